Context: an optimization exercise on an open-source flow, tuned for small area. The choices shown serve that exercise and are no tape-out recipe.
Where RTL was checked, it was by simulation tests only, not by an equivalence proof against the original.
The runs stand in the order in which they began. Some may have run side by side, so a run need not build on the results above it, and the first need not be the original design.
The series may have gaps, and a smaller design here may also do less where the tests do not look.
The RTL of runs 3 to 9 was laid out without a check of its function.
Power is estimated from default activity; no workload was simulated.

<file path="design.v">
module Systolic_array (
    input clk, reset,
    input [7:0] in_a, in_b,
    output reg [7:0] out_a, out_b,
    output reg [16:0] out_c
);
    always @(posedge clk or posedge reset) 
		begin
			if (reset) begin
				out_a <= 8'b0;
				out_b <= 8'b0;
				out_c <= 17'b0;
        end
			else 
				begin
					out_c <= out_c + (in_a * in_b);
					out_a <= in_a;
					out_b <= in_b;
				end
			end
endmodule
module Matrix_Multiplication (
  input clk, reset,
  input [7:0] a1, a2, a3, a4, b1, b2, b3, b4,
  output [16:0] c1, c2, c3, c4, c5, c6, c7, c8, c9, c10, c11, c12, c13, c14, c15, c16
);
  wire [7:0] 
  p12, p15, p23, p26, 
  p34, p37, p48, p56, 
  p59, p610, p67, p78, 
  p711, p812, p913, p910, 
  p1014, p1011, p1115, p1112, 
  p1216, p1314, p1415, p1516;
  Systolic_array B1(
    .clk(clk),
    .reset(reset),
    .in_a(a1),
    .in_b(b1),
    .out_a(p15),
    .out_b(p12),
    .out_c(c1)
  );
  Systolic_array B2(
    .clk(clk),
    .reset(reset),
    .in_a(a2),
    .in_b(p12),
    .out_a(p26),
    .out_b(p23),
    .out_c(c2)
  );
  Systolic_array B3(
    .clk(clk),
    .reset(reset),
    .in_a(a3),
    .in_b(p23),
    .out_a(p37),
    .out_b(p34),
    .out_c(c3)
  );
  Systolic_array B4(
    .clk(clk),
    .reset(reset),
    .in_a(a4),
    .in_b(p34),
    .out_a(p48),
    .out_b(),
    .out_c(c4)
  );
  Systolic_array B5(
    .clk(clk),
    .reset(reset),
    .in_a(p15),
    .in_b(b2),
    .out_a(p59),
    .out_b(p56),
    .out_c(c5)
  );
  Systolic_array B6(
    .clk(clk),
    .reset(reset),
    .in_a(p26),
    .in_b(p56),
    .out_a(p610),
    .out_b(p67),
    .out_c(c6)
  );
  Systolic_array B7(
    .clk(clk),
    .reset(reset),
    .in_a(p37),
    .in_b(p67),
    .out_a(p711),
    .out_b(p78),
    .out_c(c7)
  );
  Systolic_array B8(
    .clk(clk),
    .reset(reset),
    .in_a(p48),
    .in_b(p78),
    .out_a(p812),
    .out_b(),
    .out_c(c8)
  );
  Systolic_array B9(
    .clk(clk),
    .reset(reset),
    .in_a(p59),
    .in_b(b3),
    .out_a(p913),
    .out_b(p910),
    .out_c(c9)
  );
  Systolic_array B10(
    .clk(clk),
    .reset(reset),
    .in_a(p610),
    .in_b(p910),
    .out_a(p1014),
    .out_b(p1011),
    .out_c(c10)
  );
  Systolic_array B11(
    .clk(clk),
    .reset(reset),
    .in_a(p711),
    .in_b(p1011),
    .out_a(p1115),
    .out_b(p1112),
    .out_c(c11)
  );
  Systolic_array B12(
    .clk(clk),
    .reset(reset),
    .in_a(p812),
    .in_b(p1112),
    .out_a(p1216),
    .out_b(),
    .out_c(c12)
  );
  Systolic_array B13(
    .clk(clk),
    .reset(reset),
    .in_a(p913),
    .in_b(b4),
    .out_a(),
    .out_b(p1314),
    .out_c(c13)
  );
  Systolic_array B14(
    .clk(clk),
    .reset(reset),
    .in_a(p1014),
    .in_b(p1314),
    .out_a(),
    .out_b(p1415),
    .out_c(c14)
  );
  Systolic_array B15(
    .clk(clk),
    .reset(reset),
    .in_a(p1115),
    .in_b(p1415),
    .out_a(),
    .out_b(p1516),
    .out_c(c15)
  );
  Systolic_array B16(
    .clk(clk),
    .reset(reset),
    .in_a(p1216),
    .in_b(p1516),
    .out_a(),
    .out_b(),
    .out_c(c16)
  );
endmodule
</file>
<file path="run.sh">
#!/bin/bash
# synth_recipe.tcl (not shown) runs the flow's synth.tcl, then flattens the netlist and writes it again
# the make line also repeats each setting of config.mk as NAME=value (left out here)
make -C /OpenROAD-flow-scripts/flow DESIGN_CONFIG=/design/flow/config.mk WORK_HOME=/design/flow/orfs CLKGATE_MAP_FILE= SYNTH_SCRIPT=/design/flow/synth_recipe.tcl finish
</file>
<file path="config.mk">
export PLATFORM = sky130hd
export DESIGN_NAME = Matrix_Multiplication
export DESIGN_NICKNAME = Matrix_Multiplication
export VERILOG_FILES = /design/flow/design.v
export SDC_FILE = /design/flow/constraint.sdc
export NUM_CORES = 4
export LEC_CHECK = 0
export CAP_MARGIN = 20
export CORE_MARGIN = 2
export CORE_UTILIZATION = 40
export SLEW_MARGIN = 20
</file>
<file path="constraint.sdc">
create_clock -name core_clock -period 8.0 [get_ports {clk}]
set_input_delay 1.6000 -clock core_clock [delete_from_list [all_inputs] [get_ports {clk}]]
set_output_delay 1.6000 -clock core_clock [all_outputs]
set_load 0.01 [all_outputs]
</file>
==> results of run 1 <==
-- where the power goes --
group / leakage [uW] / internal [uW] / switching [uW]
Combinational: 0.0255 / 10200 / 11500
Sequential: 0.00540 / 3480 / 739
Clock: 0.00118 / 2060 / 1300
Total: 0.0321 / 15700 / 13600
-- cells in the mapped netlist, types with 16 or more instances --
cell type  count
or2_2         18
nor2b_1       25
and2_1       869
xnor2_1      291
o21bai_1      86
nand2_1      274
fa_1         592
a21oi_1      309
dfrtp_1      464
a211oi_1      18
and3_1        19
a31oi_1       32
o21ai_0      117
o21a_1        47
nand2b_1      27
nor3_1        51
xor2_1       104
nand3_1       35
o31ai_1       24
inv_1        949
clkbuf_1      19
ha_1         848
nand4_1       35
a21oi_2       18
or3_1         19
nor4_1        16
a21o_1       149
nor2_1       154
-- stage by stage --
step                      hold slack (ps)  cells  worst slack, ps
after floorplan                       432   5788              119
after global placement                459   7989              625
after detailed placement              461   7989              596
after CTS                             473   8115             1310
after global routing                  488   8115              931
final                                 468   8116             1150
-- cell type report --
| cell class | count | area (sq um) | share of cell area |
|---|---|---|---|
| multi-input cells | 4352 | 40900 | 0.635 |
| clock buffers | 88 | 1950 | 0.0303 |
| well taps | 1876 | 2350 | 0.0365 |
| clock inverters | 38 | 513 | 0.00797 |
| repair buffers | 348 | 3490 | 0.0543 |
| flip-flops and latches | 464 | 11600 | 0.180 |
| inverters | 949 | 3570 | 0.0554 |
| diodes | 1 | 2.50 | 0.0000389 |
-- worst min path at each step --
stage                  start       endpoint  slack [ps]  depth (start not counted)
2_1_floorplan   B13.out_b[0]   B14.out_b[0]         430                          0
6_report       B12.out_c[16]  B12.out_c[16]         470                          1
3_5_place_dp   B13.out_c[16]  B13.out_c[16]         460                          1
3_3_place_gp   B14.out_c[16]  B14.out_c[16]         460                          1
5_1_grt        B10.out_c[16]  B10.out_c[16]         490                          1
4_1_cts        B11.out_c[16]  B11.out_c[16]         470                          1
-- flip-flops by register name, summed over array words and instances (netlist names), 17 cells and up --
name       flops
B1.out_c      17
B10.out_c     17
B11.out_c     17
B12.out_c     17
B13.out_c     17
B14.out_c     17
B15.out_c     17
B16.out_c     17
B2.out_c      17
B3.out_c      17
B4.out_c      17
B5.out_c      17
B6.out_c      17
B7.out_c      17
B8.out_c      17
B9.out_c      17
-- kinds of logic (layout without fill, tap and decap cells) --
group	Yosys count	in the layout	synth area share
compound gates	928	928	0.109
xor+xnor	395	395	0.0616
fa+ha+maj	1440	1440	0.400
buf+inv	972	1423	0.0650
flops	464	464	0.207
mux	6	6	0.00107
other cells	0	1	0
simple gates	1583	1583	0.157
-- metal layers --
| metal | GRT usage | vias to the layer above |
|---|---|---|
| li1 | - | 19767 |
| met1 | 0.246 | 20173 |
| met2 | 0.334 | 685 |
| met3 | 0.0411 | 183 |
| met4 | 0.0549 | 14 |
| met5 | 0 | - |
==> qor.yml, run 1 <==
power:
  peakVddDrop_uv: 444
  p_per_area_nw_per_um2: 455
  leakagePower_uw: 0.0321
  power_uw: 29300
final_layout:
  fillers: 13209
  drive_gt1_frac: 0.0303
  final_cell_mix: "inv_1, and2_1, ha_1"
  area_growth_pct: 14.6
  finish.utilization: 0.462
  final_common_cell: "inv_1"
  nets: 7691
  stdcell_area_sq_um: 64400
cts:
  ctsHoldBuffers: 0
  cts_resized: 0
  root_buffer: "clkbuf_16"
  clock_latency_ps: 670
  cts_setup_buffers: 0
  clk_path_buf_depth: 3
  h-tree-depth: 3
  clk_pin_slew_ps: 50
  cts_tree: "done"
  cts.sinks: 464
  cts_buffers: 70
synth:
  yosysSeqAreaShare: 0.207
  synth_edf_count: 0
  synth_top_area_frac: 0.211
  syn_area_sq_um: 56100
  synthFlopType: "dfrtp_1"
  yosys-top-cells-area: "fa_1, dfrtp_1, ha_1"
  ys_types: 75
  yosys_warnings: 1
  synth-seq-cells: 464
  netlist_instances: 5788
  async_reset_ff_frac: 1.00
  yosys.area.top_type: "fa_1"
  synth_area_per_cell_sq_um: 9.70
setup_path:
  cp.depth: 20
  path_buf_inv: 4
  cp_cell_sequence: "clkdlybuf4s50_1 > nand2_1 > fa_1 > fa_1 > inv_1 > fa_1 > inv_1 > fa_1 > inv_1 > ha_1 > or3_1 > o22ai_1 > o21ba_2 > xnor2_1 > ha_1 > nand4_1 > or3_1 > a31oi_2 > nor4_1 > a311o_1"
  timing.rr.end: "B16.out_c[16]"
  critical-path-top-delay-family: "adder cells"
  worst_ep_arrival_time_ps: 7380
  cp_common_cell: "fa_1"
  reg2regPathDepth: 22
  crit_start: "a1[4]"
  worst_setup_path_start_kind: "primary input"
  rrSetupSlack_ps: 2170
  cp-end-kind: "flip-flop"
  crit_type: "primary input to flip-flop"
  crit_end: "B1.out_c[14]"
  cp.required_ps: 8530
  cp_max_fo: 11
  rr_startpoint: "B15.out_b[2]"
  cp_slowest_cell: "clkdlybuf4s50_1"
  cpPeakStageDelay_ps: 780
grt:
  grt_overflow: 0
  grt_pass1_wl_um: 225000
  track_usage: 0.195
  grt_max_degree: 127
  grt_antenna_before_repair: 11
  grt_pass1_vias: 43252
sta:
  maxSlewViolCount: 0
  setup_viol: 0
  min_period_ps: 6850
  hold_viol_final: 0
  rsz0062_at_grt: "false"
  clock_skew_ps: 35.8
  clock.fmax_mhz: 146
  tns_ps: 0
  finalCritPeriodShare: 0.856
  maxSlewHeadroom: 0.426
  worst_pin_slew_ps: 861
routing:
  met3WireLength_um: 7170
  initialDrtViolationCount: 1602
  final_antenna_net_count: 0
  viasPerCell: 5.03
  wl_um: 136000
  wl_met1_um: 58500
  drc: 0
  wl_per_cell_um: 16.7
  drt-pass1-iter-count: 5
  dr_wl_met2_um: 66100
  vias: 40822
  highest_layer: "met5"
worst_hold_path:
  worstHoldPathType: "flip-flop to flip-flop"
die:
  core-area_sq_um: 139000
  rows: 137
  die_h_um: 379
  die_x_um: 379
  die-area_sq_um: 143000
  start_util: 0.403
  pin_count: 338
run_status:
  outcome: "timing/DRC/antenna clean"
job:
  drv_cap: 0
placed_design:
  port_buffers: 337
  hpwl_um: 110000
  place_area_sq_um: 61900
  gp_congestion: 0.880
==> run 2, diff against run 1 <==
--- a/design.v
+++ b/design.v
@@ -6,16 +6,191 @@
 );
-    always @(posedge clk or posedge reset) 
-		begin
-			if (reset) begin
-				out_a <= 8'b0;
-				out_b <= 8'b0;
-				out_c <= 17'b0;
-        end
-			else 
-				begin
-					out_c <= out_c + (in_a * in_b);
-					out_a <= in_a;
-					out_b <= in_b;
-				end
-			end
+  wire [16:0] nxt;
+  wire [63:0] pp;
+  Systolic_pp P (.a(in_a), .b(in_b), .p(pp));
+  wire hs1 = pp[0] ^ out_c[0];
+  wire hc2 = (~pp[0]) & (out_c[0]);
+  wire s3, c4;
+  assign {c4, s3} = {1'b0, ~out_c[1]} + {1'b0, pp[1]} + {1'b0, pp[8]};
+  wire hs5 = hc2 ^ s3;
+  wire hc6 = (hc2) & (~s3);
+  wire s7, c8;
+  assign {c8, s7} = {1'b0, ~out_c[2]} + {1'b0, pp[2]} + {1'b0, pp[9]};
+  wire s9, c10;
+  assign {c10, s9} = {1'b0, pp[16]} + {1'b0, c4} + {1'b0, s7};
+  wire hs11 = hc6 ^ s9;
+  wire hc12 = (hc6) & (~s9);
+  wire s13, c14;
+  assign {c14, s13} = {1'b0, ~out_c[3]} + {1'b0, pp[3]} + {1'b0, pp[10]};
+  wire s15, c16;
+  assign {c16, s15} = {1'b0, pp[17]} + {1'b0, pp[24]} + {1'b0, c8};
+  wire s17, c18;
+  assign {c18, s17} = {1'b0, s13} + {1'b0, c10} + {1'b0, s15};
+  wire hs19 = hc12 ^ s17;
+  wire hc20 = (hc12) & (~s17);
+  wire s21, c22;
+  assign {c22, s21} = {1'b0, ~out_c[4]} + {1'b0, pp[4]} + {1'b0, pp[11]};
+  wire s23, c24;
+  assign {c24, s23} = {1'b0, pp[18]} + {1'b0, pp[25]} + {1'b0, pp[32]};
+  wire s25, c26;
+  assign {c26, s25} = {1'b0, c14} + {1'b0, s21} + {1'b0, s23};
+  wire s27, c28;
+  assign {c28, s27} = {1'b0, c16} + {1'b0, s25} + {1'b0, c18};
+  wire hs29 = hc20 ^ s27;
+  wire hc30 = (hc20) & (~s27);
+  wire s31, c32;
+  assign {c32, s31} = {1'b0, ~out_c[5]} + {1'b0, pp[5]} + {1'b0, pp[12]};
+  wire s33, c34;
+  assign {c34, s33} = {1'b0, pp[19]} + {1'b0, pp[26]} + {1'b0, pp[33]};
+  wire s35, c36;
+  assign {c36, s35} = {1'b0, pp[40]} + {1'b0, c22} + {1'b0, c24};
+  wire s37, c38;
+  assign {c38, s37} = {1'b0, s31} + {1'b0, s33} + {1'b0, c26};
+  wire s39, c40;
+  assign {c40, s39} = {1'b0, s35} + {1'b0, s37} + {1'b0, c28};
+  wire hs41 = hc30 ^ s39;
+  wire hc42 = (hc30) & (~s39);
+  wire s43, c44;
+  assign {c44, s43} = {1'b0, ~out_c[6]} + {1'b0, pp[6]} + {1'b0, pp[13]};
+  wire s45, c46;
+  assign {c46, s45} = {1'b0, pp[20]} + {1'b0, pp[27]} + {1'b0, pp[34]};
+  wire s47, c48;
+  assign {c48, s47} = {1'b0, pp[41]} + {1'b0, pp[48]} + {1'b0, c32};
+  wire s49, c50;
+  assign {c50, s49} = {1'b0, c34} + {1'b0, s43} + {1'b0, s45};
+  wire s51, c52;
+  assign {c52, s51} = {1'b0, c36} + {1'b0, s47} + {1'b0, s49};
+  wire s53, c54;
+  assign {c54, s53} = {1'b0, c38} + {1'b0, s51} + {1'b0, c40};
+  wire hs55 = hc42 ^ s53;
+  wire hc56 = (hc42) & (~s53);
+  wire s57, c58;
+  assign {c58, s57} = {1'b0, ~out_c[7]} + {1'b0, pp[7]} + {1'b0, pp[14]};
+  wire s59, c60;
+  assign {c60, s59} = {1'b0, pp[21]} + {1'b0, pp[28]} + {1'b0, pp[35]};
+  wire s61, c62;
+  assign {c62, s61} = {1'b0, pp[42]} + {1'b0, pp[49]} + {1'b0, pp[56]};
+  wire s63, c64;
+  assign {c64, s63} = {1'b0, c44} + {1'b0, c46} + {1'b0, s57};
+  wire s65, c66;
+  assign {c66, s65} = {1'b0, s59} + {1'b0, s61} + {1'b0, c48};
+  wire s67, c68;
+  assign {c68, s67} = {1'b0, c50} + {1'b0, s63} + {1'b0, s65};
+  wire s69, c70;
+  assign {c70, s69} = {1'b0, c52} + {1'b0, s67} + {1'b0, c54};
+  wire hs71 = hc56 ^ s69;
+  wire hc72 = (hc56) & (~s69);
+  wire s73, c74;
+  assign {c74, s73} = {1'b0, ~out_c[8]} + {1'b0, pp[15]} + {1'b0, pp[22]};
+  wire s75, c76;
+  assign {c76, s75} = {1'b0, pp[29]} + {1'b0, pp[36]} + {1'b0, pp[43]};
+  wire s77, c78;
+  assign {c78, s77} = {1'b0, pp[50]} + {1'b0, pp[57]} + {1'b0, c58};
+  wire s79, c80;
+  assign {c80, s79} = {1'b0, c60} + {1'b0, c62} + {1'b0, s73};
+  wire s81, c82;
+  assign {c82, s81} = {1'b0, s75} + {1'b0, c64} + {1'b0, s77};
+  wire s83, c84;
+  assign {c84, s83} = {1'b0, s79} + {1'b0, c66} + {1'b0, s81};
+  wire s85, c86;
+  assign {c86, s85} = {1'b0, c68} + {1'b0, s83} + {1'b0, c70};
+  wire hs87 = hc72 ^ s85;
+  wire hc88 = (hc72) & (~s85);
+  wire s89, c90;
+  assign {c90, s89} = {1'b0, ~out_c[9]} + {1'b0, pp[23]} + {1'b0, pp[30]};
+  wire s91, c92;
+  assign {c92, s91} = {1'b0, pp[37]} + {1'b0, pp[44]} + {1'b0, pp[51]};
+  wire s93, c94;
+  assign {c94, s93} = {1'b0, pp[58]} + {1'b0, c74} + {1'b0, c76};
+  wire s95, c96;
+  assign {c96, s95} = {1'b0, s89} + {1'b0, s91} + {1'b0, c78};
+  wire s97, c98;
+  assign {c98, s97} = {1'b0, c80} + {1'b0, s93} + {1'b0, c82};
+  wire s99, c100;
+  assign {c100, s99} = {1'b0, s95} + {1'b0, c84} + {1'b0, s97};
+  wire s101, c102;
+  assign {c102, s101} = {1'b0, s99} + {1'b0, c86} + {1'b0, ~hc88};
+  wire s103, c104;
+  assign {c104, s103} = {1'b0, ~out_c[10]} + {1'b0, pp[31]} + {1'b0, pp[38]};
+  wire s105, c106;
+  assign {c106, s105} = {1'b0, pp[45]} + {1'b0, pp[52]} + {1'b0, pp[59]};
+  wire s107, c108;
+  assign {c108, s107} = {1'b0, c90} + {1'b0, c92} + {1'b0, s103};
+  wire s109, c110;
+  assign {c110, s109} = {1'b0, s105} + {1'b0, c94} + {1'b0, s107};
+  wire s111, c112;
+  assign {c112, s111} = {1'b0, c96} + {1'b0, s109} + {1'b0, c98};
+  wire s113, c114;
+  assign {c114, s113} = {1'b0, c100} + {1'b0, s111} + {1'b0, c102};
+  wire s115, c116;
+  assign {c116, s115} = {1'b0, ~out_c[11]} + {1'b0, pp[39]} + {1'b0, pp[46]};
+  wire s117, c118;
+  assign {c118, s117} = {1'b0, pp[53]} + {1'b0, pp[60]} + {1'b0, c104};
+  wire s119, c120;
+  assign {c120, s119} = {1'b0, c106} + {1'b0, s115} + {1'b0, c108};
+  wire s121, c122;
+  assign {c122, s121} = {1'b0, s117} + {1'b0, c110} + {1'b0, s119};
+  wire s123, c124;
+  assign {c124, s123} = {1'b0, s121} + {1'b0, c112} + {1'b0, c114};
+  wire s125, c126;
+  assign {c126, s125} = {1'b0, ~out_c[12]} + {1'b0, pp[47]} + {1'b0, pp[54]};
+  wire s127, c128;
+  assign {c128, s127} = {1'b0, pp[61]} + {1'b0, c116} + {1'b0, s125};
+  wire s129, c130;
+  assign {c130, s129} = {1'b0, c118} + {1'b0, s127} + {1'b0, c120};
+  wire s131, c132;
+  assign {c132, s131} = {1'b0, c122} + {1'b0, s129} + {1'b0, c124};
+  wire s133, c134;
+  assign {c134, s133} = {1'b0, ~out_c[13]} + {1'b0, pp[55]} + {1'b0, pp[62]};
+  wire s135, c136;
+  assign {c136, s135} = {1'b0, c126} + {1'b0, s133} + {1'b0, c128};
+  wire s137, c138;
+  assign {c138, s137} = {1'b0, s135} + {1'b0, c130} + {1'b0, c132};
+  wire s139, c140;
+  assign {c140, s139} = {1'b0, ~out_c[14]} + {1'b0, pp[63]} + {1'b0, c134};
+  wire s141, c142;
+  assign {c142, s141} = {1'b0, s139} + {1'b0, c136} + {1'b0, c138};
+  wire s143, c144;
+  assign {c144, s143} = {1'b0, ~out_c[15]} + {1'b0, c140} + {1'b0, c142};
+  wire x145 = out_c[16] ^ c144;
+  assign nxt[0] = ~hs1;
+  assign nxt[1] = ~hs5;
+  assign nxt[2] = ~hs11;
+  assign nxt[3] = ~hs19;
+  assign nxt[4] = ~hs29;
+  assign nxt[5] = ~hs41;
+  assign nxt[6] = ~hs55;
+  assign nxt[7] = ~hs71;
+  assign nxt[8] = ~hs87;
+  assign nxt[9] = ~s101;
+  assign nxt[10] = ~s113;
+  assign nxt[11] = ~s123;
+  assign nxt[12] = ~s131;
+  assign nxt[13] = ~s137;
+  assign nxt[14] = ~s141;
+  assign nxt[15] = ~s143;
+  assign nxt[16] = ~x145;
+  always @(posedge clk or posedge reset) begin
+    if (reset) begin
+      out_a <= 8'b0;
+      out_b <= 8'b0;
+      out_c <= 17'b0;
+    end else begin
+      out_c <= nxt;
+      out_a <= in_a;
+      out_b <= in_b;
+    end
+  end
+endmodule
+module Systolic_pp (
+    input [7:0] a, b,
+    output [63:0] p
+);
+  genvar i, j;
+  generate
+    for (i = 0; i < 8; i = i + 1) begin : g_i
+      for (j = 0; j < 8; j = j + 1) begin : g_j
+        assign p[8*i+j] = ~(a[i] & b[j]);
+      end
+    end
+  endgenerate
 endmodule
==> qor.yml, run 2 <==
synth:
  yosysMostFrequentCell: "and2_1"  # was inv_1
  yosys.area.top_type: "fa_1"  # unchanged
  synth-seq-cells: 464  # unchanged
  netlist_instances: 2833  # was 5,788
  synthFlopType: "dfrtp_1"  # unchanged
  synth_area_per_cell_sq_um: 14.4  # was 9.70 sq um
  yosys_warnings: 1  # unchanged
  ys_types: 6  # was 75
  synth_top_area_frac: 0.495  # was 0.211
  synth.top_cells.by_count: "and2_1, fa_1, dfrtp_1"  # was inv_1, and2_1, ha_1
  synth_edf_count: 0  # unchanged
  yosys-top-cells-area: "fa_1, dfrtp_1, and2_1"  # was fa_1, dfrtp_1, ha_1
  yosysSeqAreaShare: 0.285  # was 0.207
  syn_area_sq_um: 40800  # was 56,100 sq um
  async_reset_ff_frac: 1.00  # unchanged
routing:
  wl_per_cell_um: 20.2  # was 16.7 um
  wl_um: 96400  # was 136,000 um
  drc: 0  # unchanged
  initialDrtViolationCount: 977  # was 1,602
  vias: 22665  # was 40,822
  drt-pass1-iter-count: 4  # was 5
  viasPerCell: 4.74  # was 5.03
  final_antenna_net_count: 0  # unchanged
sta:
  rsz0062_at_grt: "false"  # unchanged
  maxSlewViolCount: 0  # unchanged
  hold_viol_final: 0  # unchanged
  fin_hold_ws_ps: 464  # was 468 ps
  finalCritPeriodShare: 0.978  # was 0.856
  clock.fmax_mhz: 128  # was 146 MHz
  maxSlewHeadroom: 0.363  # was 0.426
  min_period_ps: 7820  # was 6850 ps
  worst_pin_slew_ps: 955  # was 861 ps
  setup_viol: 0  # unchanged
  clock_skew_ps: 16.3  # was 35.8 ps
grt:
  grt_pass1_vias: 27909  # was 43,252
  grt_pass1_wl_um: 160000  # was 225,000 um
  grt_antenna_before_repair: 5  # was 11
  track_usage: 0.200  # was 0.195
  grt_overflow: 0  # unchanged
  grt_max_degree: 157  # was 127
setup_path:
  rr_startpoint: "B11.out_b[2]"  # was B15.out_b[2]
  cp_max_fo: 5  # was 11
  crit_type: "primary input to flip-flop"  # unchanged
  crit_start: "b1[3]"  # was a1[4]
  reg2regPathDepth: 19  # was 22
  cp-end-kind: "flip-flop"  # unchanged
  worst_setup_path_start_kind: "primary input"  # unchanged
  cp.required_ps: 8530  # about the same
  worst_ep_arrival_time_ps: 8350  # was 7380 ps
run_status:
  outcome: "timing/DRC/antenna clean"  # unchanged
cts:
  cts_setup_buffers: 0  # unchanged
  cts_tree: "done"  # unchanged
  root_buffer: "clkbuf_16"  # unchanged
  h-tree-depth: 2  # was 3
  clk_path_buf_depth: 3  # unchanged
  clock_latency_ps: 650  # was 670 ps
  ctsHoldBuffers: 0  # unchanged
  cts.sinks: 464  # unchanged
  clk_pin_slew_ps: 60  # was 50 ps
  cts_buffers: 60  # was 70
die:
  die_x_um: 323  # was 379 um
  core-area_sq_um: 101000  # was 139,000 sq um
  die_h_um: 323  # was 379 um
  die-area_sq_um: 105000  # was 143,000 sq um
  rows: 117  # was 137
  pin_count: 338  # unchanged
  start_util: 0.402  # was 0.403
final_layout:
  area_growth_pct: 20.8  # was 14.6%
  drive_gt1_frac: 0.0868  # was 0.0303
  multi_input_comb_area_sq_um: 28700  # was 40,900 sq um
  final_cell_mix: "and2_1, fa_1, dfrtp_1"  # was inv_1, and2_1, ha_1
  seq_area_sq_um: 11600  # unchanged
  nets: 4579  # was 7,691
  final_common_cell: "and2_1"  # was inv_1
  fillers: 8895  # was 13,209
  finish.utilization: 0.486  # was 0.462
power:
  power_uw: 21000  # was 29,300 uW
  leakagePower_uw: 0.0222  # was 0.0321 uW
  peakVddDrop_uv: 253  # was 444 uV
  p_per_area_nw_per_um2: 425  # was 455 nW/um^2
placed_design:
  port_buffers: 337  # unchanged
  hpwl_um: 76700  # was 110,000 um
  gp_congestion: 0.844  # was 0.880
job:
  drv_cap: 0  # unchanged
worst_hold_path:
  worstHoldPathType: "flip-flop to flip-flop"  # unchanged
  hp-start: "B16.out_c[16]"  # was B12.out_c[16]
  min_path_cells: 1  # unchanged
-- run 2: cells by family after synthesis --
group | synth area share
simple gates | 0.157
fa+ha+maj | 0.539
buf+inv | 0.0163
flops | 0.285
xor+xnor | 0.00343
-- run 2: metal layers --
layer	vias to the layer above	share of wire	track usage
met5	-	0.00057	0
met4	8	0.025	0.0547
met3	145	0.053	0.0424
met2	391	0.50	0.328
met1	12479	0.43	0.271
li1	9642	-	-
-- run 2: critical path: stages --
cell	delay, ps
clkdlybuf4s50_1	540
and2_1	170
fa_1	440
fa_2	360
fa_1	520
fa_1	170
inv_1	60
fa_2	400
fa_2	410
fa_1	530
inv_1	40
ha_1	210
fa_2	410
fa_2	400
fa_2	380
fa_2	400
fa_2	370
fa_2	370
fa_1	400
xor2_1	170
-- run 2: what timing repair did --
| item | in CTS | in global routing |
|---|---|---|
| pin swaps | 0 | 6 |
| gates resized for setup | 7 | 37 |
| endpoints found under the setup margin | 4 | 14 |
-- run 2: layout make-up --
cell class / count / share of cell area
diodes: 1 / 0.0000508
clock buffers: 81 / 0.0343
repair buffers: 466 / 0.0896
inverters: 177 / 0.0136
clock inverters: 31 / 0.0102
flip-flops and latches: 464 / 0.236
well taps: 1368 / 0.0347
multi-input cells: 2192 / 0.582
-- run 2: path summary, 6_finish.rpt --
check	slack, ps	endpoint
setup / recovery	180	B1.out_c[16]
min in group asynchronous	1450	B3.out_c[4]
max in group asynchronous	5050	B5.out_c[9]
hold reg to reg	460	B16.out_c[16]
setup reg to reg	370	B12.out_c[16]
hold / removal	460	B16.out_c[16]
-- run 2: report_power, final --
group	internal [uW]	total [uW]	switching, uW
clock	1890	3040	1150
combinational	6740	13500	6740
sequential	3520	4450	928
-- run 2: metrics by stage --
step                instance area (sq um)  cells  setup slack [ps]  TNS [ps]
finish                              49300   4780               175         0
detailed placement                  47000   4667              -840    -11500
floorplan                           40900   2833              29.6         0
global placement                    47000   4667              -711     -9940
CTS                                 49200   4779              1.30         0
global route                        49300   4779              11.8         0
==> run 3, diff against run 2 <==
==> design.v (replaced) <==
module Systolic_array (
    input clk, reset,
    input [7:0] in_a, in_b,
    output reg [7:0] out_a, out_b,
    output reg [16:0] out_c
);
  wire [16:0] nxt;
  wire w1;
  Systolic_and2 u2 (.a(in_a[0]), .b(in_b[0]), .y(w1));
  wire w3;
  Systolic_nand2 u4 (.a(in_a[0]), .b(in_b[1]), .y(w3));
  wire w5;
  Systolic_nand2 u6 (.a(in_a[0]), .b(in_b[2]), .y(w5));
  wire w7;
  Systolic_nand2 u8 (.a(in_a[0]), .b(in_b[3]), .y(w7));
  wire w9;
  Systolic_nand2 u10 (.a(in_a[0]), .b(in_b[4]), .y(w9));
  wire w11;
  Systolic_nand2 u12 (.a(in_a[0]), .b(in_b[5]), .y(w11));
  wire w13;
  Systolic_nand2 u14 (.a(in_a[0]), .b(in_b[6]), .y(w13));
  wire w15;
  Systolic_nand2 u16 (.a(in_a[0]), .b(in_b[7]), .y(w15));
  wire w17;
  Systolic_nand2 u18 (.a(in_a[1]), .b(in_b[0]), .y(w17));
  wire w19;
  Systolic_nand2 u20 (.a(in_a[1]), .b(in_b[1]), .y(w19));
  wire w21;
  Systolic_nand2 u22 (.a(in_a[1]), .b(in_b[2]), .y(w21));
  wire w23;
  Systolic_nand2 u24 (.a(in_a[1]), .b(in_b[3]), .y(w23));
  wire w25;
  Systolic_nand2 u26 (.a(in_a[1]), .b(in_b[4]), .y(w25));
  wire w27;
  Systolic_nand2 u28 (.a(in_a[1]), .b(in_b[5]), .y(w27));
  wire w29;
  Systolic_nand2 u30 (.a(in_a[1]), .b(in_b[6]), .y(w29));
  wire w31;
  Systolic_nand2 u32 (.a(in_a[1]), .b(in_b[7]), .y(w31));
  wire w33;
  Systolic_nand2 u34 (.a(in_a[2]), .b(in_b[0]), .y(w33));
  wire w35;
  Systolic_nand2 u36 (.a(in_a[2]), .b(in_b[1]), .y(w35));
  wire w37;
  Systolic_nand2 u38 (.a(in_a[2]), .b(in_b[2]), .y(w37));
  wire w39;
  Systolic_nand2 u40 (.a(in_a[2]), .b(in_b[3]), .y(w39));
  wire w41;
  Systolic_nand2 u42 (.a(in_a[2]), .b(in_b[4]), .y(w41));
  wire w43;
  Systolic_nand2 u44 (.a(in_a[2]), .b(in_b[5]), .y(w43));
  wire w45;
  Systolic_nand2 u46 (.a(in_a[2]), .b(in_b[6]), .y(w45));
  wire w47;
  Systolic_nand2 u48 (.a(in_a[2]), .b(in_b[7]), .y(w47));
  wire w49;
  Systolic_nand2 u50 (.a(in_a[3]), .b(in_b[0]), .y(w49));
  wire w51;
  Systolic_nand2 u52 (.a(in_a[3]), .b(in_b[1]), .y(w51));
  wire w53;
  Systolic_nand2 u54 (.a(in_a[3]), .b(in_b[2]), .y(w53));
  wire w55;
  Systolic_nand2 u56 (.a(in_a[3]), .b(in_b[3]), .y(w55));
  wire w57;
  Systolic_nand2 u58 (.a(in_a[3]), .b(in_b[4]), .y(w57));
  wire w59;
  Systolic_nand2 u60 (.a(in_a[3]), .b(in_b[5]), .y(w59));
  wire w61;
  Systolic_nand2 u62 (.a(in_a[3]), .b(in_b[6]), .y(w61));
  wire w63;
  Systolic_nand2 u64 (.a(in_a[3]), .b(in_b[7]), .y(w63));
  wire w65;
  Systolic_nand2 u66 (.a(in_a[4]), .b(in_b[0]), .y(w65));
  wire w67;
  Systolic_nand2 u68 (.a(in_a[4]), .b(in_b[1]), .y(w67));
  wire w69;
  Systolic_nand2 u70 (.a(in_a[4]), .b(in_b[2]), .y(w69));
  wire w71;
  Systolic_nand2 u72 (.a(in_a[4]), .b(in_b[3]), .y(w71));
  wire w73;
  Systolic_nand2 u74 (.a(in_a[4]), .b(in_b[4]), .y(w73));
  wire w75;
  Systolic_nand2 u76 (.a(in_a[4]), .b(in_b[5]), .y(w75));
  wire w77;
  Systolic_nand2 u78 (.a(in_a[4]), .b(in_b[6]), .y(w77));
  wire w79;
  Systolic_nand2 u80 (.a(in_a[4]), .b(in_b[7]), .y(w79));
  wire w81;
  Systolic_nand2 u82 (.a(in_a[5]), .b(in_b[0]), .y(w81));
  wire w83;
  Systolic_nand2 u84 (.a(in_a[5]), .b(in_b[1]), .y(w83));
  wire w85;
  Systolic_nand2 u86 (.a(in_a[5]), .b(in_b[2]), .y(w85));
  wire w87;
  Systolic_nand2 u88 (.a(in_a[5]), .b(in_b[3]), .y(w87));
  wire w89;
  Systolic_nand2 u90 (.a(in_a[5]), .b(in_b[4]), .y(w89));
  wire w91;
  Systolic_nand2 u92 (.a(in_a[5]), .b(in_b[5]), .y(w91));
  wire w93;
  Systolic_nand2 u94 (.a(in_a[5]), .b(in_b[6]), .y(w93));
  wire w95;
  Systolic_nand2 u96 (.a(in_a[5]), .b(in_b[7]), .y(w95));
  wire w97;
  Systolic_nand2 u98 (.a(in_a[6]), .b(in_b[0]), .y(w97));
  wire w99;
  Systolic_nand2 u100 (.a(in_a[6]), .b(in_b[1]), .y(w99));
  wire w101;
  Systolic_nand2 u102 (.a(in_a[6]), .b(in_b[2]), .y(w101));
  wire w103;
  Systolic_nand2 u104 (.a(in_a[6]), .b(in_b[3]), .y(w103));
  wire w105;
  Systolic_nand2 u106 (.a(in_a[6]), .b(in_b[4]), .y(w105));
  wire w107;
  Systolic_nand2 u108 (.a(in_a[6]), .b(in_b[5]), .y(w107));
  wire w109;
  Systolic_nand2 u110 (.a(in_a[6]), .b(in_b[6]), .y(w109));
  wire w111;
  Systolic_nand2 u112 (.a(in_a[6]), .b(in_b[7]), .y(w111));
  wire w113;
  Systolic_nand2 u114 (.a(in_a[7]), .b(in_b[0]), .y(w113));
  wire w115;
  Systolic_nand2 u116 (.a(in_a[7]), .b(in_b[1]), .y(w115));
  wire w117;
  Systolic_nand2 u118 (.a(in_a[7]), .b(in_b[2]), .y(w117));
  wire w119;
  Systolic_nand2 u120 (.a(in_a[7]), .b(in_b[3]), .y(w119));
  wire w121;
  Systolic_nand2 u122 (.a(in_a[7]), .b(in_b[4]), .y(w121));
  wire w123;
  Systolic_nand2 u124 (.a(in_a[7]), .b(in_b[5]), .y(w123));
  wire w125;
  Systolic_nand2 u126 (.a(in_a[7]), .b(in_b[6]), .y(w125));
  wire w127;
  Systolic_nand2 u128 (.a(in_a[7]), .b(in_b[7]), .y(w127));
  wire w129;
  wire w130;
  Systolic_xor2 u131 (.a(w1), .b(out_c[0]), .y(w129));
  Systolic_nand2 u132 (.a(w1), .b(out_c[0]), .y(w130));
  wire w133;
  Systolic_inv u134 (.a(out_c[1]), .y(w133));
  wire w135;
  wire w136;
  Systolic_fa u137 (.a(w3), .b(w17), .ci(w133), .s(w135), .co(w136));
  wire w138;
  wire w139;
  Systolic_xor2 u140 (.a(w130), .b(w135), .y(w138));
  Systolic_nor2 u141 (.a(w130), .b(w135), .y(w139));
  wire w142;
  wire w143;
  Systolic_fa u144 (.a(w5), .b(w19), .ci(w33), .s(w142), .co(w143));
  wire w145;
  Systolic_inv u146 (.a(out_c[2]), .y(w145));
  wire w147;
  wire w148;
  Systolic_fa u149 (.a(w145), .b(w142), .ci(w136), .s(w147), .co(w148));
  wire w150;
  Systolic_inv u151 (.a(w147), .y(w150));
  wire w152;
  wire w153;
  Systolic_xor2 u154 (.a(w139), .b(w150), .y(w152));
  Systolic_nand2 u155 (.a(w139), .b(w150), .y(w153));
  wire w156;
  wire w157;
  Systolic_fa u158 (.a(w7), .b(w21), .ci(w35), .s(w156), .co(w157));
  wire w159;
  Systolic_inv u160 (.a(out_c[3]), .y(w159));
  wire w161;
  wire w162;
  Systolic_fa u163 (.a(w49), .b(w159), .ci(w143), .s(w161), .co(w162));
  wire w164;
  wire w165;
  Systolic_fa u166 (.a(w156), .b(w161), .ci(w148), .s(w164), .co(w165));
  wire w167;
  wire w168;
  Systolic_xor2 u169 (.a(w153), .b(w164), .y(w167));
  Systolic_nor2 u170 (.a(w153), .b(w164), .y(w168));
  wire w171;
  wire w172;
  Systolic_fa u173 (.a(w9), .b(w23), .ci(w37), .s(w171), .co(w172));
  wire w174;
  Systolic_inv u175 (.a(out_c[4]), .y(w174));
  wire w176;
  wire w177;
  Systolic_fa u178 (.a(w51), .b(w65), .ci(w174), .s(w176), .co(w177));
  wire w179;
  wire w180;
  Systolic_fa u181 (.a(w157), .b(w171), .ci(w176), .s(w179), .co(w180));
  wire w182;
  wire w183;
  Systolic_fa u184 (.a(w162), .b(w179), .ci(w165), .s(w182), .co(w183));
  wire w185;
  Systolic_inv u186 (.a(w182), .y(w185));
  wire w187;
  wire w188;
  Systolic_xor2 u189 (.a(w168), .b(w185), .y(w187));
  Systolic_nand2 u190 (.a(w168), .b(w185), .y(w188));
  wire w191;
  wire w192;
  Systolic_fa u193 (.a(w11), .b(w25), .ci(w39), .s(w191), .co(w192));
  wire w194;
  wire w195;
  Systolic_fa u196 (.a(w53), .b(w67), .ci(w81), .s(w194), .co(w195));
  wire w197;
  Systolic_inv u198 (.a(out_c[5]), .y(w197));
  wire w199;
  wire w200;
  Systolic_fa u201 (.a(w197), .b(w172), .ci(w191), .s(w199), .co(w200));
  wire w202;
  wire w203;
  Systolic_fa u204 (.a(w194), .b(w177), .ci(w199), .s(w202), .co(w203));
  wire w205;
  wire w206;
  Systolic_fa u207 (.a(w180), .b(w202), .ci(w183), .s(w205), .co(w206));
  wire w208;
  wire w209;
  Systolic_xor2 u210 (.a(w188), .b(w205), .y(w208));
  Systolic_nor2 u211 (.a(w188), .b(w205), .y(w209));
  wire w212;
  wire w213;
  Systolic_fa u214 (.a(w13), .b(w27), .ci(w41), .s(w212), .co(w213));
  wire w215;
  wire w216;
  Systolic_fa u217 (.a(w55), .b(w69), .ci(w83), .s(w215), .co(w216));
  wire w218;
  Systolic_inv u219 (.a(out_c[6]), .y(w218));
  wire w220;
  wire w221;
  Systolic_fa u222 (.a(w97), .b(w218), .ci(w192), .s(w220), .co(w221));
  wire w223;
  wire w224;
  Systolic_fa u225 (.a(w195), .b(w212), .ci(w215), .s(w223), .co(w224));
  wire w226;
  wire w227;
  Systolic_fa u228 (.a(w220), .b(w200), .ci(w223), .s(w226), .co(w227));
  wire w229;
  wire w230;
  Systolic_fa u231 (.a(w203), .b(w226), .ci(w206), .s(w229), .co(w230));
  wire w232;
  Systolic_inv u233 (.a(w229), .y(w232));
  wire w234;
  wire w235;
  Systolic_xor2 u236 (.a(w209), .b(w232), .y(w234));
  Systolic_nand2 u237 (.a(w209), .b(w232), .y(w235));
  wire w238;
  wire w239;
  Systolic_fa u240 (.a(w15), .b(w29), .ci(w43), .s(w238), .co(w239));
  wire w241;
  wire w242;
  Systolic_fa u243 (.a(w57), .b(w71), .ci(w85), .s(w241), .co(w242));
  wire w244;
  Systolic_inv u245 (.a(out_c[7]), .y(w244));
  wire w246;
  wire w247;
  Systolic_fa u248 (.a(w99), .b(w113), .ci(w244), .s(w246), .co(w247));
  wire w249;
  wire w250;
  Systolic_fa u251 (.a(w213), .b(w216), .ci(w238), .s(w249), .co(w250));
  wire w252;
  wire w253;
  Systolic_fa u254 (.a(w241), .b(w246), .ci(w221), .s(w252), .co(w253));
  wire w255;
  wire w256;
  Systolic_fa u257 (.a(w249), .b(w224), .ci(w252), .s(w255), .co(w256));
  wire w258;
  wire w259;
  Systolic_fa u260 (.a(w227), .b(w255), .ci(w230), .s(w258), .co(w259));
  wire w261;
  wire w262;
  Systolic_xor2 u263 (.a(w235), .b(w258), .y(w261));
  Systolic_nor2 u264 (.a(w235), .b(w258), .y(w262));
  wire w265;
  wire w266;
  Systolic_fa u267 (.a(w31), .b(w45), .ci(w59), .s(w265), .co(w266));
  wire w268;
  wire w269;
  Systolic_fa u270 (.a(w73), .b(w87), .ci(w101), .s(w268), .co(w269));
  wire w271;
  Systolic_inv u272 (.a(out_c[8]), .y(w271));
  wire w273;
  wire w274;
  Systolic_fa u275 (.a(w115), .b(w271), .ci(w239), .s(w273), .co(w274));
  wire w276;
  wire w277;
  Systolic_fa u278 (.a(w242), .b(w265), .ci(w268), .s(w276), .co(w277));
  wire w279;
  wire w280;
  Systolic_fa u281 (.a(w247), .b(w273), .ci(w250), .s(w279), .co(w280));
  wire w282;
  wire w283;
  Systolic_fa u284 (.a(w276), .b(w253), .ci(w279), .s(w282), .co(w283));
  wire w285;
  wire w286;
  Systolic_fa u287 (.a(w256), .b(w282), .ci(w259), .s(w285), .co(w286));
  wire w288;
  Systolic_inv u289 (.a(w285), .y(w288));
  wire w290;
  wire w291;
  Systolic_xor2 u292 (.a(w262), .b(w288), .y(w290));
  Systolic_nand2 u293 (.a(w262), .b(w288), .y(w291));
  wire w294;
  wire w295;
  Systolic_fa u296 (.a(w47), .b(w61), .ci(w75), .s(w294), .co(w295));
  wire w297;
  wire w298;
  Systolic_fa u299 (.a(w89), .b(w103), .ci(w117), .s(w297), .co(w298));
  wire w300;
  Systolic_inv u301 (.a(out_c[9]), .y(w300));
  wire w302;
  wire w303;
  Systolic_fa u304 (.a(w300), .b(w266), .ci(w269), .s(w302), .co(w303));
  wire w305;
  wire w306;
  Systolic_fa u307 (.a(w294), .b(w297), .ci(w274), .s(w305), .co(w306));
  wire w308;
  wire w309;
  Systolic_fa u310 (.a(w302), .b(w277), .ci(w305), .s(w308), .co(w309));
  wire w311;
  wire w312;
  Systolic_fa u313 (.a(w280), .b(w308), .ci(w283), .s(w311), .co(w312));
  wire w314;
  wire w315;
  Systolic_fa u316 (.a(w311), .b(w286), .ci(w291), .s(w314), .co(w315));
  wire w317;
  wire w318;
  Systolic_fa u319 (.a(w63), .b(w77), .ci(w91), .s(w317), .co(w318));
  wire w320;
  Systolic_inv u321 (.a(out_c[10]), .y(w320));
  wire w322;
  wire w323;
  Systolic_fa u324 (.a(w105), .b(w119), .ci(w320), .s(w322), .co(w323));
  wire w325;
  wire w326;
  Systolic_fa u327 (.a(w295), .b(w298), .ci(w317), .s(w325), .co(w326));
  wire w328;
  wire w329;
  Systolic_fa u330 (.a(w322), .b(w303), .ci(w325), .s(w328), .co(w329));
  wire w331;
  wire w332;
  Systolic_fa u333 (.a(w306), .b(w328), .ci(w309), .s(w331), .co(w332));
  wire w334;
  wire w335;
  Systolic_fa u336 (.a(w331), .b(w312), .ci(w315), .s(w334), .co(w335));
  wire w337;
  wire w338;
  Systolic_fa u339 (.a(w79), .b(w93), .ci(w107), .s(w337), .co(w338));
  wire w340;
  Systolic_inv u341 (.a(out_c[11]), .y(w340));
  wire w342;
  wire w343;
  Systolic_fa u344 (.a(w121), .b(w340), .ci(w318), .s(w342), .co(w343));
  wire w345;
  wire w346;
  Systolic_fa u347 (.a(w337), .b(w323), .ci(w342), .s(w345), .co(w346));
  wire w348;
  wire w349;
  Systolic_fa u350 (.a(w326), .b(w345), .ci(w329), .s(w348), .co(w349));
  wire w351;
  wire w352;
  Systolic_fa u353 (.a(w348), .b(w332), .ci(w335), .s(w351), .co(w352));
  wire w354;
  wire w355;
  Systolic_fa u356 (.a(w95), .b(w109), .ci(w123), .s(w354), .co(w355));
  wire w357;
  Systolic_inv u358 (.a(out_c[12]), .y(w357));
  wire w359;
  wire w360;
  Systolic_fa u361 (.a(w357), .b(w338), .ci(w354), .s(w359), .co(w360));
  wire w362;
  wire w363;
  Systolic_fa u364 (.a(w343), .b(w359), .ci(w346), .s(w362), .co(w363));
  wire w365;
  wire w366;
  Systolic_fa u367 (.a(w362), .b(w349), .ci(w352), .s(w365), .co(w366));
  wire w368;
  Systolic_inv u369 (.a(out_c[13]), .y(w368));
  wire w370;
  wire w371;
  Systolic_fa u372 (.a(w111), .b(w125), .ci(w368), .s(w370), .co(w371));
  wire w373;
  wire w374;
  Systolic_fa u375 (.a(w355), .b(w370), .ci(w360), .s(w373), .co(w374));
  wire w376;
  wire w377;
  Systolic_fa u378 (.a(w373), .b(w363), .ci(w366), .s(w376), .co(w377));
  wire w379;
  Systolic_inv u380 (.a(out_c[14]), .y(w379));
  wire w381;
  wire w382;
  Systolic_fa u383 (.a(w127), .b(w379), .ci(w371), .s(w381), .co(w382));
  wire w384;
  wire w385;
  Systolic_fa u386 (.a(w381), .b(w374), .ci(w377), .s(w384), .co(w385));
  wire w387;
  Systolic_inv u388 (.a(out_c[15]), .y(w387));
  wire w389;
  wire w390;
  Systolic_fa u391 (.a(w387), .b(w382), .ci(w385), .s(w389), .co(w390));
  wire w392;
  Systolic_xnor2 u393 (.a(out_c[16]), .b(w390), .y(w392));
  assign nxt[0] = w129;
  assign nxt[1] = w138;
  assign nxt[2] = w152;
  assign nxt[3] = w167;
  assign nxt[4] = w187;
  assign nxt[5] = w208;
  assign nxt[6] = w234;
  assign nxt[7] = w261;
  assign nxt[8] = w290;
  wire w394;
  Systolic_inv u395 (.a(w314), .y(w394));
  assign nxt[9] = w394;
  wire w396;
  Systolic_inv u397 (.a(w334), .y(w396));
  assign nxt[10] = w396;
  wire w398;
  Systolic_inv u399 (.a(w351), .y(w398));
  assign nxt[11] = w398;
  wire w400;
  Systolic_inv u401 (.a(w365), .y(w400));
  assign nxt[12] = w400;
  wire w402;
  Systolic_inv u403 (.a(w376), .y(w402));
  assign nxt[13] = w402;
  wire w404;
  Systolic_inv u405 (.a(w384), .y(w404));
  assign nxt[14] = w404;
  wire w406;
  Systolic_inv u407 (.a(w389), .y(w406));
  assign nxt[15] = w406;
  assign nxt[16] = w392;
  always @(posedge clk or posedge reset) begin
    if (reset) begin
      out_a <= 8'b0;
      out_b <= 8'b0;
      out_c <= 17'b0;
    end else begin
      out_c <= nxt;
      out_a <= in_a;
      out_b <= in_b;
    end
  end
endmodule
module Systolic_and2 (input a, b, output y);
  assign y = a & b;
endmodule
module Systolic_fa (input a, b, ci, output s, co);
  assign s = a ^ b ^ ci;
  assign co = (a & b) | (a & ci) | (b & ci);
endmodule
module Systolic_ha (input a, b, output s, co);
  assign s = a ^ b;
  assign co = a & b;
endmodule
module Systolic_inv (input a, output y);
  assign y = ~a;
endmodule
module Systolic_nand2 (input a, b, output y);
  assign y = ~(a & b);
endmodule
module Systolic_nor2 (input a, b, output y);
  assign y = ~(a | b);
endmodule
module Systolic_or2 (input a, b, output y);
  assign y = a | b;
endmodule
module Systolic_xnor2 (input a, b, output y);
  assign y = ~(a ^ b);
endmodule
module Systolic_xor2 (input a, b, output y);
  assign y = a ^ b;
endmodule
module Matrix_Multiplication (
  input clk, reset,
  input [7:0] a1, a2, a3, a4, b1, b2, b3, b4,
  output [16:0] c1, c2, c3, c4, c5, c6, c7, c8, c9, c10, c11, c12, c13, c14, c15, c16
);
  wire [7:0] 
  p12, p15, p23, p26, 
  p34, p37, p48, p56, 
  p59, p610, p67, p78, 
  p711, p812, p913, p910, 
  p1014, p1011, p1115, p1112, 
  p1216, p1314, p1415, p1516;
  Systolic_array B1(
    .clk(clk),
    .reset(reset),
    .in_a(a1),
    .in_b(b1),
    .out_a(p15),
    .out_b(p12),
    .out_c(c1)
  );
  Systolic_array B2(
    .clk(clk),
    .reset(reset),
    .in_a(a2),
    .in_b(p12),
    .out_a(p26),
    .out_b(p23),
    .out_c(c2)
  );
  Systolic_array B3(
    .clk(clk),
    .reset(reset),
    .in_a(a3),
    .in_b(p23),
    .out_a(p37),
    .out_b(p34),
    .out_c(c3)
  );
  Systolic_array B4(
    .clk(clk),
    .reset(reset),
    .in_a(a4),
    .in_b(p34),
    .out_a(p48),
    .out_b(),
    .out_c(c4)
  );
  Systolic_array B5(
    .clk(clk),
    .reset(reset),
    .in_a(p15),
    .in_b(b2),
    .out_a(p59),
    .out_b(p56),
    .out_c(c5)
  );
  Systolic_array B6(
    .clk(clk),
    .reset(reset),
    .in_a(p26),
    .in_b(p56),
    .out_a(p610),
    .out_b(p67),
    .out_c(c6)
  );
  Systolic_array B7(
    .clk(clk),
    .reset(reset),
    .in_a(p37),
    .in_b(p67),
    .out_a(p711),
    .out_b(p78),
    .out_c(c7)
  );
  Systolic_array B8(
    .clk(clk),
    .reset(reset),
    .in_a(p48),
    .in_b(p78),
    .out_a(p812),
    .out_b(),
    .out_c(c8)
  );
  Systolic_array B9(
    .clk(clk),
    .reset(reset),
    .in_a(p59),
    .in_b(b3),
    .out_a(p913),
    .out_b(p910),
    .out_c(c9)
  );
  Systolic_array B10(
    .clk(clk),
    .reset(reset),
    .in_a(p610),
    .in_b(p910),
    .out_a(p1014),
    .out_b(p1011),
    .out_c(c10)
  );
  Systolic_array B11(
    .clk(clk),
    .reset(reset),
    .in_a(p711),
    .in_b(p1011),
    .out_a(p1115),
    .out_b(p1112),
    .out_c(c11)
  );
  Systolic_array B12(
    .clk(clk),
    .reset(reset),
    .in_a(p812),
    .in_b(p1112),
    .out_a(p1216),
    .out_b(),
    .out_c(c12)
  );
  Systolic_array B13(
    .clk(clk),
    .reset(reset),
    .in_a(p913),
    .in_b(b4),
    .out_a(),
    .out_b(p1314),
    .out_c(c13)
  );
  Systolic_array B14(
    .clk(clk),
    .reset(reset),
    .in_a(p1014),
    .in_b(p1314),
    .out_a(),
    .out_b(p1415),
    .out_c(c14)
  );
  Systolic_array B15(
    .clk(clk),
    .reset(reset),
    .in_a(p1115),
    .in_b(p1415),
    .out_a(),
    .out_b(p1516),
    .out_c(c15)
  );
  Systolic_array B16(
    .clk(clk),
    .reset(reset),
    .in_a(p1216),
    .in_b(p1516),
    .out_a(),
    .out_b(),
    .out_c(c16)
  );
endmodule
==> flow/run.sh (new file) <==
#!/bin/bash
# Own flow: the standard layout, with the PE's leaf modules mapped one-to-one
# onto standard cells before synthesis, buf_1 port buffers and synthesis
# buffers removed at floorplan.  Each tool's output goes to a log in this folder.
set -euo pipefail
python3 flow/map.py design.v > design_mapped.v 2> map.log
EXTRA=()
[[ -f flow/cts_args ]] && EXTRA+=("CTS_ARGS=$(cat flow/cts_args)")
bash standard.sh VERILOG_FILES=$PWD/design_mapped.v \
  "BUFFER_PORTS_ARGS=-buffer_cell sky130_fd_sc_hd__buf_1" \
  REMOVE_ABC_BUFFERS=1 "${EXTRA[@]}" \
  finish > standard.log 2>&1
==> flow/map.py (new file) <==
#!/usr/bin/env python3
"""Map the leaf modules of the PE netlist (Systolic_fa, Systolic_nand2, ...)
one-to-one onto sky130hd cells.  Reads design.v, writes the mapped design to
stdout.  Each leaf module keeps its name and ports; only its body becomes a
single standard-cell instance with the same function."""
import re, sys

CELLS = {
    'fa':    ("input a, b, ci, output s, co", "sky130_fd_sc_hd__fa_1 c (.A(a), .B(b), .CIN(ci), .SUM(s), .COUT(co));"),
    'ha':    ("input a, b, output s, co", "sky130_fd_sc_hd__ha_1 c (.A(a), .B(b), .SUM(s), .COUT(co));"),
    'nand2': ("input a, b, output y", "sky130_fd_sc_hd__nand2_1 c (.A(a), .B(b), .Y(y));"),
    'and2':  ("input a, b, output y", "sky130_fd_sc_hd__and2_1 c (.A(a), .B(b), .X(y));"),
    'nor2':  ("input a, b, output y", "sky130_fd_sc_hd__nor2_1 c (.A(a), .B(b), .Y(y));"),
    'or2':   ("input a, b, output y", "sky130_fd_sc_hd__or2_1 c (.A(a), .B(b), .X(y));"),
    'xor2':  ("input a, b, output y", "sky130_fd_sc_hd__xor2_1 c (.A(a), .B(b), .X(y));"),
    'xnor2': ("input a, b, output y", "sky130_fd_sc_hd__xnor2_1 c (.A(a), .B(b), .Y(y));"),
    'inv':   ("input a, output y", "sky130_fd_sc_hd__inv_1 c (.A(a), .Y(y));"),
}

src = open(sys.argv[1]).read()
n = 0
for m, (ports, body) in CELLS.items():
    pat = re.compile(r'\bmodule\s+Systolic_' + m + r'\b.*?\bendmodule\b', re.S)
    src, k = pat.subn(f"module Systolic_{m} ({ports});\n  {body}\nendmodule", src)
    n += k
sys.stdout.write(src)
print(f"map.py: mapped {n} leaf modules", file=sys.stderr)
==> standard.sh (new file) <==
#!/bin/bash
# synth_recipe.tcl (not shown) runs the flow's synth.tcl, then flattens the netlist and writes it again
# the make line also repeats each setting of config.mk as NAME=value (left out here)
make -C /OpenROAD-flow-scripts/flow DESIGN_CONFIG=/design/flow/config.mk WORK_HOME=/design/flow/orfs CLKGATE_MAP_FILE= SYNTH_SCRIPT=/design/flow/synth_recipe.tcl "${@:-finish}"
removed: run.sh
==> qor.yml, run 3 <==
final_layout:
  drive_gt1_frac: 0.0637  # was 0.0868
  finish.utilization: 0.444  # was 0.486
  final_common_cell: "nand2_1"  # was and2_1
  fillers: 9642  # was 8,895
  diodes: 0  # was 1
  final_cell_mix: "nand2_1, fa_1, dfrtp_1"  # was and2_1, fa_1, dfrtp_1
  area_growth_pct: 9.86  # was 20.8%
  nets: 4825  # was 4,579
  stdcell_area_sq_um: 45300  # was 49,300 sq um
synth:
  synth_compound_area_frac: 0  # unchanged
  yosysMostFrequentCell: "nand2_1"  # was and2_1
  synth-seq-cells: 464  # unchanged
  synth_top_family_by_area: "adder cells"  # unchanged
  synth.top_cells.by_count: "nand2_1, fa_1, dfrtp_1"  # was and2_1, fa_1, dfrtp_1
  synth_mux_area_frac: 0  # unchanged
  synth_area_per_cell_sq_um: 11.8  # was 14.4 sq um
  ys_types: 9  # was 6
  netlist_instances: 3489  # was 2,833
  synth_xor_area_frac: 0.0340  # was 0.00343
  yosys.area_share.simple: 0.107  # was 0.157
  synth_adder_area_share: 0.490  # was 0.539
  yosysSeqAreaShare: 0.282  # was 0.285
  synth_top_area_frac: 0.490  # was 0.495
  yosys.area.top_type: "fa_1"  # unchanged
  synth_edf_count: 0  # unchanged
  yosys-top-cells-area: "fa_1, dfrtp_1, nand2_1"  # was fa_1, dfrtp_1, and2_1
  yosys_warnings: 1  # unchanged
  synthFlopType: "dfrtp_1"  # unchanged
  syn_area_sq_um: 41200  # was 40,800 sq um
  async_reset_ff_frac: 1.00  # unchanged
setup_path:
  worst_ep_arrival_time_ps: 8300  # was 8350 ps
  cp_max_fo: 4  # was 5
  crit_start: "a1[1]"  # was b1[3]
  worst_setup_path_start_kind: "primary input"  # unchanged
  crit_type: "primary input to flip-flop"  # unchanged
  cp-end-kind: "flip-flop"  # unchanged
  rr_startpoint: "B1.out_a[0]"  # was B11.out_b[2]
  cp.required_ps: 8550  # was 8530 ps
routing:
  initialDrtViolationCount: 1274  # was 977
  drc: 0  # unchanged
  vias: 24534  # was 22,665
  viasPerCell: 4.75  # was 4.74
  drt-pass1-iter-count: 7  # was 4
  final_antenna_net_count: 0  # unchanged
  wl_per_cell_um: 19.2  # was 20.2 um
  wl_um: 99100  # was 96,400 um
sta:
  fin_hold_ws_ps: 467  # was 464 ps
  worst_slack_ps: 248  # was 175 ps
  worst_pin_slew_ps: 850  # was 955 ps
  min_period_ps: 7750  # was 7820 ps
  hold_viol_final: 0  # unchanged
  finalCritPeriodShare: 0.969  # was 0.978
  clock_skew_ps: 26.4  # was 16.3 ps
  clock.fmax_mhz: 129  # was 128 MHz
  maxSlewHeadroom: 0.434  # was 0.363
  maxSlewViolCount: 0  # unchanged
  tns_ps: 0  # unchanged
  rsz0062_at_grt: "false"  # unchanged
  setup_viol: 0  # unchanged
die:
  start_util: 0.404  # was 0.402
  die-area_sq_um: 106000  # was 105,000 sq um
  pin_count: 338  # unchanged
  rows: 117  # unchanged
  die_x_um: 325  # was 323 um
  die_h_um: 325  # was 323 um
  core-area_sq_um: 102000  # was 101,000 sq um
placed_design:
  hpwl_um: 82400  # was 76,700 um
  gp_congestion: 0.881  # was 0.844
  port_buffers: 337  # unchanged
  place_ws_ps: -635  # was -840 ps
  place_area_sq_um: 43300  # was 47,000 sq um
grt:
  grt_max_degree: 105  # was 157
  grt_pass1_vias: 28472  # was 27,909
  grt_overflow: 0  # unchanged
  grt_antenna_before_repair: 7  # was 5
  grt_pass1_wl_um: 163000  # was 160,000 um
  track_usage: 0.200  # about the same
power:
  peakVddDrop_uv: 287  # was 253 uV
  p_per_area_nw_per_um2: 448  # was 425 nW/um^2
  leakagePower_uw: 0.0186  # was 0.0222 uW
cts:
  h-tree-depth: 2  # unchanged
  cts_setup_buffers: 0  # unchanged
  clk_path_buf_depth: 3  # unchanged
  cts_tree: "done"  # unchanged
  ctsHoldBuffers: 0  # unchanged
  clk_pin_slew_ps: 60  # about the same
  clock_latency_ps: 660  # was 650 ps
  cts.sinks: 464  # unchanged
  cts_buffers: 58  # was 60
  root_buffer: "clkbuf_16"  # unchanged
run_status:
  outcome: "timing/DRC/antenna clean"  # unchanged
worst_hold_path:
  worstHoldPathType: "flip-flop to flip-flop"  # unchanged
  hp-start: "B4.out_c[16]"  # was B16.out_c[16]
job:
  drv_cap: 0  # unchanged
[run 3: cell count changes in the layout (fill, tap and decap cells not counted), sizes merged, moves of 16 or more]
cell / delta
and2: -1008
clkdlybuf4s50: -304
nand2: +1088
inv: +243
buf: +342
xnor2: +16
nor2: +64
dlymetal6s2s: -26
ha: -144
xor2: +128
[run 3: path summary, 6_finish.rpt]
kind / to / slack [ps] / cells past startpoint
max: B1.out_c[15] / 250 / 21
min: B4.out_c[16] / 470 / 1
max reg2reg: B5.out_c[15] / 670 / 19
min reg2reg: B4.out_c[16] / 470 / 1
max in group asynchronous: B13.out_c[13] / 5630 / 3
min in group asynchronous: B15.out_c[8] / 1030 / 2
[run 3: layout make-up]
type                            instances  area [sq um]  area share
Clock buffer                           78          1650      0.0364
Tap cell                             1368          1710      0.0378
Multi-Input combinational cell       2336         26000       0.574
Clock inverter                         28           375     0.00829
Inverter                              417          1570      0.0347
Sequential cell                       464         11600       0.256
Timing Repair Buffer                  474          2360      0.0521
[run 3: logic make-up after synthesis]
kind of cell / count (synthesis)
simple gates: 1168
fa+ha+maj: 1008
buf+inv: 689
flops: 464
xor+xnor: 160
[run 3: where the power goes]
part	switching, uW	leakage [uW]	internal (uW)
combinational	7350	0.0122	6000
sequential	630	0.00541	3490
clock	1120	0.000988	1700
[run 3: worst max-delay path, cell delays in order]
cell and delay [ps]:
buf_1 150, buf_4 160, nand2_1 70, fa_1 410, fa_1 400, fa_1 410, fa_1 410, fa_1 430
fa_1 410, fa_1 410, fa_1 430, inv_1 80, nand2_1 60, fa_1 400, fa_1 390, fa_1 390
fa_1 380, fa_1 400, fa_1 390, fa_1 490, inv_1 40
[run 3: what timing repair did]
action,in CTS,in global routing
resized for setup,0,6
endpoints found under the hold margin,0,0
setup endpoints to repair,0,5
[run 3: metrics by stage]
step	power [uW]	instances
after CTS	20800	5165
final	20300	5165
after global routing	23000	5165
after detailed placement	17800	5059
after floorplan	13900	3217
after global placement	17400	5059
[run 3: routing by layer]
metal / global-route usage / part of all wire / wire, um
met1: 0.264 / 0.40 / 39900
met2: 0.327 / 0.49 / 48500
met3: 0.0516 / 0.079 / 7780
met4: 0.0563 / 0.028 / 2790
met5: 0 / 0.00076 / 75
==> run 4, diff against run 3 <==
==> flow/cts_args (new file) <==
-sink_clustering_enable -repair_clock_nets -dont_use_dummy_load -buf_list sky130_fd_sc_hd__clkbuf_4
==> qor.yml, run 4 <==
grt:
  grt_overflow: 0  # unchanged
  grt_max_degree: 105  # unchanged
  grt_pass1_vias: 28919  # was 28,472
  track_usage: 0.202  # was 0.200
  grt_pass1_wl_um: 163000  # about the same
  grt_antenna_before_repair: 8  # was 7
die:
  die_h_um: 325  # unchanged
  pin_count: 338  # unchanged
  core-area_sq_um: 102000  # unchanged
  die-area_sq_um: 106000  # unchanged
  die_x_um: 325  # unchanged
  start_util: 0.404  # unchanged
  rows: 117  # unchanged
synth:
  yosysSeqAreaShare: 0.282  # unchanged
  synth_edf_count: 0  # unchanged
  async_reset_ff_frac: 1.00  # unchanged
  synth_top_area_frac: 0.490  # unchanged
  yosys-top-cells-area: "fa_1, dfrtp_1, nand2_1"  # unchanged
  synth-seq-cells: 464  # unchanged
  ys_types: 9  # unchanged
  yosysMostFrequentCell: "nand2_1"  # unchanged
  syn_area_sq_um: 41200  # unchanged
  synthFlopType: "dfrtp_1"  # unchanged
  synth.top_cells.by_count: "nand2_1, fa_1, dfrtp_1"  # unchanged
  yosys.area.top_type: "fa_1"  # unchanged
  netlist_instances: 3489  # unchanged
  yosys_warnings: 1  # unchanged
  synth_area_per_cell_sq_um: 11.8  # unchanged
setup_path:
  worst_ep_arrival_time_ps: 8480  # was 8300 ps
  cp_max_fo: 6  # was 4
  crit_type: "primary input to flip-flop"  # unchanged
  cp-end-kind: "flip-flop"  # unchanged
  rrSetupSlack_ps: 650  # was 670 ps
  cp.required_ps: 8950  # was 8550 ps
  worst_setup_path_start_kind: "primary input"  # unchanged
cts:
  cts_tree: "done"  # unchanged
  clock_latency_ps: 1050  # was 660 ps
  root_buffer: "clkbuf_4"  # was clkbuf_16
  clk_path_buf_depth: 3  # unchanged
  cts_setup_buffers: 0  # unchanged
  h-tree-depth: 4  # was 2
  cts_resized: 0  # unchanged
  clk_pin_slew_ps: 60  # about the same
  ctsHoldBuffers: 0  # unchanged
  cts.sinks: 464  # unchanged
  cts_buffers: 144  # was 58
sta:
  rsz0062_at_grt: "false"  # unchanged
  setup_viol: 0  # unchanged
  finalCritPeriodShare: 0.942  # was 0.969
  fin_hold_ws_ps: 464  # was 467 ps
  clock_skew_ps: 126  # was 26.4 ps
  worst_pin_slew_ps: 835  # was 850 ps
  maxSlewHeadroom: 0.443  # was 0.434
  clock.fmax_mhz: 133  # was 129 MHz
  hold_viol_final: 0  # unchanged
  tns_ps: 0  # unchanged
  maxSlewViolCount: 0  # unchanged
  min_period_ps: 7530  # was 7750 ps
power:
  clockPowerShare: 0.093  # was 0.139
  pwr-share-comb: 0.693  # was 0.658
  leakagePower_uw: 0.0182  # was 0.0186 uW
  power_switching_uw: 8950  # was 9100 uW
  p_per_area_nw_per_um2: 434  # was 448 nW/um^2
  p_int_uw: 10300  # was 11,200 uW
  seq_power_share: 0.214  # was 0.203
  netSwitchingFraction: 0.465  # was 0.449
  peakVddDrop_uv: 255  # was 287 uV
final_layout:
  area_growth_pct: 7.57  # was 9.86%
  fillers: 9797  # was 9,642
  nets: 4911  # was 4,825
  final_cell_mix: "nand2_1, fa_1, dfrtp_1"  # unchanged
  instances_no_fill: 5205  # was 5,165
  drive_gt1_frac: 0.0735  # was 0.0637
  final_common_cell: "nand2_1"  # unchanged
placed_design:
  hpwl_um: 82400  # unchanged
  gp_congestion: 0.881  # unchanged
  port_buffers: 337  # unchanged
  dp.cells: 5059  # unchanged
routing:
  wl_um: 99400  # was 99,100 um
  drc: 0  # unchanged
  final_antenna_net_count: 0  # unchanged
  vias: 24745  # was 24,534
  initialDrtViolationCount: 1253  # was 1,274
  wl_per_cell_um: 19.1  # was 19.2 um
  viasPerCell: 4.75  # about the same
  drt-pass1-iter-count: 6  # was 7
job:
  drv_cap: 0  # unchanged
worst_hold_path:
  worstHoldPathType: "flip-flop to flip-flop"  # unchanged
run_status:
  outcome: "timing/DRC/antenna clean"  # unchanged
[run 4: cell counts after synthesis]
No cell type changed its count.
[run 4: per-layer routing]
metal | vias to the layer above | GRT usage | part of all wire
li1 | 10578 | - | -
met1 | 13247 | 0.260 | 0.40
met2 | 732 | 0.325 | 0.48
met3 | 176 | 0.0631 | 0.081
met4 | 12 | 0.0658 | 0.030
met5 | - | 0 | 0.00074
[run 4: worst paths after layout]
kind                               startpoint             to  depth (start not counted)
max in group asynchronous               reset   B5.out_c[12]                          3
worst min-delay path            B10.out_c[16]  B10.out_c[16]                          1
worst max register to register    B1.out_a[0]   B5.out_c[16]                         19
min in group asynchronous               reset   B15.out_c[3]                          2
worst min register to register  B10.out_c[16]  B10.out_c[16]                          1
worst max-delay path                    a2[1]   B2.out_c[15]                         20
[run 4: through the flow]
| step | worst slack [ps] | cell area (sq um) | power [uW] | utilization |
|---|---|---|---|---|
| 2_1_floorplan | -6540 | 39200 | 13900 | - |
| 3_3_place_gp | -451 | 43300 | 17400 | 0.424 |
| 3_5_place_dp | -635 | 43300 | 17800 | 0.424 |
| 4_1_cts | 590 | 44300 | 19800 | 0.435 |
| 5_1_grt | 319 | 44300 | 22000 | 0.435 |
| 6_report | 467 | 44300 | 19200 | 0.435 |
[run 4: cell type report]
class / instances / area, sq um / share of cell area
multi-input combinational: 2336 / 26000 / 0.586
antenna: 2 / 5.00 / 0.000113
inverter: 417 / 1570 / 0.0355
sequential: 464 / 11600 / 0.262
clock buffer: 144 / 1080 / 0.0244
timing repair buffer: 474 / 2360 / 0.0531
tap: 1368 / 1710 / 0.0386
[run 4: cells by family after synthesis]
family / Yosys count / synth area share
xor+xnor: 160 / 0.0340
buf+inv: 689 / 0.0875
flops: 464 / 0.282
fa+ha+maj: 1008 / 0.490
simple gates: 1168 / 0.107
[run 4: power by group through the flow]
stage          combinational (uW)  sequential, uW  clock, uW
2_1_floorplan                9560            4320          0
3_3_place_gp                13300            4130          0
3_5_place_dp                13700            4150          0
4_1_cts                     13800            4130       1900
5_1_grt                     15800            4230       2010
6_report                    13300            4120       1800
[run 4: critical path, stage by stage]
cell and delay [ps]:
buf_1 270, nand2_1 130, fa_1 430, fa_1 480
fa_1 420, fa_1 390, fa_1 390, fa_1 380
fa_1 390, fa_1 440, inv_1 80, nand2_1 80
fa_1 410, fa_1 440, fa_1 410, fa_1 390
fa_1 400, fa_1 400, fa_1 500, inv_1 40
==> run 5, diff against run 4 <==
==> flow/run.sh (replaced) <==
#!/bin/bash
# Own flow: the standard layout, with the PE's leaf modules mapped one-to-one
# onto standard cells before synthesis (flow/map.py), buf_1 port buffers,
# synthesis buffers removed at floorplan, and the extra ORFS settings listed
# one per line in flow/make_args.  Each tool's output goes to a log here.
set -euo pipefail
python3 flow/map.py design.v > design_mapped.v 2> map.log
EXTRA=()
if [[ -f flow/make_args ]]; then
  while IFS= read -r line; do
    [[ -n "$line" && "$line" != \#* ]] && EXTRA+=("$line")
  done < flow/make_args
fi
bash standard.sh VERILOG_FILES=$PWD/design_mapped.v \
  "BUFFER_PORTS_ARGS=-buffer_cell sky130_fd_sc_hd__buf_1" \
  REMOVE_ABC_BUFFERS=1 "${EXTRA[@]}" \
  finish > standard.log 2>&1
==> flow/make_args (new file) <==
CTS_ARGS=-sink_clustering_enable -repair_clock_nets -dont_use_dummy_load -buf_list sky130_fd_sc_hd__clkbuf_4
--- a/config.mk
+++ b/config.mk
@@ -9,3 +9,3 @@
 export CORE_MARGIN = 2
-export CORE_UTILIZATION = 40
+export CORE_UTILIZATION = 65
 export SLEW_MARGIN = 20
removed: flow/cts_args
==> qor.yml, run 5 <==
routing:
  drt-pass1-iter-count: 5  # was 6
  wl_per_cell_um: 19.7  # was 19.1 um
  initialDrtViolationCount: 1347  # was 1,253
  wl_um: 91600  # was 99,400 um
  final_antenna_net_count: 0  # unchanged
  drc: 0  # unchanged
  viasPerCell: 5.34  # was 4.75
  vias: 24818  # was 24,745
cts:
  ctsHoldBuffers: 0  # unchanged
  root_buffer: "clkbuf_4"  # unchanged
  clk_path_buf_depth: 3  # unchanged
  clock_latency_ps: 990  # was 1050 ps
  cts_resized: 0  # unchanged
  cts_setup_buffers: 0  # unchanged
  cts.sinks: 464  # unchanged
  clk_pin_slew_ps: 60  # about the same
  cts_buffers: 135  # was 144
  cts_tree: "done"  # unchanged
  h-tree-depth: 4  # unchanged
setup_path:
  cp_cell_sequence: "buf_1 > nand2_1 > fa_1 > fa_1 > fa_1 > fa_1 > fa_1 > fa_1 > fa_1 > fa_1 > inv_1 > nand2_1 > fa_1 > fa_1 > fa_1 > fa_1 > fa_1 > fa_1 > fa_1 > inv_1"  # unchanged
  critical-path-top-delay-family: "adder cells"  # unchanged
  worst_setup_path_start_kind: "primary input"  # unchanged
  cp_slowest_cell: "fa_1"  # unchanged
  cp_max_fo: 2  # was 6
  crit_type: "primary input to flip-flop"  # unchanged
  reg2regPathDepth: 19  # unchanged
  timing.rr.end: "B6.out_c[16]"  # was B5.out_c[16]
  rrSetupSlack_ps: 550  # was 650 ps
  cp.required_ps: 8790  # was 8950 ps
  path_buf_inv: 3  # unchanged
  worst_ep_arrival_time_ps: 8350  # was 8480 ps
  cpPeakStageDelay_ps: 500  # about the same
  cp-end-kind: "flip-flop"  # unchanged
  rr_startpoint: "B2.out_a[0]"  # was B1.out_a[0]
  cp_common_cell: "fa_1"  # unchanged
final_layout:
  finish.utilization: 0.690  # was 0.435
  final_cell_mix: "nand2_1, fa_1, dfrtp_1"  # unchanged
  area_growth_pct: 5.18  # was 7.57%
  fillers: 4752  # was 9,797
  final_common_cell: "nand2_1"  # unchanged
  drive_gt1_frac: 0.0643  # was 0.0735
  nets: 4873  # was 4,911
  stdcell_area_sq_um: 43400  # was 44,300 sq um
placed_design:
  gp_congestion: 0.923  # was 0.881
  port_buffers: 337  # unchanged
  place_area_sq_um: 42300  # was 43,300 sq um
  place_ws_ps: -512  # was -635 ps
  hpwl_um: 74800  # was 82,400 um
grt:
  grt_pass1_wl_um: 156000  # was 163,000 um
  gr-usage-met2: 0.515  # was 0.325
  track_usage: 0.310  # was 0.202
  gr-usage-met3: 0.0742  # was 0.0631
  use_met1: 0.401  # was 0.260
  grt_antenna_before_repair: 4  # was 8
  grt_overflow: 0  # unchanged
  grt_pass1_vias: 29886  # was 28,919
  grt-busiest-layer: "met2"  # unchanged
  grt_max_degree: 168  # was 105
die:
  rows: 92  # was 117
  start_util: 0.656  # was 0.404
  pin_count: 338  # unchanged
  die-area_sq_um: 65500  # was 106,000 sq um
  core-area_sq_um: 62900  # was 102,000 sq um
  die_h_um: 256  # was 325 um
  die_x_um: 256  # was 325 um
sta:
  finalCritPeriodShare: 0.945  # was 0.942
  maxSlewHeadroom: 0.369  # was 0.443
  min_period_ps: 7560  # was 7530 ps
  maxSlewViolCount: 0  # unchanged
  setup_viol: 0  # unchanged
  worst_pin_slew_ps: 946  # was 835 ps
  clock.fmax_mhz: 132  # was 133 MHz
  clock_skew_ps: 90.9  # was 126 ps
  worst_slack_ps: 437  # was 467 ps
  rsz0062_at_grt: "false"  # unchanged
  hold_viol_final: 0  # unchanged
power:
  netSwitchingFraction: 0.465  # about the same
  pwr-share-comb: 0.693  # about the same
  power_switching_uw: 8900  # was 8950 uW
  p_per_area_nw_per_um2: 442  # was 434 nW/um^2
  seq_power_share: 0.218  # was 0.214
  power_uw: 19100  # was 19,200 uW
  leakagePower_uw: 0.0180  # was 0.0182 uW
  clockPowerShare: 0.089  # was 0.093
  p_int_uw: 10200  # was 10,300 uW
  peakVddDrop_uv: 435  # was 255 uV
synth:
  synth_xor_area_frac: 0.0340  # unchanged
  synth_mux_area_frac: 0  # unchanged
  synth_top_family_by_area: "adder cells"  # unchanged
  synth_top_area_frac: 0.490  # unchanged
  synthFlopType: "dfrtp_1"  # unchanged
  synth_compound_area_frac: 0  # unchanged
  synth_area_per_cell_sq_um: 11.8  # unchanged
  async_reset_ff_frac: 1.00  # unchanged
  yosys.area.top_type: "fa_1"  # unchanged
  synth_adder_area_share: 0.490  # unchanged
  yosysMostFrequentCell: "nand2_1"  # unchanged
  synth.top_cells.by_count: "nand2_1, fa_1, dfrtp_1"  # unchanged
  netlist_instances: 3489  # unchanged
  synth_edf_count: 0  # unchanged
  yosys_warnings: 1  # unchanged
  yosys-top-cells-area: "fa_1, dfrtp_1, nand2_1"  # unchanged
  ys_types: 9  # unchanged
  yosys.area_share.simple: 0.107  # unchanged
  synth-seq-cells: 464  # unchanged
  yosysSeqAreaShare: 0.282  # unchanged
  syn_area_sq_um: 41200  # unchanged
worst_hold_path:
  hp-start: "B1.out_c[16]"  # was B10.out_c[16]
  min_to: "B1.out_c[16]"  # was B10.out_c[16]
  min_path_cells: 1  # unchanged
  worstHoldPathType: "flip-flop to flip-flop"  # unchanged
job:
  drv_cap: 0  # unchanged
run_status:
  outcome: "timing/DRC/antenna clean"  # unchanged
## run 5: cell counts after synthesis
No cell type changed its count.
## run 5: cells by family after synthesis
family	count (synthesis)
simple gates	1168
fa+ha+maj	1008
xor+xnor	160
flops	464
buf+inv	689
## run 5: area by class of cell
class	instances	area, sq um	area share
tap	846	1060	0.0244
antenna	4	10.0	0.000231
clock buffer	135	1010	0.0234
inverter	417	1570	0.0363
sequential	464	11600	0.268
timing repair buffer	445	2090	0.0482
multi-input combinational	2336	26000	0.600
## run 5: worst max-delay path by stage
stage,startpoint,endpoint,cells after the start
floorplan,reset,B1.out_a[0],1
global placement,b2[2],B5.out_c[15],20
detailed placement,b2[2],B5.out_c[15],20
CTS,b2[2],B5.out_c[15],20
global route,b2[2],B5.out_c[16],20
finish,b2[2],B5.out_c[15],20
## run 5: power by group through the flow
stage	logic (uW)	clock network, uW	registers [uW]
after CTS	13600	1780	4180
after global placement	13000	0	4190
after global routing	15700	1880	4270
final	13300	1700	4180
after floorplan	9560	0	4320
after detailed placement	13500	0	4200
## run 5: through the flow
step	instances	setup TNS [ps]	hold WS [ps]
2_1_floorplan	3217	-3034070	479
3_3_place_gp	4508	-4430	460
3_5_place_dp	4508	-5740	462
4_1_cts	4643	0	472
5_1_grt	4646	0	490
6_report	4647	0	469
## run 5: layer usage
metal,part of all wire,vias to the layer above
met2,0.52,902
met3,0.075,211
met4,0.037,0
li1,-,10483
met1,0.37,13222
met5,0,-
==> run 6, diff against run 5 <==
==> flow/make_args (replaced) <==
CTS_ARGS=-sink_clustering_enable -repair_clock_nets -dont_use_dummy_load -buf_list sky130_fd_sc_hd__clkbuf_8 -sink_clustering_size 20 -sink_clustering_max_diameter 60
--- a/config.mk
+++ b/config.mk
@@ -10,2 +10,3 @@
 export CORE_UTILIZATION = 65
+export GPL_TIMING_DRIVEN = 0
 export SLEW_MARGIN = 20
==> qor.yml, run 6 <==
run_status:
  outcome: "timing/DRC/antenna clean"  # unchanged
synth:
  synthFlopType: "dfrtp_1"  # unchanged
  yosysSeqAreaShare: 0.282  # unchanged
  synth_area_per_cell_sq_um: 11.8  # unchanged
  synth-seq-cells: 464  # unchanged
  async_reset_ff_frac: 1.00  # unchanged
  ys_types: 9  # unchanged
  yosys-top-cells-area: "fa_1, dfrtp_1, nand2_1"  # unchanged
  yosys.area.top_type: "fa_1"  # unchanged
  synth.top_cells.by_count: "nand2_1, fa_1, dfrtp_1"  # unchanged
  yosysMostFrequentCell: "nand2_1"  # unchanged
  synth_top_area_frac: 0.490  # unchanged
  syn_area_sq_um: 41200  # unchanged
  synth_edf_count: 0  # unchanged
  yosys_warnings: 1  # unchanged
  netlist_instances: 3489  # unchanged
setup_path:
  worst_setup_path_start_kind: "primary input"  # unchanged
  critical-path-top-delay-family: "adder cells"  # unchanged
  cp_slowest_cell: "fa_1"  # unchanged
  rr_startpoint: "B5.out_b[2]"  # was B2.out_a[0]
  cp-end-kind: "flip-flop"  # unchanged
  cp_max_fo: 9  # was 2
  path_buf_inv: 2  # was 3
  cpPeakStageDelay_ps: 590  # was 500 ps
  timing.rr.end: "B6.out_c[15]"  # was B6.out_c[16]
  cp_common_cell: "fa_1"  # unchanged
  cp_cell_sequence: "buf_1 > nand2_1 > fa_1 > fa_1 > fa_1 > fa_1 > fa_1 > fa_1 > fa_1 > inv_1 > nand2_1 > fa_1 > fa_1 > fa_1 > fa_1 > fa_1 > fa_1 > fa_1 > xnor2_1"  # was buf_1 > nand2_1 > fa_1 > fa_1 > fa_1 > fa_1 > fa_1 > fa_1 > fa_1 > fa_1 > inv_1 > nand2_1 > fa_1 > fa_1 > fa_1 > fa_1 > fa_1 > fa_1 > fa_1 > inv_1
  worst_ep_arrival_time_ps: 8350  # about the same
  cp.required_ps: 8540  # was 8790 ps
  crit_type: "primary input to flip-flop"  # unchanged
  rrSetupSlack_ps: 550  # about the same
  reg2regPathDepth: 19  # unchanged
die:
  pin_count: 338  # unchanged
  die_h_um: 256  # unchanged
  die_x_um: 256  # unchanged
  core-area_sq_um: 62900  # unchanged
  rows: 92  # unchanged
  start_util: 0.656  # unchanged
  die-area_sq_um: 65500  # unchanged
power:
  netSwitchingFraction: 0.471  # was 0.465
  peakVddDrop_uv: 330  # was 435 uV
  leakagePower_uw: 0.0174  # was 0.0180 uW
  seq_power_share: 0.226  # was 0.218
  power_switching_uw: 8610  # was 8900 uW
  p_int_uw: 9660  # was 10,200 uW
  power_uw: 18300  # was 19,100 uW
  p_per_area_nw_per_um2: 431  # was 442 nW/um^2
  pwr-share-comb: 0.701  # was 0.693
  clockPowerShare: 0.073  # was 0.089
worst_hold_path:
  min_to: "B12.out_c[16]"  # was B1.out_c[16]
  hp-start: "B12.out_c[16]"  # was B1.out_c[16]
  min_path_cells: 1  # unchanged
  worstHoldPathType: "flip-flop to flip-flop"  # unchanged
cts:
  clock_latency_ps: 690  # was 990 ps
  cts_setup_buffers: 0  # unchanged
  cts_tree: "done"  # unchanged
  cts_buffers: 47  # was 135
  clk_path_buf_depth: 3  # unchanged
  clk_pin_slew_ps: 80  # was 60 ps
  h-tree-depth: 2  # was 4
  cts.sinks: 464  # unchanged
  root_buffer: "clkbuf_8"  # was clkbuf_4
final_layout:
  fillers: 4883  # was 4,752
  area_growth_pct: 2.72  # was 5.18%
  nets: 4681  # was 4,873
  multi_input_comb_area_sq_um: 26000  # about the same
  seq_area_sq_um: 11600  # unchanged
  finish.utilization: 0.674  # was 0.690
  final_common_cell: "nand2_1"  # unchanged
  drive_gt1_frac: 0.0227  # was 0.0643
  final_cell_mix: "nand2_1, fa_1, dfrtp_1"  # unchanged
  stdcell_area_sq_um: 42300  # was 43,400 sq um
sta:
  min_period_ps: 7810  # was 7560 ps
  tns_ps: 0  # unchanged
  maxSlewHeadroom: 0.530  # was 0.369
  worst_pin_slew_ps: 705  # was 946 ps
  finalCritPeriodShare: 0.976  # was 0.945
  rsz0062_at_grt: "false"  # unchanged
  setup_viol: 0  # unchanged
  maxSlewViolCount: 0  # unchanged
  clock.fmax_mhz: 128  # was 132 MHz
  worst_slack_ps: 195  # was 437 ps
  hold_viol_final: 0  # unchanged
  clock_skew_ps: 72.2  # was 90.9 ps
routing:
  drt-pass1-iter-count: 6  # was 5
  vias: 23941  # was 24,818
  final_antenna_net_count: 0  # unchanged
  drc: 0  # unchanged
  wl_um: 86400  # was 91,600 um
  viasPerCell: 5.38  # was 5.34
  wl_per_cell_um: 19.4  # was 19.7 um
  initialDrtViolationCount: 1451  # was 1,347
grt:
  track_usage: 0.290  # was 0.310
  grt_pass1_wl_um: 148000  # was 156,000 um
  grt_antenna_before_repair: 4  # unchanged
  grt_max_degree: 104  # was 168
  grt_overflow: 0  # unchanged
  grt_pass1_vias: 28456  # was 29,886
placed_design:
  port_buffers: 337  # unchanged
  place_ws_ps: -798  # was -512 ps
  gp_congestion: 0.881  # was 0.923
  place_area_sq_um: 41600  # was 42,300 sq um
  hpwl_um: 70600  # was 74,800 um
job:
  drv_cap: 0  # unchanged
[run 6: metrics by stage]
step	hold slack, ps	cells
2_1_floorplan	479	3217
3_3_place_gp	458	4400
3_5_place_dp	460	4404
4_1_cts	476	4451
5_1_grt	502	4453
6_report	475	4454
[run 6: logic make-up (layout without fill, tap and decap cells)]
family / Yosys count / count (layout) / share of synthesized area
xor gates and xnor gates: 160 / 160 / 0.0340
and+or+nand+nor: 1168 / 1168 / 0.107
adders and majority gates: 1008 / 1008 / 0.490
DFF: 464 / 464 / 0.282
other: 0 / 3 / 0
buffers and inverters: 689 / 805 / 0.0875
[run 6: worst max-delay path by stage]
stage          cells past startpoint  start  slack, ps             to
2_1_floorplan                      1  reset      -6540    B1.out_a[0]
3_3_place_gp                       2  reset     -11270   B13.out_c[8]
3_5_place_dp                      20  b2[2]       -800   B5.out_c[16]
4_1_cts                           20  a2[0]          4   B2.out_c[16]
5_1_grt                           20  b4[0]          5  B13.out_c[16]
6_report                          19  b2[4]        190   B5.out_c[16]
[run 6: layout make-up]
| type | count | share of cell area |
|---|---|---|
| sequential | 464 | 0.274 |
| antenna | 3 | 0.000177 |
| multi-input combinational | 2336 | 0.614 |
| inverter | 417 | 0.0371 |
| timing repair buffer | 341 | 0.0338 |
| tap | 846 | 0.0250 |
| clock buffer | 47 | 0.0153 |
[run 6: power by group through the flow]
stage | Combinational [uW] | Sequential, uW | Clock (uW)
finish | 12800 | 4120 | 1330
global route | 15200 | 4230 | 1490
CTS | 13200 | 4130 | 1390
detailed placement | 13000 | 4160 | 0
global placement | 12600 | 4150 | 0
floorplan | 9560 | 4320 | 0
[run 6: what timing repair did]
item | in CTS | in global routing
gates resized for setup | 6 | 40
endpoints found under the setup margin | 5 | 14
pin swaps | 0 | 2
hold buffers | 0 | 0
[run 6: layer usage]
layer | track usage | part of all wire | up-vias
met4 | 0.109 | 0.041 | 0
met3 | 0.0547 | 0.067 | 194
met1 | 0.383 | 0.38 | 12900
met2 | 0.487 | 0.51 | 786
li1 | - | - | 10061
met5 | 0 | 0 | -
==> run 7, diff against run 6 <==
==> flow/make_args (replaced) <==
CTS_ARGS=-sink_clustering_enable -repair_clock_nets -dont_use_dummy_load -buf_list sky130_fd_sc_hd__clkbuf_4
==> qor.yml, run 7 <==
cts:
  ctsHoldBuffers: 0  # unchanged
  h-tree-depth: 4  # was 2
  clk_pin_slew_ps: 50  # was 80 ps
  cts.sinks: 464  # unchanged
  root_buffer: "clkbuf_4"  # was clkbuf_8
  cts_tree: "done"  # unchanged
  clk_path_buf_depth: 3  # unchanged
  cts_buffers: 135  # was 47
  cts_setup_buffers: 0  # unchanged
  clock_latency_ps: 990  # was 690 ps
placed_design:
  port_buffers: 337  # unchanged
  gp_congestion: 0.881  # unchanged
  dp.cells: 4404  # unchanged
  hpwl_um: 70600  # unchanged
synth:
  ys_types: 9  # unchanged
  yosysMostFrequentCell: "nand2_1"  # unchanged
  yosys-top-cells-area: "fa_1, dfrtp_1, nand2_1"  # unchanged
  synth_top_area_frac: 0.490  # unchanged
  synth-seq-cells: 464  # unchanged
  synth_area_per_cell_sq_um: 11.8  # unchanged
  yosys_warnings: 1  # unchanged
  syn_area_sq_um: 41200  # unchanged
  synthFlopType: "dfrtp_1"  # unchanged
  synth.top_cells.by_count: "nand2_1, fa_1, dfrtp_1"  # unchanged
  async_reset_ff_frac: 1.00  # unchanged
  yosysSeqAreaShare: 0.282  # unchanged
  synth_edf_count: 0  # unchanged
  yosys.area.top_type: "fa_1"  # unchanged
  netlist_instances: 3489  # unchanged
setup_path:
  cp_common_cell: "fa_1"  # unchanged
  cp_max_fo: 9  # unchanged
  crit_type: "primary input to flip-flop"  # unchanged
  cp.required_ps: 8830  # was 8540 ps
  cp_cell_sequence: "buf_1 > nand2_1 > fa_1 > fa_1 > fa_1 > fa_1 > fa_1 > fa_1 > fa_1 > fa_1 > inv_1 > nand2_1 > fa_1 > fa_1 > fa_1 > fa_1 > fa_1 > fa_1 > fa_1 > inv_1"  # was buf_1 > nand2_1 > fa_1 > fa_1 > fa_1 > fa_1 > fa_1 > fa_1 > fa_1 > inv_1 > nand2_1 > fa_1 > fa_1 > fa_1 > fa_1 > fa_1 > fa_1 > fa_1 > xnor2_1
  cp_slowest_cell: "fa_1"  # unchanged
  critical-path-top-delay-family: "adder cells"  # unchanged
  cpPeakStageDelay_ps: 530  # was 590 ps
  path_buf_inv: 3  # was 2
  cp-end-kind: "flip-flop"  # unchanged
  rrSetupSlack_ps: 600  # was 550 ps
  worst_setup_path_start_kind: "primary input"  # unchanged
  worst_ep_arrival_time_ps: 8580  # was 8350 ps
final_layout:
  final_cell_mix: "nand2_1, fa_1, dfrtp_1"  # unchanged
  final_common_cell: "nand2_1"  # unchanged
  finish.utilization: 0.679  # was 0.674
  instances_no_fill: 4549  # was 4,454
  nets: 4769  # was 4,681
  area_growth_pct: 3.51  # was 2.72%
  drive_gt1_frac: 0.0395  # was 0.0227
run_status:
  outcome: "timing/DRC/antenna clean"  # unchanged
routing:
  dr_wl_met2_um: 44500  # was 44,100 um
  highest_layer: "met4"  # unchanged
  drt-pass1-iter-count: 5  # was 6
  drc: 0  # unchanged
  wl_per_cell_um: 19.3  # was 19.4 um
  wl_um: 87600  # was 86,400 um
  viasPerCell: 5.39  # was 5.38
  vias: 24509  # was 23,941
  final_antenna_net_count: 0  # unchanged
  met3WireLength_um: 5950  # was 5750 um
  initialDrtViolationCount: 1359  # was 1,451
  wl_met1_um: 33200  # was 33,000 um
sta:
  finalCritPeriodShare: 0.969  # was 0.976
  fin_hold_ws_ps: 467  # was 475 ps
  maxSlewViolCount: 0  # unchanged
  clock.fmax_mhz: 129  # was 128 MHz
  hold_viol_final: 0  # unchanged
  worst_pin_slew_ps: 704  # was 705 ps
  clock_skew_ps: 83.8  # was 72.2 ps
  min_period_ps: 7750  # was 7810 ps
  rsz0062_at_grt: "false"  # unchanged
  maxSlewHeadroom: 0.531  # was 0.530
  setup_viol: 0  # unchanged
die:
  core-area_sq_um: 62900  # unchanged
  die_h_um: 256  # unchanged
  rows: 92  # unchanged
  die-area_sq_um: 65500  # unchanged
  start_util: 0.656  # unchanged
  die_x_um: 256  # unchanged
  pin_count: 338  # unchanged
grt:
  track_usage: 0.296  # was 0.290
  grt_pass1_wl_um: 150000  # was 148,000 um
  grt_pass1_vias: 29206  # was 28,456
  grt_antenna_before_repair: 5  # was 4
  grt_max_degree: 104  # unchanged
  grt_overflow: 0  # unchanged
power:
  p_per_area_nw_per_um2: 437  # was 431 nW/um^2
  power_uw: 18600  # was 18,300 uW
  peakVddDrop_uv: 331  # was 330 uV
  leakagePower_uw: 0.0176  # was 0.0174 uW
job:
  drv_cap: 0  # unchanged
worst_hold_path:
  worstHoldPathType: "flip-flop to flip-flop"  # unchanged
## run 7: cell types whose count changed in the layout (fill, tap and decap cells not counted), sizes merged
cell,change
diode,+7
clkbuf,+70
buf,+18
## run 7: metrics by stage
stage	TNS, ps	cell area [sq um]	setup slack [ps]
finish	0	42700	247
global route	0	42700	59.7
CTS	0	42600	260
detailed placement	-12220	41600	-798
global placement	-5200810	41500	-11270
floorplan	-3034070	39200	-6540
## run 7: logic make-up (layout without fill, tap and decap cells)
kind of cell,after synthesis,after routing,share of synthesized area
and+or+nand+nor,1168,1168,0.107
other,0,10,0
adders and majority gates,1008,1008,0.490
DFF,464,464,0.282
buffers and inverters,689,893,0.0875
xor gates and xnor gates,160,160,0.0340
## run 7: worst paths after layout
check | start | to | cells after the start
min in group asynchronous | reset | B8.out_c[15] | 2
setup reg to reg | B5.out_b[2] | B6.out_c[15] | 19
setup / recovery | b1[1] | B1.out_c[15] | 20
hold / removal | B10.out_c[16] | B10.out_c[16] | 1
hold reg to reg | B10.out_c[16] | B10.out_c[16] | 1
max in group asynchronous | reset | B5.out_c[16] | 5
## run 7: timing repair
action                                  in CTS  in global routing
resized for setup                            0                  6
endpoints found under the setup margin       0                  5
endpoints found under the hold margin        0                  0
## run 7: final cells by class
cell class	instances	area (sq um)
sequential	464	11600
fill	4874	20200
antenna	10	25.0
tap	846	1060
multi-input combinational	2336	26000
inverter	417	1570
timing repair buffer	341	1380
clock buffer	135	1010
## run 7: report_power, final
part           switching, uW  internal, uW
registers                643          3490
logic                   7160          5660
clock network            936           763
## run 7: layer usage
metal,vias to the layer above,GRT usage
met4,0,0.136
met3,233,0.0658
met1,13090,0.382
met5,-,0
li1,10277,-
met2,909,0.487
==> run 8, diff against run 7 <==
==> design.v (replaced) <==
module Systolic_array (
    input clk, reset,
    input [7:0] in_a, in_b,
    output reg [7:0] out_a, out_b,
    output reg [16:0] out_c
);
  wire [16:0] nxt;
  wire w1;
  Systolic_and2 u2 (.a(in_a[0]), .b(in_b[0]), .y(w1));
  wire w3;
  Systolic_and2 u4 (.a(in_a[0]), .b(in_b[1]), .y(w3));
  wire w5;
  Systolic_nand2 u6 (.a(in_a[0]), .b(in_b[2]), .y(w5));
  wire w7;
  Systolic_nand2 u8 (.a(in_a[0]), .b(in_b[3]), .y(w7));
  wire w9;
  Systolic_nand2 u10 (.a(in_a[0]), .b(in_b[4]), .y(w9));
  wire w11;
  Systolic_nand2 u12 (.a(in_a[0]), .b(in_b[5]), .y(w11));
  wire w13;
  Systolic_nand2 u14 (.a(in_a[0]), .b(in_b[6]), .y(w13));
  wire w15;
  Systolic_nand2 u16 (.a(in_a[0]), .b(in_b[7]), .y(w15));
  wire w17;
  Systolic_and2 u18 (.a(in_a[1]), .b(in_b[0]), .y(w17));
  wire w19;
  Systolic_nand2 u20 (.a(in_a[1]), .b(in_b[1]), .y(w19));
  wire w21;
  Systolic_nand2 u22 (.a(in_a[1]), .b(in_b[2]), .y(w21));
  wire w23;
  Systolic_nand2 u24 (.a(in_a[1]), .b(in_b[3]), .y(w23));
  wire w25;
  Systolic_nand2 u26 (.a(in_a[1]), .b(in_b[4]), .y(w25));
  wire w27;
  Systolic_nand2 u28 (.a(in_a[1]), .b(in_b[5]), .y(w27));
  wire w29;
  Systolic_nand2 u30 (.a(in_a[1]), .b(in_b[6]), .y(w29));
  wire w31;
  Systolic_nand2 u32 (.a(in_a[1]), .b(in_b[7]), .y(w31));
  wire w33;
  Systolic_nand2 u34 (.a(in_a[2]), .b(in_b[0]), .y(w33));
  wire w35;
  Systolic_nand2 u36 (.a(in_a[2]), .b(in_b[1]), .y(w35));
  wire w37;
  Systolic_nand2 u38 (.a(in_a[2]), .b(in_b[2]), .y(w37));
  wire w39;
  Systolic_nand2 u40 (.a(in_a[2]), .b(in_b[3]), .y(w39));
  wire w41;
  Systolic_nand2 u42 (.a(in_a[2]), .b(in_b[4]), .y(w41));
  wire w43;
  Systolic_nand2 u44 (.a(in_a[2]), .b(in_b[5]), .y(w43));
  wire w45;
  Systolic_nand2 u46 (.a(in_a[2]), .b(in_b[6]), .y(w45));
  wire w47;
  Systolic_nand2 u48 (.a(in_a[2]), .b(in_b[7]), .y(w47));
  wire w49;
  Systolic_nand2 u50 (.a(in_a[3]), .b(in_b[0]), .y(w49));
  wire w51;
  Systolic_nand2 u52 (.a(in_a[3]), .b(in_b[1]), .y(w51));
  wire w53;
  Systolic_nand2 u54 (.a(in_a[3]), .b(in_b[2]), .y(w53));
  wire w55;
  Systolic_nand2 u56 (.a(in_a[3]), .b(in_b[3]), .y(w55));
  wire w57;
  Systolic_nand2 u58 (.a(in_a[3]), .b(in_b[4]), .y(w57));
  wire w59;
  Systolic_nand2 u60 (.a(in_a[3]), .b(in_b[5]), .y(w59));
  wire w61;
  Systolic_nand2 u62 (.a(in_a[3]), .b(in_b[6]), .y(w61));
  wire w63;
  Systolic_nand2 u64 (.a(in_a[3]), .b(in_b[7]), .y(w63));
  wire w65;
  Systolic_nand2 u66 (.a(in_a[4]), .b(in_b[0]), .y(w65));
  wire w67;
  Systolic_nand2 u68 (.a(in_a[4]), .b(in_b[1]), .y(w67));
  wire w69;
  Systolic_nand2 u70 (.a(in_a[4]), .b(in_b[2]), .y(w69));
  wire w71;
  Systolic_nand2 u72 (.a(in_a[4]), .b(in_b[3]), .y(w71));
  wire w73;
  Systolic_nand2 u74 (.a(in_a[4]), .b(in_b[4]), .y(w73));
  wire w75;
  Systolic_nand2 u76 (.a(in_a[4]), .b(in_b[5]), .y(w75));
  wire w77;
  Systolic_nand2 u78 (.a(in_a[4]), .b(in_b[6]), .y(w77));
  wire w79;
  Systolic_nand2 u80 (.a(in_a[4]), .b(in_b[7]), .y(w79));
  wire w81;
  Systolic_nand2 u82 (.a(in_a[5]), .b(in_b[0]), .y(w81));
  wire w83;
  Systolic_nand2 u84 (.a(in_a[5]), .b(in_b[1]), .y(w83));
  wire w85;
  Systolic_nand2 u86 (.a(in_a[5]), .b(in_b[2]), .y(w85));
  wire w87;
  Systolic_nand2 u88 (.a(in_a[5]), .b(in_b[3]), .y(w87));
  wire w89;
  Systolic_nand2 u90 (.a(in_a[5]), .b(in_b[4]), .y(w89));
  wire w91;
  Systolic_nand2 u92 (.a(in_a[5]), .b(in_b[5]), .y(w91));
  wire w93;
  Systolic_nand2 u94 (.a(in_a[5]), .b(in_b[6]), .y(w93));
  wire w95;
  Systolic_nand2 u96 (.a(in_a[5]), .b(in_b[7]), .y(w95));
  wire w97;
  Systolic_nand2 u98 (.a(in_a[6]), .b(in_b[0]), .y(w97));
  wire w99;
  Systolic_nand2 u100 (.a(in_a[6]), .b(in_b[1]), .y(w99));
  wire w101;
  Systolic_nand2 u102 (.a(in_a[6]), .b(in_b[2]), .y(w101));
  wire w103;
  Systolic_nand2 u104 (.a(in_a[6]), .b(in_b[3]), .y(w103));
  wire w105;
  Systolic_nand2 u106 (.a(in_a[6]), .b(in_b[4]), .y(w105));
  wire w107;
  Systolic_nand2 u108 (.a(in_a[6]), .b(in_b[5]), .y(w107));
  wire w109;
  Systolic_nand2 u110 (.a(in_a[6]), .b(in_b[6]), .y(w109));
  wire w111;
  Systolic_nand2 u112 (.a(in_a[6]), .b(in_b[7]), .y(w111));
  wire w113;
  Systolic_nand2 u114 (.a(in_a[7]), .b(in_b[0]), .y(w113));
  wire w115;
  Systolic_nand2 u116 (.a(in_a[7]), .b(in_b[1]), .y(w115));
  wire w117;
  Systolic_nand2 u118 (.a(in_a[7]), .b(in_b[2]), .y(w117));
  wire w119;
  Systolic_nand2 u120 (.a(in_a[7]), .b(in_b[3]), .y(w119));
  wire w121;
  Systolic_nand2 u122 (.a(in_a[7]), .b(in_b[4]), .y(w121));
  wire w123;
  Systolic_nand2 u124 (.a(in_a[7]), .b(in_b[5]), .y(w123));
  wire w125;
  Systolic_nand2 u126 (.a(in_a[7]), .b(in_b[6]), .y(w125));
  wire w127;
  Systolic_nand2 u128 (.a(in_a[7]), .b(in_b[7]), .y(w127));
  wire w129;
  wire w130;
  Systolic_ha u131 (.a(w1), .b(out_c[0]), .s(w129), .co(w130));
  wire w132;
  wire w133;
  Systolic_fa u134 (.a(out_c[1]), .b(w17), .ci(w3), .s(w132), .co(w133));
  wire w135;
  wire w136;
  Systolic_ha u137 (.a(w132), .b(w130), .s(w135), .co(w136));
  wire w138;
  wire w139;
  Systolic_fa u140 (.a(w5), .b(w19), .ci(w33), .s(w138), .co(w139));
  wire w141;
  Systolic_inv u142 (.a(w138), .y(w141));
  wire w143;
  wire w144;
  Systolic_fa u145 (.a(out_c[2]), .b(w133), .ci(w141), .s(w143), .co(w144));
  wire w146;
  wire w147;
  Systolic_ha u148 (.a(w143), .b(w136), .s(w146), .co(w147));
  wire w149;
  wire w150;
  Systolic_fa u151 (.a(w49), .b(w35), .ci(w7), .s(w149), .co(w150));
  wire w152;
  wire w153;
  Systolic_fa u154 (.a(w21), .b(w139), .ci(w149), .s(w152), .co(w153));
  wire w155;
  Systolic_inv u156 (.a(w152), .y(w155));
  wire w157;
  wire w158;
  Systolic_fa u159 (.a(out_c[3]), .b(w144), .ci(w155), .s(w157), .co(w158));
  wire w160;
  wire w161;
  Systolic_ha u162 (.a(w157), .b(w147), .s(w160), .co(w161));
  wire w163;
  wire w164;
  Systolic_fa u165 (.a(w51), .b(w23), .ci(w65), .s(w163), .co(w164));
  wire w166;
  wire w167;
  Systolic_fa u168 (.a(w9), .b(w37), .ci(w150), .s(w166), .co(w167));
  wire w169;
  wire w170;
  Systolic_fa u171 (.a(w163), .b(w166), .ci(w153), .s(w169), .co(w170));
  wire w172;
  Systolic_inv u173 (.a(w169), .y(w172));
  wire w174;
  wire w175;
  Systolic_fa u176 (.a(out_c[4]), .b(w158), .ci(w172), .s(w174), .co(w175));
  wire w177;
  wire w178;
  Systolic_ha u179 (.a(w174), .b(w161), .s(w177), .co(w178));
  wire w180;
  wire w181;
  Systolic_fa u182 (.a(w39), .b(w81), .ci(w67), .s(w180), .co(w181));
  wire w183;
  wire w184;
  Systolic_fa u185 (.a(w53), .b(w25), .ci(w11), .s(w183), .co(w184));
  wire w186;
  wire w187;
  Systolic_fa u188 (.a(w164), .b(w180), .ci(w183), .s(w186), .co(w187));
  wire w189;
  wire w190;
  Systolic_fa u191 (.a(w167), .b(w186), .ci(w170), .s(w189), .co(w190));
  wire w192;
  Systolic_inv u193 (.a(w189), .y(w192));
  wire w194;
  wire w195;
  Systolic_fa u196 (.a(out_c[5]), .b(w192), .ci(w175), .s(w194), .co(w195));
  wire w197;
  wire w198;
  Systolic_ha u199 (.a(w194), .b(w178), .s(w197), .co(w198));
  wire w200;
  wire w201;
  Systolic_fa u202 (.a(w41), .b(w69), .ci(w27), .s(w200), .co(w201));
  wire w203;
  wire w204;
  Systolic_fa u205 (.a(w55), .b(w97), .ci(w83), .s(w203), .co(w204));
  wire w206;
  wire w207;
  Systolic_fa u208 (.a(w13), .b(w184), .ci(w200), .s(w206), .co(w207));
  wire w209;
  wire w210;
  Systolic_fa u211 (.a(w181), .b(w203), .ci(w187), .s(w209), .co(w210));
  wire w212;
  wire w213;
  Systolic_fa u214 (.a(w206), .b(w209), .ci(w190), .s(w212), .co(w213));
  wire w215;
  Systolic_inv u216 (.a(w212), .y(w215));
  wire w217;
  wire w218;
  Systolic_fa u219 (.a(out_c[6]), .b(w215), .ci(w195), .s(w217), .co(w218));
  wire w220;
  wire w221;
  Systolic_ha u222 (.a(w217), .b(w198), .s(w220), .co(w221));
  wire w223;
  wire w224;
  Systolic_fa u225 (.a(w71), .b(w29), .ci(w15), .s(w223), .co(w224));
  wire w226;
  wire w227;
  Systolic_fa u228 (.a(w57), .b(w113), .ci(w99), .s(w226), .co(w227));
  wire w229;
  wire w230;
  Systolic_fa u231 (.a(w85), .b(w43), .ci(w201), .s(w229), .co(w230));
  wire w232;
  wire w233;
  Systolic_fa u234 (.a(w204), .b(w226), .ci(w223), .s(w232), .co(w233));
  wire w235;
  wire w236;
  Systolic_fa u237 (.a(w229), .b(w207), .ci(w232), .s(w235), .co(w236));
  wire w238;
  wire w239;
  Systolic_fa u240 (.a(w210), .b(w235), .ci(w213), .s(w238), .co(w239));
  wire w241;
  Systolic_inv u242 (.a(w238), .y(w241));
  wire w243;
  wire w244;
  Systolic_fa u245 (.a(out_c[7]), .b(w241), .ci(w218), .s(w243), .co(w244));
  wire w246;
  wire w247;
  Systolic_ha u248 (.a(w243), .b(w221), .s(w246), .co(w247));
  wire w249;
  wire w250;
  Systolic_fa u251 (.a(w73), .b(w31), .ci(w87), .s(w249), .co(w250));
  wire w252;
  wire w253;
  Systolic_fa u254 (.a(w101), .b(w59), .ci(w45), .s(w252), .co(w253));
  wire w255;
  wire w256;
  Systolic_fa u257 (.a(w115), .b(w227), .ci(w252), .s(w255), .co(w256));
  wire w258;
  wire w259;
  Systolic_fa u260 (.a(w224), .b(w249), .ci(w233), .s(w258), .co(w259));
  wire w261;
  wire w262;
  Systolic_fa u263 (.a(w230), .b(w255), .ci(w258), .s(w261), .co(w262));
  wire w264;
  wire w265;
  Systolic_fa u266 (.a(w236), .b(w261), .ci(w239), .s(w264), .co(w265));
  wire w267;
  Systolic_inv u268 (.a(w264), .y(w267));
  wire w269;
  wire w270;
  Systolic_fa u271 (.a(out_c[8]), .b(w267), .ci(w244), .s(w269), .co(w270));
  wire w272;
  wire w273;
  Systolic_ha u274 (.a(w269), .b(w247), .s(w272), .co(w273));
  wire w275;
  wire w276;
  Systolic_fa u277 (.a(w89), .b(w61), .ci(w117), .s(w275), .co(w276));
  wire w278;
  wire w279;
  Systolic_fa u280 (.a(w75), .b(w103), .ci(w47), .s(w278), .co(w279));
  wire w281;
  wire w282;
  Systolic_fa u283 (.a(w253), .b(w278), .ci(w275), .s(w281), .co(w282));
  wire w284;
  wire w285;
  Systolic_fa u286 (.a(w250), .b(w256), .ci(w281), .s(w284), .co(w285));
  wire w287;
  wire w288;
  Systolic_fa u289 (.a(w259), .b(w284), .ci(w262), .s(w287), .co(w288));
  wire w290;
  Systolic_inv u291 (.a(w270), .y(w290));
  wire w292;
  wire w293;
  Systolic_fa u294 (.a(w287), .b(w265), .ci(w290), .s(w292), .co(w293));
  wire w295;
  Systolic_inv u296 (.a(w292), .y(w295));
  wire w297;
  wire w298;
  Systolic_fa u299 (.a(out_c[9]), .b(w273), .ci(w295), .s(w297), .co(w298));
  wire w300;
  wire w301;
  Systolic_fa u302 (.a(w77), .b(w105), .ci(w119), .s(w300), .co(w301));
  wire w303;
  wire w304;
  Systolic_fa u305 (.a(w63), .b(w91), .ci(w300), .s(w303), .co(w304));
  wire w306;
  wire w307;
  Systolic_fa u308 (.a(w279), .b(w276), .ci(w282), .s(w306), .co(w307));
  wire w309;
  wire w310;
  Systolic_fa u311 (.a(w303), .b(w285), .ci(w306), .s(w309), .co(w310));
  wire w312;
  wire w313;
  Systolic_fa u314 (.a(w309), .b(w288), .ci(w293), .s(w312), .co(w313));
  wire w315;
  Systolic_inv u316 (.a(w312), .y(w315));
  wire w317;
  wire w318;
  Systolic_fa u319 (.a(out_c[10]), .b(w315), .ci(w298), .s(w317), .co(w318));
  wire w320;
  wire w321;
  Systolic_fa u322 (.a(w121), .b(w93), .ci(w107), .s(w320), .co(w321));
  wire w323;
  wire w324;
  Systolic_fa u325 (.a(w79), .b(w301), .ci(w320), .s(w323), .co(w324));
  wire w326;
  wire w327;
  Systolic_fa u328 (.a(w304), .b(w323), .ci(w307), .s(w326), .co(w327));
  wire w329;
  wire w330;
  Systolic_fa u331 (.a(w326), .b(w310), .ci(w313), .s(w329), .co(w330));
  wire w332;
  Systolic_inv u333 (.a(w329), .y(w332));
  wire w334;
  wire w335;
  Systolic_fa u336 (.a(out_c[11]), .b(w332), .ci(w318), .s(w334), .co(w335));
  wire w337;
  wire w338;
  Systolic_fa u339 (.a(w123), .b(w95), .ci(w109), .s(w337), .co(w338));
  wire w340;
  wire w341;
  Systolic_fa u342 (.a(w321), .b(w337), .ci(w324), .s(w340), .co(w341));
  wire w343;
  wire w344;
  Systolic_fa u345 (.a(w340), .b(w327), .ci(w330), .s(w343), .co(w344));
  wire w346;
  Systolic_inv u347 (.a(w343), .y(w346));
  wire w348;
  wire w349;
  Systolic_fa u350 (.a(out_c[12]), .b(w346), .ci(w335), .s(w348), .co(w349));
  wire w351;
  wire w352;
  Systolic_fa u353 (.a(w125), .b(w111), .ci(w338), .s(w351), .co(w352));
  wire w354;
  wire w355;
  Systolic_fa u356 (.a(w351), .b(w341), .ci(w344), .s(w354), .co(w355));
  wire w357;
  Systolic_inv u358 (.a(w354), .y(w357));
  wire w359;
  wire w360;
  Systolic_fa u361 (.a(out_c[13]), .b(w357), .ci(w349), .s(w359), .co(w360));
  wire w362;
  wire w363;
  Systolic_fa u364 (.a(w127), .b(w352), .ci(w355), .s(w362), .co(w363));
  wire w365;
  Systolic_inv u366 (.a(w362), .y(w365));
  wire w367;
  wire w368;
  Systolic_fa u369 (.a(out_c[14]), .b(w365), .ci(w360), .s(w367), .co(w368));
  wire w370;
  Systolic_inv u371 (.a(w363), .y(w370));
  wire w372;
  wire w373;
  Systolic_fa u374 (.a(out_c[15]), .b(w370), .ci(w368), .s(w372), .co(w373));
  wire w375;
  Systolic_xor2 u376 (.a(out_c[16]), .b(w373), .y(w375));
  assign nxt[0] = w129;
  assign nxt[1] = w135;
  assign nxt[2] = w146;
  assign nxt[3] = w160;
  assign nxt[4] = w177;
  assign nxt[5] = w197;
  assign nxt[6] = w220;
  assign nxt[7] = w246;
  assign nxt[8] = w272;
  assign nxt[9] = w297;
  assign nxt[10] = w317;
  assign nxt[11] = w334;
  assign nxt[12] = w348;
  assign nxt[13] = w359;
  assign nxt[14] = w367;
  assign nxt[15] = w372;
  assign nxt[16] = w375;
  always @(posedge clk or posedge reset) begin
    if (reset) begin
      out_a <= 8'b0;
      out_b <= 8'b0;
      out_c <= 17'b0;
    end else begin
      out_c <= nxt;
      out_a <= in_a;
      out_b <= in_b;
    end
  end
endmodule
module Systolic_array_in (
    input clk, reset,
    input [7:0] in_a, in_b,
    output reg [7:0] out_a, out_b,
    output reg [16:0] out_c
);
  wire [16:0] nxt;
  wire w1;
  Systolic_and2 u2 (.a(in_a[0]), .b(in_b[0]), .y(w1));
  wire w3;
  Systolic_and2 u4 (.a(in_a[0]), .b(in_b[1]), .y(w3));
  wire w5;
  Systolic_nand2 u6 (.a(in_a[0]), .b(in_b[2]), .y(w5));
  wire w7;
  Systolic_nand2 u8 (.a(in_a[0]), .b(in_b[3]), .y(w7));
  wire w9;
  Systolic_nand2 u10 (.a(in_a[0]), .b(in_b[4]), .y(w9));
  wire w11;
  Systolic_nand2 u12 (.a(in_a[0]), .b(in_b[5]), .y(w11));
  wire w13;
  Systolic_nand2 u14 (.a(in_a[0]), .b(in_b[6]), .y(w13));
  wire w15;
  Systolic_nand2 u16 (.a(in_a[0]), .b(in_b[7]), .y(w15));
  wire w17;
  Systolic_and2 u18 (.a(in_a[1]), .b(in_b[0]), .y(w17));
  wire w19;
  Systolic_nand2 u20 (.a(in_a[1]), .b(in_b[1]), .y(w19));
  wire w21;
  Systolic_nand2 u22 (.a(in_a[1]), .b(in_b[2]), .y(w21));
  wire w23;
  Systolic_nand2 u24 (.a(in_a[1]), .b(in_b[3]), .y(w23));
  wire w25;
  Systolic_nand2 u26 (.a(in_a[1]), .b(in_b[4]), .y(w25));
  wire w27;
  Systolic_nand2 u28 (.a(in_a[1]), .b(in_b[5]), .y(w27));
  wire w29;
  Systolic_nand2 u30 (.a(in_a[1]), .b(in_b[6]), .y(w29));
  wire w31;
  Systolic_nand2 u32 (.a(in_a[1]), .b(in_b[7]), .y(w31));
  wire w33;
  Systolic_nand2 u34 (.a(in_a[2]), .b(in_b[0]), .y(w33));
  wire w35;
  Systolic_nand2 u36 (.a(in_a[2]), .b(in_b[1]), .y(w35));
  wire w37;
  Systolic_nand2 u38 (.a(in_a[2]), .b(in_b[2]), .y(w37));
  wire w39;
  Systolic_nand2 u40 (.a(in_a[2]), .b(in_b[3]), .y(w39));
  wire w41;
  Systolic_nand2 u42 (.a(in_a[2]), .b(in_b[4]), .y(w41));
  wire w43;
  Systolic_nand2 u44 (.a(in_a[2]), .b(in_b[5]), .y(w43));
  wire w45;
  Systolic_nand2 u46 (.a(in_a[2]), .b(in_b[6]), .y(w45));
  wire w47;
  Systolic_nand2 u48 (.a(in_a[2]), .b(in_b[7]), .y(w47));
  wire w49;
  Systolic_nand2 u50 (.a(in_a[3]), .b(in_b[0]), .y(w49));
  wire w51;
  Systolic_nand2 u52 (.a(in_a[3]), .b(in_b[1]), .y(w51));
  wire w53;
  Systolic_nand2 u54 (.a(in_a[3]), .b(in_b[2]), .y(w53));
  wire w55;
  Systolic_nand2 u56 (.a(in_a[3]), .b(in_b[3]), .y(w55));
  wire w57;
  Systolic_nand2 u58 (.a(in_a[3]), .b(in_b[4]), .y(w57));
  wire w59;
  Systolic_nand2 u60 (.a(in_a[3]), .b(in_b[5]), .y(w59));
  wire w61;
  Systolic_nand2 u62 (.a(in_a[3]), .b(in_b[6]), .y(w61));
  wire w63;
  Systolic_nand2 u64 (.a(in_a[3]), .b(in_b[7]), .y(w63));
  wire w65;
  Systolic_nand2 u66 (.a(in_a[4]), .b(in_b[0]), .y(w65));
  wire w67;
  Systolic_nand2 u68 (.a(in_a[4]), .b(in_b[1]), .y(w67));
  wire w69;
  Systolic_nand2 u70 (.a(in_a[4]), .b(in_b[2]), .y(w69));
  wire w71;
  Systolic_nand2 u72 (.a(in_a[4]), .b(in_b[3]), .y(w71));
  wire w73;
  Systolic_nand2 u74 (.a(in_a[4]), .b(in_b[4]), .y(w73));
  wire w75;
  Systolic_nand2 u76 (.a(in_a[4]), .b(in_b[5]), .y(w75));
  wire w77;
  Systolic_nand2 u78 (.a(in_a[4]), .b(in_b[6]), .y(w77));
  wire w79;
  Systolic_nand2 u80 (.a(in_a[4]), .b(in_b[7]), .y(w79));
  wire w81;
  Systolic_nand2 u82 (.a(in_a[5]), .b(in_b[0]), .y(w81));
  wire w83;
  Systolic_nand2 u84 (.a(in_a[5]), .b(in_b[1]), .y(w83));
  wire w85;
  Systolic_nand2 u86 (.a(in_a[5]), .b(in_b[2]), .y(w85));
  wire w87;
  Systolic_nand2 u88 (.a(in_a[5]), .b(in_b[3]), .y(w87));
  wire w89;
  Systolic_nand2 u90 (.a(in_a[5]), .b(in_b[4]), .y(w89));
  wire w91;
  Systolic_nand2 u92 (.a(in_a[5]), .b(in_b[5]), .y(w91));
  wire w93;
  Systolic_nand2 u94 (.a(in_a[5]), .b(in_b[6]), .y(w93));
  wire w95;
  Systolic_nand2 u96 (.a(in_a[5]), .b(in_b[7]), .y(w95));
  wire w97;
  Systolic_nand2 u98 (.a(in_a[6]), .b(in_b[0]), .y(w97));
  wire w99;
  Systolic_nand2 u100 (.a(in_a[6]), .b(in_b[1]), .y(w99));
  wire w101;
  Systolic_nand2 u102 (.a(in_a[6]), .b(in_b[2]), .y(w101));
  wire w103;
  Systolic_nand2 u104 (.a(in_a[6]), .b(in_b[3]), .y(w103));
  wire w105;
  Systolic_nand2 u106 (.a(in_a[6]), .b(in_b[4]), .y(w105));
  wire w107;
  Systolic_nand2 u108 (.a(in_a[6]), .b(in_b[5]), .y(w107));
  wire w109;
  Systolic_nand2 u110 (.a(in_a[6]), .b(in_b[6]), .y(w109));
  wire w111;
  Systolic_nand2 u112 (.a(in_a[6]), .b(in_b[7]), .y(w111));
  wire w113;
  Systolic_nand2 u114 (.a(in_a[7]), .b(in_b[0]), .y(w113));
  wire w115;
  Systolic_nand2 u116 (.a(in_a[7]), .b(in_b[1]), .y(w115));
  wire w117;
  Systolic_nand2 u118 (.a(in_a[7]), .b(in_b[2]), .y(w117));
  wire w119;
  Systolic_nand2 u120 (.a(in_a[7]), .b(in_b[3]), .y(w119));
  wire w121;
  Systolic_nand2 u122 (.a(in_a[7]), .b(in_b[4]), .y(w121));
  wire w123;
  Systolic_nand2 u124 (.a(in_a[7]), .b(in_b[5]), .y(w123));
  wire w125;
  Systolic_nand2 u126 (.a(in_a[7]), .b(in_b[6]), .y(w125));
  wire w127;
  Systolic_nand2 u128 (.a(in_a[7]), .b(in_b[7]), .y(w127));
  wire w129;
  wire w130;
  Systolic_ha u131 (.a(w1), .b(out_c[0]), .s(w129), .co(w130));
  wire w132;
  wire w133;
  Systolic_fa u134 (.a(out_c[1]), .b(w3), .ci(w17), .s(w132), .co(w133));
  wire w135;
  wire w136;
  Systolic_ha u137 (.a(w132), .b(w130), .s(w135), .co(w136));
  wire w138;
  wire w139;
  Systolic_fa u140 (.a(w33), .b(w19), .ci(w5), .s(w138), .co(w139));
  wire w141;
  Systolic_inv u142 (.a(w138), .y(w141));
  wire w143;
  wire w144;
  Systolic_fa u145 (.a(out_c[2]), .b(w133), .ci(w141), .s(w143), .co(w144));
  wire w146;
  wire w147;
  Systolic_ha u148 (.a(w143), .b(w136), .s(w146), .co(w147));
  wire w149;
  wire w150;
  Systolic_fa u151 (.a(w21), .b(w49), .ci(w35), .s(w149), .co(w150));
  wire w152;
  wire w153;
  Systolic_fa u154 (.a(w7), .b(w139), .ci(w149), .s(w152), .co(w153));
  wire w155;
  Systolic_inv u156 (.a(w152), .y(w155));
  wire w157;
  wire w158;
  Systolic_fa u159 (.a(out_c[3]), .b(w144), .ci(w155), .s(w157), .co(w158));
  wire w160;
  wire w161;
  Systolic_ha u162 (.a(w157), .b(w147), .s(w160), .co(w161));
  wire w163;
  wire w164;
  Systolic_fa u165 (.a(w37), .b(w9), .ci(w23), .s(w163), .co(w164));
  wire w166;
  wire w167;
  Systolic_fa u168 (.a(w51), .b(w65), .ci(w150), .s(w166), .co(w167));
  wire w169;
  wire w170;
  Systolic_fa u171 (.a(w163), .b(w166), .ci(w153), .s(w169), .co(w170));
  wire w172;
  Systolic_inv u173 (.a(w169), .y(w172));
  wire w174;
  wire w175;
  Systolic_fa u176 (.a(out_c[4]), .b(w158), .ci(w172), .s(w174), .co(w175));
  wire w177;
  wire w178;
  Systolic_ha u179 (.a(w174), .b(w161), .s(w177), .co(w178));
  wire w180;
  wire w181;
  Systolic_fa u182 (.a(w53), .b(w25), .ci(w39), .s(w180), .co(w181));
  wire w183;
  wire w184;
  Systolic_fa u185 (.a(w67), .b(w81), .ci(w11), .s(w183), .co(w184));
  wire w186;
  wire w187;
  Systolic_fa u188 (.a(w164), .b(w183), .ci(w180), .s(w186), .co(w187));
  wire w189;
  wire w190;
  Systolic_fa u191 (.a(w167), .b(w186), .ci(w170), .s(w189), .co(w190));
  wire w192;
  Systolic_inv u193 (.a(w189), .y(w192));
  wire w194;
  wire w195;
  Systolic_fa u196 (.a(out_c[5]), .b(w192), .ci(w175), .s(w194), .co(w195));
  wire w197;
  wire w198;
  Systolic_ha u199 (.a(w194), .b(w178), .s(w197), .co(w198));
  wire w200;
  wire w201;
  Systolic_fa u202 (.a(w13), .b(w41), .ci(w55), .s(w200), .co(w201));
  wire w203;
  wire w204;
  Systolic_fa u205 (.a(w27), .b(w83), .ci(w97), .s(w203), .co(w204));
  wire w206;
  wire w207;
  Systolic_fa u208 (.a(w69), .b(w184), .ci(w200), .s(w206), .co(w207));
  wire w209;
  wire w210;
  Systolic_fa u211 (.a(w181), .b(w203), .ci(w206), .s(w209), .co(w210));
  wire w212;
  wire w213;
  Systolic_fa u214 (.a(w187), .b(w209), .ci(w190), .s(w212), .co(w213));
  wire w215;
  Systolic_inv u216 (.a(w212), .y(w215));
  wire w217;
  wire w218;
  Systolic_fa u219 (.a(out_c[6]), .b(w215), .ci(w195), .s(w217), .co(w218));
  wire w220;
  wire w221;
  Systolic_ha u222 (.a(w217), .b(w198), .s(w220), .co(w221));
  wire w223;
  wire w224;
  Systolic_fa u225 (.a(w113), .b(w71), .ci(w57), .s(w223), .co(w224));
  wire w226;
  wire w227;
  Systolic_fa u228 (.a(w85), .b(w29), .ci(w43), .s(w226), .co(w227));
  wire w229;
  wire w230;
  Systolic_fa u231 (.a(w99), .b(w15), .ci(w204), .s(w229), .co(w230));
  wire w232;
  wire w233;
  Systolic_fa u234 (.a(w201), .b(w226), .ci(w223), .s(w232), .co(w233));
  wire w235;
  wire w236;
  Systolic_fa u237 (.a(w229), .b(w207), .ci(w232), .s(w235), .co(w236));
  wire w238;
  wire w239;
  Systolic_fa u240 (.a(w210), .b(w235), .ci(w213), .s(w238), .co(w239));
  wire w241;
  Systolic_inv u242 (.a(w238), .y(w241));
  wire w243;
  wire w244;
  Systolic_fa u245 (.a(out_c[7]), .b(w241), .ci(w218), .s(w243), .co(w244));
  wire w246;
  wire w247;
  Systolic_ha u248 (.a(w243), .b(w221), .s(w246), .co(w247));
  wire w249;
  wire w250;
  Systolic_fa u251 (.a(w87), .b(w31), .ci(w73), .s(w249), .co(w250));
  wire w252;
  wire w253;
  Systolic_fa u254 (.a(w115), .b(w59), .ci(w101), .s(w252), .co(w253));
  wire w255;
  wire w256;
  Systolic_fa u257 (.a(w45), .b(w227), .ci(w224), .s(w255), .co(w256));
  wire w258;
  wire w259;
  Systolic_fa u260 (.a(w249), .b(w252), .ci(w230), .s(w258), .co(w259));
  wire w261;
  wire w262;
  Systolic_fa u263 (.a(w255), .b(w233), .ci(w258), .s(w261), .co(w262));
  wire w264;
  wire w265;
  Systolic_fa u266 (.a(w236), .b(w261), .ci(w239), .s(w264), .co(w265));
  wire w267;
  Systolic_inv u268 (.a(w264), .y(w267));
  wire w269;
  wire w270;
  Systolic_fa u271 (.a(out_c[8]), .b(w267), .ci(w244), .s(w269), .co(w270));
  wire w272;
  wire w273;
  Systolic_ha u274 (.a(w269), .b(w247), .s(w272), .co(w273));
  wire w275;
  wire w276;
  Systolic_fa u277 (.a(w75), .b(w103), .ci(w117), .s(w275), .co(w276));
  wire w278;
  wire w279;
  Systolic_fa u280 (.a(w89), .b(w61), .ci(w47), .s(w278), .co(w279));
  wire w281;
  wire w282;
  Systolic_fa u283 (.a(w250), .b(w253), .ci(w275), .s(w281), .co(w282));
  wire w284;
  wire w285;
  Systolic_fa u286 (.a(w278), .b(w256), .ci(w281), .s(w284), .co(w285));
  wire w287;
  wire w288;
  Systolic_fa u289 (.a(w259), .b(w284), .ci(w262), .s(w287), .co(w288));
  wire w290;
  Systolic_inv u291 (.a(w270), .y(w290));
  wire w292;
  wire w293;
  Systolic_fa u294 (.a(w287), .b(w265), .ci(w290), .s(w292), .co(w293));
  wire w295;
  Systolic_inv u296 (.a(w292), .y(w295));
  wire w297;
  wire w298;
  Systolic_fa u299 (.a(out_c[9]), .b(w273), .ci(w295), .s(w297), .co(w298));
  wire w300;
  wire w301;
  Systolic_fa u302 (.a(w63), .b(w91), .ci(w77), .s(w300), .co(w301));
  wire w303;
  wire w304;
  Systolic_fa u305 (.a(w119), .b(w105), .ci(w276), .s(w303), .co(w304));
  wire w306;
  wire w307;
  Systolic_fa u308 (.a(w279), .b(w300), .ci(w282), .s(w306), .co(w307));
  wire w309;
  wire w310;
  Systolic_fa u311 (.a(w303), .b(w306), .ci(w285), .s(w309), .co(w310));
  wire w312;
  wire w313;
  Systolic_fa u314 (.a(w309), .b(w288), .ci(w293), .s(w312), .co(w313));
  wire w315;
  Systolic_inv u316 (.a(w312), .y(w315));
  wire w317;
  wire w318;
  Systolic_fa u319 (.a(out_c[10]), .b(w315), .ci(w298), .s(w317), .co(w318));
  wire w320;
  wire w321;
  Systolic_fa u322 (.a(w79), .b(w121), .ci(w107), .s(w320), .co(w321));
  wire w323;
  wire w324;
  Systolic_fa u325 (.a(w93), .b(w301), .ci(w320), .s(w323), .co(w324));
  wire w326;
  wire w327;
  Systolic_fa u328 (.a(w304), .b(w323), .ci(w307), .s(w326), .co(w327));
  wire w329;
  wire w330;
  Systolic_fa u331 (.a(w326), .b(w310), .ci(w313), .s(w329), .co(w330));
  wire w332;
  Systolic_inv u333 (.a(w329), .y(w332));
  wire w334;
  wire w335;
  Systolic_fa u336 (.a(out_c[11]), .b(w332), .ci(w318), .s(w334), .co(w335));
  wire w337;
  wire w338;
  Systolic_fa u339 (.a(w123), .b(w109), .ci(w95), .s(w337), .co(w338));
  wire w340;
  wire w341;
  Systolic_fa u342 (.a(w321), .b(w337), .ci(w324), .s(w340), .co(w341));
  wire w343;
  wire w344;
  Systolic_fa u345 (.a(w340), .b(w327), .ci(w330), .s(w343), .co(w344));
  wire w346;
  Systolic_inv u347 (.a(w343), .y(w346));
  wire w348;
  wire w349;
  Systolic_fa u350 (.a(out_c[12]), .b(w346), .ci(w335), .s(w348), .co(w349));
  wire w351;
  wire w352;
  Systolic_fa u353 (.a(w125), .b(w111), .ci(w338), .s(w351), .co(w352));
  wire w354;
  wire w355;
  Systolic_fa u356 (.a(w351), .b(w341), .ci(w344), .s(w354), .co(w355));
  wire w357;
  Systolic_inv u358 (.a(w354), .y(w357));
  wire w359;
  wire w360;
  Systolic_fa u361 (.a(out_c[13]), .b(w357), .ci(w349), .s(w359), .co(w360));
  wire w362;
  wire w363;
  Systolic_fa u364 (.a(w127), .b(w352), .ci(w355), .s(w362), .co(w363));
  wire w365;
  Systolic_inv u366 (.a(w362), .y(w365));
  wire w367;
  wire w368;
  Systolic_fa u369 (.a(out_c[14]), .b(w365), .ci(w360), .s(w367), .co(w368));
  wire w370;
  Systolic_inv u371 (.a(w363), .y(w370));
  wire w372;
  wire w373;
  Systolic_fa u374 (.a(out_c[15]), .b(w370), .ci(w368), .s(w372), .co(w373));
  wire w375;
  Systolic_xor2 u376 (.a(out_c[16]), .b(w373), .y(w375));
  assign nxt[0] = w129;
  assign nxt[1] = w135;
  assign nxt[2] = w146;
  assign nxt[3] = w160;
  assign nxt[4] = w177;
  assign nxt[5] = w197;
  assign nxt[6] = w220;
  assign nxt[7] = w246;
  assign nxt[8] = w272;
  assign nxt[9] = w297;
  assign nxt[10] = w317;
  assign nxt[11] = w334;
  assign nxt[12] = w348;
  assign nxt[13] = w359;
  assign nxt[14] = w367;
  assign nxt[15] = w372;
  assign nxt[16] = w375;
  always @(posedge clk or posedge reset) begin
    if (reset) begin
      out_a <= 8'b0;
      out_b <= 8'b0;
      out_c <= 17'b0;
    end else begin
      out_c <= nxt;
      out_a <= in_a;
      out_b <= in_b;
    end
  end
endmodule
module Systolic_and2 (input a, b, output y);
  assign y = a & b;
endmodule
module Systolic_fa (input a, b, ci, output s, co);
  assign s = a ^ b ^ ci;
  assign co = (a & b) | (a & ci) | (b & ci);
endmodule
module Systolic_ha (input a, b, output s, co);
  assign s = a ^ b;
  assign co = a & b;
endmodule
module Systolic_inv (input a, output y);
  assign y = ~a;
endmodule
module Systolic_nand2 (input a, b, output y);
  assign y = ~(a & b);
endmodule
module Systolic_nor2 (input a, b, output y);
  assign y = ~(a | b);
endmodule
module Systolic_nor2b (input a, bn, output y);
  assign y = ~(a | ~bn);
endmodule
module Systolic_or2 (input a, b, output y);
  assign y = a | b;
endmodule
module Systolic_or2b (input a, bn, output y);
  assign y = a | ~bn;
endmodule
module Systolic_xnor2 (input a, b, output y);
  assign y = ~(a ^ b);
endmodule
module Systolic_xor2 (input a, b, output y);
  assign y = a ^ b;
endmodule
module Matrix_Multiplication (
  input clk, reset,
  input [7:0] a1, a2, a3, a4, b1, b2, b3, b4,
  output [16:0] c1, c2, c3, c4, c5, c6, c7, c8, c9, c10, c11, c12, c13, c14, c15, c16
);
  wire [7:0] 
  p12, p15, p23, p26, 
  p34, p37, p48, p56, 
  p59, p610, p67, p78, 
  p711, p812, p913, p910, 
  p1014, p1011, p1115, p1112, 
  p1216, p1314, p1415, p1516;
  Systolic_array B1(
    .clk(clk),
    .reset(reset),
    .in_a(a1),
    .in_b(b1),
    .out_a(p15),
    .out_b(p12),
    .out_c(c1)
  );
  Systolic_array B2(
    .clk(clk),
    .reset(reset),
    .in_a(a2),
    .in_b(p12),
    .out_a(p26),
    .out_b(p23),
    .out_c(c2)
  );
  Systolic_array B3(
    .clk(clk),
    .reset(reset),
    .in_a(a3),
    .in_b(p23),
    .out_a(p37),
    .out_b(p34),
    .out_c(c3)
  );
  Systolic_array B4(
    .clk(clk),
    .reset(reset),
    .in_a(a4),
    .in_b(p34),
    .out_a(p48),
    .out_b(),
    .out_c(c4)
  );
  Systolic_array B5(
    .clk(clk),
    .reset(reset),
    .in_a(p15),
    .in_b(b2),
    .out_a(p59),
    .out_b(p56),
    .out_c(c5)
  );
  Systolic_array_in B6(
    .clk(clk),
    .reset(reset),
    .in_a(p26),
    .in_b(p56),
    .out_a(p610),
    .out_b(p67),
    .out_c(c6)
  );
  Systolic_array_in B7(
    .clk(clk),
    .reset(reset),
    .in_a(p37),
    .in_b(p67),
    .out_a(p711),
    .out_b(p78),
    .out_c(c7)
  );
  Systolic_array_in B8(
    .clk(clk),
    .reset(reset),
    .in_a(p48),
    .in_b(p78),
    .out_a(p812),
    .out_b(),
    .out_c(c8)
  );
  Systolic_array B9(
    .clk(clk),
    .reset(reset),
    .in_a(p59),
    .in_b(b3),
    .out_a(p913),
    .out_b(p910),
    .out_c(c9)
  );
  Systolic_array_in B10(
    .clk(clk),
    .reset(reset),
    .in_a(p610),
    .in_b(p910),
    .out_a(p1014),
    .out_b(p1011),
    .out_c(c10)
  );
  Systolic_array_in B11(
    .clk(clk),
    .reset(reset),
    .in_a(p711),
    .in_b(p1011),
    .out_a(p1115),
    .out_b(p1112),
    .out_c(c11)
  );
  Systolic_array_in B12(
    .clk(clk),
    .reset(reset),
    .in_a(p812),
    .in_b(p1112),
    .out_a(p1216),
    .out_b(),
    .out_c(c12)
  );
  Systolic_array B13(
    .clk(clk),
    .reset(reset),
    .in_a(p913),
    .in_b(b4),
    .out_a(),
    .out_b(p1314),
    .out_c(c13)
  );
  Systolic_array_in B14(
    .clk(clk),
    .reset(reset),
    .in_a(p1014),
    .in_b(p1314),
    .out_a(),
    .out_b(p1415),
    .out_c(c14)
  );
  Systolic_array_in B15(
    .clk(clk),
    .reset(reset),
    .in_a(p1115),
    .in_b(p1415),
    .out_a(),
    .out_b(p1516),
    .out_c(c15)
  );
  Systolic_array_in B16(
    .clk(clk),
    .reset(reset),
    .in_a(p1216),
    .in_b(p1516),
    .out_a(),
    .out_b(),
    .out_c(c16)
  );
endmodule
==> flow/make_args (replaced) <==
CTS_ARGS=-sink_clustering_enable -repair_clock_nets -dont_use_dummy_load -buf_list sky130_fd_sc_hd__clkbuf_8 -sink_clustering_size 20 -sink_clustering_max_diameter 60
--- a/flow/map.py
+++ b/flow/map.py
@@ -17,2 +17,4 @@
     'inv':   ("input a, output y", "sky130_fd_sc_hd__inv_1 c (.A(a), .Y(y));"),
+    'nor2b': ("input a, bn, output y", "sky130_fd_sc_hd__nor2b_1 c (.A(a), .B_N(bn), .Y(y));"),
+    'or2b':  ("input a, bn, output y", "sky130_fd_sc_hd__or2b_1 c (.A(a), .B_N(bn), .X(y));"),
 }
==> qor.yml, run 8 <==
final_layout:
  area_growth_pct: 3.40  # was 3.51%
  multi_input_comb_area_sq_um: 26200  # was 26,000 sq um
  fillers: 4599  # was 4,874
  finish.utilization: 0.681  # was 0.679
  instances_no_fill: 4126  # was 4,549
  seq_area_sq_um: 11600  # about the same
  nets: 4507  # was 4,769
  drive_gt1_frac: 0.0517  # was 0.0395
  final_common_cell: "nand2_1"  # unchanged
  stdcell_area_sq_um: 42000  # was 42,700 sq um
  final_cell_mix: "nand2_1, fa_1, dfrtp_1"  # unchanged
synth:
  synth_area_per_cell_sq_um: 12.8  # was 11.8 sq um
  yosysMostFrequentCell: "fa_1"  # was nand2_1
  synthFlopType: "dfrtp_1"  # unchanged
  yosysSeqAreaShare: 0.286  # was 0.282
  async_reset_ff_frac: 1.00  # unchanged
  synth-seq-cells: 464  # unchanged
  syn_area_sq_um: 40600  # was 41,200 sq um
  synth.top_cells.by_count: "fa_1, nand2_1, dfrtp_1"  # was nand2_1, fa_1, dfrtp_1
  yosys.area.top_type: "fa_1"  # unchanged
  yosys_warnings: 2  # was 1
  ys_types: 8  # was 9
  yosys-top-cells-area: "fa_1, dfrtp_1, nand2_1"  # unchanged
  synth_top_area_frac: 0.497  # was 0.490
  netlist_instances: 3169  # was 3,489
  synth_edf_count: 0  # unchanged
cts:
  h-tree-depth: 2  # was 4
  clk_path_buf_depth: 3  # unchanged
  ctsHoldBuffers: 0  # unchanged
  cts_buffers: 48  # was 135
  clock_latency_ps: 690  # was 990 ps
  clk_pin_slew_ps: 70  # was 50 ps
  cts.sinks: 464  # unchanged
  cts_tree: "done"  # unchanged
  root_buffer: "clkbuf_8"  # was clkbuf_4
sta:
  clock.fmax_mhz: 127  # was 129 MHz
  clock_skew_ps: 72.5  # was 83.8 ps
  min_period_ps: 7860  # was 7750 ps
  tns_ps: 0  # unchanged
  hold_viol_final: 0  # unchanged
  worst_pin_slew_ps: 569  # was 704 ps
  maxSlewHeadroom: 0.620  # was 0.531
  setup_viol: 0  # unchanged
  maxSlewViolCount: 0  # unchanged
  finalCritPeriodShare: 0.982  # was 0.969
setup_path:
  cp_max_fo: 9  # unchanged
  cp_cell_sequence: "buf_4 > nand2_1 > fa_2 > fa_1 > fa_1 > fa_2 > inv_1 > fa_1 > fa_1 > fa_1 > fa_1 > ha_1 > fa_1 > fa_2 > fa_2 > fa_2 > fa_2 > fa_1 > fa_1 > xor2_1"  # was buf_1 > nand2_1 > fa_1 > fa_1 > fa_1 > fa_1 > fa_1 > fa_1 > fa_1 > fa_1 > inv_1 > nand2_1 > fa_1 > fa_1 > fa_1 > fa_1 > fa_1 > fa_1 > fa_1 > inv_1
  worst_ep_arrival_time_ps: 8390  # was 8580 ps
  worst_setup_path_start_kind: "primary input"  # unchanged
  cp-end-kind: "flip-flop"  # unchanged
  crit_start: "a3[3]"  # was b1[1]
  crit_type: "primary input to flip-flop"  # unchanged
  rr_startpoint: "B9.out_b[2]"  # was B5.out_b[2]
  cpPeakStageDelay_ps: 540  # was 530 ps
  cp_slowest_cell: "fa_2"  # was fa_1
  cp.required_ps: 8530  # was 8830 ps
  cp_common_cell: "fa_1"  # unchanged
grt:
  grt_pass1_wl_um: 138000  # was 150,000 um
  grt_antenna_before_repair: 4  # was 5
  grt_pass1_vias: 27302  # was 29,206
  grt_max_degree: 98  # was 104
  gr-usage-met3: 0.0553  # was 0.0658
  grt-busiest-layer: "met2"  # unchanged
  grt_overflow: 0  # unchanged
  gr-usage-met2: 0.468  # was 0.487
  use_met1: 0.365  # was 0.382
  track_usage: 0.277  # was 0.296
die:
  pin_count: 338  # unchanged
  die-area_sq_um: 64500  # was 65,500 sq um
  start_util: 0.659  # was 0.656
  rows: 91  # was 92
  die_h_um: 254  # was 256 um
  core-area_sq_um: 61700  # was 62,900 sq um
  die_x_um: 254  # was 256 um
run_status:
  outcome: "timing/DRC/antenna clean"  # unchanged
placed_design:
  gp_congestion: 0.893  # was 0.881
  dp.cells: 4076  # was 4,404
  place_area_sq_um: 41100  # was 41,600 sq um
  hpwl_um: 66200  # was 70,600 um
  port_buffers: 337  # unchanged
routing:
  drt-pass1-iter-count: 7  # was 5
  initialDrtViolationCount: 1372  # was 1,359
  wl_per_cell_um: 19.7  # was 19.3 um
  final_antenna_net_count: 0  # unchanged
  wl_um: 81200  # was 87,600 um
  drc: 0  # unchanged
  viasPerCell: 5.53  # was 5.39
  vias: 22824  # was 24,509
worst_hold_path:
  hp-start: "B12.out_c[16]"  # was B10.out_c[16]
  worstHoldPathType: "flip-flop to flip-flop"  # unchanged
power:
  p_per_area_nw_per_um2: 364  # was 437 nW/um^2
  peakVddDrop_uv: 342  # was 331 uV
  power_uw: 15300  # was 18,600 uW
  leakagePower_uw: 0.0173  # was 0.0176 uW
job:
  drv_cap: 0  # unchanged
[run 8: report_power, final]
group          total, uW  internal, uW  switching [uW]
clock network       1360           533             824
logic               9680          4350            5330
registers           4260          3460             806
[run 8: final timing paths]
check | slack [ps] | cells after the start | endpoint
setup / recovery | 140 | 20 | B3.out_c[16]
max in group asynchronous | 5330 | 5 | B1.out_c[1]
setup reg to reg | 360 | 21 | B10.out_c[16]
hold reg to reg | 470 | 1 | B12.out_c[16]
min in group asynchronous | 940 | 2 | B7.out_c[5]
hold / removal | 470 | 1 | B12.out_c[16]
[run 8: layer usage]
| metal | part of all wire | wire length [um] |
|---|---|---|
| met3 | 0.073 | 5900 |
| met5 | 0.00032 | 26 |
| met4 | 0.037 | 3000 |
| met1 | 0.37 | 29700 |
| met2 | 0.52 | 42600 |
[run 8: cells by family after synthesis]
| kind of cell | count (synthesis) | share of synthesized area |
|---|---|---|
| DFF | 464 | 0.286 |
| xor gates and xnor gates | 16 | 0.00345 |
| adders and majority gates | 1152 | 0.541 |
| and+or+nand+nor | 1024 | 0.0975 |
| buffers and inverters | 513 | 0.0725 |
[run 8: what timing repair did]
| item | CTS | global route |
|---|---|---|
| resized for setup | 51 | 102 |
| pin swaps | 0 | 9 |
| buffers inserted | 0 | 0 |
| setup endpoints to repair | 14 | 16 |
| endpoints found under the hold margin | 0 | 0 |
| gates cloned | 0 | 0 |
[run 8: stage by stage]
step                      hold slack [ps]  setup WS, ps
after floorplan                       472         -6540
after global placement                452        -11120
after detailed placement              455         -1050
after CTS                             471          1.39
after global routing                  490         -9.31
final                                 466           142
[run 8: cell type report]
class	count	share of cell area
Inverter	241	0.0217
Timing Repair Buffer	342	0.0367
Tap cell	837	0.0249
Multi-Input combinational cell	2192	0.624
Sequential cell	464	0.276
Antenna cell	2	0.000119
Clock buffer	48	0.0157
[run 8: worst max-delay path, delay by kind of cell]
kind | cells | cell delay, ps
fa+ha+maj | 16 | 6300
buf+inv | 2 | 240
xor+xnor | 1 | 150
simple gates | 1 | 100
==> run 9, diff against run 8 <==
==> design.v: back to that of run 3 <==
==> flow/make_args (replaced) <==
CTS_ARGS=-sink_clustering_enable -repair_clock_nets -dont_use_dummy_load -buf_list sky130_fd_sc_hd__clkbuf_16 -sink_clustering_size 30 -sink_clustering_max_diameter 60
==> qor.yml, run 9 <==
worst_hold_path:
  worstHoldPathType: "flip-flop to flip-flop"  # unchanged
routing:
  wl_um: 87100  # was 81,200 um
  vias: 24027  # was 22,824
  final_antenna_net_count: 0  # unchanged
  viasPerCell: 5.39  # was 5.53
  wl_per_cell_um: 19.5  # was 19.7 um
  drt-pass1-iter-count: 7  # unchanged
  drc: 0  # unchanged
  initialDrtViolationCount: 1401  # was 1,372
sta:
  min_period_ps: 7810  # was 7860 ps
  setup_viol: 0  # unchanged
  clock_skew_ps: 48.5  # was 72.5 ps
  rsz0062_at_grt: "false"
  fin_hold_ws_ps: 470  # was 466 ps
  worst_pin_slew_ps: 705  # was 569 ps
  worst_slack_ps: 191  # was 142 ps
  finalCritPeriodShare: 0.976  # was 0.982
  maxSlewViolCount: 0  # unchanged
  clock.fmax_mhz: 128  # was 127 MHz
  maxSlewHeadroom: 0.530  # was 0.620
  hold_viol_final: 0  # unchanged
cts:
  clk_pin_slew_ps: 80  # was 70 ps
  h-tree-depth: 2  # unchanged
  cts_buffers: 47  # was 48
  root_buffer: "clkbuf_16"  # was clkbuf_8
  ctsHoldBuffers: 0  # unchanged
  clock_latency_ps: 600  # was 690 ps
  cts_tree: "done"  # unchanged
  cts.sinks: 464  # unchanged
  cts_setup_buffers: 0  # unchanged
  clk_path_buf_depth: 3  # unchanged
grt:
  grt_pass1_vias: 28560  # was 27,302
  grt_pass1_wl_um: 149000  # was 138,000 um
  grt_max_degree: 104  # was 98
  grt_antenna_before_repair: 6  # was 4
  grt_overflow: 0  # unchanged
  track_usage: 0.292  # was 0.277
placed_design:
  place_ws_ps: -798  # was -1050 ps
  gp_congestion: 0.881  # was 0.893
  port_buffers: 337  # unchanged
  hpwl_um: 70600  # was 66,200 um
  dp.cells: 4404  # was 4,076
setup_path:
  worst_ep_arrival_time_ps: 8280  # was 8390 ps
  cp.required_ps: 8470  # was 8530 ps
  crit_type: "primary input to flip-flop"  # unchanged
  critical-path-top-delay-family: "adder cells"  # unchanged
  cpPeakStageDelay_ps: 530  # was 540 ps
  cp_slowest_cell: "fa_1"  # was fa_2
  path_buf_inv: 3  # was 2
  cp_common_cell: "fa_1"  # unchanged
  cp-end-kind: "flip-flop"  # unchanged
  cp_max_fo: 9  # unchanged
  worst_setup_path_start_kind: "primary input"  # unchanged
  cp_cell_sequence: "clkbuf_4 > nand2_1 > fa_1 > fa_1 > fa_1 > fa_1 > fa_1 > fa_1 > fa_1 > fa_1 > inv_1 > nand2_1 > fa_1 > fa_1 > fa_1 > fa_1 > fa_1 > fa_1 > fa_1 > inv_1"  # was buf_4 > nand2_1 > fa_2 > fa_1 > fa_1 > fa_2 > inv_1 > fa_1 > fa_1 > fa_1 > fa_1 > ha_1 > fa_1 > fa_2 > fa_2 > fa_2 > fa_2 > fa_1 > fa_1 > xor2_1
synth:
  yosys.area.top_type: "fa_1"  # unchanged
  synth-seq-cells: 464  # unchanged
  synth_area_per_cell_sq_um: 11.8  # was 12.8 sq um
  async_reset_ff_frac: 1.00  # unchanged
  synthFlopType: "dfrtp_1"  # unchanged
  synth.top_cells.by_count: "nand2_1, fa_1, dfrtp_1"  # was fa_1, nand2_1, dfrtp_1
  ys_types: 9  # was 8
  yosysSeqAreaShare: 0.282  # was 0.286
  yosysMostFrequentCell: "nand2_1"  # was fa_1
  yosys-top-cells-area: "fa_1, dfrtp_1, nand2_1"  # unchanged
  yosys_warnings: 1  # was 2
  netlist_instances: 3489  # was 3,169
  synth_edf_count: 0  # unchanged
  synth_top_area_frac: 0.490  # was 0.497
  syn_area_sq_um: 41200  # was 40,600 sq um
final_layout:
  fillers: 4802  # was 4,599
  nets: 4681  # was 4,507
  drive_gt1_frac: 0.0261  # was 0.0517
  seq_area_sq_um: 11600  # about the same
  instances_no_fill: 4454  # was 4,126
  area_growth_pct: 4.09  # was 3.40%
  final_common_cell: "nand2_1"  # unchanged
  final_cell_mix: "nand2_1, fa_1, dfrtp_1"  # unchanged
  multi_input_comb_area_sq_um: 26000  # was 26,200 sq um
  finish.utilization: 0.683  # was 0.681
die:
  die-area_sq_um: 65500  # was 64,500 sq um
  core-area_sq_um: 62900  # was 61,700 sq um
  pin_count: 338  # unchanged
  die_h_um: 256  # was 254 um
  rows: 92  # was 91
  start_util: 0.656  # was 0.659
  die_x_um: 256  # was 254 um
power:
  power_uw: 18900  # was 15,300 uW
  p_per_area_nw_per_um2: 440  # was 364 nW/um^2
  peakVddDrop_uv: 333  # was 342 uV
  leakagePower_uw: 0.0176  # was 0.0173 uW
run_status:
  outcome: "timing/DRC/antenna clean"  # unchanged
job:
  drv_cap: 0  # unchanged
-- run 9: changes by cell type after synthesis --
cell	delta
ha_1	-144
inv_1	+176
and2_1	-32
xor2_1	+128
xnor2_1	+16
nand2_1	+112
nor2_1	+64
-- run 9: worst paths after layout --
kind / startpoint / slack [ps] / depth (start not counted) / endpoint
max: b3[2] / 190 / 20 / B9.out_c[15]
min: B10.out_c[16] / 470 / 1 / B10.out_c[16]
max reg2reg: B5.out_b[2] / 580 / 19 / B6.out_c[15]
min reg2reg: B10.out_c[16] / 470 / 1 / B10.out_c[16]
max in group asynchronous: reset / 5030 / 5 / B9.out_c[16]
min in group asynchronous: reset / 1150 / 2 / B7.out_c[2]
-- run 9: logic make-up after synthesis --
group                    Yosys count  synth area share
XOR/XNOR                         160            0.0340
flip-flops                       464             0.282
adder cells (fa/ha/maj)         1008             0.490
buffers and inverters            689            0.0875
AND/OR/NAND/NOR                 1168             0.107
-- run 9: stage by stage --
step	instance area, sq um	TNS (ps)
floorplan	39200	-3034070
global placement	41500	-5200810
detailed placement	41600	-12220
CTS	42800	0
global route	42900	0
finish	42900	0
-- run 9: what timing repair did --
| action | CTS | global route |
|---|---|---|
| pin swaps | 0 | 2 |
| endpoints found under the setup margin | 10 | 14 |
| gates resized for setup | 17 | 40 |
-- run 9: area by class of cell --
class                      count  share of cell area
clock buffer                  47              0.0274
multi-input combinational   2336               0.607
timing repair buffer         341              0.0339
inverter                     417              0.0367
sequential                   464               0.271
antenna                        3            0.000175
tap                          846              0.0247
-- run 9: report_power, final --
part | leakage, uW | internal (uW) | switching [uW]
Clock | 0.000579 | 1030 | 886
Combinational | 0.0116 | 5670 | 7170
Sequential | 0.00541 | 3490 | 645
-- run 9: per-layer routing --
layer / wire length (um) / vias to the layer above / GRT usage
li1: - / 10072 / -
met1: 32800 / 12900 / 0.385
met2: 44300 / 842 / 0.489
met3: 6170 / 211 / 0.0547
met4: 3760 / 2 / 0.114
met5: 13 / - / 0
==> run 10, diff against run 9 <==
==> design.v (replaced) <==
module Systolic_array (
    input clk, reset,
    input [7:0] in_na, in_nb,           
    output reg [7:0] out_na, out_nb,    
    output reg [16:0] out_c
);
  wire [16:0] nxt;
  wire w1;
  Systolic_nor2 u2 (.a(in_na[0]), .b(in_nb[0]), .y(w1));
  wire w3;
  Systolic_nor2 u4 (.a(in_na[0]), .b(in_nb[1]), .y(w3));
  wire w5;
  Systolic_nor2 u6 (.a(in_na[0]), .b(in_nb[2]), .y(w5));
  wire w7;
  Systolic_nor2 u8 (.a(in_na[0]), .b(in_nb[3]), .y(w7));
  wire w9;
  Systolic_nor2 u10 (.a(in_na[0]), .b(in_nb[4]), .y(w9));
  wire w11;
  Systolic_nor2 u12 (.a(in_na[0]), .b(in_nb[5]), .y(w11));
  wire w13;
  Systolic_nor2 u14 (.a(in_na[0]), .b(in_nb[6]), .y(w13));
  wire w15;
  Systolic_nor2 u16 (.a(in_na[0]), .b(in_nb[7]), .y(w15));
  wire w17;
  Systolic_nor2 u18 (.a(in_na[1]), .b(in_nb[0]), .y(w17));
  wire w19;
  Systolic_nor2 u20 (.a(in_na[1]), .b(in_nb[1]), .y(w19));
  wire w21;
  Systolic_nor2 u22 (.a(in_na[1]), .b(in_nb[2]), .y(w21));
  wire w23;
  Systolic_nor2 u24 (.a(in_na[1]), .b(in_nb[3]), .y(w23));
  wire w25;
  Systolic_nor2 u26 (.a(in_na[1]), .b(in_nb[4]), .y(w25));
  wire w27;
  Systolic_nor2 u28 (.a(in_na[1]), .b(in_nb[5]), .y(w27));
  wire w29;
  Systolic_nor2 u30 (.a(in_na[1]), .b(in_nb[6]), .y(w29));
  wire w31;
  Systolic_nor2 u32 (.a(in_na[1]), .b(in_nb[7]), .y(w31));
  wire w33;
  Systolic_nor2 u34 (.a(in_na[2]), .b(in_nb[0]), .y(w33));
  wire w35;
  Systolic_nor2 u36 (.a(in_na[2]), .b(in_nb[1]), .y(w35));
  wire w37;
  Systolic_nor2 u38 (.a(in_na[2]), .b(in_nb[2]), .y(w37));
  wire w39;
  Systolic_nor2 u40 (.a(in_na[2]), .b(in_nb[3]), .y(w39));
  wire w41;
  Systolic_nor2 u42 (.a(in_na[2]), .b(in_nb[4]), .y(w41));
  wire w43;
  Systolic_nor2 u44 (.a(in_na[2]), .b(in_nb[5]), .y(w43));
  wire w45;
  Systolic_nor2 u46 (.a(in_na[2]), .b(in_nb[6]), .y(w45));
  wire w47;
  Systolic_nor2 u48 (.a(in_na[2]), .b(in_nb[7]), .y(w47));
  wire w49;
  Systolic_nor2 u50 (.a(in_na[3]), .b(in_nb[0]), .y(w49));
  wire w51;
  Systolic_nor2 u52 (.a(in_na[3]), .b(in_nb[1]), .y(w51));
  wire w53;
  Systolic_nor2 u54 (.a(in_na[3]), .b(in_nb[2]), .y(w53));
  wire w55;
  Systolic_nor2 u56 (.a(in_na[3]), .b(in_nb[3]), .y(w55));
  wire w57;
  Systolic_nor2 u58 (.a(in_na[3]), .b(in_nb[4]), .y(w57));
  wire w59;
  Systolic_nor2 u60 (.a(in_na[3]), .b(in_nb[5]), .y(w59));
  wire w61;
  Systolic_nor2 u62 (.a(in_na[3]), .b(in_nb[6]), .y(w61));
  wire w63;
  Systolic_nor2 u64 (.a(in_na[3]), .b(in_nb[7]), .y(w63));
  wire w65;
  Systolic_nor2 u66 (.a(in_na[4]), .b(in_nb[0]), .y(w65));
  wire w67;
  Systolic_nor2 u68 (.a(in_na[4]), .b(in_nb[1]), .y(w67));
  wire w69;
  Systolic_nor2 u70 (.a(in_na[4]), .b(in_nb[2]), .y(w69));
  wire w71;
  Systolic_nor2 u72 (.a(in_na[4]), .b(in_nb[3]), .y(w71));
  wire w73;
  Systolic_nor2 u74 (.a(in_na[4]), .b(in_nb[4]), .y(w73));
  wire w75;
  Systolic_nor2 u76 (.a(in_na[4]), .b(in_nb[5]), .y(w75));
  wire w77;
  Systolic_nor2 u78 (.a(in_na[4]), .b(in_nb[6]), .y(w77));
  wire w79;
  Systolic_nor2 u80 (.a(in_na[4]), .b(in_nb[7]), .y(w79));
  wire w81;
  Systolic_nor2 u82 (.a(in_na[5]), .b(in_nb[0]), .y(w81));
  wire w83;
  Systolic_nor2 u84 (.a(in_na[5]), .b(in_nb[1]), .y(w83));
  wire w85;
  Systolic_nor2 u86 (.a(in_na[5]), .b(in_nb[2]), .y(w85));
  wire w87;
  Systolic_nor2 u88 (.a(in_na[5]), .b(in_nb[3]), .y(w87));
  wire w89;
  Systolic_nor2 u90 (.a(in_na[5]), .b(in_nb[4]), .y(w89));
  wire w91;
  Systolic_nor2 u92 (.a(in_na[5]), .b(in_nb[5]), .y(w91));
  wire w93;
  Systolic_nor2 u94 (.a(in_na[5]), .b(in_nb[6]), .y(w93));
  wire w95;
  Systolic_nor2 u96 (.a(in_na[5]), .b(in_nb[7]), .y(w95));
  wire w97;
  Systolic_nor2 u98 (.a(in_na[6]), .b(in_nb[0]), .y(w97));
  wire w99;
  Systolic_nor2 u100 (.a(in_na[6]), .b(in_nb[1]), .y(w99));
  wire w101;
  Systolic_nor2 u102 (.a(in_na[6]), .b(in_nb[2]), .y(w101));
  wire w103;
  Systolic_nor2 u104 (.a(in_na[6]), .b(in_nb[3]), .y(w103));
  wire w105;
  Systolic_nor2 u106 (.a(in_na[6]), .b(in_nb[4]), .y(w105));
  wire w107;
  Systolic_nor2 u108 (.a(in_na[6]), .b(in_nb[5]), .y(w107));
  wire w109;
  Systolic_nor2 u110 (.a(in_na[6]), .b(in_nb[6]), .y(w109));
  wire w111;
  Systolic_nor2 u112 (.a(in_na[6]), .b(in_nb[7]), .y(w111));
  wire w113;
  Systolic_nor2 u114 (.a(in_na[7]), .b(in_nb[0]), .y(w113));
  wire w115;
  Systolic_nor2 u116 (.a(in_na[7]), .b(in_nb[1]), .y(w115));
  wire w117;
  Systolic_nor2 u118 (.a(in_na[7]), .b(in_nb[2]), .y(w117));
  wire w119;
  Systolic_nor2 u120 (.a(in_na[7]), .b(in_nb[3]), .y(w119));
  wire w121;
  Systolic_nor2 u122 (.a(in_na[7]), .b(in_nb[4]), .y(w121));
  wire w123;
  Systolic_nor2 u124 (.a(in_na[7]), .b(in_nb[5]), .y(w123));
  wire w125;
  Systolic_nor2 u126 (.a(in_na[7]), .b(in_nb[6]), .y(w125));
  wire w127;
  Systolic_nor2 u128 (.a(in_na[7]), .b(in_nb[7]), .y(w127));
  wire w129;
  wire w130;
  Systolic_ha u131 (.a(out_c[0]), .b(w1), .s(w129), .co(w130));
  wire w132;
  wire w133;
  Systolic_ha u134 (.a(out_c[1]), .b(w17), .s(w132), .co(w133));
  wire w135;
  wire w136;
  Systolic_fa u137 (.a(w3), .b(w130), .ci(w132), .s(w135), .co(w136));
  wire w138;
  wire w139;
  Systolic_fa u140 (.a(out_c[2]), .b(w33), .ci(w19), .s(w138), .co(w139));
  wire w141;
  wire w142;
  Systolic_ha u143 (.a(w5), .b(w133), .s(w141), .co(w142));
  wire w144;
  wire w145;
  Systolic_fa u146 (.a(w138), .b(w141), .ci(w136), .s(w144), .co(w145));
  wire w147;
  wire w148;
  Systolic_ha u149 (.a(out_c[3]), .b(w21), .s(w147), .co(w148));
  wire w150;
  wire w151;
  Systolic_fa u152 (.a(w7), .b(w35), .ci(w49), .s(w150), .co(w151));
  wire w153;
  wire w154;
  Systolic_fa u155 (.a(w147), .b(w142), .ci(w139), .s(w153), .co(w154));
  wire w156;
  wire w157;
  Systolic_fa u158 (.a(w150), .b(w153), .ci(w145), .s(w156), .co(w157));
  wire w159;
  wire w160;
  Systolic_fa u161 (.a(out_c[4]), .b(w65), .ci(w9), .s(w159), .co(w160));
  wire w162;
  wire w163;
  Systolic_fa u164 (.a(w37), .b(w23), .ci(w51), .s(w162), .co(w163));
  wire w165;
  wire w166;
  Systolic_fa u167 (.a(w148), .b(w151), .ci(w159), .s(w165), .co(w166));
  wire w168;
  wire w169;
  Systolic_fa u170 (.a(w162), .b(w154), .ci(w165), .s(w168), .co(w169));
  wire w171;
  wire w172;
  Systolic_ha u173 (.a(w168), .b(w157), .s(w171), .co(w172));
  wire w174;
  wire w175;
  Systolic_fa u176 (.a(out_c[5]), .b(w81), .ci(w67), .s(w174), .co(w175));
  wire w177;
  wire w178;
  Systolic_fa u179 (.a(w11), .b(w39), .ci(w25), .s(w177), .co(w178));
  wire w180;
  wire w181;
  Systolic_fa u182 (.a(w53), .b(w160), .ci(w163), .s(w180), .co(w181));
  wire w183;
  wire w184;
  Systolic_fa u185 (.a(w177), .b(w174), .ci(w166), .s(w183), .co(w184));
  wire w186;
  wire w187;
  Systolic_fa u188 (.a(w180), .b(w183), .ci(w169), .s(w186), .co(w187));
  wire w189;
  wire w190;
  Systolic_ha u191 (.a(w172), .b(w186), .s(w189), .co(w190));
  wire w192;
  wire w193;
  Systolic_fa u194 (.a(out_c[6]), .b(w41), .ci(w27), .s(w192), .co(w193));
  wire w195;
  wire w196;
  Systolic_ha u197 (.a(w55), .b(w83), .s(w195), .co(w196));
  wire w198;
  wire w199;
  Systolic_fa u200 (.a(w69), .b(w97), .ci(w13), .s(w198), .co(w199));
  wire w201;
  wire w202;
  Systolic_fa u203 (.a(w195), .b(w178), .ci(w198), .s(w201), .co(w202));
  wire w204;
  wire w205;
  Systolic_fa u206 (.a(w175), .b(w192), .ci(w181), .s(w204), .co(w205));
  wire w207;
  wire w208;
  Systolic_fa u209 (.a(w201), .b(w184), .ci(w204), .s(w207), .co(w208));
  wire w210;
  wire w211;
  Systolic_fa u212 (.a(w207), .b(w187), .ci(w190), .s(w210), .co(w211));
  wire w213;
  wire w214;
  Systolic_fa u215 (.a(out_c[7]), .b(w113), .ci(w71), .s(w213), .co(w214));
  wire w216;
  wire w217;
  Systolic_fa u218 (.a(w43), .b(w85), .ci(w29), .s(w216), .co(w217));
  wire w219;
  wire w220;
  Systolic_fa u221 (.a(w57), .b(w99), .ci(w15), .s(w219), .co(w220));
  wire w222;
  wire w223;
  Systolic_fa u224 (.a(w196), .b(w193), .ci(w199), .s(w222), .co(w223));
  wire w225;
  wire w226;
  Systolic_fa u227 (.a(w216), .b(w213), .ci(w219), .s(w225), .co(w226));
  wire w228;
  wire w229;
  Systolic_fa u230 (.a(w202), .b(w222), .ci(w225), .s(w228), .co(w229));
  wire w231;
  wire w232;
  Systolic_fa u233 (.a(w205), .b(w228), .ci(w208), .s(w231), .co(w232));
  wire w234;
  wire w235;
  Systolic_ha u236 (.a(w231), .b(w211), .s(w234), .co(w235));
  wire w237;
  wire w238;
  Systolic_fa u239 (.a(out_c[8]), .b(w115), .ci(w101), .s(w237), .co(w238));
  wire w240;
  wire w241;
  Systolic_fa u242 (.a(w87), .b(w73), .ci(w45), .s(w240), .co(w241));
  wire w243;
  wire w244;
  Systolic_ha u245 (.a(w31), .b(w59), .s(w243), .co(w244));
  wire w246;
  wire w247;
  Systolic_fa u248 (.a(w243), .b(w214), .ci(w240), .s(w246), .co(w247));
  wire w249;
  wire w250;
  Systolic_fa u251 (.a(w217), .b(w220), .ci(w237), .s(w249), .co(w250));
  wire w252;
  wire w253;
  Systolic_fa u254 (.a(w223), .b(w226), .ci(w246), .s(w252), .co(w253));
  wire w255;
  wire w256;
  Systolic_fa u257 (.a(w249), .b(w229), .ci(w252), .s(w255), .co(w256));
  wire w258;
  wire w259;
  Systolic_fa u260 (.a(w255), .b(w232), .ci(w235), .s(w258), .co(w259));
  wire w261;
  wire w262;
  Systolic_fa u263 (.a(out_c[9]), .b(w89), .ci(w103), .s(w261), .co(w262));
  wire w264;
  wire w265;
  Systolic_fa u266 (.a(w61), .b(w75), .ci(w117), .s(w264), .co(w265));
  wire w267;
  wire w268;
  Systolic_fa u269 (.a(w47), .b(w244), .ci(w238), .s(w267), .co(w268));
  wire w270;
  wire w271;
  Systolic_fa u272 (.a(w241), .b(w264), .ci(w261), .s(w270), .co(w271));
  wire w273;
  wire w274;
  Systolic_fa u275 (.a(w247), .b(w267), .ci(w250), .s(w273), .co(w274));
  wire w276;
  wire w277;
  Systolic_fa u278 (.a(w270), .b(w253), .ci(w273), .s(w276), .co(w277));
  wire w279;
  wire w280;
  Systolic_fa u281 (.a(w256), .b(w276), .ci(w259), .s(w279), .co(w280));
  wire w282;
  wire w283;
  Systolic_fa u284 (.a(out_c[10]), .b(w63), .ci(w91), .s(w282), .co(w283));
  wire w285;
  wire w286;
  Systolic_fa u287 (.a(w77), .b(w105), .ci(w119), .s(w285), .co(w286));
  wire w288;
  wire w289;
  Systolic_fa u290 (.a(w265), .b(w262), .ci(w282), .s(w288), .co(w289));
  wire w291;
  wire w292;
  Systolic_fa u293 (.a(w285), .b(w268), .ci(w271), .s(w291), .co(w292));
  wire w294;
  wire w295;
  Systolic_fa u296 (.a(w288), .b(w274), .ci(w291), .s(w294), .co(w295));
  wire w297;
  wire w298;
  Systolic_fa u299 (.a(w277), .b(w294), .ci(w280), .s(w297), .co(w298));
  wire w300;
  wire w301;
  Systolic_fa u302 (.a(out_c[11]), .b(w79), .ci(w93), .s(w300), .co(w301));
  wire w303;
  wire w304;
  Systolic_fa u305 (.a(w107), .b(w121), .ci(w283), .s(w303), .co(w304));
  wire w306;
  wire w307;
  Systolic_fa u308 (.a(w286), .b(w300), .ci(w303), .s(w306), .co(w307));
  wire w309;
  wire w310;
  Systolic_fa u311 (.a(w289), .b(w292), .ci(w306), .s(w309), .co(w310));
  wire w312;
  wire w313;
  Systolic_fa u314 (.a(w295), .b(w309), .ci(w298), .s(w312), .co(w313));
  wire w315;
  wire w316;
  Systolic_fa u317 (.a(out_c[12]), .b(w123), .ci(w109), .s(w315), .co(w316));
  wire w318;
  wire w319;
  Systolic_fa u320 (.a(w95), .b(w301), .ci(w315), .s(w318), .co(w319));
  wire w321;
  wire w322;
  Systolic_fa u323 (.a(w304), .b(w318), .ci(w307), .s(w321), .co(w322));
  wire w324;
  wire w325;
  Systolic_fa u326 (.a(w321), .b(w310), .ci(w313), .s(w324), .co(w325));
  wire w327;
  wire w328;
  Systolic_fa u329 (.a(out_c[13]), .b(w111), .ci(w125), .s(w327), .co(w328));
  wire w330;
  wire w331;
  Systolic_fa u332 (.a(w316), .b(w327), .ci(w319), .s(w330), .co(w331));
  wire w333;
  wire w334;
  Systolic_fa u335 (.a(w330), .b(w322), .ci(w325), .s(w333), .co(w334));
  wire w336;
  wire w337;
  Systolic_fa u338 (.a(out_c[14]), .b(w127), .ci(w328), .s(w336), .co(w337));
  wire w339;
  wire w340;
  Systolic_fa u341 (.a(w336), .b(w331), .ci(w334), .s(w339), .co(w340));
  wire w342;
  wire w343;
  Systolic_fa u344 (.a(out_c[15]), .b(w337), .ci(w340), .s(w342), .co(w343));
  wire w345;
  Systolic_xor2 u346 (.a(out_c[16]), .b(w343), .y(w345));
  assign nxt[0] = w129;
  assign nxt[1] = w135;
  assign nxt[2] = w144;
  assign nxt[3] = w156;
  assign nxt[4] = w171;
  assign nxt[5] = w189;
  assign nxt[6] = w210;
  assign nxt[7] = w234;
  assign nxt[8] = w258;
  assign nxt[9] = w279;
  assign nxt[10] = w297;
  assign nxt[11] = w312;
  assign nxt[12] = w324;
  assign nxt[13] = w333;
  assign nxt[14] = w339;
  assign nxt[15] = w342;
  assign nxt[16] = w345;
  always @(posedge clk or posedge reset) begin
    if (reset) begin
      out_na <= 8'hff;
      out_nb <= 8'hff;
      out_c <= 17'b0;
    end else begin
      out_c <= nxt;
      out_na <= in_na;
      out_nb <= in_nb;
    end
  end
endmodule
module Systolic_array_in (
    input clk, reset,
    input [7:0] in_na, in_nb,           
    output reg [7:0] out_na, out_nb,    
    output reg [16:0] out_c
);
  wire [16:0] nxt;
  wire w1;
  Systolic_nor2 u2 (.a(in_na[0]), .b(in_nb[0]), .y(w1));
  wire w3;
  Systolic_nor2 u4 (.a(in_na[0]), .b(in_nb[1]), .y(w3));
  wire w5;
  Systolic_nor2 u6 (.a(in_na[0]), .b(in_nb[2]), .y(w5));
  wire w7;
  Systolic_nor2 u8 (.a(in_na[0]), .b(in_nb[3]), .y(w7));
  wire w9;
  Systolic_nor2 u10 (.a(in_na[0]), .b(in_nb[4]), .y(w9));
  wire w11;
  Systolic_nor2 u12 (.a(in_na[0]), .b(in_nb[5]), .y(w11));
  wire w13;
  Systolic_nor2 u14 (.a(in_na[0]), .b(in_nb[6]), .y(w13));
  wire w15;
  Systolic_nor2 u16 (.a(in_na[0]), .b(in_nb[7]), .y(w15));
  wire w17;
  Systolic_nor2 u18 (.a(in_na[1]), .b(in_nb[0]), .y(w17));
  wire w19;
  Systolic_nor2 u20 (.a(in_na[1]), .b(in_nb[1]), .y(w19));
  wire w21;
  Systolic_nor2 u22 (.a(in_na[1]), .b(in_nb[2]), .y(w21));
  wire w23;
  Systolic_nor2 u24 (.a(in_na[1]), .b(in_nb[3]), .y(w23));
  wire w25;
  Systolic_nor2 u26 (.a(in_na[1]), .b(in_nb[4]), .y(w25));
  wire w27;
  Systolic_nor2 u28 (.a(in_na[1]), .b(in_nb[5]), .y(w27));
  wire w29;
  Systolic_nor2 u30 (.a(in_na[1]), .b(in_nb[6]), .y(w29));
  wire w31;
  Systolic_nor2 u32 (.a(in_na[1]), .b(in_nb[7]), .y(w31));
  wire w33;
  Systolic_nor2 u34 (.a(in_na[2]), .b(in_nb[0]), .y(w33));
  wire w35;
  Systolic_nor2 u36 (.a(in_na[2]), .b(in_nb[1]), .y(w35));
  wire w37;
  Systolic_nor2 u38 (.a(in_na[2]), .b(in_nb[2]), .y(w37));
  wire w39;
  Systolic_nor2 u40 (.a(in_na[2]), .b(in_nb[3]), .y(w39));
  wire w41;
  Systolic_nor2 u42 (.a(in_na[2]), .b(in_nb[4]), .y(w41));
  wire w43;
  Systolic_nor2 u44 (.a(in_na[2]), .b(in_nb[5]), .y(w43));
  wire w45;
  Systolic_nor2 u46 (.a(in_na[2]), .b(in_nb[6]), .y(w45));
  wire w47;
  Systolic_nor2 u48 (.a(in_na[2]), .b(in_nb[7]), .y(w47));
  wire w49;
  Systolic_nor2 u50 (.a(in_na[3]), .b(in_nb[0]), .y(w49));
  wire w51;
  Systolic_nor2 u52 (.a(in_na[3]), .b(in_nb[1]), .y(w51));
  wire w53;
  Systolic_nor2 u54 (.a(in_na[3]), .b(in_nb[2]), .y(w53));
  wire w55;
  Systolic_nor2 u56 (.a(in_na[3]), .b(in_nb[3]), .y(w55));
  wire w57;
  Systolic_nor2 u58 (.a(in_na[3]), .b(in_nb[4]), .y(w57));
  wire w59;
  Systolic_nor2 u60 (.a(in_na[3]), .b(in_nb[5]), .y(w59));
  wire w61;
  Systolic_nor2 u62 (.a(in_na[3]), .b(in_nb[6]), .y(w61));
  wire w63;
  Systolic_nor2 u64 (.a(in_na[3]), .b(in_nb[7]), .y(w63));
  wire w65;
  Systolic_nor2 u66 (.a(in_na[4]), .b(in_nb[0]), .y(w65));
  wire w67;
  Systolic_nor2 u68 (.a(in_na[4]), .b(in_nb[1]), .y(w67));
  wire w69;
  Systolic_nor2 u70 (.a(in_na[4]), .b(in_nb[2]), .y(w69));
  wire w71;
  Systolic_nor2 u72 (.a(in_na[4]), .b(in_nb[3]), .y(w71));
  wire w73;
  Systolic_nor2 u74 (.a(in_na[4]), .b(in_nb[4]), .y(w73));
  wire w75;
  Systolic_nor2 u76 (.a(in_na[4]), .b(in_nb[5]), .y(w75));
  wire w77;
  Systolic_nor2 u78 (.a(in_na[4]), .b(in_nb[6]), .y(w77));
  wire w79;
  Systolic_nor2 u80 (.a(in_na[4]), .b(in_nb[7]), .y(w79));
  wire w81;
  Systolic_nor2 u82 (.a(in_na[5]), .b(in_nb[0]), .y(w81));
  wire w83;
  Systolic_nor2 u84 (.a(in_na[5]), .b(in_nb[1]), .y(w83));
  wire w85;
  Systolic_nor2 u86 (.a(in_na[5]), .b(in_nb[2]), .y(w85));
  wire w87;
  Systolic_nor2 u88 (.a(in_na[5]), .b(in_nb[3]), .y(w87));
  wire w89;
  Systolic_nor2 u90 (.a(in_na[5]), .b(in_nb[4]), .y(w89));
  wire w91;
  Systolic_nor2 u92 (.a(in_na[5]), .b(in_nb[5]), .y(w91));
  wire w93;
  Systolic_nor2 u94 (.a(in_na[5]), .b(in_nb[6]), .y(w93));
  wire w95;
  Systolic_nor2 u96 (.a(in_na[5]), .b(in_nb[7]), .y(w95));
  wire w97;
  Systolic_nor2 u98 (.a(in_na[6]), .b(in_nb[0]), .y(w97));
  wire w99;
  Systolic_nor2 u100 (.a(in_na[6]), .b(in_nb[1]), .y(w99));
  wire w101;
  Systolic_nor2 u102 (.a(in_na[6]), .b(in_nb[2]), .y(w101));
  wire w103;
  Systolic_nor2 u104 (.a(in_na[6]), .b(in_nb[3]), .y(w103));
  wire w105;
  Systolic_nor2 u106 (.a(in_na[6]), .b(in_nb[4]), .y(w105));
  wire w107;
  Systolic_nor2 u108 (.a(in_na[6]), .b(in_nb[5]), .y(w107));
  wire w109;
  Systolic_nor2 u110 (.a(in_na[6]), .b(in_nb[6]), .y(w109));
  wire w111;
  Systolic_nor2 u112 (.a(in_na[6]), .b(in_nb[7]), .y(w111));
  wire w113;
  Systolic_nor2 u114 (.a(in_na[7]), .b(in_nb[0]), .y(w113));
  wire w115;
  Systolic_nor2 u116 (.a(in_na[7]), .b(in_nb[1]), .y(w115));
  wire w117;
  Systolic_nor2 u118 (.a(in_na[7]), .b(in_nb[2]), .y(w117));
  wire w119;
  Systolic_nor2 u120 (.a(in_na[7]), .b(in_nb[3]), .y(w119));
  wire w121;
  Systolic_nor2 u122 (.a(in_na[7]), .b(in_nb[4]), .y(w121));
  wire w123;
  Systolic_nor2 u124 (.a(in_na[7]), .b(in_nb[5]), .y(w123));
  wire w125;
  Systolic_nor2 u126 (.a(in_na[7]), .b(in_nb[6]), .y(w125));
  wire w127;
  Systolic_nor2 u128 (.a(in_na[7]), .b(in_nb[7]), .y(w127));
  wire w129;
  wire w130;
  Systolic_ha u131 (.a(out_c[0]), .b(w1), .s(w129), .co(w130));
  wire w132;
  wire w133;
  Systolic_ha u134 (.a(out_c[1]), .b(w17), .s(w132), .co(w133));
  wire w135;
  wire w136;
  Systolic_fa u137 (.a(w3), .b(w130), .ci(w132), .s(w135), .co(w136));
  wire w138;
  wire w139;
  Systolic_fa u140 (.a(out_c[2]), .b(w33), .ci(w19), .s(w138), .co(w139));
  wire w141;
  wire w142;
  Systolic_ha u143 (.a(w5), .b(w133), .s(w141), .co(w142));
  wire w144;
  wire w145;
  Systolic_fa u146 (.a(w138), .b(w141), .ci(w136), .s(w144), .co(w145));
  wire w147;
  wire w148;
  Systolic_ha u149 (.a(out_c[3]), .b(w21), .s(w147), .co(w148));
  wire w150;
  wire w151;
  Systolic_fa u152 (.a(w7), .b(w35), .ci(w49), .s(w150), .co(w151));
  wire w153;
  wire w154;
  Systolic_fa u155 (.a(w147), .b(w142), .ci(w139), .s(w153), .co(w154));
  wire w156;
  wire w157;
  Systolic_fa u158 (.a(w150), .b(w153), .ci(w145), .s(w156), .co(w157));
  wire w159;
  wire w160;
  Systolic_fa u161 (.a(out_c[4]), .b(w65), .ci(w9), .s(w159), .co(w160));
  wire w162;
  wire w163;
  Systolic_fa u164 (.a(w37), .b(w23), .ci(w51), .s(w162), .co(w163));
  wire w165;
  wire w166;
  Systolic_fa u167 (.a(w148), .b(w151), .ci(w159), .s(w165), .co(w166));
  wire w168;
  wire w169;
  Systolic_fa u170 (.a(w162), .b(w154), .ci(w165), .s(w168), .co(w169));
  wire w171;
  wire w172;
  Systolic_ha u173 (.a(w168), .b(w157), .s(w171), .co(w172));
  wire w174;
  wire w175;
  Systolic_fa u176 (.a(out_c[5]), .b(w81), .ci(w67), .s(w174), .co(w175));
  wire w177;
  wire w178;
  Systolic_fa u179 (.a(w11), .b(w39), .ci(w25), .s(w177), .co(w178));
  wire w180;
  wire w181;
  Systolic_fa u182 (.a(w53), .b(w160), .ci(w163), .s(w180), .co(w181));
  wire w183;
  wire w184;
  Systolic_fa u185 (.a(w177), .b(w174), .ci(w166), .s(w183), .co(w184));
  wire w186;
  wire w187;
  Systolic_fa u188 (.a(w180), .b(w183), .ci(w169), .s(w186), .co(w187));
  wire w189;
  wire w190;
  Systolic_ha u191 (.a(w172), .b(w186), .s(w189), .co(w190));
  wire w192;
  wire w193;
  Systolic_fa u194 (.a(out_c[6]), .b(w41), .ci(w27), .s(w192), .co(w193));
  wire w195;
  wire w196;
  Systolic_ha u197 (.a(w55), .b(w83), .s(w195), .co(w196));
  wire w198;
  wire w199;
  Systolic_fa u200 (.a(w69), .b(w97), .ci(w13), .s(w198), .co(w199));
  wire w201;
  wire w202;
  Systolic_fa u203 (.a(w195), .b(w178), .ci(w198), .s(w201), .co(w202));
  wire w204;
  wire w205;
  Systolic_fa u206 (.a(w175), .b(w192), .ci(w181), .s(w204), .co(w205));
  wire w207;
  wire w208;
  Systolic_fa u209 (.a(w201), .b(w184), .ci(w204), .s(w207), .co(w208));
  wire w210;
  wire w211;
  Systolic_fa u212 (.a(w207), .b(w187), .ci(w190), .s(w210), .co(w211));
  wire w213;
  wire w214;
  Systolic_fa u215 (.a(out_c[7]), .b(w113), .ci(w71), .s(w213), .co(w214));
  wire w216;
  wire w217;
  Systolic_fa u218 (.a(w43), .b(w85), .ci(w29), .s(w216), .co(w217));
  wire w219;
  wire w220;
  Systolic_fa u221 (.a(w57), .b(w99), .ci(w15), .s(w219), .co(w220));
  wire w222;
  wire w223;
  Systolic_fa u224 (.a(w196), .b(w193), .ci(w199), .s(w222), .co(w223));
  wire w225;
  wire w226;
  Systolic_fa u227 (.a(w216), .b(w213), .ci(w219), .s(w225), .co(w226));
  wire w228;
  wire w229;
  Systolic_fa u230 (.a(w202), .b(w222), .ci(w225), .s(w228), .co(w229));
  wire w231;
  wire w232;
  Systolic_fa u233 (.a(w205), .b(w228), .ci(w208), .s(w231), .co(w232));
  wire w234;
  wire w235;
  Systolic_ha u236 (.a(w231), .b(w211), .s(w234), .co(w235));
  wire w237;
  wire w238;
  Systolic_fa u239 (.a(out_c[8]), .b(w115), .ci(w101), .s(w237), .co(w238));
  wire w240;
  wire w241;
  Systolic_fa u242 (.a(w87), .b(w73), .ci(w45), .s(w240), .co(w241));
  wire w243;
  wire w244;
  Systolic_ha u245 (.a(w31), .b(w59), .s(w243), .co(w244));
  wire w246;
  wire w247;
  Systolic_fa u248 (.a(w243), .b(w214), .ci(w240), .s(w246), .co(w247));
  wire w249;
  wire w250;
  Systolic_fa u251 (.a(w217), .b(w220), .ci(w237), .s(w249), .co(w250));
  wire w252;
  wire w253;
  Systolic_fa u254 (.a(w223), .b(w226), .ci(w246), .s(w252), .co(w253));
  wire w255;
  wire w256;
  Systolic_fa u257 (.a(w249), .b(w229), .ci(w252), .s(w255), .co(w256));
  wire w258;
  wire w259;
  Systolic_fa u260 (.a(w255), .b(w232), .ci(w235), .s(w258), .co(w259));
  wire w261;
  wire w262;
  Systolic_fa u263 (.a(out_c[9]), .b(w89), .ci(w103), .s(w261), .co(w262));
  wire w264;
  wire w265;
  Systolic_fa u266 (.a(w61), .b(w75), .ci(w117), .s(w264), .co(w265));
  wire w267;
  wire w268;
  Systolic_fa u269 (.a(w47), .b(w244), .ci(w238), .s(w267), .co(w268));
  wire w270;
  wire w271;
  Systolic_fa u272 (.a(w241), .b(w264), .ci(w261), .s(w270), .co(w271));
  wire w273;
  wire w274;
  Systolic_fa u275 (.a(w267), .b(w247), .ci(w250), .s(w273), .co(w274));
  wire w276;
  wire w277;
  Systolic_fa u278 (.a(w270), .b(w253), .ci(w273), .s(w276), .co(w277));
  wire w279;
  wire w280;
  Systolic_fa u281 (.a(w256), .b(w276), .ci(w259), .s(w279), .co(w280));
  wire w282;
  wire w283;
  Systolic_fa u284 (.a(out_c[10]), .b(w63), .ci(w91), .s(w282), .co(w283));
  wire w285;
  wire w286;
  Systolic_fa u287 (.a(w77), .b(w105), .ci(w119), .s(w285), .co(w286));
  wire w288;
  wire w289;
  Systolic_fa u290 (.a(w265), .b(w262), .ci(w282), .s(w288), .co(w289));
  wire w291;
  wire w292;
  Systolic_fa u293 (.a(w285), .b(w268), .ci(w271), .s(w291), .co(w292));
  wire w294;
  wire w295;
  Systolic_fa u296 (.a(w288), .b(w274), .ci(w291), .s(w294), .co(w295));
  wire w297;
  wire w298;
  Systolic_fa u299 (.a(w277), .b(w294), .ci(w280), .s(w297), .co(w298));
  wire w300;
  wire w301;
  Systolic_fa u302 (.a(out_c[11]), .b(w79), .ci(w93), .s(w300), .co(w301));
  wire w303;
  wire w304;
  Systolic_fa u305 (.a(w107), .b(w121), .ci(w283), .s(w303), .co(w304));
  wire w306;
  wire w307;
  Systolic_fa u308 (.a(w286), .b(w300), .ci(w303), .s(w306), .co(w307));
  wire w309;
  wire w310;
  Systolic_fa u311 (.a(w289), .b(w292), .ci(w306), .s(w309), .co(w310));
  wire w312;
  wire w313;
  Systolic_fa u314 (.a(w295), .b(w309), .ci(w298), .s(w312), .co(w313));
  wire w315;
  wire w316;
  Systolic_fa u317 (.a(out_c[12]), .b(w123), .ci(w109), .s(w315), .co(w316));
  wire w318;
  wire w319;
  Systolic_fa u320 (.a(w95), .b(w301), .ci(w315), .s(w318), .co(w319));
  wire w321;
  wire w322;
  Systolic_fa u323 (.a(w304), .b(w318), .ci(w307), .s(w321), .co(w322));
  wire w324;
  wire w325;
  Systolic_fa u326 (.a(w321), .b(w310), .ci(w313), .s(w324), .co(w325));
  wire w327;
  wire w328;
  Systolic_fa u329 (.a(out_c[13]), .b(w111), .ci(w125), .s(w327), .co(w328));
  wire w330;
  wire w331;
  Systolic_fa u332 (.a(w316), .b(w327), .ci(w319), .s(w330), .co(w331));
  wire w333;
  wire w334;
  Systolic_fa u335 (.a(w330), .b(w322), .ci(w325), .s(w333), .co(w334));
  wire w336;
  wire w337;
  Systolic_fa u338 (.a(out_c[14]), .b(w127), .ci(w328), .s(w336), .co(w337));
  wire w339;
  wire w340;
  Systolic_fa u341 (.a(w336), .b(w331), .ci(w334), .s(w339), .co(w340));
  wire w342;
  wire w343;
  Systolic_fa u344 (.a(out_c[15]), .b(w337), .ci(w340), .s(w342), .co(w343));
  wire w345;
  Systolic_xor2 u346 (.a(out_c[16]), .b(w343), .y(w345));
  assign nxt[0] = w129;
  assign nxt[1] = w135;
  assign nxt[2] = w144;
  assign nxt[3] = w156;
  assign nxt[4] = w171;
  assign nxt[5] = w189;
  assign nxt[6] = w210;
  assign nxt[7] = w234;
  assign nxt[8] = w258;
  assign nxt[9] = w279;
  assign nxt[10] = w297;
  assign nxt[11] = w312;
  assign nxt[12] = w324;
  assign nxt[13] = w333;
  assign nxt[14] = w339;
  assign nxt[15] = w342;
  assign nxt[16] = w345;
  always @(posedge clk or posedge reset) begin
    if (reset) begin
      out_na <= 8'hff;
      out_nb <= 8'hff;
      out_c <= 17'b0;
    end else begin
      out_c <= nxt;
      out_na <= in_na;
      out_nb <= in_nb;
    end
  end
endmodule
module Systolic_inv8 (input [7:0] a, output [7:0] y);
  Systolic_inv u0 (.a(a[0]), .y(y[0]));
  Systolic_inv u1 (.a(a[1]), .y(y[1]));
  Systolic_inv u2 (.a(a[2]), .y(y[2]));
  Systolic_inv u3 (.a(a[3]), .y(y[3]));
  Systolic_inv u4 (.a(a[4]), .y(y[4]));
  Systolic_inv u5 (.a(a[5]), .y(y[5]));
  Systolic_inv u6 (.a(a[6]), .y(y[6]));
  Systolic_inv u7 (.a(a[7]), .y(y[7]));
endmodule
module Systolic_fa (input a, b, ci, output s, co);
  assign s = a ^ b ^ ci;
  assign co = (a & b) | (a & ci) | (b & ci);
endmodule
module Systolic_ha (input a, b, output s, co);
  assign s = a ^ b;
  assign co = a & b;
endmodule
module Systolic_inv (input a, output y);
  assign y = ~a;
endmodule
module Systolic_nor2 (input a, b, output y);
  assign y = ~(a | b);
endmodule
module Systolic_xor2 (input a, b, output y);
  assign y = a ^ b;
endmodule
module Matrix_Multiplication (
  input clk, reset,
  input [7:0] a1, a2, a3, a4, b1, b2, b3, b4,
  output [16:0] c1, c2, c3, c4, c5, c6, c7, c8, c9, c10, c11, c12, c13, c14, c15, c16
);
  wire [7:0] na1, na2, na3, na4, nb1, nb2, nb3, nb4;
  Systolic_inv8 Ia1 (.a(a1), .y(na1));
  Systolic_inv8 Ia2 (.a(a2), .y(na2));
  Systolic_inv8 Ia3 (.a(a3), .y(na3));
  Systolic_inv8 Ia4 (.a(a4), .y(na4));
  Systolic_inv8 Ib1 (.a(b1), .y(nb1));
  Systolic_inv8 Ib2 (.a(b2), .y(nb2));
  Systolic_inv8 Ib3 (.a(b3), .y(nb3));
  Systolic_inv8 Ib4 (.a(b4), .y(nb4));
  wire [7:0] va00, vb00;
  wire [7:0] va01, vb01;
  wire [7:0] va02, vb02;
  wire [7:0] va03, vb03;
  wire [7:0] va10, vb10;
  wire [7:0] va11, vb11;
  wire [7:0] va12, vb12;
  wire [7:0] va13, vb13;
  wire [7:0] va20, vb20;
  wire [7:0] va21, vb21;
  wire [7:0] va22, vb22;
  wire [7:0] va23, vb23;
  wire [7:0] va30, vb30;
  wire [7:0] va31, vb31;
  wire [7:0] va32, vb32;
  wire [7:0] va33, vb33;
  Systolic_array B1 (.clk(clk), .reset(reset), .in_na(na1), .in_nb(nb1), .out_na(va00), .out_nb(vb00), .out_c(c1));
  Systolic_array B2 (.clk(clk), .reset(reset), .in_na(na2), .in_nb(vb00), .out_na(va01), .out_nb(vb01), .out_c(c2));
  Systolic_array B3 (.clk(clk), .reset(reset), .in_na(na3), .in_nb(vb01), .out_na(va02), .out_nb(vb02), .out_c(c3));
  Systolic_array B4 (.clk(clk), .reset(reset), .in_na(na4), .in_nb(vb02), .out_na(va03), .out_nb(), .out_c(c4));
  Systolic_array B5 (.clk(clk), .reset(reset), .in_na(va00), .in_nb(nb2), .out_na(va10), .out_nb(vb10), .out_c(c5));
  Systolic_array_in B6 (.clk(clk), .reset(reset), .in_na(va01), .in_nb(vb10), .out_na(va11), .out_nb(vb11), .out_c(c6));
  Systolic_array_in B7 (.clk(clk), .reset(reset), .in_na(va02), .in_nb(vb11), .out_na(va12), .out_nb(vb12), .out_c(c7));
  Systolic_array_in B8 (.clk(clk), .reset(reset), .in_na(va03), .in_nb(vb12), .out_na(va13), .out_nb(), .out_c(c8));
  Systolic_array B9 (.clk(clk), .reset(reset), .in_na(va10), .in_nb(nb3), .out_na(va20), .out_nb(vb20), .out_c(c9));
  Systolic_array_in B10 (.clk(clk), .reset(reset), .in_na(va11), .in_nb(vb20), .out_na(va21), .out_nb(vb21), .out_c(c10));
  Systolic_array_in B11 (.clk(clk), .reset(reset), .in_na(va12), .in_nb(vb21), .out_na(va22), .out_nb(vb22), .out_c(c11));
  Systolic_array_in B12 (.clk(clk), .reset(reset), .in_na(va13), .in_nb(vb22), .out_na(va23), .out_nb(), .out_c(c12));
  Systolic_array B13 (.clk(clk), .reset(reset), .in_na(va20), .in_nb(nb4), .out_na(), .out_nb(vb30), .out_c(c13));
  Systolic_array_in B14 (.clk(clk), .reset(reset), .in_na(va21), .in_nb(vb30), .out_na(), .out_nb(vb31), .out_c(c14));
  Systolic_array_in B15 (.clk(clk), .reset(reset), .in_na(va22), .in_nb(vb31), .out_na(), .out_nb(vb32), .out_c(c15));
  Systolic_array_in B16 (.clk(clk), .reset(reset), .in_na(va23), .in_nb(vb32), .out_na(), .out_nb(), .out_c(c16));
endmodule
==> flow/make_args (replaced) <==
CTS_ARGS=-sink_clustering_enable -repair_clock_nets -dont_use_dummy_load -buf_list sky130_fd_sc_hd__clkbuf_16 -sink_clustering_size 24 -sink_clustering_max_diameter 100
--- a/flow/map.py
+++ b/flow/map.py
@@ -16,3 +16,3 @@
     'xnor2': ("input a, b, output y", "sky130_fd_sc_hd__xnor2_1 c (.A(a), .B(b), .Y(y));"),
-    'inv':   ("input a, output y", "sky130_fd_sc_hd__inv_1 c (.A(a), .Y(y));"),
+    'inv':   ("input a, output y", "sky130_fd_sc_hd__inv_2 c (.A(a), .Y(y));"),
     'nor2b': ("input a, bn, output y", "sky130_fd_sc_hd__nor2b_1 c (.A(a), .B_N(bn), .Y(y));"),
==> qor.yml, run 10 <==
run_status:
  outcome: "timing/DRC/antenna clean"  # unchanged
cts:
  cts.sinks: 464  # unchanged
  cts_buffers: 30  # was 47
  clock_latency_ps: 630  # was 600 ps
  root_buffer: "clkbuf_16"  # unchanged
  cts_setup_buffers: 0  # unchanged
  clk_pin_slew_ps: 90  # was 80 ps
  h-tree-depth: 1  # was 2
  clk_path_buf_depth: 3  # unchanged
  ctsHoldBuffers: 0  # unchanged
  cts_tree: "done"  # unchanged
  cts_resized: 0  # was 17
sta:
  tns_ps: 0  # unchanged
  maxSlewViolCount: 0  # unchanged
  clock.fmax_mhz: 133  # was 128 MHz
  hold_viol_final: 0  # unchanged
  clock_skew_ps: 59.0  # was 48.5 ps
  fin_hold_ws_ps: 420  # was 470 ps
  rsz0062_at_grt: "false"  # unchanged
  maxSlewHeadroom: 0.638  # was 0.530
  min_period_ps: 7490  # was 7810 ps
  worst_pin_slew_ps: 543  # was 705 ps
  setup_viol: 0  # unchanged
  finalCritPeriodShare: 0.936  # was 0.976
synth:
  synth_area_per_cell_sq_um: 13.4  # was 11.8 sq um
  yosysSeqAreaShare: 0.296  # was 0.282
  yosys_warnings: 2  # was 1
  netlist_instances: 2993  # was 3,489
  yosysMostFrequentCell: "nor2_1"  # was nand2_1
  synth-seq-cells: 464  # unchanged
  async_reset_ff_frac: 1.00  # unchanged
  synth.top_cells.by_count: "nor2_1, fa_1, buf_4, dfrtp_1, dfstp_2"  # was nand2_1, fa_1, dfrtp_1
  ys_types: 9  # unchanged
  synth_top_area_frac: 0.503  # was 0.490
  syn_area_sq_um: 40100  # was 41,200 sq um
  yosys-top-cells-area: "fa_1, dfrtp_1, dfstp_2"  # was fa_1, dfrtp_1, nand2_1
  synthFlopType: "dfrtp_1"  # unchanged
  synth_edf_count: 0  # unchanged
  yosys.area.top_type: "fa_1"  # unchanged
setup_path:
  worst_setup_path_start_kind: "primary input"  # unchanged
  worst_ep_arrival_time_ps: 8010  # was 8280 ps
  crit_type: "primary input to flip-flop"  # unchanged
  cp_max_fo: 9  # unchanged
  cp_common_cell: "fa_1"  # unchanged
  cp_cell_sequence: "buf_1 > inv_2 > nor2_1 > fa_1 > fa_1 > fa_1 > fa_1 > ha_1 > fa_1 > ha_1 > fa_1 > fa_1 > fa_1 > fa_1 > fa_1 > fa_1 > fa_1 > fa_1 > xor2_1"  # was clkbuf_4 > nand2_1 > fa_1 > fa_1 > fa_1 > fa_1 > fa_1 > fa_1 > fa_1 > fa_1 > inv_1 > nand2_1 > fa_1 > fa_1 > fa_1 > fa_1 > fa_1 > fa_1 > fa_1 > inv_1
  cpPeakStageDelay_ps: 530  # about the same
  cp-end-kind: "flip-flop"  # unchanged
  rrSetupSlack_ps: 1010  # was 580 ps
  cp.required_ps: 8520  # was 8470 ps
  cp_slowest_cell: "fa_1"  # unchanged
placed_design:
  dp.cells: 3852  # was 4,404
  gp_congestion: 0.887  # was 0.881
  hpwl_um: 69000  # was 70,600 um
  port_buffers: 337  # unchanged
  place_area_sq_um: 40400  # was 41,600 sq um
final_layout:
  final_common_cell: "nor2_1"  # was nand2_1
  fillers: 4501  # was 4,802
  stdcell_area_sq_um: 41200  # was 42,900 sq um
  area_growth_pct: 2.69  # was 4.09%
  drive_gt1_frac: 0.0941  # was 0.0261
  instances_no_fill: 3882  # was 4,454
  nets: 4312  # was 4,681
  final_cell_mix: "nor2_1, fa_1, buf_1"  # was nand2_1, fa_1, dfrtp_1
  multi_input_comb_area_sq_um: 26000  # about the same
  diodes: 0  # was 3
  seq_area_sq_um: 11900  # was 11,600 sq um
  finish.utilization: 0.671  # was 0.683
routing:
  wl_per_cell_um: 22.3  # was 19.5 um
  initialDrtViolationCount: 1088  # was 1,401
  final_antenna_net_count: 0  # unchanged
  wl_um: 86400  # was 87,100 um
  vias: 22233  # was 24,027
  drt-pass1-iter-count: 5  # was 7
  drc: 0  # unchanged
  viasPerCell: 5.73  # was 5.39
grt:
  grt_pass1_vias: 26630  # was 28,560
  grt_pass1_wl_um: 144000  # was 149,000 um
  grt_overflow: 0  # unchanged
  grt_max_degree: 109  # was 104
  track_usage: 0.294  # was 0.292
  grt_antenna_before_repair: 0  # was 6
power:
  leakagePower_uw: 0.0185  # was 0.0176 uW
  p_per_area_nw_per_um2: 416  # was 440 nW/um^2
  peakVddDrop_uv: 404  # was 333 uV
job:
  drv_cap: 0  # unchanged
die:
  start_util: 0.653  # was 0.656
  die_x_um: 252  # was 256 um
  rows: 91  # was 92
  core-area_sq_um: 61400  # was 62,900 sq um
  die-area_sq_um: 63700  # was 65,500 sq um
  pin_count: 338  # unchanged
  die_h_um: 252  # was 256 um
worst_hold_path:
  worstHoldPathType: "flip-flop to flip-flop"  # unchanged
-- run 10: changes by cell type after synthesis --
cell / before / now
and2_1: 16 / 0
xor2_1: 144 / 16
ha_1: 0 / 144
dfrtp_1: 464 / 272
nor2_1: 64 / 1024
inv_1: 417 / 1
inv_2: 0 / 64
nand2_1: 1088 / 0
dfstp_2: 0 / 192
xnor2_1: 16 / 0
-- run 10: through the flow --
stage / setup WS (ps) / total power, uW
after detailed placement: -155 / 15900
after global routing: 360 / 19400
after global placement: -11140 / 15200
final: 508 / 17100
after floorplan: -6220 / 12200
after CTS: 549 / 17600
-- run 10: logic make-up (layout without fill, tap and decap cells) --
family | count (synthesis) | count (layout) | share of synthesized area
adder cells (fa/ha/maj) | 1152 | 1152 | 0.548
AND/OR/NAND/NOR | 1024 | 1024 | 0.0958
flip-flops | 464 | 464 | 0.296
buffers and inverters | 337 | 436 | 0.0570
XOR/XNOR | 16 | 16 | 0.00349
-- run 10: final cells by class --
type,count,share of cell area
multi-input combinational,2192,0.630
sequential,464,0.288
timing repair buffer,341,0.0334
tap,790,0.0240
clock buffer,30,0.0182
inverter,65,0.00611
-- run 10: report_power, final --
group | internal [uW] | total, uW | switching, uW
Clock | 660 | 1480 | 816
Sequential | 3570 | 4440 | 866
Combinational | 5240 | 11200 | 5970
-- run 10: worst max-delay path: cells and delay by family --
| family | cells | cell delay [ps] |
|---|---|---|
| xor gates and xnor gates | 1 | 150 |
| adders and majority gates | 15 | 5800 |
| buffers and inverters | 2 | 300 |
| and+or+nand+nor | 1 | 160 |
-- run 10: layer usage --
layer / up-vias / GRT usage / routed length (um)
li1: 9028 / - / -
met1: 12281 / 0.402 / 33100
met2: 742 / 0.490 / 44800
met3: 182 / 0.0464 / 5200
met4: 0 / 0.0992 / 3350
met5: - / 0 / 0
-- run 10: final timing paths --
check | start | endpoint | depth (start not counted)
max | a4[0] | B4.out_c[16] | 19
min | B1.out_nb[7] | B2.out_nb[7] | 0
max reg2reg | B14.out_nb[3] | B15.out_c[16] | 17
min reg2reg | B1.out_nb[7] | B2.out_nb[7] | 0
max in group asynchronous | reset | B4.out_na[5] | 6
min in group asynchronous | reset | B13.out_c[12] | 2
==> run 11, diff against run 10 <==
==> flow/make_args (replaced) <==
CTS_ARGS=-sink_clustering_enable -repair_clock_nets -dont_use_dummy_load -buf_list sky130_fd_sc_hd__clkbuf_8 -sink_clustering_size 15 -sink_clustering_max_diameter 80
==> qor.yml, run 11 <==
placed_design:
  gp_congestion: 0.887  # unchanged
  dp.cells: 3852  # unchanged
  port_buffers: 337  # unchanged
  place_ws_ps: -155  # unchanged
  hpwl_um: 69000  # unchanged
synth:
  async_reset_ff_frac: 1.00  # unchanged
  synth_area_per_cell_sq_um: 13.4  # unchanged
  yosys_warnings: 2  # unchanged
  synth_top_area_frac: 0.503  # unchanged
  ys_types: 9  # unchanged
  synthFlopType: "dfrtp_1"  # unchanged
  yosys.area.top_type: "fa_1"  # unchanged
  yosysSeqAreaShare: 0.296  # unchanged
  synth-seq-cells: 464  # unchanged
  synth_edf_count: 0  # unchanged
  yosys-top-cells-area: "fa_1, dfrtp_1, dfstp_2"  # unchanged
  netlist_instances: 2993  # unchanged
  synth.top_cells.by_count: "nor2_1, fa_1, buf_4, dfrtp_1, dfstp_2"  # unchanged
  yosysMostFrequentCell: "nor2_1"  # unchanged
  syn_area_sq_um: 40100  # unchanged
routing:
  drc: 0  # unchanged
  wl_um: 86500  # was 86,400 um
  wl_per_cell_um: 22.2  # was 22.3 um
  vias: 22269  # was 22,233
  final_antenna_net_count: 0  # unchanged
  viasPerCell: 5.72  # was 5.73
  initialDrtViolationCount: 1089  # was 1,088
  drt-pass1-iter-count: 6  # was 5
setup_path:
  crit_end: "B4.out_c[16]"  # unchanged
  cp.required_ps: 8530  # was 8520 ps
  crit_type: "primary input to flip-flop"  # unchanged
  worst_ep_arrival_time_ps: 8000  # was 8010 ps
  cp-end-kind: "flip-flop"  # unchanged
  worst_setup_path_start_kind: "primary input"  # unchanged
  rrSetupSlack_ps: 1040  # was 1010 ps
  rr_startpoint: "B14.out_nb[3]"  # unchanged
  reg2regPathDepth: 17  # unchanged
  timing.rr.end: "B15.out_c[16]"  # unchanged
  cp_max_fo: 9  # unchanged
  crit_start: "a4[0]"  # unchanged
power:
  p_int_uw: 9250  # was 9470 uW
  pwr-share-comb: 0.663  # was 0.655
  leakagePower_uw: 0.0184  # was 0.0185 uW
  clockPowerShare: 0.074  # was 0.086
  power_switching_uw: 7630  # was 7650 uW
  peakVddDrop_uv: 397  # was 404 uV
  seq_power_share: 0.263  # was 0.259
  netSwitchingFraction: 0.452  # was 0.447
  p_per_area_nw_per_um2: 412  # was 416 nW/um^2
worst_hold_path:
  worstHoldPathType: "flip-flop to flip-flop"  # unchanged
sta:
  maxSlewHeadroom: 0.639  # was 0.638
  clock_skew_ps: 47.8  # was 59.0 ps
  min_period_ps: 7470  # was 7490 ps
  worst_slack_ps: 526  # was 508 ps
  maxSlewViolCount: 0  # unchanged
  worst_pin_slew_ps: 542  # was 543 ps
  clock.fmax_mhz: 134  # was 133 MHz
  setup_viol: 0  # unchanged
  hold_viol_final: 0  # unchanged
  rsz0062_at_grt: "false"  # unchanged
  finalCritPeriodShare: 0.934  # was 0.936
die:
  die-area_sq_um: 63700  # unchanged
  die_x_um: 252  # unchanged
  die_h_um: 252  # unchanged
  rows: 91  # unchanged
  start_util: 0.653  # unchanged
  pin_count: 338  # unchanged
  core-area_sq_um: 61400  # unchanged
cts:
  ctsHoldBuffers: 0  # unchanged
  cts.sinks: 464  # unchanged
  h-tree-depth: 2  # was 1
  cts_buffers: 40  # was 30
  cts_resized: 0  # unchanged
  root_buffer: "clkbuf_8"  # was clkbuf_16
  clock_latency_ps: 630  # about the same
  clk_pin_slew_ps: 100  # was 90 ps
  cts_tree: "done"  # unchanged
  clk_path_buf_depth: 3  # unchanged
  cts_setup_buffers: 0  # unchanged
job:
  drv_cap: 0  # unchanged
run_status:
  outcome: "timing/DRC/antenna clean"  # unchanged
grt:
  grt_pass1_wl_um: 144000  # about the same
  track_usage: 0.296  # was 0.294
  grt_max_degree: 109  # unchanged
  grt_antenna_before_repair: 1  # was 0
  grt_pass1_vias: 26731  # was 26,630
  grt_overflow: 0  # unchanged
final_layout:
  area_growth_pct: 2.20  # was 2.69%
  seq_area_sq_um: 11900  # unchanged
  drive_gt1_frac: 0.0970  # was 0.0941
  multi_input_comb_area_sq_um: 26000  # unchanged
  fillers: 4561  # was 4,501
  final_common_cell: "nor2_1"  # unchanged
  final_cell_mix: "nor2_1, fa_1, buf_1"  # unchanged
  nets: 4322  # was 4,312
  instances_no_fill: 3893  # was 3,882
## run 11: layout make-up
class / instances / share of cell area
multi-input combinational: 2192 / 0.634
inverter: 65 / 0.00614
tap: 790 / 0.0241
timing repair buffer: 341 / 0.0336
sequential: 464 / 0.289
clock buffer: 40 / 0.0134
antenna: 1 / 0.0000611
## run 11: routing by layer
layer,vias up,wire (um),global-route usage,part of all wire
li1,9041,-,-,-
met1,12279,33000,0.401,0.38
met2,753,44700,0.489,0.52
met3,196,5340,0.0515,0.062
met4,0,3490,0.112,0.040
met5,-,0,0,0
## run 11: per-stage QoR
stage	setup TNS [ps]	instance area (sq um)	hold WS, ps	total power (uW)	utilization
2_1_floorplan	-2183700	38100	396	12200	-
3_3_place_gp	-4151540	40300	429	15200	0.657
3_5_place_dp	-394	40400	428	15900	0.659
4_1_cts	0	41000	389	17300	0.668
5_1_grt	0	41000	394	19200	0.668
6_report	0	41000	400	16900	0.668
## run 11: cells by family (layout without fill, tap and decap cells)
kind of cell | count (synthesis) | count (layout) | share of synthesized area
DFF | 464 | 464 | 0.296
other | 0 | 1 | 0
xor gates and xnor gates | 16 | 16 | 0.00349
and+or+nand+nor | 1024 | 1024 | 0.0958
buffers and inverters | 337 | 446 | 0.0570
adders and majority gates | 1152 | 1152 | 0.548
## run 11: how the worst min path moves through the flow
stage	from	slack, ps	depth (start not counted)	to
floorplan	B9.out_nb[0]	400	0	B10.out_nb[0]
detailed placement	B5.out_nb[7]	430	0	B6.out_nb[7]
global route	B4.out_na[6]	390	0	B8.out_na[6]
global placement	B4.out_na[7]	430	0	B8.out_na[7]
finish	B4.out_na[6]	400	0	B8.out_na[6]
CTS	B4.out_na[6]	390	0	B8.out_na[6]
## run 11: power by group through the flow
stage | combinational [uW] | sequential [uW] | clock [uW]
floorplan | 7610 | 4590 | 0
detailed placement | 11400 | 4480 | 0
global placement | 10800 | 4470 | 0
global route | 13200 | 4580 | 1390
CTS | 11600 | 4450 | 1310
finish | 11200 | 4440 | 1260
## run 11: critical path, stage by stage
cell and delay (ps):
buf_1 160, inv_2 130, nor2_1 160, fa_1 460
fa_1 440, fa_1 530, fa_1 430, ha_1 210
fa_1 380, ha_1 210, fa_1 380, fa_1 400
fa_1 390, fa_1 400, fa_1 400, fa_1 390
fa_1 390, fa_1 390, xor2_1 150
==> run 12, diff against run 11 <==
--- a/config.mk
+++ b/config.mk
@@ -9,3 +9,3 @@
 export CORE_MARGIN = 2
-export CORE_UTILIZATION = 65
+export CORE_UTILIZATION = 80
 export GPL_TIMING_DRIVEN = 0
==> qor.yml, run 12 <==
run_status:
  outcome: "timing/DRC/antenna clean"  # unchanged
synth:
  synth_edf_count: 0  # unchanged
  netlist_instances: 2993  # unchanged
  async_reset_ff_frac: 1.00  # unchanged
  yosys-top-cells-area: "fa_1, dfrtp_1, dfstp_2"  # unchanged
  synthFlopType: "dfrtp_1"  # unchanged
  synth.top_cells.by_count: "nor2_1, fa_1, buf_4, dfrtp_1, dfstp_2"  # unchanged
  yosysSeqAreaShare: 0.296  # unchanged
  yosys.area.top_type: "fa_1"  # unchanged
  yosysMostFrequentCell: "nor2_1"  # unchanged
  ys_types: 9  # unchanged
  yosys_warnings: 2  # unchanged
  synth_top_area_frac: 0.503  # unchanged
  syn_area_sq_um: 40100  # unchanged
  synth_area_per_cell_sq_um: 13.4  # unchanged
  synth-seq-cells: 464  # unchanged
cts:
  cts_buffers: 39  # was 40
  cts_resized: 0  # unchanged
  ctsHoldBuffers: 0  # unchanged
  clk_pin_slew_ps: 100  # about the same
  clock_latency_ps: 660  # was 630 ps
  cts.sinks: 464  # unchanged
  h-tree-depth: 2  # unchanged
  clk_path_buf_depth: 3  # unchanged
  cts_tree: "done"  # unchanged
  root_buffer: "clkbuf_8"  # unchanged
  cts_setup_buffers: 0  # unchanged
worst_hold_path:
  min_path_cells: 0  # unchanged
  worstHoldPathType: "flip-flop to flip-flop"  # unchanged
sta:
  rsz0062_at_grt: "false"  # unchanged
  maxSlewViolCount: 0  # unchanged
  worst_pin_slew_ps: 515  # was 542 ps
  clock.fmax_mhz: 134  # about the same
  clock_skew_ps: 69.8  # was 47.8 ps
  tns_ps: 0  # unchanged
  finalCritPeriodShare: 0.931  # was 0.934
  fin_hold_ws_ps: 410  # was 400 ps
  min_period_ps: 7450  # was 7470 ps
  hold_viol_final: 0  # unchanged
  maxSlewHeadroom: 0.657  # was 0.639
  setup_viol: 0  # unchanged
die:
  rows: 82  # was 91
  die-area_sq_um: 51900  # was 63,700 sq um
  pin_count: 338  # unchanged
  core-area_sq_um: 49900  # was 61,400 sq um
  start_util: 0.804  # was 0.653
  die_x_um: 228  # was 252 um
  die_h_um: 228  # was 252 um
power:
  peakVddDrop_uv: 392  # was 397 uV
  p_per_area_nw_per_um2: 416  # was 412 nW/um^2
  leakagePower_uw: 0.0184  # about the same
  power_uw: 17000  # was 16,900 uW
routing:
  drt-pass1-iter-count: 6  # unchanged
  drc: 0  # unchanged
  wl_um: 85500  # was 86,500 um
  wl_per_cell_um: 22.7  # was 22.2 um
  viasPerCell: 6.11  # was 5.72
  initialDrtViolationCount: 1696  # was 1,089
  final_antenna_net_count: 0  # unchanged
  vias: 23051  # was 22,269
final_layout:
  fillers: 2842  # was 4,561
  instances_no_fill: 3775  # was 3,893
  stdcell_area_sq_um: 40900  # was 41,000 sq um
  final_common_cell: "nor2_1"  # unchanged
  seq_area_sq_um: 11900  # unchanged
  drive_gt1_frac: 0.0970  # unchanged
  area_growth_pct: 1.87  # was 2.20%
  nets: 4322  # unchanged
  final_cell_mix: "nor2_1, fa_1, buf_1"  # unchanged
  multi_input_comb_area_sq_um: 26000  # unchanged
grt:
  grt_overflow: 0  # unchanged
  grt_pass1_wl_um: 145000  # was 144,000 um
  grt_antenna_before_repair: 0  # was 1
  track_usage: 0.364  # was 0.296
  grt_max_degree: 95  # was 109
  grt_pass1_vias: 27699  # was 26,731
setup_path:
  reg2regPathDepth: 17  # unchanged
  cp.required_ps: 8480  # was 8530 ps
  worst_ep_arrival_time_ps: 7930  # was 8000 ps
  cp-end-kind: "flip-flop"  # unchanged
  crit_type: "primary input to flip-flop"  # unchanged
  cp_max_fo: 9  # unchanged
  worst_setup_path_start_kind: "primary input"  # unchanged
placed_design:
  gp_congestion: 0.902  # was 0.887
  port_buffers: 337  # unchanged
  place_area_sq_um: 40300  # was 40,400 sq um
  dp.cells: 3735  # was 3,852
  hpwl_um: 68800  # was 69,000 um
job:
  drv_cap: 0  # unchanged
## run 12: cell count changes in the layout (fill, tap and decap cells not counted)
| cell | previous run | this run |
|---|---|---|
| clkbuf_8 | 40 | 39 |
| buf_16 | 4 | 5 |
## run 12: kinds of logic after synthesis
logic type / after synthesis / synth area share
simple gates: 1024 / 0.0958
flops: 464 / 0.296
xor+xnor: 16 / 0.00349
buf+inv: 337 / 0.0570
fa+ha+maj: 1152 / 0.548
## run 12: worst max-delay path, cell delays in order
cell and delay [ps]:
buf_1 80, inv_2 180, nor2_1 100, fa_1 470, fa_1 430, fa_1 540, fa_1 440, ha_1 210
fa_1 360, ha_1 200, fa_1 430, fa_1 410, fa_1 390, fa_1 390, fa_1 380, fa_1 390
fa_1 390, fa_1 390, xor2_1 150
## run 12: where the power goes
group | internal (uW) | switching [uW] | total (uW)
combinational | 5280 | 6040 | 11300
sequential | 3570 | 886 | 4460
clock | 438 | 787 | 1230
## run 12: metrics by stage
| stage | setup WS [ps] | util |
|---|---|---|
| after floorplan | -6220 | - |
| after global placement | -10550 | 0.806 |
| after detailed placement | -74.3 | 0.808 |
| after CTS | 601 | 0.819 |
| after global routing | 353 | 0.819 |
| final | 552 | 0.819 |
## run 12: area by class of cell
type	instances	share of cell area
Timing Repair Buffer	342	0.0343
Multi-Input combinational cell	2192	0.636
Tap cell	672	0.0206
Inverter	65	0.00616
Sequential cell	464	0.290
Clock buffer	39	0.0131
Antenna cell	1	0.0000613
## run 12: per-layer routing
layer | share of wire | global-route usage | wire length [um]
met1 | 0.36 | 0.506 | 30500
met2 | 0.51 | 0.577 | 43400
met3 | 0.082 | 0.0755 | 7050
met4 | 0.054 | 0.167 | 4650
met5 | 0 | 0 | 0
## run 12: worst paths after layout
| kind | startpoint | end | slack (ps) |
|---|---|---|---|
| setup / recovery | a3[0] | B3.out_c[16] | 550 |
| hold / removal | B1.out_nb[7] | B2.out_nb[7] | 410 |
| setup reg to reg | B14.out_nb[3] | B15.out_c[16] | 1060 |
| hold reg to reg | B1.out_nb[7] | B2.out_nb[7] | 410 |
| max in group asynchronous | reset | B1.out_nb[7] | 5460 |
| min in group asynchronous | reset | B15.out_c[3] | 990 |
==> run 13, diff against run 12 <==
==> flow/make_args (replaced) <==
CTS_ARGS=-sink_clustering_enable -repair_clock_nets -dont_use_dummy_load -buf_list sky130_fd_sc_hd__clkbuf_8 -sink_clustering_size 18 -sink_clustering_max_diameter 70
--- a/config.mk
+++ b/config.mk
@@ -9,3 +9,3 @@
 export CORE_MARGIN = 2
-export CORE_UTILIZATION = 80
+export CORE_UTILIZATION = 65
 export GPL_TIMING_DRIVEN = 0
==> qor.yml, run 13 <==
grt:
  grt_pass1_vias: 26704  # was 27,699
  grt_max_degree: 109  # was 95
  grt_overflow: 0  # unchanged
  grt_antenna_before_repair: 1  # was 0
  track_usage: 0.295  # was 0.364
  grt_pass1_wl_um: 144000  # was 145,000 um
power:
  seq_power_share: 0.263  # was 0.262
  netSwitchingFraction: 0.452  # was 0.454
  pwr-share-comb: 0.662  # was 0.666
  leakagePower_uw: 0.0184  # about the same
  peakVddDrop_uv: 399  # was 392 uV
  p_int_uw: 9260  # was 9290 uW
  clockPowerShare: 0.075  # was 0.072
  power_switching_uw: 7630  # was 7710 uW
  p_per_area_nw_per_um2: 412  # was 416 nW/um^2
cts:
  clock_latency_ps: 660  # about the same
  cts.sinks: 464  # unchanged
  cts_resized: 0  # unchanged
  ctsHoldBuffers: 0  # unchanged
  h-tree-depth: 2  # unchanged
  root_buffer: "clkbuf_8"  # unchanged
  clk_pin_slew_ps: 100  # about the same
  clk_path_buf_depth: 3  # unchanged
  cts_buffers: 41  # was 39
  cts_setup_buffers: 0  # unchanged
  cts_tree: "done"  # unchanged
sta:
  clock.fmax_mhz: 133  # was 134 MHz
  clock_skew_ps: 59.8  # was 69.8 ps
  min_period_ps: 7500  # was 7450 ps
  tns_ps: 0  # unchanged
  finalCritPeriodShare: 0.938  # was 0.931
  maxSlewHeadroom: 0.638  # was 0.657
  rsz0062_at_grt: "false"  # unchanged
  worst_pin_slew_ps: 543  # was 515 ps
  maxSlewViolCount: 0  # unchanged
  setup_viol: 0  # unchanged
  hold_viol_final: 0  # unchanged
setup_path:
  crit_type: "primary input to flip-flop"  # unchanged
  path_buf_inv: 2  # unchanged
  cp_max_fo: 9  # unchanged
  worst_ep_arrival_time_ps: 8000  # was 7930 ps
  worst_setup_path_start_kind: "primary input"  # unchanged
  critical-path-top-delay-family: "adder cells"  # unchanged
  cp_cell_sequence: "buf_1 > inv_2 > nor2_1 > fa_1 > fa_1 > fa_1 > fa_1 > ha_1 > fa_1 > ha_1 > fa_1 > fa_1 > fa_1 > fa_1 > fa_1 > fa_1 > fa_1 > fa_1 > xor2_1"  # unchanged
  cp-end-kind: "flip-flop"  # unchanged
  cp.required_ps: 8500  # was 8480 ps
  cp_slowest_cell: "fa_1"  # unchanged
  cp_common_cell: "fa_1"  # unchanged
  cpPeakStageDelay_ps: 530  # was 540 ps
synth:
  synth_area_per_cell_sq_um: 13.4  # unchanged
  ys_types: 9  # unchanged
  yosysMostFrequentCell: "nor2_1"  # unchanged
  synth-seq-cells: 464  # unchanged
  synthFlopType: "dfrtp_1"  # unchanged
  syn_area_sq_um: 40100  # unchanged
  async_reset_ff_frac: 1.00  # unchanged
  yosysSeqAreaShare: 0.296  # unchanged
  yosys_warnings: 2  # unchanged
  yosys.area.top_type: "fa_1"  # unchanged
  synth.top_cells.by_count: "nor2_1, fa_1, buf_4, dfrtp_1, dfstp_2"  # unchanged
  netlist_instances: 2993  # unchanged
  synth_edf_count: 0  # unchanged
  yosys-top-cells-area: "fa_1, dfrtp_1, dfstp_2"  # unchanged
  synth_top_area_frac: 0.503  # unchanged
die:
  pin_count: 338  # unchanged
  die_h_um: 252  # was 228 um
  die_x_um: 252  # was 228 um
  rows: 91  # was 82
  die-area_sq_um: 63700  # was 51,900 sq um
  start_util: 0.653  # was 0.804
  core-area_sq_um: 61400  # was 49,900 sq um
routing:
  wl_per_cell_um: 22.2  # was 22.7 um
  vias: 22340  # was 23,051
  initialDrtViolationCount: 1117  # was 1,696
  drt-pass1-iter-count: 5  # was 6
  viasPerCell: 5.74  # was 6.11
  drc: 0  # unchanged
  final_antenna_net_count: 0  # unchanged
  wl_um: 86400  # was 85,500 um
final_layout:
  stdcell_area_sq_um: 41000  # was 40,900 sq um
  final_common_cell: "nor2_1"  # unchanged
  final_cell_mix: "nor2_1, fa_1, buf_1"  # unchanged
  area_growth_pct: 2.23  # was 1.87%
  nets: 4323  # was 4,322
  fillers: 4549  # was 2,842
  drive_gt1_frac: 0.0973  # was 0.0970
worst_hold_path:
  worstHoldPathType: "flip-flop to flip-flop"  # unchanged
placed_design:
  place_area_sq_um: 40400  # was 40,300 sq um
  port_buffers: 337  # unchanged
  gp_congestion: 0.887  # was 0.902
  hpwl_um: 69000  # was 68,800 um
run_status:
  outcome: "timing/DRC/antenna clean"  # unchanged
job:
  drv_cap: 0  # unchanged
==> run 13: metal layers <==
metal,vias to the layer above,share of wire,routed length [um],track usage
met4,0,0.040,3450,0.113
met2,764,0.52,44600,0.488
li1,9051,-,-,-
met1,12329,0.38,32900,0.400
met3,196,0.063,5430,0.0508
met5,-,0,0,0
==> run 13: power by group through the flow <==
stage / logic [uW] / registers [uW] / clock network [uW]
final: 11200 / 4440 / 1270
after CTS: 11600 / 4450 / 1320
after global routing: 13200 / 4580 / 1410
after floorplan: 7610 / 4590 / 0
after global placement: 10800 / 4470 / 0
after detailed placement: 11400 / 4480 / 0
==> run 13: path summary, 6_finish.rpt <==
path	startpoint	endpoint	slack, ps	cells past startpoint
hold reg to reg	B3.out_na[0]	B7.out_na[0]	390	0
hold / removal	B3.out_na[0]	B7.out_na[0]	390	0
setup / recovery	a4[0]	B4.out_c[16]	500	19
max in group asynchronous	reset	B4.out_na[6]	4660	6
min in group asynchronous	reset	B13.out_c[10]	980	2
setup reg to reg	B7.out_na[4]	B11.out_c[16]	1030	17
==> run 13: kinds of logic (layout without fill, tap and decap cells) <==
group / Yosys count / count (layout) / share of synthesized area
flops: 464 / 464 / 0.296
other cells: 0 / 1 / 0
xor+xnor: 16 / 16 / 0.00349
buf+inv: 337 / 447 / 0.0570
simple gates: 1024 / 1024 / 0.0958
fa+ha+maj: 1152 / 1152 / 0.548
==> run 13: cell type report <==
type	instances	area, sq um	area share
clock buffer	41	564	0.0138
inverter	65	251	0.00613
tap	790	988	0.0241
multi-input combinational	2192	26000	0.633
timing repair buffer	341	1380	0.0335
sequential	464	11900	0.289
antenna	1	2.50	0.0000610
==> run 13: per-stage QoR <==
step	util	setup slack (ps)	std cells	hold WS (ps)	power, uW
floorplan	-	-6220	2721	396	12200
global placement	0.657	-11140	3848	429	15200
detailed placement	0.659	-155	3852	428	15900
CTS	0.668	538	3893	382	17400
global route	0.668	341	3894	385	19200
finish	0.668	499	3894	386	16900
==> run 14, diff against run 13 <==
==> flow/make_args (replaced) <==
CTS_ARGS=-sink_clustering_enable -repair_clock_nets -dont_use_dummy_load -buf_list sky130_fd_sc_hd__clkbuf_8 -sink_clustering_size 17 -sink_clustering_max_diameter 60
==> qor.yml, run 14 <==
routing:
  wl_um: 86700  # was 86,400 um
  viasPerCell: 5.72  # was 5.74
  initialDrtViolationCount: 1172  # was 1,117
  drt-pass1-iter-count: 5  # unchanged
  vias: 22341  # was 22,340
  wl_per_cell_um: 22.2  # about the same
  drc: 0  # unchanged
  final_antenna_net_count: 0  # unchanged
setup_path:
  rrSetupSlack_ps: 1060  # was 1030 ps
  worst_setup_path_start_kind: "primary input"  # unchanged
  timing.rr.end: "B6.out_c[16]"  # was B11.out_c[16]
  cp.required_ps: 8530  # was 8500 ps
  crit_type: "primary input to flip-flop"  # unchanged
  cp_max_fo: 9  # unchanged
  cp-end-kind: "flip-flop"  # unchanged
  worst_ep_arrival_time_ps: 7990  # was 8000 ps
  reg2regPathDepth: 17  # unchanged
  rr_startpoint: "B2.out_na[4]"  # was B7.out_na[4]
placed_design:
  gp_congestion: 0.887  # unchanged
  hpwl_um: 69000  # unchanged
  port_buffers: 337  # unchanged
  dp.cells: 3852  # unchanged
  place_ws_ps: -155  # unchanged
worst_hold_path:
  hp-start: "B3.out_na[0]"  # unchanged
  worstHoldPathType: "flip-flop to flip-flop"  # unchanged
  min_path_cells: 0  # unchanged
  min_to: "B7.out_na[0]"  # unchanged
die:
  pin_count: 338  # unchanged
  die_h_um: 252  # unchanged
  rows: 91  # unchanged
  die_x_um: 252  # unchanged
  start_util: 0.653  # unchanged
  die-area_sq_um: 63700  # unchanged
  core-area_sq_um: 61400  # unchanged
synth:
  yosys_warnings: 2  # unchanged
  synth_area_per_cell_sq_um: 13.4  # unchanged
  syn_area_sq_um: 40100  # unchanged
  yosys-top-cells-area: "fa_1, dfrtp_1, dfstp_2"  # unchanged
  yosysMostFrequentCell: "nor2_1"  # unchanged
  async_reset_ff_frac: 1.00  # unchanged
  netlist_instances: 2993  # unchanged
  synth-seq-cells: 464  # unchanged
  synth_edf_count: 0  # unchanged
  synth_top_area_frac: 0.503  # unchanged
  synthFlopType: "dfrtp_1"  # unchanged
  ys_types: 9  # unchanged
  yosysSeqAreaShare: 0.296  # unchanged
  synth.top_cells.by_count: "nor2_1, fa_1, buf_4, dfrtp_1, dfstp_2"  # unchanged
  yosys.area.top_type: "fa_1"  # unchanged
cts:
  clk_path_buf_depth: 3  # unchanged
  h-tree-depth: 2  # unchanged
  clock_latency_ps: 690  # was 660 ps
  cts_tree: "done"  # unchanged
  cts_buffers: 49  # was 41
  cts.sinks: 464  # unchanged
  cts_resized: 0  # unchanged
  cts_setup_buffers: 0  # unchanged
  clk_pin_slew_ps: 90  # was 100 ps
  root_buffer: "clkbuf_8"  # unchanged
  ctsHoldBuffers: 0  # unchanged
power:
  p_per_area_nw_per_um2: 414  # was 412 nW/um^2
  leakagePower_uw: 0.0184  # about the same
  peakVddDrop_uv: 393  # was 399 uV
grt:
  grt_pass1_wl_um: 145000  # was 144,000 um
  grt_pass1_vias: 26835  # was 26,704
  grt_max_degree: 109  # unchanged
  grt_antenna_before_repair: 1  # unchanged
  track_usage: 0.296  # was 0.295
  grt_overflow: 0  # unchanged
job:
  drv_cap: 0  # unchanged
sta:
  worst_pin_slew_ps: 546  # was 543 ps
  finalCritPeriodShare: 0.933  # was 0.938
  clock.fmax_mhz: 134  # was 133 MHz
  maxSlewViolCount: 0  # unchanged
  clock_skew_ps: 41.5  # was 59.8 ps
  setup_viol: 0  # unchanged
  worst_slack_ps: 533  # was 499 ps
  maxSlewHeadroom: 0.636  # was 0.638
  hold_viol_final: 0  # unchanged
  rsz0062_at_grt: "false"  # unchanged
  min_period_ps: 7470  # was 7500 ps
run_status:
  outcome: "timing/DRC/antenna clean"  # unchanged
final_layout:
  final_common_cell: "nor2_1"  # unchanged
  area_growth_pct: 2.51  # was 2.23%
  nets: 4331  # was 4,323
  instances_no_fill: 3903  # was 3,894
  finish.utilization: 0.670  # was 0.668
  drive_gt1_frac: 0.0996  # was 0.0973
  final_cell_mix: "nor2_1, fa_1, buf_1"  # unchanged
-- run 14: kinds of logic after synthesis --
logic type | after synthesis | synth area share
AND/OR/NAND/NOR | 1024 | 0.0958
buffers and inverters | 337 | 0.0570
flip-flops | 464 | 0.296
adder cells (fa/ha/maj) | 1152 | 0.548
XOR/XNOR | 16 | 0.00349
-- run 14: metrics by stage --
stage	cell area [sq um]	setup TNS (ps)	total power [uW]	hold slack, ps
after global routing	41100	0	19300	409
after CTS	41100	0	17500	391
final	41100	0	17000	408
after detailed placement	40400	-394	15900	428
after floorplan	38100	-2183700	12200	396
after global placement	40300	-4151540	15200	429
-- run 14: area by class of cell --
cell class	count	area [sq um]
antenna	2	5.00
clock buffer	49	674
fill	4534	20300
inverter	65	251
multi-input combinational	2192	26000
sequential	464	11900
tap	790	988
timing repair buffer	341	1380
-- run 14: worst max path at each step --
| stage | from | to | depth (start not counted) |
|---|---|---|---|
| final | a4[0] | B4.out_c[16] | 19 |
| after global routing | a4[0] | B4.out_c[16] | 19 |
| after CTS | a4[0] | B4.out_c[16] | 19 |
| after detailed placement | a4[0] | B4.out_c[16] | 19 |
| after global placement | reset | B8.out_c[10] | 2 |
| after floorplan | reset | B1.out_c[0] | 1 |
-- run 14: power by group --
part           internal [uW]  total, uW  switching (uW)
logic                   5230      11200            5960
registers               3570       4440             865
clock network            543       1380             839
total                   9350      17000            7660
-- run 14: layer usage --
layer / wire, um / share of wire / global-route usage / up-vias
met1: 32800 / 0.38 / 0.399 / 12301
met5: 0 / 0 / 0 / -
met3: 5600 / 0.065 / 0.0567 / 204
met2: 44900 / 0.52 / 0.490 / 776
li1: - / - / - / 9060
met4: 3360 / 0.039 / 0.108 / 0
-- run 14: worst max-delay path: stages --
cell and delay (ps):
buf_1 160, inv_2 130, nor2_1 160, fa_1 460, fa_1 440, fa_1 530
fa_1 430, ha_1 210, fa_1 380, ha_1 210, fa_1 380, fa_1 400
fa_1 390, fa_1 400, fa_1 400, fa_1 390, fa_1 390, fa_1 380
xor2_1 150
==> run 15, diff against run 14 <==
==> flow/make_args (replaced) <==
CTS_ARGS=-sink_clustering_enable -dont_use_dummy_load -buf_list sky130_fd_sc_hd__clkbuf_8 -sink_clustering_size 16 -sink_clustering_max_diameter 90
==> qor.yml, run 15 <==
run_status:
  outcome: "timing/DRC/antenna clean"  # unchanged
sta:
  min_period_ps: 7500  # was 7470 ps
  finalCritPeriodShare: 0.937  # was 0.933
  maxSlewViolCount: 0  # unchanged
  worst_slack_ps: 500  # was 533 ps
  rsz0062_at_grt: "false"  # unchanged
  maxSlewHeadroom: 0.640  # was 0.636
  setup_viol: 0  # unchanged
  worst_pin_slew_ps: 539  # was 546 ps
  tns_ps: 0  # unchanged
  clock.fmax_mhz: 133  # was 134 MHz
  hold_viol_final: 0  # unchanged
  clock_skew_ps: 35.4  # was 41.5 ps
synth:
  async_reset_ff_frac: 1.00  # unchanged
  synthFlopType: "dfrtp_1"  # unchanged
  ys_types: 9  # unchanged
  synth.top_cells.by_count: "nor2_1, fa_1, buf_4, dfrtp_1, dfstp_2"  # unchanged
  synth_top_area_frac: 0.503  # unchanged
  yosys.area.top_type: "fa_1"  # unchanged
  yosys-top-cells-area: "fa_1, dfrtp_1, dfstp_2"  # unchanged
  netlist_instances: 2993  # unchanged
  syn_area_sq_um: 40100  # unchanged
  synth_area_per_cell_sq_um: 13.4  # unchanged
  synth_edf_count: 0  # unchanged
  yosysSeqAreaShare: 0.296  # unchanged
  yosys_warnings: 2  # unchanged
  synth-seq-cells: 464  # unchanged
  yosysMostFrequentCell: "nor2_1"  # unchanged
die:
  pin_count: 338  # unchanged
  rows: 91  # unchanged
  die_x_um: 252  # unchanged
  die_h_um: 252  # unchanged
  start_util: 0.653  # unchanged
  core-area_sq_um: 61400  # unchanged
  die-area_sq_um: 63700  # unchanged
setup_path:
  cp_max_fo: 9  # unchanged
  cp.required_ps: 8520  # was 8530 ps
  timing.rr.end: "B15.out_c[16]"  # was B6.out_c[16]
  worst_setup_path_start_kind: "primary input"  # unchanged
  rrSetupSlack_ps: 1060  # about the same
  crit_type: "primary input to flip-flop"  # unchanged
  worst_ep_arrival_time_ps: 8020  # was 7990 ps
  reg2regPathDepth: 17  # unchanged
  cp-end-kind: "flip-flop"  # unchanged
  rr_startpoint: "B14.out_nb[3]"  # was B2.out_na[4]
cts:
  cts_buffers: 36  # was 49
  clk_pin_slew_ps: 100  # was 90 ps
  root_buffer: "clkbuf_8"  # unchanged
  cts_resized: 0  # unchanged
  clock_latency_ps: 630  # was 690 ps
  cts_tree: "done"  # unchanged
  h-tree-depth: 2  # unchanged
  cts.sinks: 464  # unchanged
  cts_setup_buffers: 0  # unchanged
  ctsHoldBuffers: 0  # unchanged
  clk_path_buf_depth: 3  # unchanged
grt:
  grt_max_degree: 109  # unchanged
  grt_antenna_before_repair: 1  # unchanged
  grt_overflow: 0  # unchanged
  track_usage: 0.295  # was 0.296
  grt_pass1_wl_um: 144000  # was 145,000 um
  grt_pass1_vias: 26713  # was 26,835
worst_hold_path:
  hp-start: "B1.out_nb[4]"  # was B3.out_na[0]
  min_path_cells: 0  # unchanged
  min_to: "B2.out_nb[4]"  # was B7.out_na[0]
  worstHoldPathType: "flip-flop to flip-flop"  # unchanged
routing:
  viasPerCell: 5.72  # about the same
  final_antenna_net_count: 0  # unchanged
  drt-pass1-iter-count: 5  # unchanged
  wl_per_cell_um: 22.2  # about the same
  drc: 0  # unchanged
  vias: 22231  # was 22,341
  initialDrtViolationCount: 1227  # was 1,172
  wl_um: 86300  # was 86,700 um
placed_design:
  port_buffers: 337  # unchanged
  gp_congestion: 0.887  # unchanged
  place_area_sq_um: 40400  # unchanged
  place_ws_ps: -155  # unchanged
  dp.cells: 3852  # unchanged
  hpwl_um: 69000  # unchanged
final_layout:
  final_cell_mix: "nor2_1, fa_1, buf_1"  # unchanged
  drive_gt1_frac: 0.0959  # was 0.0996
  nets: 4318  # was 4,331
  stdcell_area_sq_um: 40900  # was 41,100 sq um
  instances_no_fill: 3889  # was 3,903
  area_growth_pct: 2.06  # was 2.51%
  final_common_cell: "nor2_1"  # unchanged
power:
  peakVddDrop_uv: 391  # was 393 uV
  leakagePower_uw: 0.0184  # about the same
  power_switching_uw: 7620  # was 7660 uW
  clockPowerShare: 0.072  # was 0.081
  netSwitchingFraction: 0.453  # was 0.450
  power_uw: 16800  # was 17,000 uW
  seq_power_share: 0.263  # was 0.261
  p_per_area_nw_per_um2: 411  # was 414 nW/um^2
  pwr-share-comb: 0.665  # was 0.658
  p_int_uw: 9210  # was 9350 uW
job:
  drv_cap: 0  # unchanged
-- run 15: changes by cell type in the layout (fill, tap and decap cells not counted), sizes merged --
cell / previous run / this run
diode: 2 / 1
clkbuf: 49 / 36
-- run 15: metrics by stage --
stage | hold slack (ps) | util
floorplan | 396 | -
global placement | 429 | 0.657
detailed placement | 428 | 0.659
CTS | 418 | 0.667
global route | 421 | 0.667
finish | 412 | 0.667
-- run 15: final cells by class --
class | instances | area, sq um
antenna | 1 | 2.50
inverter | 65 | 251
clock buffer | 36 | 495
sequential | 464 | 11900
timing repair buffer | 341 | 1380
multi-input combinational | 2192 | 26000
tap | 790 | 988
fill | 4558 | 20400
-- run 15: logic make-up after synthesis --
kind of cell	count (synthesis)	share of synthesized area
xor+xnor	16	0.00349
flops	464	0.296
buf+inv	337	0.0570
simple gates	1024	0.0958
fa+ha+maj	1152	0.548
-- run 15: worst max-delay path: stages --
cell    delay, ps
buf_1         170
inv_2         140
nor2_1        160
fa_1          460
fa_1          440
fa_1          530
fa_1          430
ha_1          210
fa_1          380
ha_1          210
fa_1          380
fa_1          400
fa_1          390
fa_1          400
fa_1          400
fa_1          390
fa_1          390
fa_1          390
xor2_1        150
-- run 15: layer usage --
layer  up-vias  track usage  part of all wire
met2       755        0.489              0.52
met4         0        0.110             0.039
met1     12252        0.400              0.38
li1       9038            -                 -
met3       186       0.0502             0.063
met5         -            0                 0
-- run 15: worst max-delay path by stage --
| stage | from | to |
|---|---|---|
| finish | a4[0] | B4.out_c[16] |
| global route | a4[0] | B4.out_c[16] |
| CTS | a4[0] | B4.out_c[16] |
| detailed placement | a4[0] | B4.out_c[16] |
| global placement | reset | B8.out_c[10] |
| floorplan | reset | B1.out_c[0] |
-- run 15: power groups by stage --
stage / clock network [uW] / registers, uW / logic [uW]
after global placement: 0 / 4470 / 10800
after CTS: 1250 / 4450 / 11600
after global routing: 1330 / 4570 / 13200
final: 1210 / 4430 / 11200
after floorplan: 0 / 4590 / 7610
after detailed placement: 0 / 4480 / 11400
==> run 16, diff against run 15 <==
==> flow/make_args (replaced) <==
CTS_ARGS=-sink_clustering_enable -repair_clock_nets -dont_use_dummy_load -buf_list sky130_fd_sc_hd__clkbuf_8 -sink_clustering_size 15 -sink_clustering_max_diameter 120
--- a/config.mk
+++ b/config.mk
@@ -11,2 +11,3 @@
 export GPL_TIMING_DRIVEN = 0
+export PLACE_DENSITY = 0.85
 export SLEW_MARGIN = 20
==> qor.yml, run 16 <==
run_status:
  outcome: "timing/DRC/antenna clean"  # unchanged
die:
  die_h_um: 252  # unchanged
  rows: 91  # unchanged
  core-area_sq_um: 61400  # unchanged
  die_x_um: 252  # unchanged
  start_util: 0.653  # unchanged
  die-area_sq_um: 63700  # unchanged
  pin_count: 338  # unchanged
grt:
  use_met1: 0.404  # was 0.400
  gr-usage-met2: 0.492  # was 0.489
  grt_max_degree: 107  # was 109
  grt-busiest-layer: "met2"  # unchanged
  grt_pass1_wl_um: 147000  # was 144,000 um
  grt_overflow: 0  # unchanged
  grt_pass1_vias: 27277  # was 26,713
  gr-usage-met3: 0.0626  # was 0.0502
  grt_antenna_before_repair: 1  # unchanged
  track_usage: 0.302  # was 0.295
final_layout:
  multi_input_comb_area_sq_um: 26000  # unchanged
  fillers: 4105  # was 4,558
  instances_no_fill: 3890  # was 3,889
  final_cell_mix: "nor2_1, fa_1, buf_1"  # unchanged
  area_growth_pct: 2.13  # was 2.06%
  nets: 4319  # was 4,318
  seq_area_sq_um: 11900  # unchanged
  drive_gt1_frac: 0.0962  # was 0.0959
  final_common_cell: "nor2_1"  # unchanged
sta:
  maxSlewHeadroom: 0.630  # was 0.640
  maxSlewViolCount: 0  # unchanged
  clock.fmax_mhz: 135  # was 133 MHz
  worst_pin_slew_ps: 555  # was 539 ps
  finalCritPeriodShare: 0.927  # was 0.937
  setup_viol: 0  # unchanged
  clock_skew_ps: 60.8  # was 35.4 ps
  tns_ps: 0  # unchanged
  worst_slack_ps: 582  # was 500 ps
  rsz0062_at_grt: "false"  # unchanged
  fin_hold_ws_ps: 424  # was 412 ps
  min_period_ps: 7420  # was 7500 ps
  hold_viol_final: 0  # unchanged
synth:
  ys_types: 9  # unchanged
  async_reset_ff_frac: 1.00  # unchanged
  synth_area_per_cell_sq_um: 13.4  # unchanged
  synthFlopType: "dfrtp_1"  # unchanged
  yosys-top-cells-area: "fa_1, dfrtp_1, dfstp_2"  # unchanged
  synth_edf_count: 0  # unchanged
  netlist_instances: 2993  # unchanged
  yosys.area.top_type: "fa_1"  # unchanged
  syn_area_sq_um: 40100  # unchanged
  yosysSeqAreaShare: 0.296  # unchanged
  synth-seq-cells: 464  # unchanged
  synth_top_area_frac: 0.503  # unchanged
  yosys_warnings: 2  # unchanged
  yosysMostFrequentCell: "nor2_1"  # unchanged
  synth.top_cells.by_count: "nor2_1, fa_1, buf_4, dfrtp_1, dfstp_2"  # unchanged
cts:
  ctsHoldBuffers: 0  # unchanged
  cts_buffers: 36  # unchanged
  cts.sinks: 464  # unchanged
  clk_path_buf_depth: 3  # unchanged
  cts_setup_buffers: 0  # unchanged
  clock_latency_ps: 650  # was 630 ps
  root_buffer: "clkbuf_8"  # unchanged
  clk_pin_slew_ps: 110  # was 100 ps
  h-tree-depth: 2  # unchanged
  cts_resized: 0  # unchanged
  cts_tree: "done"  # unchanged
setup_path:
  cp_slowest_cell: "fa_1"  # unchanged
  critical-path-top-delay-family: "adder cells"  # unchanged
  crit_start: "a3[0]"  # was a4[0]
  cp-end-kind: "flip-flop"  # unchanged
  crit_type: "primary input to flip-flop"  # unchanged
  cp_common_cell: "fa_1"  # unchanged
  cp_cell_sequence: "buf_1 > inv_2 > nor2_1 > fa_1 > fa_1 > fa_1 > fa_1 > ha_1 > fa_1 > ha_1 > fa_1 > fa_1 > fa_1 > fa_1 > fa_1 > fa_1 > fa_1 > fa_1 > xor2_1"  # unchanged
  worst_ep_arrival_time_ps: 7950  # was 8020 ps
  cp.required_ps: 8530  # was 8520 ps
  worst_setup_path_start_kind: "primary input"  # unchanged
  cp_max_fo: 9  # unchanged
  cpPeakStageDelay_ps: 520  # was 530 ps
  rr_startpoint: "B10.out_nb[3]"  # was B14.out_nb[3]
  path_buf_inv: 2  # unchanged
placed_design:
  port_buffers: 337  # unchanged
  gp_congestion: 0.931  # was 0.887
  hpwl_um: 69600  # was 69,000 um
  dp.cells: 3853  # was 3,852
  place_ws_ps: -104  # was -155 ps
routing:
  viasPerCell: 5.91  # was 5.72
  wl_um: 88600  # was 86,300 um
  vias: 22976  # was 22,231
  initialDrtViolationCount: 1806  # was 1,227
  drt-pass1-iter-count: 8  # was 5
  final_antenna_net_count: 0  # unchanged
  wl_per_cell_um: 22.8  # was 22.2 um
  drc: 0  # unchanged
power:
  peakVddDrop_uv: 315  # was 391 uV
  p_per_area_nw_per_um2: 414  # was 411 nW/um^2
  leakagePower_uw: 0.0184  # about the same
worst_hold_path:
  worstHoldPathType: "flip-flop to flip-flop"  # unchanged
  hp-start: "B7.out_na[3]"  # was B1.out_nb[4]
job:
  drv_cap: 0  # unchanged
[run 16: final timing paths]
check / endpoint / slack (ps) / cells after the start
worst max-delay path: B3.out_c[16] / 580 / 19
max in group asynchronous: B12.out_na[7] / 5370 / 5
min in group asynchronous: B1.out_c[1] / 960 / 2
worst max register to register: B11.out_c[16] / 1010 / 17
worst min-delay path: B11.out_na[3] / 420 / 0
worst min register to register: B11.out_na[3] / 420 / 0
[run 16: cell type report]
| cell class | count | area share |
|---|---|---|
| Multi-Input combinational cell | 2192 | 0.634 |
| Sequential cell | 464 | 0.289 |
| Timing Repair Buffer | 342 | 0.0342 |
| Tap cell | 790 | 0.0241 |
| Clock buffer | 36 | 0.0121 |
| Inverter | 65 | 0.00614 |
| Antenna cell | 1 | 0.0000611 |
[run 16: report_power, final]
part,switching [uW],internal [uW],total (uW)
logic,6000,5240,11200
clock network,813,407,1220
registers,912,3570,4480
total,7720,9220,16900
[run 16: per-stage QoR]
stage | cell area (sq um) | utilization | power (uW)
after detailed placement | 40500 | 0.659 | 15900
after global placement | 40300 | 0.657 | 14900
after CTS | 41000 | 0.667 | 17200
after floorplan | 38100 | - | 12200
final | 41000 | 0.667 | 16900
after global routing | 41000 | 0.667 | 19000
[run 16: cells by family (layout without fill, tap and decap cells)]
logic type               after synthesis  count (layout)  share of synthesized area
XOR/XNOR                              16              16                    0.00349
adder cells (fa/ha/maj)             1152            1152                      0.548
buffers and inverters                337             443                     0.0570
flip-flops                           464             464                      0.296
other                                  0               1                          0
AND/OR/NAND/NOR                     1024            1024                     0.0958
[run 16: per-layer routing]
layer | vias to the layer above | share of wire
met2 | 1140 | 0.51
met4 | 0 | 0.048
met3 | 283 | 0.081
li1 | 9040 | -
met1 | 12513 | 0.36
met5 | - | 0
[run 16: worst reg2reg max path, stage by stage, from the launching register on]
cell and delay (ps):
dfstp_2 700, nor2_1 100, fa_1 460, fa_1 450
fa_1 530, fa_1 430, ha_1 220, fa_1 370
ha_1 200, fa_1 390, fa_1 430, fa_1 400
fa_1 390, fa_1 380, fa_1 390, fa_1 450
fa_1 400, xor2_1 150
==> run 17, diff against run 16 <==
--- a/config.mk
+++ b/config.mk
@@ -9,5 +9,6 @@
 export CORE_MARGIN = 2
-export CORE_UTILIZATION = 65
+export CORE_UTILIZATION = 55
+export GPL_ROUTABILITY_DRIVEN = 0
 export GPL_TIMING_DRIVEN = 0
-export PLACE_DENSITY = 0.85
+export PLACE_DENSITY = 0.75
 export SLEW_MARGIN = 20
==> qor.yml, run 17 <==
run_status:
  outcome: "timing/DRC/antenna clean"  # unchanged
sta:
  setup_viol: 0  # unchanged
  hold_viol_final: 0  # unchanged
  maxSlewHeadroom: 0.584  # was 0.630
  finalCritPeriodShare: 0.927  # about the same
  worst_pin_slew_ps: 624  # was 555 ps
  tns_ps: 0  # unchanged
  clock_skew_ps: 55.8  # was 60.8 ps
  clock.fmax_mhz: 135  # about the same
  rsz0062_at_grt: "false"  # unchanged
  min_period_ps: 7420  # about the same
  maxSlewViolCount: 0  # unchanged
routing:
  final_antenna_net_count: 0  # unchanged
  drc: 0  # unchanged
  initialDrtViolationCount: 1451  # was 1,806
  wl_um: 88200  # was 88,600 um
  wl_per_cell_um: 21.7  # was 22.8 um
  drt-pass1-iter-count: 5  # was 8
  viasPerCell: 5.58  # was 5.91
  vias: 22673  # was 22,976
grt:
  grt-busiest-layer: "met2"  # unchanged
  gr-usage-met2: 0.416  # was 0.492
  grt_overflow: 0  # unchanged
  use_met1: 0.334  # was 0.404
  track_usage: 0.252  # was 0.302
  gr-usage-met3: 0.0528  # was 0.0626
  grt_antenna_before_repair: 1  # unchanged
  grt_pass1_wl_um: 146000  # was 147,000 um
  grt_max_degree: 105  # was 107
  grt_pass1_vias: 26803  # was 27,277
synth:
  yosys_warnings: 2  # unchanged
  async_reset_ff_frac: 1.00  # unchanged
  synth_edf_count: 0  # unchanged
  synth_area_per_cell_sq_um: 13.4  # unchanged
  ys_types: 9  # unchanged
  yosys.area.top_type: "fa_1"  # unchanged
  yosysSeqAreaShare: 0.296  # unchanged
  synth_top_area_frac: 0.503  # unchanged
  syn_area_sq_um: 40100  # unchanged
  yosys-top-cells-area: "fa_1, dfrtp_1, dfstp_2"  # unchanged
  netlist_instances: 2993  # unchanged
  synth-seq-cells: 464  # unchanged
  yosysMostFrequentCell: "nor2_1"  # unchanged
  synthFlopType: "dfrtp_1"  # unchanged
  synth.top_cells.by_count: "nor2_1, fa_1, buf_4, dfrtp_1, dfstp_2"  # unchanged
setup_path:
  cp_common_cell: "fa_1"  # unchanged
  worst_ep_arrival_time_ps: 7930  # was 7950 ps
  cp_max_fo: 9  # unchanged
  cp_cell_sequence: "buf_1 > inv_2 > nor2_1 > fa_1 > fa_1 > fa_1 > fa_1 > ha_1 > fa_1 > ha_1 > fa_1 > fa_1 > fa_1 > fa_1 > fa_1 > fa_1 > fa_1 > fa_1 > xor2_1"  # unchanged
  cp-end-kind: "flip-flop"  # unchanged
  cpPeakStageDelay_ps: 520  # about the same
  crit_type: "primary input to flip-flop"  # unchanged
  worst_setup_path_start_kind: "primary input"  # unchanged
  cp_slowest_cell: "fa_1"  # unchanged
  cp.required_ps: 8520  # was 8530 ps
cts:
  clk_path_buf_depth: 3  # unchanged
  clock_latency_ps: 640  # was 650 ps
  clk_pin_slew_ps: 110  # about the same
  cts_tree: "done"  # unchanged
  h-tree-depth: 2  # unchanged
  cts_resized: 0  # unchanged
  root_buffer: "clkbuf_8"  # unchanged
  ctsHoldBuffers: 0  # unchanged
  cts_setup_buffers: 0  # unchanged
  cts.sinks: 464  # unchanged
  cts_buffers: 37  # was 36
placed_design:
  hpwl_um: 69100  # was 69,600 um
  port_buffers: 337  # unchanged
final_layout:
  nets: 4319  # unchanged
  area_growth_pct: 2.63  # was 2.13%
  multi_input_comb_area_sq_um: 26000  # unchanged
  fillers: 5798  # was 4,105
  final_cell_mix: "nor2_1, fa_1, buf_1"  # unchanged
  drive_gt1_frac: 0.0962  # unchanged
  finish.utilization: 0.567  # was 0.667
  final_common_cell: "nor2_1"  # unchanged
  seq_area_sq_um: 11900  # unchanged
die:
  pin_count: 338  # unchanged
  rows: 99  # was 91
  die-area_sq_um: 75100  # was 63,700 sq um
  die_x_um: 274  # was 252 um
  start_util: 0.552  # was 0.653
  die_h_um: 274  # was 252 um
  core-area_sq_um: 72600  # was 61,400 sq um
worst_hold_path:
  worstHoldPathType: "flip-flop to flip-flop"  # unchanged
job:
  drv_cap: 0  # unchanged
power:
  leakagePower_uw: 0.0184  # about the same
  peakVddDrop_uv: 324  # was 315 uV
  power_uw: 17000  # was 16,900 uW
  p_per_area_nw_per_um2: 412  # was 414 nW/um^2
run 17: cell counts after synthesis:
No cell type changed its count.
run 17: worst paths after layout:
| kind | start | to | slack (ps) | cells after the start |
|---|---|---|---|---|
| max | b1[3] | B1.out_c[16] | 580 | 19 |
| min | B2.out_nb[5] | B3.out_nb[5] | 380 | 0 |
| max reg2reg | B7.out_na[4] | B11.out_c[16] | 1060 | 17 |
| min reg2reg | B2.out_nb[5] | B3.out_nb[5] | 380 | 0 |
| max in group asynchronous | reset | B4.out_na[1] | 5480 | 4 |
| min in group asynchronous | reset | B9.out_c[15] | 1080 | 2 |
run 17: kinds of logic after synthesis:
kind of cell | Yosys count | share of synthesized area
buffers and inverters | 337 | 0.0570
DFF | 464 | 0.296
xor gates and xnor gates | 16 | 0.00349
adders and majority gates | 1152 | 0.548
and+or+nand+nor | 1024 | 0.0958
run 17: metrics by stage:
stage	setup slack (ps)	hold slack [ps]	cell area, sq um	cells
after CTS	614	381	41200	4058
after global routing	391	385	41200	4060
final	582	380	41200	4060
after global placement	-11510	427	40500	4017
after floorplan	-6220	396	38100	2721
after detailed placement	-94.5	423	40600	4021
run 17: per-layer routing:
layer / vias to the layer above / part of all wire / routed length, um
met5: - / 0 / 0
met4: 0 / 0.041 / 3580
met2: 994 / 0.51 / 45000
li1: 9037 / - / -
met3: 212 / 0.078 / 6860
met1: 12430 / 0.37 / 32800
run 17: critical path, delay by kind of cell:
family / cells / cell delay [ps]
fa+ha+maj: 15 / 5840
simple gates: 1 / 100
xor+xnor: 1 / 150
buf+inv: 2 / 250
run 17: cell type report:
| cell class | count | share of cell area |
|---|---|---|
| Clock buffer | 37 | 0.0124 |
| Sequential cell | 464 | 0.288 |
| Multi-Input combinational cell | 2192 | 0.631 |
| Inverter | 65 | 0.00611 |
| Timing Repair Buffer | 341 | 0.0334 |
| Antenna cell | 2 | 0.000122 |
| Tap cell | 959 | 0.0292 |
run 17: report_power, final:
| group | total [uW] | internal [uW] | switching, uW |
|---|---|---|---|
| clock network | 1240 | 418 | 822 |
| registers | 4450 | 3570 | 880 |
| logic | 11300 | 5250 | 6010 |
| total | 17000 | 9240 | 7710 |
==> run 18, diff against run 17 <==
--- a/config.mk
+++ b/config.mk
@@ -9,6 +9,4 @@
 export CORE_MARGIN = 2
-export CORE_UTILIZATION = 55
-export GPL_ROUTABILITY_DRIVEN = 0
+export CORE_UTILIZATION = 65
 export GPL_TIMING_DRIVEN = 0
-export PLACE_DENSITY = 0.75
 export SLEW_MARGIN = 20
==> qor.yml, run 18 <==
run_status:
  outcome: "timing/DRC/antenna clean"  # unchanged
power:
  leakagePower_uw: 0.0184  # about the same
  peakVddDrop_uv: 396  # was 324 uV
  pwr-share-comb: 0.665  # was 0.664
  netSwitchingFraction: 0.453  # was 0.455
  seq_power_share: 0.264  # was 0.262
  p_int_uw: 9210  # was 9240 uW
  p_per_area_nw_per_um2: 411  # was 412 nW/um^2
  power_switching_uw: 7620  # was 7710 uW
  clockPowerShare: 0.071  # was 0.073
grt:
  grt_pass1_wl_um: 144000  # was 146,000 um
  grt_pass1_vias: 26721  # was 26,803
  grt_antenna_before_repair: 1  # unchanged
  grt_overflow: 0  # unchanged
  grt_max_degree: 109  # was 105
  track_usage: 0.295  # was 0.252
routing:
  wl_per_cell_um: 22.2  # was 21.7 um
  viasPerCell: 5.72  # was 5.58
  drt-pass1-iter-count: 6  # was 5
  wl_um: 86500  # was 88,200 um
  initialDrtViolationCount: 1085  # was 1,451
  vias: 22234  # was 22,673
  drc: 0  # unchanged
  final_antenna_net_count: 0  # unchanged
sta:
  min_period_ps: 7470  # was 7420 ps
  worst_pin_slew_ps: 544  # was 624 ps
  tns_ps: 0  # unchanged
  hold_viol_final: 0  # unchanged
  worst_slack_ps: 533  # was 582 ps
  maxSlewHeadroom: 0.638  # was 0.584
  rsz0062_at_grt: "false"  # unchanged
  finalCritPeriodShare: 0.933  # was 0.927
  clock_skew_ps: 53.5  # was 55.8 ps
  maxSlewViolCount: 0  # unchanged
  clock.fmax_mhz: 134  # was 135 MHz
  setup_viol: 0  # unchanged
placed_design:
  dp.cells: 3852  # was 4,021
  hpwl_um: 69000  # was 69,100 um
  port_buffers: 337  # unchanged
  place_ws_ps: -155  # was -94.5 ps
  gp_congestion: 0.887
die:
  die_h_um: 252  # was 274 um
  core-area_sq_um: 61400  # was 72,600 sq um
  rows: 91  # was 99
  die-area_sq_um: 63700  # was 75,100 sq um
  pin_count: 338  # unchanged
  start_util: 0.653  # was 0.552
  die_x_um: 252  # was 274 um
synth:
  yosysMostFrequentCell: "nor2_1"  # unchanged
  synth_top_area_frac: 0.503  # unchanged
  netlist_instances: 2993  # unchanged
  yosys-top-cells-area: "fa_1, dfrtp_1, dfstp_2"  # unchanged
  synth_edf_count: 0  # unchanged
  synthFlopType: "dfrtp_1"  # unchanged
  synth.top_cells.by_count: "nor2_1, fa_1, buf_4, dfrtp_1, dfstp_2"  # unchanged
  async_reset_ff_frac: 1.00  # unchanged
  yosysSeqAreaShare: 0.296  # unchanged
  synth-seq-cells: 464  # unchanged
  yosys.area.top_type: "fa_1"  # unchanged
  ys_types: 9  # unchanged
  synth_area_per_cell_sq_um: 13.4  # unchanged
  yosys_warnings: 2  # unchanged
  syn_area_sq_um: 40100  # unchanged
setup_path:
  cp.required_ps: 8540  # was 8520 ps
  critical-path-top-delay-family: "adder cells"  # unchanged
  cp_common_cell: "fa_1"  # unchanged
  cp_max_fo: 9  # unchanged
  worst_ep_arrival_time_ps: 8000  # was 7930 ps
  cp_cell_sequence: "buf_1 > inv_2 > nor2_1 > fa_1 > fa_1 > fa_1 > fa_1 > ha_1 > fa_1 > ha_1 > fa_1 > fa_1 > fa_1 > fa_1 > fa_1 > fa_1 > fa_1 > fa_1 > xor2_1"  # unchanged
  cp-end-kind: "flip-flop"  # unchanged
  crit_type: "primary input to flip-flop"  # unchanged
  path_buf_inv: 2  # unchanged
  reg2regPathDepth: 17  # unchanged
  cp_slowest_cell: "fa_1"  # unchanged
  worst_setup_path_start_kind: "primary input"  # unchanged
  cp.depth: 19  # unchanged
  cpPeakStageDelay_ps: 530  # was 520 ps
cts:
  root_buffer: "clkbuf_8"  # unchanged
  cts_resized: 0  # unchanged
  ctsHoldBuffers: 0  # unchanged
  clk_path_buf_depth: 3  # unchanged
  cts.sinks: 464  # unchanged
  h-tree-depth: 2  # unchanged
  cts_buffers: 36  # was 37
  cts_setup_buffers: 0  # unchanged
  clock_latency_ps: 650  # was 640 ps
  clk_pin_slew_ps: 110  # about the same
  cts_tree: "done"  # unchanged
final_layout:
  final_cell_mix: "nor2_1, fa_1, buf_1"  # unchanged
  drive_gt1_frac: 0.0959  # was 0.0962
  area_growth_pct: 2.06  # was 2.63%
  nets: 4318  # was 4,319
  instances_no_fill: 3889  # was 4,060
  final_common_cell: "nor2_1"  # unchanged
job:
  drv_cap: 0  # unchanged
worst_hold_path:
  min_path_cells: 0  # unchanged
  worstHoldPathType: "flip-flop to flip-flop"  # unchanged
==> run 18: worst paths after layout <==
kind	startpoint	end	slack, ps
setup / recovery	a4[0]	B4.out_c[16]	530
hold / removal	B7.out_na[1]	B11.out_na[1]	420
setup reg to reg	B14.out_nb[3]	B15.out_c[16]	1040
hold reg to reg	B7.out_na[1]	B11.out_na[1]	420
max in group asynchronous	reset	B4.out_na[6]	4710
min in group asynchronous	reset	B13.out_c[12]	980
==> run 18: cell families (layout without fill, tap and decap cells) <==
group	after synthesis	after routing	share of synthesized area
adders and majority gates	1152	1152	0.548
and+or+nand+nor	1024	1024	0.0958
DFF	464	464	0.296
buffers and inverters	337	442	0.0570
xor gates and xnor gates	16	16	0.00349
other	0	1	0
==> run 18: per-layer routing <==
metal	wire length [um]	vias to the layer above	GRT usage
li1	-	9030	-
met1	32700	12238	0.400
met2	44800	782	0.489
met3	5620	184	0.0541
met4	3330	0	0.107
met5	0	-	0
==> run 18: stage by stage <==
stage	power (uW)	instance area, sq um	hold WS, ps	utilization
after floorplan	12200	38100	396	-
after global placement	15200	40300	429	0.657
after detailed placement	15900	40400	428	0.659
after CTS	17300	40900	421	0.667
after global routing	19100	40900	425	0.667
final	16800	40900	421	0.667
==> run 18: layout make-up <==
class	count	area, sq um
Sequential cell	464	11900
Inverter	65	251
Fill cell	4560	20400
Timing Repair Buffer	341	1380
Multi-Input combinational cell	2192	26000
Tap cell	790	988
Antenna cell	1	2.50
Clock buffer	36	495
==> run 18: power by group through the flow <==
| stage | logic (uW) | clock network [uW] | registers (uW) |
|---|---|---|---|
| 2_1_floorplan | 7610 | 0 | 4590 |
| 3_3_place_gp | 10800 | 0 | 4470 |
| 3_5_place_dp | 11400 | 0 | 4480 |
| 4_1_cts | 11600 | 1260 | 4450 |
| 5_1_grt | 13200 | 1330 | 4570 |
| 6_report | 11200 | 1200 | 4440 |

-- re-timing with driven ports --
Ports are ideal in the flow. The routed layouts listed here were re-timed in OpenROAD. Step 1 (the two cells are an assumption about what drives the block):
set clk [get_ports {clk}]
set_driving_cell -lib_cell sky130_fd_sc_hd__clkbuf_16 $clk
set_driving_cell -lib_cell sky130_fd_sc_hd__buf_2 [delete_from_list [all_inputs] $clk]
Step 2, shift: input delay + t, output delay - t, t = (earliest + latest rising clock arrival at the registers) / 2. This alone moves slack from input paths to output paths. Three values: ideal, step 1, step 2; two values: the first two.
run	t (ns)	setup slack, ns	worst data-port slew with drivers (ns)
run 1	0.736	1.152 / 1.209 / 0.473	0.16
run 2	0.710	0.175 / 0.216 / -0.494	0.07
run 3	0.717	0.248 / 0.290 / -0.427	0.15
run 4	1.043	0.467 / 0.490 / -0.553	0.15
run 5	0.998	0.437 / 0.469 / -0.529	0.08
run 6	0.714	0.195 / 0.222 / -0.492	0.08
run 7	1.004	0.247 / 0.245 / -0.759	0.08
run 8	0.716	0.142 / 0.166 / -0.549	0.10
run 9	0.645	0.191 / 0.197 / -0.448	0.07
run 10	0.659	0.508 / 0.549 / -0.110	0.05
run 11	0.686	0.526 / 0.570 / -0.116	0.05
run 12	0.686	0.552 / 0.585 / -0.101	0.04
run 13	0.703	0.499 / 0.542 / -0.160	0.05
run 14	0.720	0.533 / 0.569 / -0.151	0.05
run 15	0.676	0.500 / 0.536 / -0.140	0.05
run 16	0.686	0.582 / 0.598 / -0.088	0.06
run 17	0.676	0.582 / 0.623 / -0.054	0.04
run 18	0.677	0.533 / 0.569 / -0.108	0.05
With both steps, setup timing fails in 17 of these runs, where it was met with ideal ports. For run 4, which loses most, drivers alone change the setup slack by +0.023 ns; drivers and shift together by -1.020 ns.
